From an optimization exercise on the open Yosys and OpenROAD flow, aimed at small area; shortcuts taken in it are not production practice. At most, simulation tests tie the RTL to the original design; equivalence was not proved. Order is by start time. A run may have started before the one above it ended, and the first run may already hold edits. The series may have gaps, and a smaller design here may also do less where the tests do not look. The RTL of runs 4 to 8 and 13 was laid out without a check of its function. The clock input has no modelled driver; a real chip could not lean on it and would need a root buffer or a full tree.

==> flow/config.mk <==
export PLATFORM = sky130hd
export DESIGN_NAME = top
export DESIGN_NICKNAME = top
export VERILOG_FILES = /design/flow/design.v
export SDC_FILE = /design/flow/constraint.sdc
export NUM_CORES = 4
export LEC_CHECK = 0
export CAP_MARGIN = 20
export CORE_MARGIN = 2
export CORE_UTILIZATION = 40
export SLEW_MARGIN = 20
==> flow/constraint.sdc <==
create_clock -name core_clock -period 10.0 [get_ports {clk}]
set_input_delay 2.0000 -clock core_clock [delete_from_list [all_inputs] [get_ports {clk}]]
set_output_delay 2.0000 -clock core_clock [all_outputs]
set_load 0.01 [all_outputs]
==> flow/design.v <==
module seven_seg_decoder(
    input  [3:0] digit,
    output reg [6:0] segs
);
    always @(*) begin
        case (digit)
            4'd0: segs = 7'b1000000;
            4'd1: segs = 7'b1111001;
            4'd2: segs = 7'b0100100;
            4'd3: segs = 7'b0110000;
            4'd4: segs = 7'b0011001;
            4'd5: segs = 7'b0010010;
            4'd6: segs = 7'b0000010;
            4'd7: segs = 7'b1111000;
            4'd8: segs = 7'b0000000;
            4'd9: segs = 7'b0010000;
            default: segs = 7'b1111111;
        endcase
    end
endmodule
module scan_counter(
    input  wire clk,
    input  wire tick,       
    input  wire rst_n,
    output reg  [1:0] sel
);
    always @(posedge clk or negedge rst_n) begin
        if (!rst_n) begin
            sel <= 2'd0;
        end else if (tick) begin
            sel <= sel + 2'd1;
        end
    end
endmodule
module four_digit_7seg(
    input clk,
    input tick_1k,
    input rst_n,
    input [7:0] left_value,
    input [7:0] right_value,
    output reg [6:0] seg,
    output reg [3:0] an
);
    wire [1:0] digit_sel;
    wire [3:0] left_ones = left_value[3:0];
    wire [3:0] left_tens = left_value[7:4];
    wire [3:0] right_ones = right_value[3:0];
    wire [3:0] right_tens = right_value[7:4];
    wire [6:0] seg_left_tens;
    wire [6:0] seg_left_ones;
    wire [6:0] seg_right_tens;
    wire [6:0] seg_right_ones;
    seven_seg_decoder D1 (.digit(left_tens),  .segs(seg_left_tens));
    seven_seg_decoder D2 (.digit(left_ones),  .segs(seg_left_ones));
    seven_seg_decoder D3 (.digit(right_tens), .segs(seg_right_tens));
    seven_seg_decoder D4 (.digit(right_ones), .segs(seg_right_ones));
    scan_counter u_scan_counter (
        .clk      (clk),
        .tick     (tick_1k),
        .rst_n    (rst_n),
        .sel      (digit_sel)
    );
    always @(*) begin
        case (digit_sel)
            2'b00: begin
                an  = 4'b1110;
                seg = seg_left_ones;
            end
            2'b01: begin
                an  = 4'b1101;
                seg = seg_left_tens;
            end
            2'b10: begin
                an  = 4'b1011;
                seg = seg_right_ones;
            end
            2'b11: begin
                an  = 4'b0111;
                seg = seg_right_tens;
            end
            default: begin
                an  = 4'b1111;   
                seg = 7'b1111111;
            end
        endcase
    end
endmodule
module debounce_one_pulse #(
    parameter CNTR_WIDTH = 20
)(
    input  clk,
    input  rst_n,
    input  btn_raw,
    output reg btn_level,
    output reg btn_pulse
);
    reg sync_0, sync_1;
    always @(posedge clk or negedge rst_n) begin
        if (!rst_n) begin
            sync_0 <= 1'b0;
            sync_1 <= 1'b0;
        end else begin
            sync_0 <= btn_raw;
            sync_1 <= sync_0;
        end
    end
    reg [CNTR_WIDTH-1:0] cnt;
    always @(posedge clk or negedge rst_n) begin
        if (!rst_n) begin
            cnt       <= {CNTR_WIDTH{1'b0}};
            btn_level <= 1'b0;
        end else if (sync_1 == btn_level) begin
            cnt <= {CNTR_WIDTH{1'b0}};
        end else begin
            cnt <= cnt + 1'b1;
            if (&cnt) begin
                btn_level <= sync_1;
                cnt       <= {CNTR_WIDTH{1'b0}};
            end
        end
    end
    reg btn_level_d;
    always @(posedge clk or negedge rst_n) begin
        if (!rst_n) begin
            btn_level_d <= 1'b0;
            btn_pulse   <= 1'b0;
        end else begin
            btn_level_d <= btn_level;
            btn_pulse   <= btn_level & ~btn_level_d;
        end
    end
endmodule
module button_io #(
    parameter DEBOUNCE_CNTR_WIDTH = 20,
    parameter NUM_LEVELS          = 3,
    parameter LEVEL_BITS          = 2
)(
    input  clk,
    input  rst_n,
    input  btn_start,
    input  btn_difficulty,
    input  btn_clear,
    output start_pulse,
    output difficulty_pulse,
    output clear_pulse,
    output [LEVEL_BITS-1:0] difficulty_level
);
    wire start_level;
    wire diff_level_raw;
    wire clear_level;
    reg [LEVEL_BITS-1:0] difficulty_level_reg;
    assign difficulty_level = difficulty_level_reg;
    debounce_one_pulse #(
        .CNTR_WIDTH(DEBOUNCE_CNTR_WIDTH)
    ) u_start_button (
        .clk       (clk),
        .rst_n     (rst_n),
        .btn_raw   (btn_start),
        .btn_level (start_level),
        .btn_pulse (start_pulse)
    );
    debounce_one_pulse #(
        .CNTR_WIDTH(DEBOUNCE_CNTR_WIDTH)
    ) u_diff_button (
        .clk       (clk),
        .rst_n     (rst_n),
        .btn_raw   (btn_difficulty),
        .btn_level (diff_level_raw),
        .btn_pulse (difficulty_pulse)
    );
    debounce_one_pulse #(
        .CNTR_WIDTH(DEBOUNCE_CNTR_WIDTH)
    ) u_clear_button (
        .clk       (clk),
        .rst_n     (rst_n),
        .btn_raw   (btn_clear),
        .btn_level (clear_level),
        .btn_pulse (clear_pulse)
    );
    localparam [LEVEL_BITS-1:0] MAX_LEVEL = NUM_LEVELS - 1;
    always @(posedge clk or negedge rst_n) begin
        if (!rst_n) begin
            difficulty_level_reg <= {LEVEL_BITS{1'b0}};
        end else if (difficulty_pulse) begin
            if (difficulty_level_reg == MAX_LEVEL)
                difficulty_level_reg <= {LEVEL_BITS{1'b0}};
            else
                difficulty_level_reg <= difficulty_level_reg + 1'b1;
        end
    end
endmodule
module clock_divider #(
    parameter integer DIV_1HZ   = 100_000_000,   
    parameter integer DIV_SCAN = 50_000
)(
    input  wire clk,
    input  wire rst_n,
    output reg  clk_1hz,
    output reg  clk_scan,
    output wire tick_1hz,
    output wire tick_scan
);
    reg [31:0] cnt_1hz;
    reg [31:0] cnt_scan;
    assign tick_1hz  = (cnt_1hz  == (DIV_1HZ  / 2) - 1) && !clk_1hz;
    assign tick_scan = (cnt_scan == (DIV_SCAN / 2) - 1) && !clk_scan;
    always @(posedge clk or negedge rst_n) begin
        if (!rst_n) begin
            cnt_1hz  <= 32'd0;
            clk_1hz  <= 1'b0;
            cnt_scan <= 32'd0;
            clk_scan <= 1'b0;
        end else begin
            if (cnt_1hz == (DIV_1HZ / 2) - 1) begin
                cnt_1hz <= 32'd0;
                clk_1hz <= ~clk_1hz;
            end else begin
                cnt_1hz <= cnt_1hz + 32'd1;
            end
            if (cnt_scan == (DIV_SCAN / 2) - 1) begin
                cnt_scan <= 32'd0;
                clk_scan <= ~clk_scan;
            end else begin
                cnt_scan <= cnt_scan + 32'd1;
            end
        end
    end
endmodule
module sec_counter(
    input  wire clk,
    input  wire tick,       
    input  wire rst_n,
    input  wire enable,
    input  wire clear,
    output reg  [5:0] sec
);
    always @(posedge clk or negedge rst_n) begin
        if (!rst_n) begin
            sec <= 6'd0;
        end else begin
            if (clear) begin
                sec <= 6'd0;
            end else if (tick && enable) begin
                if (sec < 6'd63)
                    sec <= sec + 6'd1;
            end
        end
    end
endmodule
module random(
    input  wire clk,
    input  wire rst_n,
    input  wire enable,
    output reg  [2:0] random_num  
);
    reg [15:0] lfsr;
    wire feedback = lfsr[15] ^ lfsr[13] ^ lfsr[12] ^ lfsr[10];
    always @(posedge clk or negedge rst_n) begin
        if (!rst_n) begin
            lfsr <= 16'hACE1;    
            random_num <= 3'd0;
        end else begin
            lfsr <= {lfsr[14:0], feedback};
            if (enable) begin
                if (lfsr[2:0] < 5)
                    random_num <= lfsr[2:0];
                else
                    random_num <= lfsr[2:0] - 3'd3;    
            end
        end
    end
endmodule
module mole_led_ctrl(
    input  wire        clk_game,
    input  wire        rst_n,
    input  wire        enable,
    input  wire [2:0]  rand_idx,
    input  wire        timeout_pulse,
    input  wire [4:0]  btn_hit_pulse,
    output reg  [4:0]  mole_led,
    output reg         hit_pulse,
    output reg         start_timer
);
    reg [2:0] curr_idx;
    reg       has_mole;
    always @(posedge clk_game or negedge rst_n) begin
        if (!rst_n) begin
            mole_led    <= 5'b00000;
            curr_idx    <= 3'd0;
            hit_pulse   <= 1'b0;
            start_timer <= 1'b0;
            has_mole    <= 1'b0;
        end else begin
            hit_pulse   <= 1'b0;
            start_timer <= 1'b0;
            if (!enable) begin
                mole_led <= 5'b00000;
                has_mole <= 1'b0;
            end else begin
                if (!has_mole || timeout_pulse) begin
                    if (timeout_pulse) begin
                        curr_idx    <= rand_idx;               
                        mole_led    <= 5'b00001 << rand_idx;  
                        has_mole    <= 1'b1;                   
                        start_timer <= 1'b1;                   
                    end else begin
                        curr_idx    <= rand_idx;               
                        mole_led    <= 5'b00001 << rand_idx;  
                        has_mole    <= 1'b1;                   
                        start_timer <= 1'b1;                   
                    end
                end else begin
                    if (btn_hit_pulse[curr_idx]) begin
                        hit_pulse <= 1'b1;
                        mole_led  <= 5'b00000;
                        has_mole  <= 1'b0;
                    end
                end
            end
        end
    end
endmodule
module difficulty_timer #(
    parameter integer LED_TICKS_EASY = 10,
    parameter integer LED_TICKS_MED  = 7,
    parameter integer LED_TICKS_HARD = 4
)(
    input  wire       clk_game,
    input  wire       rst_n,
    input  wire       enable,  
    input  wire       start,  
    input  wire [1:0] level,
    output reg        timeout_pulse, 
    output reg        active  
);
    reg [31:0] tick_cnt;   
    wire [31:0] tick_limit;
    assign tick_limit = (level == 2'd0) ? LED_TICKS_EASY :
                        (level == 2'd1) ? LED_TICKS_MED  :
                                          LED_TICKS_HARD;
    always @(posedge clk_game or negedge rst_n) begin
        if (!rst_n) begin
            tick_cnt      <= 32'd0;
            timeout_pulse <= 1'b0;
            active        <= 1'b0;
        end else begin
            timeout_pulse <= 1'b0;
            if (!enable) begin
                tick_cnt <= 32'd0;
                active   <= 1'b0;
            end else begin
                if (start) begin
                    tick_cnt <= 32'd0;
                    active   <= 1'b1;
                end else if (active) begin
                    tick_cnt <= tick_cnt + 32'd1;
                    if (tick_cnt >= tick_limit - 1) begin
                        timeout_pulse <= 1'b1;
                        active        <= 1'b0;
                    end
                end
            end
        end
    end
endmodule
module mole_led_and_random #(
    parameter integer LED_TICKS_EASY = 10,
    parameter integer LED_TICKS_MED  = 7,
    parameter integer LED_TICKS_HARD = 4
)(
    input  wire        clk_game,
    input  wire        rst_n,
    input  wire        enable,
    input  wire [1:0]  level,
    input  wire [4:0]  btn_hit_pulse,
    output wire [4:0]  mole_led,
    output wire        hit_pulse,
    output wire        timeout_pulse
);
    wire [2:0] rand_num;
    wire       timer_start;
    wire       timer_active;
    random u_random(
        .clk        (clk_game),
        .rst_n      (rst_n),
        .enable     (enable),
        .random_num (rand_num)
    );
    mole_led_ctrl u_mole_led_ctrl(
        .clk_game      (clk_game),
        .rst_n         (rst_n),
        .enable        (enable),
        .rand_idx      (rand_num),
        .timeout_pulse (timeout_pulse),
        .btn_hit_pulse (btn_hit_pulse),
        .mole_led      (mole_led),
        .hit_pulse     (hit_pulse),
        .start_timer   (timer_start)
    );
    difficulty_timer #(
        .LED_TICKS_EASY (LED_TICKS_EASY),
        .LED_TICKS_MED  (LED_TICKS_MED),
        .LED_TICKS_HARD (LED_TICKS_HARD)
    ) u_difficulty_timer(
        .clk_game      (clk_game),
        .rst_n         (rst_n),
        .enable        (enable),
        .start         (timer_start),
        .level         (level),
        .timeout_pulse (timeout_pulse),
        .active        (timer_active)
    );
endmodule
module score_counter #(
    parameter WIDTH = 8,
    parameter MAX_SCORE = 99
)(
    input  wire             clk,
    input  wire             rst_n,
    input  wire             enable,
    input  wire             clear,
    input  wire             hit_pulse,
    output reg  [WIDTH-1:0] score   
);
    always @(posedge clk or negedge rst_n) begin
        if (!rst_n) begin
            score <= {WIDTH{1'b0}};
        end else begin
            if (clear) begin
                score <= {WIDTH{1'b0}};
            end else if (enable && hit_pulse) begin
                if (score[7:4] < 4'd9 || (score[7:4] == 4'd9 && score[3:0] < 4'd9)) begin
                    if (score[3:0] < 4'd9) begin
                        score[3:0] <= score[3:0] + 4'd1;
                    end else begin
                        score[3:0] <= 4'd0;
                        score[7:4] <= score[7:4] + 4'd1;
                    end
                end
            end
        end
    end
endmodule
module game_control_fsm(
    input  wire        clk,
    input  wire        rst_n,
    input  wire        btn_start,              
    input  wire        btn_clear_score,        
    input  wire        btn_difficulty_pulse,   
    input  wire [1:0]  difficulty_level_input,
    input  wire [5:0]  countdown_sec,          
    input  wire [5:0]  game_time_sec,          
    input  wire [7:0]  score,                  
    output reg         enable_countdown,
    output reg         clear_countdown,
    output reg         enable_game_timer,
    output reg         clear_game_timer,
    output reg         enable_score,
    output reg         clear_score,
    output reg         enable_mole_ctrl,
    output reg [1:0]   difficulty_level,
    output reg [7:0]   display_value,
    output reg [7:0]   display_left,
    output reg [7:0]   display_right
);
    localparam [1:0] STATE_IDLE      = 2'b00;
    localparam [1:0] STATE_COUNTDOWN = 2'b01;
    localparam [1:0] STATE_PLAYING   = 2'b10;
    localparam [1:0] STATE_GAME_OVER = 2'b11;
    localparam [5:0] COUNTDOWN_MAX = 6'd5;     
    localparam [5:0] GAME_TIME_MAX = 6'd30;    
    reg [1:0] state, next_state;
    reg [1:0] difficulty_reg;
    reg [1:0] prev_state;   
    always @(posedge clk or negedge rst_n) begin
        if (!rst_n) begin
            state          <= STATE_IDLE;
            prev_state     <= STATE_IDLE;
            difficulty_reg <= 2'b00;
        end else begin
            prev_state <= state;   
            state <= next_state;
            if ((state == STATE_IDLE || state == STATE_GAME_OVER) &&
                btn_difficulty_pulse) begin
                difficulty_reg <= difficulty_level_input;
            end
        end
    end
    always @(*) begin
        next_state = state;
        case (state)
            STATE_IDLE: begin
                if (btn_start)
                    next_state = STATE_COUNTDOWN;
            end
            STATE_COUNTDOWN: begin
                if (countdown_sec >= COUNTDOWN_MAX)
                    next_state = STATE_PLAYING;
                else if (btn_start)
                    next_state = STATE_COUNTDOWN;
            end
            STATE_PLAYING: begin
                if (game_time_sec >= GAME_TIME_MAX)
                    next_state = STATE_GAME_OVER;
                else if (btn_start)
                    next_state = STATE_COUNTDOWN;
            end
            STATE_GAME_OVER: begin
                if (btn_start)
                    next_state = STATE_COUNTDOWN;
            end
            default: begin
                next_state = STATE_IDLE;
            end
        endcase
    end
    always @(posedge clk or negedge rst_n) begin
        if (!rst_n) begin
            enable_countdown   <= 1'b0;
            clear_countdown    <= 1'b1;
            enable_game_timer  <= 1'b0;
            clear_game_timer   <= 1'b1;
            enable_score       <= 1'b0;
            clear_score        <= 1'b1;
            enable_mole_ctrl   <= 1'b0;
            difficulty_level   <= 2'b00;
            display_value      <= 8'd0;
            display_left       <= 8'd0;
            display_right      <= 8'd0;
        end else begin
            enable_countdown   <= 1'b0;
            enable_game_timer  <= 1'b0;
            enable_score       <= 1'b0;
            enable_mole_ctrl   <= 1'b0;
            clear_countdown    <= 1'b0;
            clear_game_timer   <= 1'b0;
            clear_score        <= 1'b0;
            difficulty_level   <= difficulty_reg;
            display_value      <= 8'd0;
            display_left       <= 8'd0;
            display_right      <= 8'd0;
            case (state)
                STATE_IDLE: begin
                    clear_countdown  <= 1'b1;
                    clear_game_timer <= 1'b1;
                    clear_score      <= 1'b1;
                    display_value    <= {4'd0, difficulty_reg};
                    display_left     <= 8'd0;
                    display_right    <= {4'd0, difficulty_reg};
                    if (btn_clear_score) begin
                        clear_score      <= 1'b1;
                        clear_game_timer <= 1'b1;
                    end
                end
                STATE_COUNTDOWN: begin
                    if (prev_state != STATE_COUNTDOWN) begin
                        clear_countdown <= 1'b1;
                    end
                    enable_countdown  <= 1'b1;
                    clear_game_timer  <= 1'b1;
                    clear_score       <= 1'b1;
                    display_left <= 8'd0;
                    if (countdown_sec < COUNTDOWN_MAX) begin
                        display_value <= {4'd0, (COUNTDOWN_MAX - countdown_sec)};
                        display_right <= {4'd0, (COUNTDOWN_MAX - countdown_sec)};
                    end else begin
                        display_value <= 8'd0;
                        display_right <= 8'd0;
                    end
                    if (btn_clear_score) begin
                        clear_score      <= 1'b1;
                        clear_game_timer <= 1'b1;
                    end
                    if (btn_start) begin
                        clear_countdown <= 1'b1;
                    end
                end
                STATE_PLAYING: begin
                    enable_game_timer <= 1'b1;
                    enable_score      <= 1'b1;
                    enable_mole_ctrl  <= 1'b1;
                    display_value     <= score;
                    if (game_time_sec <= GAME_TIME_MAX) begin
                        case (game_time_sec)
                            6'd0: display_left <= 8'h30;
                            6'd1: display_left <= 8'h29;
                            6'd2: display_left <= 8'h28;
                            6'd3: display_left <= 8'h27;
                            6'd4: display_left <= 8'h26;
                            6'd5: display_left <= 8'h25;
                            6'd6: display_left <= 8'h24;
                            6'd7: display_left <= 8'h23;
                            6'd8: display_left <= 8'h22;
                            6'd9: display_left <= 8'h21;
                            6'd10: display_left <= 8'h20;
                            6'd11: display_left <= 8'h19;
                            6'd12: display_left <= 8'h18;
                            6'd13: display_left <= 8'h17;
                            6'd14: display_left <= 8'h16;
                            6'd15: display_left <= 8'h15;
                            6'd16: display_left <= 8'h14;
                            6'd17: display_left <= 8'h13;
                            6'd18: display_left <= 8'h12;
                            6'd19: display_left <= 8'h11;
                            6'd20: display_left <= 8'h10;
                            6'd21: display_left <= 8'h09;
                            6'd22: display_left <= 8'h08;
                            6'd23: display_left <= 8'h07;
                            6'd24: display_left <= 8'h06;
                            6'd25: display_left <= 8'h05;
                            6'd26: display_left <= 8'h04;
                            6'd27: display_left <= 8'h03;
                            6'd28: display_left <= 8'h02;
                            6'd29: display_left <= 8'h01;
                            6'd30: display_left <= 8'h00;
                            default: display_left <= 8'd0;
                        endcase
                    end else begin
                        display_left <= 8'd0;
                    end
                    display_right <= score;
                    if (prev_state != STATE_PLAYING) begin
                        clear_game_timer <= 1'b1;
                    end
                    if (btn_clear_score) begin
                        clear_score      <= 1'b1;
                        clear_game_timer <= 1'b1;
                    end
                    if (btn_start) begin
                        clear_countdown  <= 1'b1;
                        clear_game_timer <= 1'b1;
                        clear_score      <= 1'b1;
                    end
                end
                STATE_GAME_OVER: begin
                    display_value <= score;
                    display_left  <= 8'd0;
                    display_right <= score;
                    if (btn_clear_score) begin
                        clear_score      <= 1'b1;
                        clear_game_timer <= 1'b1;
                    end
                end
                default: begin
                end
            endcase
        end
    end
endmodule
module top (
    input        clk,
    input        reset,
    input        button_start,
    input        button_clear,
    input        button_difficulity,
    input        button_hammer,
    input  [4:0] swith,
    output [4:0] LED,
    output [6:0] seg,
    output [3:0] digit_select
);
    wire rst_n;
    assign rst_n = ~reset;
    wire start_pulse;
    wire difficulty_pulse;
    wire clear_pulse;
    wire [1:0] difficulty_level_btn;
    button_io #(
        .DEBOUNCE_CNTR_WIDTH(4),
        .NUM_LEVELS(3),
        .LEVEL_BITS(2)
    ) u_button_io (
        .clk              (clk),
        .rst_n            (rst_n),
        .btn_start        (button_start),
        .btn_difficulty   (button_difficulity),
        .btn_clear        (button_clear),
        .start_pulse      (start_pulse),
        .difficulty_pulse (difficulty_pulse),
        .clear_pulse      (clear_pulse),
        .difficulty_level (difficulty_level_btn)
    );
    wire clk_1hz;
    wire clk_scan;
    wire tick_1hz;
    wire tick_scan;
    clock_divider #(
        .DIV_1HZ  (400),
        .DIV_SCAN (8)
    ) u_clk_divider (
        .clk      (clk),
        .rst_n    (rst_n),
        .clk_1hz  (clk_1hz),
        .clk_scan (clk_scan),
        .tick_1hz (tick_1hz),
        .tick_scan(tick_scan)
    );
    wire [5:0] countdown_sec;
    wire [5:0] game_time_sec;
    wire enable_countdown;
    wire clear_countdown;
    wire enable_game_timer;
    wire clear_game_timer;
    sec_counter u_countdown (
        .clk     (clk),
        .tick    (tick_1hz),
        .rst_n   (rst_n),
        .enable  (enable_countdown),
        .clear   (clear_countdown),
        .sec     (countdown_sec)
    );
    sec_counter u_game_timer (
        .clk     (clk),
        .tick    (tick_1hz),
        .rst_n   (rst_n),
        .enable  (enable_game_timer),
        .clear   (clear_game_timer),
        .sec     (game_time_sec)
    );
    wire hit_btn_level;
    wire hit_btn_pulse;
    debounce_one_pulse #(
        .CNTR_WIDTH(4)
    ) u_hit_button (
        .clk       (clk),
        .rst_n     (rst_n),
        .btn_raw   (button_hammer),
        .btn_level (hit_btn_level),
        .btn_pulse (hit_btn_pulse)
    );
    wire [4:0] mole_led;
    reg [4:0] btn_hit_pulse_vec;
    reg [4:0] swith_prev;               
    reg [4:0] switch_initial_state;     
    reg [4:0] switch_edge_detected;     
    reg [4:0] mole_led_prev;            
    always @(posedge clk or negedge rst_n) begin
        if (!rst_n) begin
            swith_prev          <= 5'b00000;
            switch_initial_state <= 5'b00000;
            switch_edge_detected <= 5'b00000;
            mole_led_prev       <= 5'b00000;
        end else begin
            swith_prev <= swith;
            mole_led_prev <= mole_led;
            if ((mole_led & ~mole_led_prev) != 5'b00000) begin
                switch_initial_state <= (switch_initial_state & ~(mole_led & ~mole_led_prev)) | 
                                        (swith & (mole_led & ~mole_led_prev));
                switch_edge_detected <= switch_edge_detected & ~(mole_led & ~mole_led_prev);
            end
            if (mole_led != 5'b00000) begin
                switch_edge_detected <= switch_edge_detected | 
                                        (mole_led & swith & ~swith_prev) |    
                                        (mole_led & ~swith & swith_prev);     
            end else begin
                switch_edge_detected <= 5'b00000;
            end
            if (hit_btn_pulse) begin
                switch_edge_detected <= 5'b00000;
            end
        end
    end
    always @(posedge clk or negedge rst_n) begin
        if (!rst_n) begin
            btn_hit_pulse_vec <= 5'b00000;
        end else begin
            if (hit_btn_pulse) begin
                btn_hit_pulse_vec <= switch_edge_detected & mole_led;
            end else begin
                btn_hit_pulse_vec <= 5'b00000;
            end
        end
    end
    wire       hit_pulse;
    wire       timeout_pulse;
    wire enable_mole_ctrl;
    wire enable_difficulty_timer;
    wire [1:0] difficulty_level_fsm;
    mole_led_and_random #(
        .LED_TICKS_EASY(1200),  
        .LED_TICKS_MED (800),   
        .LED_TICKS_HARD(400)    
    ) u_mole_led_and_random (
        .clk_game      (clk),
        .rst_n         (rst_n),
        .enable        (enable_mole_ctrl),
        .level         (difficulty_level_fsm),   
        .btn_hit_pulse (btn_hit_pulse_vec),
        .mole_led      (mole_led),
        .hit_pulse     (hit_pulse),
        .timeout_pulse (timeout_pulse)
    );
    assign LED = mole_led;
    wire enable_score;
    wire clear_score;
    wire [7:0] score;
    score_counter #(
        .WIDTH(8),
        .MAX_SCORE(99)
    ) u_score_counter (
        .clk       (clk),
        .rst_n     (rst_n),
        .enable    (enable_score),
        .clear     (clear_score),
        .hit_pulse (hit_pulse),
        .score     (score)
    );
    wire [7:0] display_value;
    wire [7:0] display_left;
    wire [7:0] display_right;
    game_control_fsm u_game_control_fsm (
        .clk                   (clk),
        .rst_n                 (rst_n),
        .btn_start             (start_pulse),
        .btn_clear_score       (clear_pulse),
        .btn_difficulty_pulse  (difficulty_pulse),
        .difficulty_level_input(difficulty_level_btn),
        .countdown_sec         (countdown_sec),
        .game_time_sec         (game_time_sec),
        .score                 (score),
        .enable_countdown      (enable_countdown),
        .clear_countdown       (clear_countdown),
        .enable_game_timer     (enable_game_timer),
        .clear_game_timer      (clear_game_timer),
        .enable_score          (enable_score),
        .clear_score           (clear_score),
        .enable_mole_ctrl      (enable_mole_ctrl),
        .difficulty_level      (difficulty_level_fsm),
        .display_value         (display_value),
        .display_left          (display_left),
        .display_right         (display_right)
    );
    four_digit_7seg u_four_digit_7seg (
        .clk         (clk),
        .tick_1k     (tick_scan),
        .rst_n       (rst_n),
        .left_value  (display_left),
        .right_value (display_right),
        .seg         (seg),
        .an          (digit_select)
    );
endmodule
==> flow/run.sh <==
#!/bin/bash
# synth_recipe.tcl (not shown) runs the flow's synth.tcl, then flattens the netlist and writes it again
# the make line also repeats each setting of config.mk as NAME=value (left out here)
make -C /OpenROAD-flow-scripts/flow DESIGN_CONFIG=/design/flow/config.mk WORK_HOME=/design/flow/orfs CLKGATE_MAP_FILE= SYNTH_SCRIPT=/design/flow/synth_recipe.tcl finish
==> results of run 1 <==
## worst reg2reg max path: stages, from the launching register on
cell and delay (ns):
dfrtp_1 0.68, nor2b_1 0.73, a21oi_1 0.29, nand3_1 0.23, nor2_1 0.06, o221a_2 0.24
## path summary, 6_finish.rpt
kind / start / end / slack (ns) / depth (start not counted)
min in group asynchronous: reset / u_button_io.u_clear_button.cnt[3] / 1.96 / 2
hold / removal: u_mole_led_and_random.u_random.lfsr[3] / u_mole_led_and_random.u_random.lfsr[4] / 0.35 / 0
setup reg to reg: u_game_control_fsm.enable_game_timer / register / 7.66 / 5
hold reg to reg: u_mole_led_and_random.u_random.lfsr[3] / u_mole_led_and_random.u_random.lfsr[4] / 0.35 / 0
max in group asynchronous: reset / u_score_counter.score[4] / 6.64 / 3
setup / recovery: u_four_digit_7seg.u_scan_counter.sel[0] / seg[0] / 5.40 / 6
## routing by layer
layer  share of wire [%]  vias up  track usage (%)
met5                   0        -                0
met4                 2.4        0            3.982
met3                 3.6       37            2.472
met2                  43      106            22.43
met1                  51     3774            22.23
li1                    -     3840                -
## cell usage in the layout, fill, tap and decap left out, types with 4 or more instances in the layout
cell	Yosys	layout
nor3_1	22	22
buf_4	1	5
nor4_4	5	5
a31oi_1	8	8
o221ai_1	4	4
a21o_1	4	4
nor3b_1	4	4
nand2b_1	17	17
o211ai_1	6	6
a311oi_1	9	9
clkbuf_8	0	4
clkdlybuf4s50_1	0	26
dfstp_2	11	11
xor2_1	35	35
and4_1	10	10
nor2b_1	22	22
nand3_1	43	43
and3_1	21	21
mux2_2	10	10
nand4_1	30	30
a21oi_1	41	41
a211oi_1	8	8
nand4b_1	4	4
nor2_1	108	108
dfrtp_1	221	221
o21a_1	4	4
nor4_1	19	19
ha_1	60	60
and2_1	4	4
inv_1	54	53
clkbuf_16	0	27
mux2i_1	15	15
clkinv_2	0	10
xnor2_1	68	68
o21ai_0	40	40
nand2_1	69	69
## final cells by class
type	count	area, µm²	area share [%]
inverter	54	210.2	1.627
clock inverter	14	147.6	1.143
timing repair buffer	31	297.8	2.306
sequential	232	5819	45.05
tap	378	473.0	3.662
multi-input combinational	758	5234	40.52
clock buffer	32	734.5	5.686
## kinds of logic (layout without fill, tap and decap cells)
logic type	count (synthesis)	count (layout)	synth area share, %
AND/OR/NAND/NOR	408	408	19.70
flip-flops	232	232	51.32
AO/OA/AOI/OAI	158	158	9.169
XOR/XNOR	103	103	7.955
buffers and inverters	74	131	2.560
adder cells (fa/ha/maj)	60	60	6.620
multiplexers	27	27	2.648
other	1	2	0.03307
## metrics by stage
stage,cell area [µm²],std cells
floorplan,11340,1064
global placement,12030,1453
detailed placement,12030,1453
CTS,12920,1499
global route,12920,1499
finish,12920,1499
==> metrics.yaml, run 1 <==
status: "no timing/DRC/antenna violations"
post-route-util_pct: 46.36
portBuffers: 26
ys_top_cells_by_area: "dfrtp_1 (49%), ha_1 (6.6%), xnor2_1 (5.3%), nor2_1 (3.6%), xor2_1 (2.7%)"
synth-edff-count: 0
yosysWarnings: 13
cp_top_family: "buffers and inverters"
rsz0062_at_grt: "no"
max_stage_delay_ns: 0.57
async_flop_share_pct: 100.0
synth_most_common_cell: "dfrtp_1"
cts_tree: "done"
netlist_area_um2: 11340
dieArea_um2: 29710
worstSetupPathType: "register to output pin"
coreArea_um2: 27860
via_per_inst: 5.175
clk_path_buf_depth: 3
grt_pass1_wl_um: 36960
drt-pass1-iter-count: 5
dp_hpwl_um: 14290
die_h_um: 172.4
end_kind: "output pin"
drv_cap: 0
postSynthAreaPerCell_um2: 10.67
finalCritPeriodShare_pct: 46.01
yosysUniqueCellTypes: 76
hold_path_class: "register to register"
synthTopCellsByCount: "dfrtp_1 (221), nor2_1 (108), nand2_1 (69)"
holdWs_ns: 0.3458
rows: 61
drc: 0
grt_pass1_vias: 7621
yosys_register_bits: 232
routed_wl_um: 21060
start_util_pct: 40.71
pre_cts_slack_ns: 5.945
crit_path_top_delay_cell: "clkdlybuf4s50_1"
clk_latency_ns: 0.53
grt.overflow.total: 0
htreeDepth: 1
hold_violations: 0
timing.fmax_mhz: 217.4
postCtsHoldBufs: 0
finalSetupTns_ns: 0
maxSlewHeadroom_pct: 37.60
dr_total_vias: 7757
synth_top_area_share_pct: 48.77
cp_max_fo: 6
cts_root_buffer: "clkbuf_16"
setup_viol: 0
final_layout_size_suffix_gt1_share_pct: 8.831
period_needed_ns: 4.601
cts_buffers: 26
clk_pin_slew_ns: 0.06
antennaDiodeCount: 0
crit_path_start_kind: "register"
pin_count: 27
gp_congestion: 0.7956
top_regs: "u_clk_divider.cnt_1hz (32), u_clk_divider.cnt_scan (32), u_mole_led_and_random.u_difficulty_timer.tick_cnt (32)"
syn_to_final_growth_pct: 13.90
grt_max_degree: 89
die_x_um: 172.4
cts_sinks: 232
synth_cells: 1063
report.final.slew_viol_count: 0
finClkSkew_ns: 0.01942
n_fill_cell: 2579
cts_resized: 0
crit_chain: "inv_1 -> ha_1 -> o21ai_0 -> o22a_1 -> a22oi_1 -> clkdlybuf4s50_1"
fin_nets: 1174
synth_ff_type: "dfrtp_1"
worst-path-buf-inv: 2
worst_pin_slew_ns: 0.9359
ant_nets: 0
track_usage_pct: 14.91
postCtsSetupBuffers: 0
crit_arrival_ns: 2.60
synth_top_area_cell: "dfrtp_1"
ys_seq_area_share_pct: 51.32
fin_ws_ns: 5.399
worstPathRequired_ns: 8.00
routedWlPerCell_um: 14.05
antenna_found_initial: 0
drt-initial-drc-count: 434
Power of run 1 is not shown: the default activity estimate is doubtful for this run.
==> inputs of run 2 (changes only) <==
==> flow/design.v (replaced) <==
module wam_debounce (
    input      clk,
    input      reset,
    input      raw,
    output reg pulse
);
    reg       s0, s1, lvl, lvl_d;
    reg [3:0] cnt;
    always @(posedge clk or posedge reset) begin
        if (reset) begin
            s0    <= 1'b0;
            s1    <= 1'b0;
            lvl   <= 1'b0;
            lvl_d <= 1'b0;
            pulse <= 1'b0;
            cnt   <= 4'd0;
        end else begin
            s0    <= raw;
            s1    <= s0;
            lvl_d <= lvl;
            pulse <= lvl & ~lvl_d;
            cnt   <= (s1 == lvl) ? 4'd0 : cnt + 4'd1;
            if (s1 != lvl && &cnt)
                lvl <= s1;
        end
    end
endmodule
module top (
    input        clk,
    input        reset,
    input        button_start,
    input        button_clear,
    input        button_difficulity,
    input        button_hammer,
    input  [4:0] swith,
    output [4:0] LED,
    output [6:0] seg,
    output [3:0] digit_select
);
    wire start_p, clear_p, diff_p, hammer_p;
    wam_debounce u_db_start (.clk(clk), .reset(reset), .raw(button_start),       .pulse(start_p));
    wam_debounce u_db_clear (.clk(clk), .reset(reset), .raw(button_clear),       .pulse(clear_p));
    wam_debounce u_db_diff  (.clk(clk), .reset(reset), .raw(button_difficulity), .pulse(diff_p));
    wam_debounce u_db_ham   (.clk(clk), .reset(reset), .raw(button_hammer),      .pulse(hammer_p));
    reg [1:0] dl;
    always @(posedge clk or posedge reset) begin
        if (reset)       dl <= 2'd0;
        else if (diff_p) dl <= (dl == 2'd2) ? 2'd0 : dl + 2'd1;
    end
    reg [9:0] R;
    always @(posedge clk or posedge reset) begin
        if (reset) R <= 10'd4;
        else       R <= (R == 10'd799) ? 10'd0 : R + 10'd1;
    end
    wire       tick = (R == 10'd203) || (R == 10'd603);
    wire [1:0] sel  = R[4:3];
    localparam [1:0] S_IDLE = 2'd0, S_CD = 2'd1, S_PLAY = 2'd2, S_GO = 2'd3;
    reg [1:0] state, prev;
    reg [1:0] diff_reg;
    reg       clr_cd, clr_gt, clr_sc;
    reg [2:0] cd;
    reg [4:0] gt;
    reg [7:0] score;
    reg [7:0] disp_l, disp_r;
    wire en_cd = (prev == S_CD);
    wire E     = (prev == S_PLAY);
    reg [1:0] nstate;
    always @(*) begin
        nstate = state;
        case (state)
            S_IDLE: if (start_p) nstate = S_CD;
            S_CD:   if (cd >= 3'd5) nstate = S_PLAY;
            S_PLAY: if (gt >= 5'd30) nstate = S_GO; else if (start_p) nstate = S_CD;
            S_GO:   if (start_p) nstate = S_CD;
        endcase
    end
    reg [7:0] left_bcd;
    always @(*) begin
        case (gt)
            5'd0:  left_bcd = 8'h30;
            5'd1:  left_bcd = 8'h29;
            5'd2:  left_bcd = 8'h28;
            5'd3:  left_bcd = 8'h27;
            5'd4:  left_bcd = 8'h26;
            5'd5:  left_bcd = 8'h25;
            5'd6:  left_bcd = 8'h24;
            5'd7:  left_bcd = 8'h23;
            5'd8:  left_bcd = 8'h22;
            5'd9:  left_bcd = 8'h21;
            5'd10: left_bcd = 8'h20;
            5'd11: left_bcd = 8'h19;
            5'd12: left_bcd = 8'h18;
            5'd13: left_bcd = 8'h17;
            5'd14: left_bcd = 8'h16;
            5'd15: left_bcd = 8'h15;
            5'd16: left_bcd = 8'h14;
            5'd17: left_bcd = 8'h13;
            5'd18: left_bcd = 8'h12;
            5'd19: left_bcd = 8'h11;
            5'd20: left_bcd = 8'h10;
            5'd21: left_bcd = 8'h09;
            5'd22: left_bcd = 8'h08;
            5'd23: left_bcd = 8'h07;
            5'd24: left_bcd = 8'h06;
            5'd25: left_bcd = 8'h05;
            5'd26: left_bcd = 8'h04;
            5'd27: left_bcd = 8'h03;
            5'd28: left_bcd = 8'h02;
            5'd29: left_bcd = 8'h01;
            default: left_bcd = 8'h00;
        endcase
    end
    always @(posedge clk or posedge reset) begin
        if (reset) begin
            state    <= S_IDLE;
            prev     <= S_IDLE;
            diff_reg <= 2'd0;
            clr_cd   <= 1'b1;
            clr_gt   <= 1'b1;
            clr_sc   <= 1'b1;
            disp_l   <= 8'd0;
            disp_r   <= 8'd0;
        end else begin
            state <= nstate;
            prev  <= state;
            if ((state == S_IDLE || state == S_GO) && diff_p)
                diff_reg <= dl;
            case (state)
                S_IDLE: begin
                    clr_cd <= 1'b1; clr_gt <= 1'b1; clr_sc <= 1'b1;
                    disp_l <= 8'd0;
                    disp_r <= {6'd0, diff_reg};
                end
                S_CD: begin
                    clr_cd <= (prev != S_CD) | start_p;
                    clr_gt <= 1'b1; clr_sc <= 1'b1;
                    disp_l <= 8'd0;
                    disp_r <= (cd < 3'd5) ? {5'd0, 3'd5 - cd} : 8'd0;
                end
                S_PLAY: begin
                    clr_cd <= start_p;
                    clr_gt <= (prev != S_PLAY) | clear_p | start_p;
                    clr_sc <= clear_p | start_p;
                    disp_l <= left_bcd;
                    disp_r <= score;
                end
                default: begin
                    clr_cd <= 1'b0;
                    clr_gt <= clear_p;
                    clr_sc <= clear_p;
                    disp_l <= 8'd0;
                    disp_r <= score;
                end
            endcase
        end
    end
    always @(posedge clk or posedge reset) begin
        if (reset) begin
            cd <= 3'd0;
            gt <= 5'd0;
        end else begin
            if (clr_cd)           cd <= 3'd0;
            else if (tick & en_cd) cd <= cd + 3'd1;
            if (clr_gt)           gt <= 5'd0;
            else if (tick & E)    gt <= gt + 5'd1;
        end
    end
    reg [15:0] lfsr;
    reg [2:0]  rn;
    wire fb = lfsr[15] ^ lfsr[13] ^ lfsr[12] ^ lfsr[10];
    always @(posedge clk or posedge reset) begin
        if (reset) begin
            lfsr <= 16'hACE1;
            rn   <= 3'd0;
        end else begin
            lfsr <= {lfsr[14:0], fb};
            if (E) rn <= lfsr[2:0];
        end
    end
    reg [4:0] rn_led;
    always @(*) begin
        case (rn)
            3'd0: rn_led = 5'b00001;
            3'd1: rn_led = 5'b00010;
            3'd2, 3'd5: rn_led = 5'b00100;
            3'd3, 3'd6: rn_led = 5'b01000;
            default: rn_led = 5'b10000;
        endcase
    end
    reg [4:0]  mole_led;
    reg [4:0]  sw_prev, sed;
    reg        hv, hit_pulse, st;
    reg [10:0] tcnt;
    wire has = |mole_led;
    reg [10:0] lim;
    always @(*) begin
        case (diff_reg)
            2'd0:    lim = 11'd1200;
            2'd1:    lim = 11'd800;
            default: lim = 11'd400;
        endcase
    end
    wire to   = (tcnt == lim);
    wire load = E & (~has | to);
    wire [4:0] led_n = ~E ? 5'd0 : (~has | to) ? rn_led : hv ? 5'd0 : mole_led;
    always @(posedge clk or posedge reset) begin
        if (reset) begin
            mole_led  <= 5'd0;
            sw_prev   <= 5'd0;
            sed       <= 5'd0;
            hv        <= 1'b0;
            hit_pulse <= 1'b0;
            st        <= 1'b0;
            tcnt      <= 11'd0;
        end else begin
            mole_led  <= led_n;
            sw_prev   <= swith;
            sed       <= (hammer_p | ~has) ? 5'd0 : sed | (mole_led & (swith ^ sw_prev));
            hv        <= hammer_p & |(sed & mole_led & led_n);
            hit_pulse <= E & has & ~to & hv;
            st        <= load;
            tcnt      <= (~E | st) ? 11'd0 : tcnt + 11'd1;
        end
    end
    always @(posedge clk or posedge reset) begin
        if (reset) begin
            score <= 8'd0;
        end else if (clr_sc) begin
            score <= 8'd0;
        end else if (E & hit_pulse & (score != 8'h99)) begin
            if (score[3:0] == 4'd9) score <= {score[7:4] + 4'd1, 4'd0};
            else                    score[3:0] <= score[3:0] + 4'd1;
        end
    end
    assign LED = mole_led;
    reg [3:0] nib;
    reg [3:0] an;
    always @(*) begin
        case (sel)
            2'd0: begin nib = disp_l[3:0]; an = 4'b1110; end
            2'd1: begin nib = disp_l[7:4]; an = 4'b1101; end
            2'd2: begin nib = disp_r[3:0]; an = 4'b1011; end
            default: begin nib = disp_r[7:4]; an = 4'b0111; end
        endcase
    end
    reg [6:0] sg;
    always @(*) begin
        case (nib)
            4'd0: sg = 7'b1000000;
            4'd1: sg = 7'b1111001;
            4'd2: sg = 7'b0100100;
            4'd3: sg = 7'b0110000;
            4'd4: sg = 7'b0011001;
            4'd5: sg = 7'b0010010;
            4'd6: sg = 7'b0000010;
            4'd7: sg = 7'b1111000;
            4'd8: sg = 7'b0000000;
            4'd9: sg = 7'b0010000;
            default: sg = 7'b1111111;
        endcase
    end
    assign seg = sg;
    assign digit_select = an;
endmodule
--- a/flow/config.mk
+++ b/flow/config.mk
@@ -5,6 +5,7 @@
 export SDC_FILE = /design/flow/constraint.sdc
 export NUM_CORES = 4
 export LEC_CHECK = 0
+export ABC_AREA = 1
 export CAP_MARGIN = 20
 export CORE_MARGIN = 2
 export CORE_UTILIZATION = 40
==> metrics.yaml, run 2 <==
fin_nets: 768  # -35%
r2r-start: "tcnt[0]"
antenna_found_initial: 0  # unchanged
coreArea_um2: 15260  # -45%
worstPathRequired_ns: 8.00  # about the same
crit_arrival_ns: 2.79  # +0.19 ns
rsz0062_at_grt: "no"
cts_root_buffer: "clkbuf_16"
cts_buffers: 17  # -35%
via_per_inst: 4.834  # -6.6%
worstRegToRegCells: 13  # +8
grt_pass1_vias: 4482  # -41%
crit_path_start_kind: "register"
maxSlewHeadroom_pct: 39.17  # +1.6 points
synth-edff-count: 0  # unchanged
reg2reg_setup_slack_ns: 8.27  # +0.61 ns
finalCritPeriodShare_pct: 47.90  # +1.9 points
dp_hpwl_um: 7883  # -45%
cp_max_fo: 9  # +3
start_util_pct: 40.97  # +0.26 points
drt-initial-drc-count: 296  # -32%
clk_pin_slew_ns: 0.06  # about the same
gp_congestion: 0.8632  # +8.5%
top_regs: "lfsr (16), tcnt (11), R (10)"
cts_sinks: 135  # -42%
portBuffers: 26  # unchanged
setup_viol: 0  # unchanged
status: "no timing/DRC/antenna violations"
period_needed_ns: 4.790  # +0.1897 ns
postLayoutCellArea_um2: 7363  # -43%
synth_cells: 688  # -35%
netlist_area_um2: 6251  # -45%
postCtsHoldBufs: 0  # unchanged
rows: 45  # -26%
grt_max_degree: 76  # -15%
ys_top_cells_by_area: "dfrtp_1 (49%), nand2_1 (6.5%), inv_1 (6.4%), ha_1 (5.8%), dfstp_2 (5.0%)"
clk_path_buf_depth: 2  # -1
dr_total_vias: 4602  # -41%
largest_register_ffs: 16
hold_start: "lfsr[3]"
ant_nets: 0  # unchanged
routed_wl_um: 11120  # -47%
clk_latency_ns: 0.42  # -0.11 ns
drt-pass1-iter-count: 4  # -1
drc: 0  # unchanged
worstSetupPathType: "register to output pin"
hold_path_class: "register to register"
synth_ff_type: "dfrtp_1"
cts_tree: "done"
yosys_register_bits: 135  # -42%
synth_top_area_cell: "dfrtp_1"
r2r_end: "hv"
die_h_um: 129.0  # -25%
routedWlPerCell_um: 11.68  # -17%
grt.overflow.total: 0  # unchanged
dpl_cell_area_um2: 6753  # -44%
dieArea_um2: 16640  # -44%
yosysUniqueCellTypes: 43  # -43%
worst_pin_slew_ns: 0.9125  # -0.02345 ns
syn_to_final_growth_pct: 17.79
htreeDepth: 4  # +3
hold_violations: 0  # unchanged
synth_top_area_share_pct: 49.24  # +0.47 points
largest_register: "lfsr"
finClkSkew_ns: 0.007779  # -0.01164 ns
cts_resized: 0  # unchanged
final_layout_size_suffix_gt1_share_pct: 10.26  # +1.4 points
antennaDiodeCount: 0  # unchanged
async_flop_share_pct: 100.0  # unchanged
track_usage_pct: 14.94  # +0.034 points
final_common_cell: "dfrtp_1"
drv_cap: 0  # unchanged
die_x_um: 129.0  # -25%
report.final.slew_viol_count: 0  # unchanged
n_fill_cell: 1395  # -46%
pin_count: 27  # unchanged
ys_seq_area_share_pct: 54.28  # +3.0 points
postCtsSetupBuffers: 0  # unchanged
hold_depth: 0  # unchanged
synth_most_common_cell: "dfrtp_1"
hold_end: "lfsr[4]"
synthTopCellsByCount: "dfrtp_1 (123), nand2_1 (108), inv_1 (106)"
grt_pass1_wl_um: 19910  # -46%
holdWs_ns: 0.3439  # -0.001888 ns
layout_common_cells: "dfrtp_1 (123), nand2_1 (108), inv_1 (105)"
yosysWarnings: 2  # -11
postSynthAreaPerCell_um2: 9.086  # -15%
finalSetupTns_ns: 0  # unchanged
end_kind: "output pin"
timing.fmax_mhz: 208.8  # -4.0%
==> run 2: cell count changes in the layout (fill, tap and decap cells not counted), moves of 19 or more <==
cell     previous run  this run
and3_1             21         1
nor4_1             19         0
nor2_1            108        78
xor2_1             35         6
nand2_1            69       108
ha_1               60        29
nor2b_1            22         0
xnor2_1            68        10
nand4_1            30         9
inv_1              53       105
dfrtp_1           221       123
==> run 2: cells by family (layout without fill, tap and decap cells) <==
logic type / count (synthesis) / after routing / share of synthesized area, %
compound gates: 107 / 107 / 9.728
simple gates: 284 / 284 / 20.68
fa+ha+maj: 29 / 29 / 5.805
flops: 135 / 135 / 54.28
buf+inv: 117 / 170 / 7.266
xor+xnor: 16 / 16 / 2.242
==> run 2: how the worst max path moves through the flow <==
stage	startpoint	end	slack (ns)	cells past startpoint
6_report	R[3]	seg[4]	5.21	10
5_1_grt	R[3]	seg[4]	4.97	10
4_1_cts	R[3]	seg[4]	5.20	10
3_5_place_dp	R[3]	seg[4]	5.67	10
3_3_place_gp	R[3]	seg[4]	5.83	10
2_1_floorplan	reset	R[0]	4.41	1
==> run 2: layout make-up <==
cell class | instances | area, µm² | share of cell area [%]
sequential | 135 | 3393 | 46.08
multi-input combinational | 436 | 2404 | 32.64
inverter | 111 | 424.2 | 5.760
timing repair buffer | 27 | 267.8 | 3.636
clock buffer | 19 | 452.9 | 6.151
tap | 211 | 264.0 | 3.585
clock inverter | 13 | 157.7 | 2.141
==> run 2: routing by layer <==
layer	wire length [µm]	GRT usage, %	vias up
met1	5315	19.16	2203
met2	5172	23.87	81
met5	0	0	-
met3	436	4.624	20
li1	-	-	2298
met4	199	5.818	0
==> run 2: worst max-delay path, stage by stage (launching register included) <==
cell             delay (ns)
dfrtp_1                0.57
inv_1                  0.17
nand3_1                0.11
nand3_1                0.10
o21ai_2                0.14
inv_1                  0.11
ha_1                   0.22
o21ai_0                0.21
a21oi_1                0.06
a21oi_1                0.14
clkdlybuf4s50_1        0.55
==> run 2: stage by stage <==
stage,worst slack (ns),utilization [%],instances
2_1_floorplan,4.409,-,688
3_3_place_gp,5.827,44.26,920
3_5_place_dp,5.671,44.26,920
4_1_cts,5.196,48.26,952
5_1_grt,4.974,48.26,952
6_report,5.210,48.26,952
Power of run 2 is not shown: the default activity estimate is doubtful for this run.
==> inputs of run 3 (changes only) <==
--- a/flow/config.mk
+++ b/flow/config.mk
@@ -5,7 +5,6 @@
 export SDC_FILE = /design/flow/constraint.sdc
 export NUM_CORES = 4
 export LEC_CHECK = 0
-export ABC_AREA = 1
 export CAP_MARGIN = 20
 export CORE_MARGIN = 2
 export CORE_UTILIZATION = 40
==> metrics.yaml, run 3 <==
postCtsSetupBuffers: 0  # unchanged
cts_resized: 0  # unchanged
crit_end: "seg[3]"
hold_depth: 0  # unchanged
worstPathRequired_ns: 8.00  # about the same
cp_top_family: "multiplexers"
synth_cells: 544  # -21%
grt_pass1_wl_um: 18670  # -6.2%
die_h_um: 127.4  # -1.2%
dr_total_vias: 3913  # -15%
crit_path_top_delay_cell: "mux4_2"
finClkSkew_ns: 0.007996  # +0.0002171 ns
postCtsHoldBufs: 0  # unchanged
layout_common_cells: "dfrtp_1 (123), nor2_1 (74), ha_1 (29)"
status: "no timing/DRC/antenna violations"
yosys_register_bits: 135  # unchanged
max_stage_delay_ns: 0.63  # +0.06 ns
finalSetupTns_ns: 0  # unchanged
start_util_pct: 40.54  # -0.43 points
portBuffers: 26  # unchanged
cts_sinks: 135  # unchanged
drt-initial-drc-count: 161  # -46%
synth_ff_type: "dfrtp_1"
syn_to_final_growth_pct: 17.45
cts_tree: "done"
crit_arrival_ns: 2.92  # +0.13 ns
coreArea_um2: 15030  # -1.5%
clk_pin_slew_ns: 0.06  # about the same
netlist_area_um2: 6095  # -2.5%
crit_path_start_kind: "register"
maxSlewHeadroom_pct: 39.50  # +0.34 points
cts_root_buffer: "clkbuf_16"
dp_hpwl_um: 7280  # -7.6%
hold_path_class: "register to register"
finalCritPeriodShare_pct: 49.21  # +1.3 points
r2r_end: "gt[4]"
synth_top_area_cell: "dfrtp_1"
grt_pass1_vias: 3961  # -12%
cts_buffers: 17  # unchanged
hold_violations: 0  # unchanged
postSynthAreaPerCell_um2: 11.20  # +23%
htreeDepth: 4  # unchanged
r2r-start: "R[0]"
die_x_um: 127.4  # -1.2%
async_flop_share_pct: 100.0  # unchanged
via_per_inst: 5.010  # +3.6%
crit_chain: "mux4_2 -> ha_1 -> nand2b_1 -> o21ai_0 -> a21oi_1 -> clkdlybuf4s50_1"
crit_start: "R[3]"
gp_congestion: 0.8377  # -3.0%
synth_top_area_share_pct: 50.50  # +1.3 points
top_regs: "lfsr (16), tcnt (11), R (10)"
ys_top_cells_by_area: "dfrtp_1 (51%), ha_1 (6.0%), dfstp_2 (5.2%), nor2_1 (4.6%), xor2_1 (3.9%)"
rsz0062_at_grt: "no"
grt_max_degree: 74  # -2.6%
report.final.slew_viol_count: 0  # unchanged
cp_max_fo: 12  # +3
synthTopCellsByCount: "dfrtp_1 (123), nor2_1 (74), ha_1 (29)"
worstSetupPathType: "register to output pin"
period_needed_ns: 4.921  # +0.1311 ns
synth_most_common_cell: "dfrtp_1"
setup_viol: 0  # unchanged
worst_pin_slew_ns: 0.9074  # -0.005061 ns
antennaDiodeCount: 0  # unchanged
clk_path_buf_depth: 2  # unchanged
fin_nets: 620  # -19%
largest_register_ffs: 16  # unchanged
final_layout_size_suffix_gt1_share_pct: 11.30  # +1.0 points
worstRegToRegCells: 6  # -7
track_usage_pct: 14.36  # -0.58 points
dieArea_um2: 16240  # -2.4%
pin_count: 27  # unchanged
worst-path-buf-inv: 1  # -2
routedWlPerCell_um: 13.65  # +17%
clk_latency_ns: 0.41  # about the same
end_kind: "output pin"
synth-edff-count: 0  # unchanged
timing.fmax_mhz: 203.2  # -2.7%
reg2reg_setup_slack_ns: 7.74  # -0.53 ns
drc: 0  # unchanged
ant_nets: 0  # unchanged
yosysWarnings: 2  # unchanged
grt.overflow.total: 0  # unchanged
antenna_found_initial: 0  # unchanged
final_common_cell: "dfrtp_1"
routed_wl_um: 10660  # -4.2%
drt-pass1-iter-count: 4  # unchanged
rows: 45  # unchanged
critical_path_depth: 6  # -4
post-route-util_pct: 47.62  # -0.64 points
largest_register: "lfsr"
yosysUniqueCellTypes: 51  # +19%
drv_cap: 0  # unchanged
ys_seq_area_share_pct: 55.68  # +1.4 points
## run 3: cell types whose count changed after synthesis, sizes merged, moves of 11 or more
cell,previous run,this run
nand3,48,27
o21ai,52,21
xor2,6,27
nor3,15,4
xnor2,10,21
nand2,115,27
inv,110,27
mux2i,0,11
nor2b,0,16
## run 3: area by class of cell
class                   count  area (µm²)
clock buffers              17       425.4
clock inverters            15       201.4
fillers                  1315        7875
inverters                  27       103.9
multi-input cells         372        2531
flip-flops and latches    135        3393
well taps                 188       235.2
repair buffers             27       267.8
## run 3: kinds of logic after synthesis
group / count (synthesis) / synth area share (%)
AOI/OAI and AO/OA: 71 / 7.617
xor gates and xnor gates: 48 / 6.898
adders and majority gates: 30 / 6.118
buffers and inverters: 37 / 2.792
DFF: 135 / 55.68
muxes: 23 / 4.393
and+or+nand+nor: 200 / 16.51
## run 3: routing by layer
metal,track usage [%],up-vias,routed length (µm)
met2,22.68,44,5065
met1,18.94,1928,5127
met5,0,-,0
met4,5.818,0,193
met3,3.769,20,271
li1,-,1921,-
## run 3: how the worst min path moves through the flow
stage	start	end	slack, ns
3_3_place_gp	u_db_clear.s0	u_db_clear.s1	0.33
5_1_grt	u_db_clear.s0	u_db_clear.s1	0.35
6_report	u_db_diff.s0	u_db_diff.s1	0.35
4_1_cts	u_db_diff.s0	u_db_diff.s1	0.35
2_1_floorplan	lfsr[3]	lfsr[4]	0.33
3_5_place_dp	u_db_clear.s0	u_db_clear.s1	0.34
## run 3: worst reg2reg max path, cell delays in order (launching register included)
cell and delay [ns]:
dfrtp_1 0.37, ha_1 0.29, or4b_4 0.54, a2111oi_4 0.54
nand4_1 0.18, xor2_1 0.17, nor2_1 0.10
## run 3: per-stage QoR
stage                     area [µm²]  setup slack, ns  hold slack (ns)  instances
final                           7158            5.079           0.3490        781
after CTS                       7158            5.096           0.3511        781
after global routing            7158            4.892           0.3549        781
after floorplan                 6095            4.409           0.3312        544
after global placement          6531            5.648           0.3334        749
after detailed placement        6531            5.550           0.3379        749
Power of run 3 is not shown: the default activity estimate is doubtful for this run.
==> inputs of run 4 (changes only) <==
==> flow/design.v (replaced) <==
module wam_debounce (
    input      clk,
    input      reset,
    input      raw,
    output reg pulse
);
    reg       s0, s1, lvl, lvl_d;
    reg [3:0] cnt;
    wire      diff = s1 ^ lvl;
    always @(posedge clk or posedge reset) begin
        if (reset) begin
            s0    <= 1'b0;
            s1    <= 1'b0;
            lvl   <= 1'b0;
            lvl_d <= 1'b0;
            pulse <= 1'b0;
            cnt   <= 4'd0;
        end else begin
            s0    <= raw;
            s1    <= s0;
            lvl_d <= lvl;
            pulse <= lvl & ~lvl_d;
            cnt   <= diff ? cnt + 4'd1 : 4'd0;
            lvl   <= lvl ^ (diff & (&cnt));
        end
    end
endmodule
module top (
    input        clk,
    input        reset,
    input        button_start,
    input        button_clear,
    input        button_difficulity,
    input        button_hammer,
    input  [4:0] swith,
    output [4:0] LED,
    output [6:0] seg,
    output [3:0] digit_select
);
    wire start_p, clear_p, diff_p, hammer_p;
    wam_debounce u_db_start (.clk(clk), .reset(reset), .raw(button_start),       .pulse(start_p));
    wam_debounce u_db_clear (.clk(clk), .reset(reset), .raw(button_clear),       .pulse(clear_p));
    wam_debounce u_db_diff  (.clk(clk), .reset(reset), .raw(button_difficulity), .pulse(diff_p));
    wam_debounce u_db_ham   (.clk(clk), .reset(reset), .raw(button_hammer),      .pulse(hammer_p));
    reg [1:0] dl;
    always @(posedge clk or posedge reset) begin
        if (reset)       dl <= 2'd0;
        else if (diff_p) dl <= {dl[0], ~dl[1] & ~dl[0]};
    end
    reg  [9:0] R;
    wire [9:0] R_inc = R + 10'd1;
    wire       R_wrap = R[9] & R[8] & (&R[4:0]);
    always @(posedge clk or posedge reset) begin
        if (reset) R <= 10'd4;
        else       R <= R_wrap ? 10'd0 : R_inc;
    end
    wire       tick     = (R == 10'd203) || (R == 10'd603);
    wire [1:0] sel      = R[4:3];
    wire [1:0] sel_next = R_inc[4:3];
    localparam [1:0] S_IDLE = 2'd0, S_CD = 2'd1, S_PLAY = 2'd2, S_GO = 2'd3;
    reg [1:0] state, prev;
    reg [1:0] diff_reg;
    reg       clr_cd, clr_gt, clr_sc;
    reg [2:0] c5;           
    reg [1:0] rt;           
    reg [3:0] ro;           
    reg [7:0] score;
    wire en_cd   = (prev == S_CD);
    wire E       = (prev == S_PLAY);
    wire cd_done = (c5 == 3'd0);
    wire gt_done = (rt == 2'd0) && (ro == 4'd0);
    reg [1:0] nstate;
    always @(*) begin
        nstate = state;
        case (state)
            S_IDLE: if (start_p) nstate = S_CD;
            S_CD:   if (cd_done) nstate = S_PLAY;
            S_PLAY: if (gt_done) nstate = S_GO; else if (start_p) nstate = S_CD;
            S_GO:   if (start_p) nstate = S_CD;
        endcase
    end
    always @(posedge clk or posedge reset) begin
        if (reset) begin
            state    <= S_IDLE;
            prev     <= S_IDLE;
            diff_reg <= 2'd0;
            clr_cd   <= 1'b1;
            clr_gt   <= 1'b1;
            clr_sc   <= 1'b1;
        end else begin
            state <= nstate;
            prev  <= state;
            if ((state == S_IDLE || state == S_GO) && diff_p)
                diff_reg <= dl;
            case (state)
                S_IDLE: begin
                    clr_cd <= 1'b1; clr_gt <= 1'b1; clr_sc <= 1'b1;
                end
                S_CD: begin
                    clr_cd <= (prev != S_CD) | start_p;
                    clr_gt <= 1'b1; clr_sc <= 1'b1;
                end
                S_PLAY: begin
                    clr_cd <= start_p;
                    clr_gt <= (prev != S_PLAY) | clear_p | start_p;
                    clr_sc <= clear_p | start_p;
                end
                default: begin
                    clr_cd <= 1'b0;
                    clr_gt <= clear_p;
                    clr_sc <= clear_p;
                end
            endcase
        end
    end
    always @(posedge clk or posedge reset) begin
        if (reset) begin
            c5 <= 3'd5;
            rt <= 2'd3;
            ro <= 4'd0;
        end else begin
            if (clr_cd)             c5 <= 3'd5;
            else if (tick & en_cd)  c5 <= c5 - 3'd1;
            if (clr_gt) begin
                rt <= 2'd3;
                ro <= 4'd0;
            end else if (tick & E) begin
                if (ro == 4'd0) begin
                    ro <= 4'd9;
                    rt <= rt - 2'd1;
                end else begin
                    ro <= ro - 4'd1;
                end
            end
        end
    end
    reg [15:0] lfsr;
    reg [2:0]  rn;
    wire fb = lfsr[15] ^ lfsr[13] ^ lfsr[12] ^ lfsr[10];
    always @(posedge clk or posedge reset) begin
        if (reset) begin
            lfsr <= 16'hACE1;
            rn   <= 3'd0;
        end else begin
            lfsr <= {lfsr[14:0], fb};
            if (E) rn <= lfsr[2:0];
        end
    end
    reg [4:0] rn_led;
    always @(*) begin
        case (rn)
            3'd0: rn_led = 5'b00001;
            3'd1: rn_led = 5'b00010;
            3'd2, 3'd5: rn_led = 5'b00100;
            3'd3, 3'd6: rn_led = 5'b01000;
            default: rn_led = 5'b10000;
        endcase
    end
    reg [4:0]  mole_led;
    reg [4:0]  sw_prev, sed;
    reg        hv;
    reg [10:0] v;
    wire has = |mole_led;
    reg lim_hi;    
    always @(*) begin
        case (diff_reg)
            2'd0:    lim_hi = v[10] & v[7] & v[5] & v[4];    
            2'd1:    lim_hi = v[9] & v[8] & v[5];            
            default: lim_hi = v[8] & v[7] & v[4];            
        endcase
    end
    wire at_lim = lim_hi & ~v[0];
    wire to     = lim_hi & v[0];
    wire load   = ~has | to;
    wire [4:0] led_n = ~E ? 5'd0 : load ? rn_led : hv ? 5'd0 : mole_led;
    always @(posedge clk or posedge reset) begin
        if (reset) begin
            mole_led <= 5'd0;
            sw_prev  <= 5'd0;
            sed      <= 5'd0;
            hv       <= 1'b0;
            v        <= 11'd0;
        end else begin
            mole_led <= led_n;
            sw_prev  <= swith;
            sed      <= (hammer_p | ~has) ? 5'd0 : sed | (mole_led & (swith ^ sw_prev));
            hv       <= hammer_p & |(sed & mole_led & led_n);
            v        <= (~E | (load & ~at_lim)) ? 11'd0 : v + 11'd1;
        end
    end
    wire hit = E & ~has & ~clr_gt;
    always @(posedge clk or posedge reset) begin
        if (reset) begin
            score <= 8'd0;
        end else if (clr_sc) begin
            score <= 8'd0;
        end else if (hit & (score != 8'h99)) begin
            if (score[3:0] == 4'd9) score <= {score[7:4] + 4'd1, 4'd0};
            else                    score[3:0] <= score[3:0] + 4'd1;
        end
    end
    assign LED = mole_led;
    reg [3:0] nr;
    reg [3:0] nib_n;
    always @(*) begin
        case (sel_next)
            2'd0: nib_n = (state == S_PLAY) ? ro : 4'd0;
            2'd1: nib_n = (state == S_PLAY) ? {2'd0, rt} : 4'd0;
            2'd2: case (state)
                      S_IDLE:  nib_n = {2'd0, diff_reg};
                      S_CD:    nib_n = {1'b0, c5};
                      default: nib_n = score[3:0];
                  endcase
            default: nib_n = state[1] ? score[7:4] : 4'd0;
        endcase
    end
    always @(posedge clk or posedge reset) begin
        if (reset) nr <= 4'd0;
        else       nr <= nib_n;
    end
    reg [3:0] an;
    always @(*) begin
        case (sel)
            2'd0:    an = 4'b1110;
            2'd1:    an = 4'b1101;
            2'd2:    an = 4'b1011;
            default: an = 4'b0111;
        endcase
    end
    reg [6:0] sg;
    always @(*) begin
        case (nr)
            4'd0: sg = 7'b1000000;
            4'd1: sg = 7'b1111001;
            4'd2: sg = 7'b0100100;
            4'd3: sg = 7'b0110000;
            4'd4: sg = 7'b0011001;
            4'd5: sg = 7'b0010010;
            4'd6: sg = 7'b0000010;
            4'd7: sg = 7'b1111000;
            4'd8: sg = 7'b0000000;
            4'd9: sg = 7'b0010000;
            default: sg = 7'b1111111;
        endcase
    end
    assign seg = sg;
    assign digit_select = an;
endmodule
==> metrics.yaml, run 4 <==
status: "no timing/DRC/antenna violations"
fin_nets: 590  # -4.8%
dieArea_um2: 15180  # -6.5%
post-route-util_pct: 48.68  # +1.1 points
async_flop_share_pct: 100.0  # unchanged
synth-compound-area-share_pct: 10.30  # +2.7 points
rows: 43  # -4.4%
cts_tree: "done"
synth-adder-area-share_pct: 5.503  # -0.61 points
drc: 0  # unchanged
synth_xor_area_share_pct: 5.239  # -1.7 points
crit_path_start_kind: "register"
largest_register_ffs: 16  # unchanged
postLayoutCellArea_um2: 6756  # -5.6%
period_needed_ns: 4.146  # -0.7752 ns
ys_top_cells_by_area: "dfrtp_1 (48%), dfstp_2 (7.4%), ha_1 (5.5%), a21oi_1 (3.3%), xnor2_1 (2.6%)"
yosys_register_bits: 124  # -8.1%
cp_max_fo: 5  # -7
dr_total_vias: 3916  # +0.077%
hold_path_class: "register to register"
cts_sinks: 124  # -8.1%
gp_congestion: 0.7867  # -6.1%
antennaDiodeCount: 0  # unchanged
track_usage_pct: 15.09  # +0.72 points
synth_most_common_cell: "dfrtp_1"
use_met1_pct: 19.60  # +0.65 points
grt_use_met2_pct: 23.94  # +1.3 points
syn_to_final_growth_pct: 18.86
drv_cap: 0  # unchanged
clk_latency_ns: 0.41  # about the same
grt_pass1_wl_um: 17900  # -4.1%
cts_resized: 0  # unchanged
coreArea_um2: 13880  # -7.7%
worstRegToRegCells: 4  # -2
grt_max_degree: 65  # -12%
cts_root_buffer: "clkbuf_16"
end_kind: "output pin"
finalSetupTns_ns: 0  # unchanged
setup_viol: 0  # unchanged
cts_buffers: 17  # unchanged
clk_pin_slew_ns: 0.05  # about the same
layout_common_cells: "dfrtp_1 (108), nor2_1 (37), a21oi_1 (37), nand2_1 (37), clkdlybuf4s50_1 (26)"
r2r_end: "score[7]"
yosysWarnings: 2  # unchanged
dpl_cell_area_um2: 6108  # -6.5%
via_per_inst: 5.242  # +4.6%
synthMuxAreaShare_pct: 3.236  # -1.2 points
postCtsHoldBufs: 0  # unchanged
report.final.slew_viol_count: 0  # unchanged
finalCritPeriodShare_pct: 41.46  # -7.8 points
worst-path-buf-inv: 2  # +1
largest_register: "lfsr"
synth_top_area_share_pct: 47.55  # -3.0 points
finClkSkew_ns: 0.003509  # -0.004487 ns
worstSetupPathType: "register to output pin"
yosysUniqueCellTypes: 56  # +9.8%
final_layout_size_suffix_gt1_share_pct: 13.05  # +1.8 points
met3_usage_pct: 3.782  # +0.013 points
grt.overflow.total: 0  # unchanged
synth_cells: 525  # -3.5%
hold_depth: 0  # unchanged
synth-simple-area-share_pct: 18.07  # +1.6 points
die_h_um: 123.2  # -3.3%
drt-initial-drc-count: 157  # -2.5%
ys_seq_area_share_pct: 54.94  # -0.73 points
drt-pass1-iter-count: 4  # unchanged
rsz0062_at_grt: "no"
n_fill_cell: 1226  # -6.8%
synth_top_family_by_area: "simple AND/OR/NAND/NOR gates"
max_stage_delay_ns: 0.48  # -0.15 ns
portBuffers: 26  # unchanged
hold_violations: 0  # unchanged
postCtsSetupBuffers: 0  # unchanged
pin_count: 27  # unchanged
crit_arrival_ns: 2.15  # -0.77 ns
reg2reg_setup_slack_ns: 7.61  # -0.13 ns
routedWlPerCell_um: 13.82  # +1.3%
synth_ff_type: "dfrtp_1"
crit_chain: "inv_1 -> ha_1 -> or2_2 -> a21oi_1 -> nor2_1 -> clkdlybuf4s50_1"
worst_pin_slew_ns: 0.8388  # -0.06861 ns
routed_wl_um: 10320  # -3.1%
htreeDepth: 4  # unchanged
top_regs: "lfsr (16), v (11), R (10)"
die_x_um: 123.2  # -3.3%
synth_top_area_cell: "dfrtp_1"
worstPathRequired_ns: 8.00  # about the same
clk_path_buf_depth: 2  # unchanged
final_common_cell: "dfrtp_1"
final-seq-area_um2: 3123  # -8.0%
hold_start: "u_db_ham.s0"
antenna_found_initial: 0  # unchanged
multi_input_area_um2: 2407  # -4.9%
dp_hpwl_um: 6900  # -5.2%
timing.fmax_mhz: 241.2  # +19%
crit_path_top_delay_cell: "clkdlybuf4s50_1"
cp_top_family: "buffers and inverters"
maxSlewHeadroom_pct: 43.89  # +4.4 points
netlist_area_um2: 5684  # -6.7%
ant_nets: 0  # unchanged
hold_end: "u_db_ham.s1"
busiest_layer: "met2"
synthTopCellsByCount: "dfrtp_1 (108), a21oi_1 (37), nand2_1 (37), nor2_1 (37), ha_1 (25)"
r2r-start: "mole_led[1]"
synth-edff-count: 0  # unchanged
grt_pass1_vias: 3804  # -4.0%
start_util_pct: 40.95  # +0.41 points
postSynthAreaPerCell_um2: 10.83  # -3.4%
==> run 4: changes by cell type in the layout (fill, tap and decap cells not counted), moves of 10 or more <==
cell / previous run / this run
xor2_1: 27 / 17
a21oi_1: 27 / 37
dfrtp_1: 123 / 108
nor2_1: 74 / 37
nor3_1: 4 / 22
nand2_1: 27 / 37
==> run 4: kinds of logic (layout without fill, tap and decap cells) <==
| logic type | Yosys count | count (layout) |
|---|---|---|
| simple gates | 192 | 192 |
| flops | 124 | 124 |
| compound gates | 95 | 95 |
| buf+inv | 39 | 81 |
| xor+xnor | 34 | 34 |
| fa+ha+maj | 25 | 25 |
| mux | 16 | 16 |
==> run 4: how the worst max path moves through the flow <==
stage / from / endpoint / slack, ns / cells after the start
floorplan: reset / R[0] / 4.73 / 1
global placement: reset / u_db_ham.cnt[1] / 6.17 / 3
detailed placement: reset / u_db_ham.cnt[0] / 6.14 / 3
CTS: nr[1] / seg[0] / 5.84 / 6
global route: nr[1] / seg[0] / 5.74 / 6
finish: nr[1] / seg[0] / 5.85 / 6
==> run 4: layout make-up <==
type | instances | share of cell area (%)
multi-input cells | 362 | 35.63
inverters | 22 | 1.259
well taps | 180 | 3.333
repair buffers | 27 | 3.963
clock inverters | 14 | 3.241
flip-flops and latches | 124 | 46.22
clock buffers | 18 | 6.352
==> run 4: metrics by stage <==
stage          setup slack (ns)  instances  hold slack (ns)
2_1_floorplan             4.727        525           0.3312
3_3_place_gp              6.171        715           0.3348
3_5_place_dp              6.138        715           0.3372
4_1_cts                   5.842        747           0.3501
5_1_grt                   5.741        747           0.3497
6_report                  5.854        747           0.3467
==> run 4: per-layer routing <==
layer | routed length (µm) | part of all wire [%]
met1 | 4849 | 47
met2 | 4981 | 48
met3 | 352 | 3.4
met4 | 138 | 1.3
met5 | 0 | 0
Power of run 4 is not shown: the default activity estimate is doubtful for this run.
==> inputs of run 5 (changes only) <==
--- a/flow/config.mk
+++ b/flow/config.mk
@@ -7,5 +7,7 @@
 export LEC_CHECK = 0
 export CAP_MARGIN = 20
 export CORE_MARGIN = 2
-export CORE_UTILIZATION = 40
+export CORE_UTILIZATION = 70
+export CTS_BUF_LIST = sky130_fd_sc_hd__clkbuf_4
+export CTS_CLUSTER_SIZE = 30
 export SLEW_MARGIN = 20
==> metrics.yaml, run 5 <==
status: "no timing/DRC/antenna violations"
hold_violations: 0  # unchanged
worstPathRequired_ns: 8.00  # about the same
synth_most_common_cell: "dfrtp_1"
crit_path_start_kind: "register"
hold_path_class: "register to register"
finalSetupTns_ns: 0  # unchanged
ys_seq_area_share_pct: 54.94  # unchanged
synth_cells: 525  # unchanged
dp_cells: 637  # -11%
maxSlewHeadroom_pct: 40.09  # -3.8 points
worstSetupPathType: "register to output pin"
grt_max_degree: 72  # +11%
cts_tree: "done"
synth_top_area_share_pct: 47.55  # unchanged
dr_total_vias: 3974  # +1.5%
track_usage_pct: 26.69  # +12 points
synth-edff-count: 0  # unchanged
rows: 32  # -26%
fin_nets: 590  # unchanged
drc: 0  # unchanged
rsz0062_at_grt: "no"
cts_root_buffer: "clkbuf_4"
cts_buffers: 17  # unchanged
synthTopCellsByCount: "dfrtp_1 (108), a21oi_1 (37), nand2_1 (37), nor2_1 (37), ha_1 (25)"
max_stage_delay_ns: 0.49  # about the same
coreArea_um2: 7807  # -44%
crit_chain: "inv_1 -> ha_1 -> or2_2 -> a21oi_1 -> a31oi_1 -> clkdlybuf4s50_1"
crit_path_top_delay_cell: "clkdlybuf4s50_1"
clk_latency_ns: 0.50  # +0.09 ns
postCtsHoldBufs: 0  # unchanged
gp_congestion: 0.8052  # +2.4%
drv_cap: 0  # unchanged
yosysWarnings: 2  # unchanged
grt_pass1_vias: 4018  # +5.6%
ant_nets: 0  # unchanged
cts_resized: 0  # unchanged
postCtsSetupBuffers: 0  # unchanged
routed_wl_um: 10330  # about the same
antennaDiodeCount: 0  # unchanged
pin_count: 27  # unchanged
dp_hpwl_um: 7297  # +5.7%
top_regs: "lfsr (16), v (11), R (10)"
netlist_area_um2: 5684  # unchanged
report.final.slew_viol_count: 0  # unchanged
layout_common_cells: "dfrtp_1 (108), nor2_1 (37), a21oi_1 (37), nand2_1 (37), clkdlybuf4s50_1 (26)"
drt-initial-drc-count: 214  # +36%
dieArea_um2: 8857  # -42%
htreeDepth: 4  # unchanged
timing.fmax_mhz: 236.3  # -2.0%
finClkSkew_ns: 0.01527  # +0.01176 ns
grt_pass1_wl_um: 18240  # +1.9%
cp_max_fo: 5  # unchanged
period_needed_ns: 4.233  # +0.08631 ns
end_kind: "output pin"
synth_top_area_cell: "dfrtp_1"
die_h_um: 94.11  # -24%
routedWlPerCell_um: 15.43  # +12%
crit_arrival_ns: 2.23  # +0.08 ns
async_flop_share_pct: 100.0  # unchanged
syn_to_final_growth_pct: 10.41
synth_ff_type: "dfrtp_1"
final_cell_count_no_fill: 669  # -10%
via_per_inst: 5.940  # +13%
die_x_um: 94.11  # -24%
final_common_cell: "dfrtp_1"
ys_top_cells_by_area: "dfrtp_1 (48%), dfstp_2 (7.4%), ha_1 (5.5%), a21oi_1 (3.3%), xnor2_1 (2.6%)"
yosys_register_bits: 124  # unchanged
yosysUniqueCellTypes: 56  # unchanged
final_layout_size_suffix_gt1_share_pct: 13.23  # +0.18 points
start_util_pct: 72.80  # +32 points
finalCritPeriodShare_pct: 42.33  # +0.86 points
portBuffers: 26  # unchanged
drt-pass1-iter-count: 4  # unchanged
clk_pin_slew_ns: 0.12  # +0.07 ns
largest_register_ffs: 16  # unchanged
cts_sinks: 124  # unchanged
antenna_found_initial: 0  # unchanged
postSynthAreaPerCell_um2: 10.83  # unchanged
largest_register: "lfsr"
setup_viol: 0  # unchanged
grt.overflow.total: 0  # unchanged
worst_pin_slew_ns: 0.8956  # +0.05683 ns
clk_path_buf_depth: 2  # unchanged
==> run 5: cell counts after synthesis <==
Identical to the previous run, type by type.
==> run 5: kinds of logic after synthesis <==
logic type                 Yosys count  synth area share, %
DFF                                124                54.94
and+or+nand+nor                    192                18.07
xor gates and xnor gates            34                5.239
AOI/OAI and AO/OA                   95                10.30
adders and majority gates           25                5.503
muxes                               16                3.236
buffers and inverters               39                2.708
==> run 5: critical path: cells and delay by family, from the launching register on <==
| family | cells | cell delay (ns) |
|---|---|---|
| and+or+nand+nor | 1 | 0.27 |
| buffers and inverters | 2 | 0.62 |
| adders and majority gates | 1 | 0.20 |
| DFF | 1 | 0.42 |
| AOI/OAI and AO/OA | 2 | 0.25 |
==> run 5: metal layers <==
layer,track usage (%),up-vias,part of all wire [%]
li1,-,1908,-
met1,33.39,1971,43
met2,46.13,77,52
met3,5.778,18,2.9
met4,9.179,0,1.5
met5,0,-,0
==> run 5: per-stage QoR <==
step / setup WS [ns] / utilization [%] / hold WS [ns] / instance area (µm²)
after floorplan: 4.727 / - / 0.3312 / 5684
after global placement: 6.204 / 76.99 / 0.3357 / 6011
after detailed placement: 6.149 / 76.99 / 0.3355 / 6011
after CTS: 5.729 / 80.38 / 0.3639 / 6276
after global routing: 5.602 / 80.38 / 0.3683 / 6276
final: 5.767 / 80.38 / 0.3629 / 6276
==> run 5: final cells by class <==
type | count | area [µm²]
Inverter | 22 | 85.08
Clock inverter | 12 | 115.1
Sequential cell | 124 | 3123
Multi-Input combinational cell | 362 | 2407
Clock buffer | 20 | 150.1
Fill cell | 480 | 1531
Tap cell | 102 | 127.6
Timing Repair Buffer | 27 | 267.8
==> run 5: final timing paths <==
kind / start / endpoint / slack (ns) / depth (start not counted)
setup / recovery: nr[1] / seg[3] / 5.77 / 6
hold / removal: u_db_start.s0 / u_db_start.s1 / 0.36 / 0
setup reg to reg: mole_led[2] / score[7] / 7.66 / 4
hold reg to reg: u_db_start.s0 / u_db_start.s1 / 0.36 / 0
max in group asynchronous: reset / score[0] / 6.79 / 3
min in group asynchronous: reset / u_db_start.cnt[2] / 1.93 / 2
Power of run 5 is not shown: the default activity estimate is doubtful for this run.
==> inputs of run 6 (changes only) <==
--- a/flow/config.mk
+++ b/flow/config.mk
@@ -8,6 +8,6 @@
 export CAP_MARGIN = 20
 export CORE_MARGIN = 2
 export CORE_UTILIZATION = 70
-export CTS_BUF_LIST = sky130_fd_sc_hd__clkbuf_4
+export CTS_BUF_LIST = sky130_fd_sc_hd__clkbuf_8
 export CTS_CLUSTER_SIZE = 30
 export SLEW_MARGIN = 20
==> metrics.yaml, run 6 <==
yosys_register_bits: 124  # unchanged
hold_depth: 0  # unchanged
ys_seq_area_share_pct: 54.94  # unchanged
htreeDepth: 4  # unchanged
grt_max_degree: 72  # unchanged
drt-pass1-iter-count: 4  # unchanged
dieArea_um2: 8857  # unchanged
die_x_um: 94.11  # unchanged
hold_path_class: "register to register"
cts_resized: 0  # unchanged
ys_top_cells_by_area: "dfrtp_1 (48%), dfstp_2 (7.4%), ha_1 (5.5%), a21oi_1 (3.3%), xnor2_1 (2.6%)"
synth_ff_type: "dfrtp_1"
clk_pin_slew_ns: 0.08  # -0.04 ns
fin_nets: 590  # unchanged
cts_root_buffer: "clkbuf_8"
cp_max_fo: 5  # unchanged
r2r-start: "R[0]"
maxSlewHeadroom_pct: 40.14  # +0.054 points
final_layout_size_suffix_gt1_share_pct: 12.70  # -0.53 points
grt_pass1_vias: 4103  # +2.1%
synth-edff-count: 0  # unchanged
largest_register: "lfsr"
yosysWarnings: 2  # unchanged
clk_path_buf_depth: 2  # unchanged
async_flop_share_pct: 100.0  # unchanged
crit_path_start_kind: "register"
postCtsSetupBuffers: 0  # unchanged
finalSetupTns_ns: 0  # unchanged
status: "no timing/DRC/antenna violations"
cts_tree: "done"
portBuffers: 26  # unchanged
clk_latency_ns: 0.43  # -0.07 ns
grt_pass1_wl_um: 18700  # +2.5%
routed_wl_um: 10650  # +3.1%
drv_cap: 0  # unchanged
via_per_inst: 5.952  # +0.20%
largest_register_ffs: 16  # unchanged
worst_pin_slew_ns: 0.8948  # -0.0008037 ns
crit_arrival_ns: 2.18  # -0.05 ns
cts_sinks: 124  # unchanged
antenna_found_initial: 0  # unchanged
postCtsHoldBufs: 0  # unchanged
routedWlPerCell_um: 15.91  # +3.1%
pin_count: 27  # unchanged
coreArea_um2: 7807  # unchanged
finalCritPeriodShare_pct: 41.75  # -0.57 points
start_util_pct: 72.80  # unchanged
grt.overflow.total: 0  # unchanged
top_regs: "lfsr (16), v (11), R (10)"
hold_violations: 0  # unchanged
synth_top_area_share_pct: 47.55  # unchanged
finClkSkew_ns: 0.007988  # -0.007282 ns
antennaDiodeCount: 0  # unchanged
timing.fmax_mhz: 239.5  # +1.4%
hold_end: "u_db_start.s1"
postSynthAreaPerCell_um2: 10.83  # unchanged
worstRegToRegCells: 5  # +1
worstSetupPathType: "register to output pin"
end_kind: "output pin"
r2r_end: "ro[3]"
synth_cells: 525  # unchanged
reg2reg_setup_slack_ns: 7.59  # -0.07 ns
rsz0062_at_grt: "no"
gp_congestion: 0.8052  # unchanged
synthTopCellsByCount: "dfrtp_1 (108), a21oi_1 (37), nand2_1 (37), nor2_1 (37), ha_1 (25)"
drc: 0  # unchanged
dp_hpwl_um: 7297  # unchanged
synth_top_area_cell: "dfrtp_1"
hold_start: "u_db_start.s0"
track_usage_pct: 27.62  # +0.93 points
syn_to_final_growth_pct: 12.08
rows: 32  # unchanged
yosysUniqueCellTypes: 56  # unchanged
worstPathRequired_ns: 8.00  # about the same
cts_buffers: 17  # unchanged
ant_nets: 0  # unchanged
period_needed_ns: 4.175  # -0.05727 ns
netlist_area_um2: 5684  # unchanged
drt-initial-drc-count: 197  # -7.9%
layout_common_cells: "dfrtp_1 (108), nor2_1 (37), a21oi_1 (37), nand2_1 (37), clkdlybuf4s50_1 (26)"
synth_most_common_cell: "dfrtp_1"
dr_total_vias: 3982  # +0.20%
final_common_cell: "dfrtp_1"
die_h_um: 94.11  # unchanged
report.final.slew_viol_count: 0  # unchanged
setup_viol: 0  # unchanged
==> run 6: through the flow <==
stage / worst slack [ns] / utilization (%) / hold WS, ns / cell area, µm² / instances
final: 5.825 / 81.60 / 0.3517 / 6371 / 669
after global routing: 5.698 / 81.60 / 0.3589 / 6371 / 669
after CTS: 5.796 / 81.60 / 0.3529 / 6371 / 669
after detailed placement: 6.149 / 76.99 / 0.3355 / 6011 / 637
after global placement: 6.204 / 76.99 / 0.3357 / 6011 / 637
after floorplan: 4.727 / - / 0.3312 / 5684 / 525
==> run 6: logic make-up after synthesis <==
family | Yosys count | share of synthesized area (%)
flops | 124 | 54.94
compound gates | 95 | 10.30
buf+inv | 39 | 2.708
mux | 16 | 3.236
xor+xnor | 34 | 5.239
simple gates | 192 | 18.07
fa+ha+maj | 25 | 5.503
==> run 6: how the worst max path moves through the flow <==
stage / from / slack (ns) / to / depth (start not counted)
finish: nr[1] / 5.82 / seg[3] / 6
global route: nr[1] / 5.70 / seg[3] / 6
CTS: nr[1] / 5.80 / seg[3] / 6
detailed placement: reset / 6.15 / nr[1] / 3
global placement: reset / 6.20 / score[4] / 3
floorplan: reset / 4.73 / R[0] / 1
==> run 6: metal layers <==
metal | share of wire, % | wire, µm | GRT usage (%) | vias to the layer above
met5 | 0 | 0 | 0 | -
met4 | 1.5 | 165 | 10.87 | 0
met3 | 3.5 | 372 | 6.982 | 19
met2 | 52 | 5499 | 46.96 | 71
met1 | 43 | 4609 | 33.96 | 1983
li1 | - | - | - | 1909
==> run 6: layout make-up <==
| class | instances | area (µm²) |
|---|---|---|
| fillers | 470 | 1436 |
| clock buffers | 17 | 234.0 |
| inverters | 22 | 85.08 |
| well taps | 102 | 127.6 |
| repair buffers | 27 | 267.8 |
| multi-input cells | 362 | 2407 |
| clock inverters | 15 | 126.4 |
| flip-flops and latches | 124 | 3123 |
==> run 6: worst max-delay path, cell delays in order (launching register included) <==
cell and delay (ns):
dfrtp_1 0.42, inv_1 0.13, ha_1 0.20, or2_2 0.27, a21oi_1 0.19, a31oi_1 0.06, clkdlybuf4s50_1 0.49
Power of run 6 is not shown: the default activity estimate is doubtful for this run.
==> inputs of run 7 (changes only) <==
--- a/flow/config.mk
+++ b/flow/config.mk
@@ -7,7 +7,7 @@
 export LEC_CHECK = 0
 export CAP_MARGIN = 20
 export CORE_MARGIN = 2
-export CORE_UTILIZATION = 70
-export CTS_BUF_LIST = sky130_fd_sc_hd__clkbuf_8
-export CTS_CLUSTER_SIZE = 30
+export CORE_UTILIZATION = 60
+export CTS_BUF_LIST = sky130_fd_sc_hd__clkbuf_4
+export CTS_CLUSTER_SIZE = 16
 export SLEW_MARGIN = 20
==> metrics.yaml, run 7 <==
critical_path_depth: 6  # unchanged
dpl_cell_area_um2: 6022  # +0.19%
clk_path_buf_depth: 2  # unchanged
worst_pin_slew_ns: 0.9254  # +0.03052 ns
cp_top_family: "buffers and inverters"
crit_path_top_delay_cell: "clkdlybuf4s50_1"
yosys_register_bits: 124  # unchanged
drt-pass1-iter-count: 4  # unchanged
syn_to_final_growth_pct: 10.57
async_flop_share_pct: 100.0  # unchanged
finalCritPeriodShare_pct: 43.27  # +1.5 points
period_needed_ns: 4.327  # +0.1518 ns
hold_violations: 0  # unchanged
grt.overflow.total: 0  # unchanged
ant_nets: 0  # unchanged
n_fill_cell: 708  # +51%
yosysUniqueCellTypes: 56  # unchanged
synth_cells: 525  # unchanged
dieArea_um2: 10270  # +16%
pre_cts_slack_ns: 6.175  # +0.02651 ns
synth_top_area_cell: "dfrtp_1"
synth-edff-count: 0  # unchanged
grt_pass1_wl_um: 17940  # -4.1%
track_usage_pct: 22.54  # -5.1 points
synth_most_common_cell: "dfrtp_1"
die_x_um: 101.3  # +7.7%
rows: 35  # +9.4%
final-seq-area_um2: 3123  # unchanged
yosysWarnings: 2  # unchanged
final_layout_size_suffix_gt1_share_pct: 12.35  # -0.35 points
cts_tree: "done"
synth_ff_type: "dfrtp_1"
largest_register_ffs: 16  # unchanged
multi_input_area_um2: 2407  # unchanged
max_stage_delay_ns: 0.50  # about the same
finalSetupTns_ns: 0  # unchanged
largest_register: "lfsr"
cts_buffers: 17  # unchanged
dr_total_vias: 3907  # -1.9%
final_cell_count_no_fill: 678  # +1.3%
hold_depth: 0  # unchanged
cts_root_buffer: "clkbuf_4"
setup_viol: 0  # unchanged
worstRegToRegCells: 4  # -1
routed_wl_um: 10170  # -4.5%
netlist_area_um2: 5684  # unchanged
maxSlewHeadroom_pct: 38.10  # -2.0 points
postCtsHoldBufs: 0  # unchanged
drt-initial-drc-count: 179  # -9.1%
antennaDiodeCount: 0  # unchanged
htreeDepth: 4  # unchanged
synth_top_area_share_pct: 47.55  # unchanged
top_regs: "lfsr (16), v (11), R (10)"
clk_latency_ns: 0.51  # +0.08 ns
cts_resized: 0  # unchanged
worstSetupPathType: "register to output pin"
coreArea_um2: 9196  # +18%
layout_common_cells: "dfrtp_1 (108), nor2_1 (37), a21oi_1 (37), nand2_1 (37), clkdlybuf4s50_1 (26)"
pin_count: 27  # unchanged
rsz0062_at_grt: "no"
gp_congestion: 0.8355  # +3.8%
postSynthAreaPerCell_um2: 10.83  # unchanged
fin_ws_ns: 5.673  # -0.1518 ns
start_util_pct: 61.81  # -11 points
clk_pin_slew_ns: 0.10  # +0.02 ns
synthTopCellsByCount: "dfrtp_1 (108), a21oi_1 (37), nand2_1 (37), nor2_1 (37), ha_1 (25)"
crit_path_start_kind: "register"
worst-path-buf-inv: 2  # unchanged
finClkSkew_ns: 0.02234  # +0.01436 ns
portBuffers: 26  # unchanged
dp_cells: 646  # +1.4%
cts_sinks: 124  # unchanged
dp_hpwl_um: 6982  # -4.3%
via_per_inst: 5.763  # -3.2%
hold_path_class: "register to register"
status: "no timing/DRC/antenna violations"
postCtsSetupBuffers: 0  # unchanged
final_common_cell: "dfrtp_1"
report.final.slew_viol_count: 0  # unchanged
grt_max_degree: 67  # -6.9%
crit_arrival_ns: 2.33  # +0.15 ns
grt_pass1_vias: 3859  # -5.9%
ys_top_cells_by_area: "dfrtp_1 (48%), dfstp_2 (7.4%), ha_1 (5.5%), a21oi_1 (3.3%), xnor2_1 (2.6%)"
cp_max_fo: 5  # unchanged
end_kind: "output pin"
fin_nets: 590  # unchanged
die_h_um: 101.3  # +7.7%
timing.fmax_mhz: 231.1  # -3.5%
drc: 0  # unchanged
postLayoutCellArea_um2: 6285  # -1.4%
drv_cap: 0  # unchanged
worstPathRequired_ns: 8.00  # about the same
ys_seq_area_share_pct: 54.94  # unchanged
routedWlPerCell_um: 14.99  # -5.8%
antenna_found_initial: 0  # unchanged
crit_chain: "inv_1 -> ha_1 -> or2_2 -> a21oi_1 -> nor2_1 -> clkdlybuf4s50_1"
==> run 7: cell count changes in the layout (fill, tap and decap cells not counted), sizes merged <==
cell      delta
inv          -5
clkinv       +2
bufinv       +1
clkbuf       +1
clkinvlp     +1
==> run 7: cell families (layout without fill, tap and decap cells) <==
logic type	count (synthesis)	count (layout)	synth area share, %
buf+inv	39	81	2.708
mux	16	16	3.236
fa+ha+maj	25	25	5.503
flops	124	124	54.94
compound gates	95	95	10.30
simple gates	192	192	18.07
xor+xnor	34	34	5.239
==> run 7: worst paths after layout <==
| path | to | startpoint | slack (ns) |
|---|---|---|---|
| hold / removal | lfsr[6] | lfsr[5] | 0.36 |
| hold reg to reg | lfsr[6] | lfsr[5] | 0.36 |
| max in group asynchronous | mole_led[1] | reset | 6.80 |
| setup / recovery | seg[0] | nr[1] | 5.67 |
| setup reg to reg | score[7] | mole_led[1] | 7.64 |
| min in group asynchronous | lfsr[9] | reset | 1.96 |
==> run 7: per-layer routing <==
metal  vias to the layer above  wire length [µm]  GRT usage (%)
met4                         0               124          9.044
met3                        13               310          5.590
met2                        60              5177          37.49
met1                      1922              4554          28.51
li1                       1912                 -              -
met5                         -                 0              0
==> run 7: worst reg2reg max path: stages, from the launching register on <==
cell and delay [ns]:
dfrtp_1 0.46, or4_4 0.60, or4_4 0.57, or4_1 0.52
a21oi_1 0.16
==> run 7: layout make-up <==
class                      count  share of cell area, %
tap                          111                  2.210
inverter                      22                  1.354
multi-input combinational    362                  38.30
sequential                   124                  49.69
clock buffer                  18                  2.150
timing repair buffer          27                  4.260
clock inverter                14                  2.031
==> run 7: stage by stage <==
step | utilization [%] | hold WS [ns]
final | 68.34 | 0.3563
after global routing | 68.34 | 0.3662
after CTS | 68.34 | 0.3594
after detailed placement | 65.48 | 0.3386
after global placement | 65.48 | 0.3314
after floorplan | - | 0.3312
Power of run 7 is not shown: the default activity estimate is doubtful for this run.
==> inputs of run 8 (changes only) <==
==> flow/flow/run.sh (new file) <==
#!/bin/bash
set -euo pipefail
cd "$(dirname "$0")/.."
cp config.mk config_own.mk
cat >> config_own.mk <<'EOC'
export BUFFER_PORTS_ARGS = -buffer_cell sky130_fd_sc_hd__buf_1
export CTS_ARGS = -sink_clustering_enable -repair_clock_nets -buf_list sky130_fd_sc_hd__clkbuf_8 -dont_use_dummy_load
EOC
sed "s#DESIGN_CONFIG=[^ ]*#DESIGN_CONFIG=$PWD/config_own.mk#" standard.sh > standard_own.sh
bash standard_own.sh > flow_standard.log 2>&1
==> flow/standard.sh (new file) <==
#!/bin/bash
# synth_recipe.tcl (not shown) runs the flow's synth.tcl, then flattens the netlist and writes it again
# the make line also repeats each setting of config.mk as NAME=value (left out here)
make -C /OpenROAD-flow-scripts/flow DESIGN_CONFIG=/design/flow/config.mk WORK_HOME=/design/flow/orfs CLKGATE_MAP_FILE= SYNTH_SCRIPT=/design/flow/synth_recipe.tcl "${@:-finish}"
--- a/flow/config.mk
+++ b/flow/config.mk
@@ -7,7 +7,7 @@
 export LEC_CHECK = 0
 export CAP_MARGIN = 20
 export CORE_MARGIN = 2
-export CORE_UTILIZATION = 60
-export CTS_BUF_LIST = sky130_fd_sc_hd__clkbuf_4
-export CTS_CLUSTER_SIZE = 16
+export CORE_UTILIZATION = 70
+export CTS_BUF_LIST = sky130_fd_sc_hd__clkbuf_8
+export CTS_CLUSTER_SIZE = 30
 export SLEW_MARGIN = 20
removed: flow/run.sh
==> metrics.yaml, run 8 <==
maxSlewHeadroom_pct: 42.11  # +4.0 points
finalCritPeriodShare_pct: 37.66  # -5.6 points
via_per_inst: 5.965  # +3.5%
synth_ff_type: "dfrtp_1"
crit_chain: "inv_1 -> ha_1 -> or2_2 -> a21oi_1 -> a31oi_1 -> buf_1"
drt-initial-drc-count: 203  # +13%
htreeDepth: 4  # unchanged
track_usage_pct: 26.54  # +4.0 points
multi_input_area_um2: 2407  # unchanged
hold_path_class: "register to register"
yosysWarnings: 2  # unchanged
postCtsSetupBuffers: 0  # unchanged
routedWlPerCell_um: 15.89  # +6.0%
period_needed_ns: 3.766  # -0.5611 ns
routed_wl_um: 10400  # +2.3%
cts_tree: "done"
hold_violations: 0  # unchanged
die_x_um: 94.11  # -7.1%
synth_most_common_cell: "dfrtp_1"
n_fill_cell: 501  # -29%
gp_congestion: 0.8115  # -2.9%
cts_buffers: 17  # unchanged
yosys_register_bits: 124  # unchanged
drv_cap: 0  # unchanged
dr_total_vias: 3901  # -0.15%
coreArea_um2: 7807  # -15%
ant_nets: 0  # unchanged
ys_top_cells_by_area: "dfrtp_1 (48%), dfstp_2 (7.4%), ha_1 (5.5%), a21oi_1 (3.3%), xnor2_1 (2.6%)"
crit_path_start_kind: "register"
cp_top_family: "flip-flops"
finClkSkew_ns: 0.02776  # +0.005417 ns
postCtsHoldBufs: 0  # unchanged
report.final.slew_viol_count: 0  # unchanged
cts_root_buffer: "clkbuf_8"
worst-path-buf-inv: 2  # unchanged
layout_common_cells: "dfrtp_1 (108), nor2_1 (37), a21oi_1 (37), nand2_1 (37), buf_1 (26)"
postSynthAreaPerCell_um2: 10.83  # unchanged
final_common_cell: "dfrtp_1"
top_regs: "lfsr (16), v (11), R (10)"
worstSetupPathType: "register to output pin"
synth_top_area_share_pct: 47.55  # unchanged
start_util_pct: 72.80  # +11 points
grt.overflow.total: 0  # unchanged
dp_hpwl_um: 7000  # +0.27%
cts_sinks: 124  # unchanged
clk_latency_ns: 0.43  # -0.08 ns
timing.fmax_mhz: 265.5  # +15%
synth_cells: 525  # unchanged
crit_path_top_delay_cell: "dfrtp_1"
antennaDiodeCount: 0  # unchanged
grt_max_degree: 73  # +9.0%
rows: 32  # -8.6%
synth_top_area_cell: "dfrtp_1"
rsz0062_at_grt: "no"
cts_resized: 0  # unchanged
worstPathRequired_ns: 8.00  # about the same
cp_max_fo: 5  # unchanged
grt_pass1_vias: 3916  # +1.5%
die_h_um: 94.11  # -7.1%
portBuffers: 26  # unchanged
clk_pin_slew_ns: 0.07  # -0.03 ns
netlist_area_um2: 5684  # unchanged
max_stage_delay_ns: 0.40  # -0.10 ns
setup_viol: 0  # unchanged
grt_pass1_wl_um: 17980  # +0.23%
final_layout_size_suffix_gt1_share_pct: 10.87  # -1.5 points
pin_count: 27  # unchanged
synth-edff-count: 0  # unchanged
syn_to_final_growth_pct: 7.000
yosysUniqueCellTypes: 56  # unchanged
status: "no timing/DRC/antenna violations"
largest_register: "lfsr"
drc: 0  # unchanged
crit_arrival_ns: 1.77  # -0.56 ns
end_kind: "output pin"
dieArea_um2: 8857  # -14%
async_flop_share_pct: 100.0  # unchanged
finalSetupTns_ns: 0  # unchanged
post-route-util_pct: 77.90  # +9.6 points
clk_path_buf_depth: 2  # unchanged
worst_pin_slew_ns: 0.8683  # -0.05701 ns
fin_nets: 590  # unchanged
final-seq-area_um2: 3123  # unchanged
drt-pass1-iter-count: 5  # +1
ys_seq_area_share_pct: 54.94  # unchanged
antenna_found_initial: 0  # unchanged
synthTopCellsByCount: "dfrtp_1 (108), a21oi_1 (37), nand2_1 (37), nor2_1 (37), ha_1 (25)"
largest_register_ffs: 16  # unchanged
==> run 8: cell counts after synthesis <==
Identical to the previous run, type by type.
==> run 8: kinds of logic (layout without fill, tap and decap cells) <==
group                      after synthesis  in the layout  synth area share, %
adders and majority gates               25             25                5.503
and+or+nand+nor                        192            192                18.07
xor gates and xnor gates                34             34                5.239
buffers and inverters                   39             66                2.708
AOI/OAI and AO/OA                       95             95                10.30
muxes                                   16             16                3.236
DFF                                    124            124                54.94
==> run 8: final timing paths <==
| check | from | endpoint | slack, ns | depth (start not counted) |
|---|---|---|---|---|
| max | nr[1] | seg[3] | 6.23 | 6 |
| min | u_db_clear.s0 | u_db_clear.s1 | 0.34 | 0 |
| max reg2reg | mole_led[1] | score[7] | 7.59 | 4 |
| min reg2reg | u_db_clear.s0 | u_db_clear.s1 | 0.34 | 0 |
| max in group asynchronous | reset | score[4] | 7.02 | 3 |
| min in group asynchronous | reset | lfsr[12] | 1.66 | 2 |
==> run 8: per-layer routing <==
layer	share of wire (%)	wire (µm)	GRT usage [%]
met1	45	4642	34.32
met2	51	5352	44.70
met3	2.6	269	4.735
met4	1.3	130	10.63
met5	0	0	0
==> run 8: per-stage QoR <==
step / hold WS [ns] / cells / cell area (µm²) / setup slack (ns)
after CTS: 0.3416 / 654 / 6082 / 6.220
after global routing: 0.3523 / 654 / 6082 / 6.081
final: 0.3411 / 654 / 6082 / 6.234
after detailed placement: 0.3371 / 637 / 5848 / 6.509
after floorplan: 0.3312 / 525 / 5684 / 4.727
after global placement: 0.3370 / 637 / 5848 / 6.540
==> run 8: layout make-up <==
type | instances | share of cell area (%)
Timing Repair Buffer | 27 | 1.728
Sequential cell | 124 | 51.35
Tap cell | 102 | 2.098
Multi-Input combinational cell | 362 | 39.58
Inverter | 22 | 1.399
Clock buffer | 17 | 3.847
Power of run 8 is not shown: the default activity estimate is doubtful for this run.
==> inputs of run 9 (changes only) <==
--- a/flow/design.v
+++ b/flow/design.v
@@ -156,22 +156,24 @@
             default: rn_led = 5'b10000;
         endcase
     end
-    reg [4:0]  mole_led;
-    reg [4:0]  sw_prev, sed;
-    reg        hv;
-    reg [10:0] v;
-    wire has = |mole_led;
-    reg lim_hi;    
+    reg [4:0] mole_led;
+    reg [4:0] sw_prev, sed;
+    reg       hv, to;
+    reg [8:0] lo;
+    reg [1:0] hi;
+    wire has    = |mole_led;
+    wire lo_end = (lo == 9'b110101000);    
+    wire lo_beg = (lo == 9'd0);
+    reg  hi_lim;
     always @(*) begin
         case (diff_reg)
-            2'd0:    lim_hi = v[10] & v[7] & v[5] & v[4];    
-            2'd1:    lim_hi = v[9] & v[8] & v[5];            
-            default: lim_hi = v[8] & v[7] & v[4];            
-        endcase
-    end
-    wire at_lim = lim_hi & ~v[0];
-    wire to     = lim_hi & v[0];
-    wire load   = ~has | to;
+            2'd0:    hi_lim = (hi == 2'd3);
+            2'd1:    hi_lim = (hi == 2'd2);
+            default: hi_lim = (hi == 2'd1);
+        endcase
+    end
+    wire load = ~has | to;
+    wire trst = ~E | load;
     wire [4:0] led_n = ~E ? 5'd0 : load ? rn_led : hv ? 5'd0 : mole_led;
     always @(posedge clk or posedge reset) begin
         if (reset) begin
@@ -179,25 +181,30 @@
             sw_prev  <= 5'd0;
             sed      <= 5'd0;
             hv       <= 1'b0;
-            v        <= 11'd0;
+            to       <= 1'b0;
+            lo       <= 9'd0;
+            hi       <= 2'd0;
         end else begin
             mole_led <= led_n;
             sw_prev  <= swith;
             sed      <= (hammer_p | ~has) ? 5'd0 : sed | (mole_led & (swith ^ sw_prev));
             hv       <= hammer_p & |(sed & mole_led & led_n);
-            v        <= (~E | (load & ~at_lim)) ? 11'd0 : v + 11'd1;
+            to       <= E & hi_lim & lo_beg;
+            lo       <= (trst | lo_end) ? 9'd0 : {lo[7:0], ~(lo[8] ^ lo[4])};
+            hi       <= trst ? 2'd0 : hi + {1'b0, lo_end};
         end
     end
     wire hit = E & ~has & ~clr_gt;
-    always @(posedge clk or posedge reset) begin
-        if (reset) begin
-            score <= 8'd0;
-        end else if (clr_sc) begin
-            score <= 8'd0;
-        end else if (hit & (score != 8'h99)) begin
-            if (score[3:0] == 4'd9) score <= {score[7:4] + 4'd1, 4'd0};
-            else                    score[3:0] <= score[3:0] + 4'd1;
-        end
+    wire [3:0] so = score[3:0];
+    wire [3:0] st = score[7:4];
+    wire o9  = so[3] & so[0];
+    wire inc = hit & ~(o9 & st[3] & st[0]);
+    wire ti  = inc & o9;
+    wire [7:0] tg = {ti & st[0] & (st[3] | (st[2] & st[1])), ti & st[1] & st[0], ti & st[0] & ~st[3], ti,
+                     inc & so[0] & (so[3] | (so[2] & so[1])), inc & so[1] & so[0], inc & so[0] & ~so[3], inc};
+    always @(posedge clk or posedge reset) begin
+        if (reset) score <= 8'd0;
+        else       score <= clr_sc ? 8'd0 : score ^ tg;
     end
     assign LED = mole_led;
     reg [3:0] nr;
@@ -227,22 +234,15 @@
             default: an = 4'b0111;
         endcase
     end
-    reg [6:0] sg;
-    always @(*) begin
-        case (nr)
-            4'd0: sg = 7'b1000000;
-            4'd1: sg = 7'b1111001;
-            4'd2: sg = 7'b0100100;
-            4'd3: sg = 7'b0110000;
-            4'd4: sg = 7'b0011001;
-            4'd5: sg = 7'b0010010;
-            4'd6: sg = 7'b0000010;
-            4'd7: sg = 7'b1111000;
-            4'd8: sg = 7'b0000000;
-            4'd9: sg = 7'b0010000;
-            default: sg = 7'b1111111;
-        endcase
-    end
+    wire [3:0] d = nr;
+    wire sa = d[3] | d[1] | (d[2] & d[0]) | (~d[2] & ~d[0]);
+    wire sb = ~d[2] | (d[1] & d[0]) | (~d[1] & ~d[0]);
+    wire sc = d[2] | ~d[1] | d[0];
+    wire sd = d[3] | (~d[2] & ~d[0]) | (d[1] & ~d[0]) | (~d[2] & d[1]) | (d[2] & ~d[1] & d[0]);
+    wire se = (~d[2] & ~d[0]) | (d[1] & ~d[0]);
+    wire sf = d[3] | (~d[1] & ~d[0]) | (d[2] & ~d[1]) | (d[2] & ~d[0]);
+    wire sgg = d[3] | (d[2] & ~d[1]) | (~d[2] & d[1]) | (d[1] & ~d[0]);
+    wire [6:0] sg = ~{sgg, sf, se, sd, sc, sb, sa};
     assign seg = sg;
     assign digit_select = an;
 endmodule
==> metrics.yaml, run 9 <==
status: "no timing/DRC/antenna violations"
period_needed_ns: 3.494  # -0.2718 ns
die_h_um: 91.57  # -2.7%
finalCritPeriodShare_pct: 34.94  # -2.7 points
final_cell_count_no_fill: 600  # -8.3%
worstSetupPathType: "register to output pin"
n_fill_cell: 467  # -6.8%
drv_cap: 0  # unchanged
worstPathRequired_ns: 8.00  # about the same
dr_total_vias: 3546  # -9.1%
start_util_pct: 73.22  # +0.42 points
reg2reg_setup_slack_ns: 7.78  # +0.19 ns
worst_pin_slew_ns: 0.8526  # -0.01571 ns
crit_arrival_ns: 1.49  # -0.28 ns
setup_viol: 0  # unchanged
ys_seq_area_share_pct: 58.65  # +3.7 points
end_kind: "output pin"
drt-pass1-iter-count: 5  # unchanged
die_x_um: 91.57  # -2.7%
timing.fmax_mhz: 286.2  # +7.8%
via_per_inst: 5.910  # -0.92%
final_layout_size_suffix_gt1_share_pct: 10.78  # -0.091 points
async_flop_share_pct: 100.0  # unchanged
final_common_cell: "dfrtp_1"
synth_ff_type: "dfrtp_1"
postSynthAreaPerCell_um2: 11.49  # +6.2%
clk_pin_slew_ns: 0.08  # about the same
synth_top_area_cell: "dfrtp_1"
cts_buffers: 17  # unchanged
coreArea_um2: 7331  # -6.1%
cts_root_buffer: "clkbuf_8"
syn_to_final_growth_pct: 8.345
dp_cells: 582  # -8.6%
hold_violations: 0  # unchanged
synthTopCellsByCount: "dfrtp_1 (109), nor2_1 (45), a21oi_1 (27)"
synth-edff-count: 0  # unchanged
ant_nets: 0  # unchanged
antenna_found_initial: 0  # unchanged
drc: 0  # unchanged
antennaDiodeCount: 0  # unchanged
rows: 31  # -3.1%
routedWlPerCell_um: 15.52  # -2.4%
yosys_register_bits: 125  # +0.81%
dp_hpwl_um: 6307  # -9.9%
clk_latency_ns: 0.42  # about the same
maxSlewHeadroom_pct: 42.96  # +0.85 points
cp_max_fo: 6  # +1
synth_most_common_cell: "dfrtp_1"
yosysWarnings: 2  # unchanged
top_regs: "lfsr (16), R (10), lo (9)"
routed_wl_um: 9311  # -10%
grt_pass1_wl_um: 16090  # -11%
clk_path_buf_depth: 2  # unchanged
grt.overflow.total: 0  # unchanged
cts_tree: "done"
fin_nets: 533  # -9.7%
largest_register: "lfsr"
pre_cts_slack_ns: 6.512  # +0.003340 ns
crit_path_start_kind: "register"
yosysUniqueCellTypes: 55  # -1.8%
cts_resized: 0  # unchanged
report.final.slew_viol_count: 0  # unchanged
drt-initial-drc-count: 183  # -9.9%
pin_count: 27  # unchanged
finClkSkew_ns: 0.02450  # -0.003262 ns
gp_congestion: 0.8979  # +11%
htreeDepth: 4  # unchanged
synth_cells: 467  # -11%
rsz0062_at_grt: "no"
portBuffers: 26  # unchanged
grt_max_degree: 84  # +15%
dieArea_um2: 8384  # -5.3%
fin_ws_ns: 6.506  # +0.2718 ns
layout_common_cells: "dfrtp_1 (109), nor2_1 (45), a21oi_1 (27)"
ys_top_cells_by_area: "dfrtp_1 (51%), dfstp_2 (7.8%), ha_1 (4.4%), nor2_1 (3.1%), xnor2_1 (2.9%)"
track_usage_pct: 24.72  # -1.8 points
grt_pass1_vias: 3514  # -10%
cts_sinks: 125  # +0.81%
postCtsHoldBufs: 0  # unchanged
largest_register_ffs: 16  # unchanged
postCtsSetupBuffers: 0  # unchanged
synth_top_area_share_pct: 50.82  # +3.3 points
netlist_area_um2: 5368  # -5.6%
hold_path_class: "register to register"
finalSetupTns_ns: 0  # unchanged
run 9: cell count changes after synthesis, moves of 6 or more:
cell and delta:
a21oi_1 -10, nand2b_1 +6, nand2_1 -17, and2_1 +7, nor3_1 -13, nor2_1 +8
a31oi_1 +6, nand3_1 -6, o21ai_0 -10, ha_1 -6
run 9: cells by family (layout without fill, tap and decap cells):
| kind of cell | after synthesis | count (layout) | synth area share [%] |
|---|---|---|---|
| AND/OR/NAND/NOR | 172 | 172 | 17.88 |
| flip-flops | 125 | 125 | 58.65 |
| AO/OA/AOI/OAI | 76 | 76 | 9.044 |
| XOR/XNOR | 32 | 32 | 5.221 |
| buffers and inverters | 30 | 64 | 2.168 |
| adder cells (fa/ha/maj) | 19 | 19 | 4.429 |
| multiplexers | 13 | 13 | 2.611 |
run 9: per-stage QoR:
step	cell area [µm²]	hold WS, ns	utilization (%)
3_5_place_dp	5554	0.3347	75.76
4_1_cts	5788	0.3453	78.96
5_1_grt	5816	0.3427	79.33
3_3_place_gp	5554	0.3347	75.76
6_report	5816	0.3468	79.33
2_1_floorplan	5368	0.3312	-
run 9: critical path: stages (launching register included):
cell,delay [ns]
dfrtp_1,0.43
nand2b_1,0.18
a21o_1,0.19
a21oi_1,0.12
buf_1,0.16
run 9: cell type report:
class	instances	area, µm²	area share, %
Tap cell	99	123.9	2.130
Inverter	19	73.82	1.269
Timing Repair Buffer	28	132.6	2.281
Multi-Input combinational cell	312	2103	36.17
Clock buffer	17	234.0	4.023
Sequential cell	125	3148	54.13
run 9: final timing paths:
kind,from,endpoint,cells after the start
max,nr[0],seg[3],4
min,lfsr[5],lfsr[6],0
max reg2reg,prev[1],rt[0],4
min reg2reg,lfsr[5],lfsr[6],0
max in group asynchronous,reset,R[2],4
min in group asynchronous,reset,u_db_start.s0,2
run 9: layer usage:
| metal | part of all wire [%] | up-vias | track usage (%) |
|---|---|---|---|
| met1 | 43 | 1760 | 32.15 |
| li1 | - | 1681 | - |
| met4 | 1.8 | 0 | 9.848 |
| met5 | 0 | - | 0 |
| met3 | 5.1 | 15 | 6.722 |
| met2 | 50 | 90 | 39.77 |
Power of run 9 is not shown: the default activity estimate is doubtful for this run.
==> inputs of run 10 (changes only) <==
--- a/flow/config.mk
+++ b/flow/config.mk
@@ -5,9 +5,9 @@
 export SDC_FILE = /design/flow/constraint.sdc
 export NUM_CORES = 4
 export LEC_CHECK = 0
-export CAP_MARGIN = 20
+export CAP_MARGIN = 0
 export CORE_MARGIN = 2
 export CORE_UTILIZATION = 70
 export CTS_BUF_LIST = sky130_fd_sc_hd__clkbuf_8
 export CTS_CLUSTER_SIZE = 30
-export SLEW_MARGIN = 20
+export SLEW_MARGIN = 0
==> metrics.yaml, run 10 <==
die_x_um: 91.57  # unchanged
crit_path_start_kind: "register"
reg2reg_setup_slack_ns: 7.78  # about the same
synthTopCellsByCount: "dfrtp_1 (109), nor2_1 (45), a21oi_1 (27)"
hold_end: "lfsr[6]"
timing.fmax_mhz: 286.2  # about the same
antennaDiodeCount: 0  # unchanged
dp_cells: 582  # unchanged
cts_sinks: 125  # unchanged
coreArea_um2: 7331  # unchanged
die_h_um: 91.57  # unchanged
fin_nets: 532  # -0.19%
pre_cts_slack_ns: 6.512  # unchanged
routedWlPerCell_um: 15.24  # -1.8%
largest_register: "lfsr"
fin_ws_ns: 6.506  # +0.0004100 ns
multi_input_area_um2: 2103  # unchanged
top_regs: "lfsr (16), R (10), lo (9)"
hold_violations: 0  # unchanged
worst_pin_slew_ns: 0.9506  # +0.09797 ns
r2r_end: "rt[0]"
ys_seq_area_share_pct: 58.65  # unchanged
period_needed_ns: 3.494  # -0.0004100 ns
syn_to_final_growth_pct: 7.832
antenna_found_initial: 0  # unchanged
start_util_pct: 73.22  # unchanged
final-seq-area_um2: 3148  # unchanged
drc: 0  # unchanged
layout_common_cells: "dfrtp_1 (109), nor2_1 (45), a21oi_1 (27)"
dieArea_um2: 8384  # unchanged
worstRegToRegCells: 4  # unchanged
crit_arrival_ns: 1.49  # about the same
htreeDepth: 4  # unchanged
setup_viol: 0  # unchanged
grt_max_degree: 84  # unchanged
clk_pin_slew_ns: 0.08  # about the same
cp_max_fo: 6  # unchanged
postCtsHoldBufs: 0  # unchanged
grt_pass1_wl_um: 16090  # unchanged
worstPathRequired_ns: 8.00  # about the same
finalCritPeriodShare_pct: 34.94  # about the same
grt.overflow.total: 0  # unchanged
clk_latency_ns: 0.43  # about the same
hold_path_class: "register to register"
routed_wl_um: 9131  # -1.9%
cts_buffers: 17  # unchanged
clk_path_buf_depth: 2  # unchanged
hold_start: "lfsr[5]"
final_cell_count_no_fill: 599  # -0.17%
async_flop_share_pct: 100.0  # unchanged
track_usage_pct: 24.72  # unchanged
netlist_area_um2: 5368  # unchanged
dp_hpwl_um: 6307  # unchanged
hold_depth: 0  # unchanged
end_kind: "output pin"
yosysUniqueCellTypes: 55  # unchanged
synth-edff-count: 0  # unchanged
synth_most_common_cell: "dfrtp_1"
status: "no timing/DRC/antenna violations"
cts_resized: 0  # unchanged
synth_ff_type: "dfrtp_1"
largest_register_ffs: 16  # unchanged
pin_count: 27  # unchanged
cts_tree: "done"
rsz0062_at_grt: "no"
synth_top_area_share_pct: 50.82  # unchanged
yosys_register_bits: 125  # unchanged
crit_start: "nr[0]"
via_per_inst: 5.868  # -0.71%
dr_total_vias: 3515  # -0.87%
n_fill_cell: 480  # +2.8%
maxSlewHeadroom_pct: 36.63  # -6.3 points
rows: 31  # unchanged
ant_nets: 0  # unchanged
portBuffers: 26  # unchanged
final_common_cell: "dfrtp_1"
drv_cap: 0  # unchanged
finalSetupTns_ns: 0  # unchanged
drt-pass1-iter-count: 5  # unchanged
yosysWarnings: 2  # unchanged
gp_congestion: 0.8979  # unchanged
report.final.slew_viol_count: 0  # unchanged
grt_pass1_vias: 3514  # unchanged
finClkSkew_ns: 0.02771  # +0.003213 ns
r2r-start: "prev[1]"
synth_top_area_cell: "dfrtp_1"
drt-initial-drc-count: 223  # +22%
ys_top_cells_by_area: "dfrtp_1 (51%), dfstp_2 (7.8%), ha_1 (4.4%), nor2_1 (3.1%), xnor2_1 (2.9%)"
cts_root_buffer: "clkbuf_8"
postCtsSetupBuffers: 0  # unchanged
synth_cells: 467  # unchanged
postSynthAreaPerCell_um2: 11.49  # unchanged
worstSetupPathType: "register to output pin"
final_layout_size_suffix_gt1_share_pct: 10.60  # -0.18 points
## run 10: cell counts after synthesis
Identical to the previous run, type by type.
## run 10: per-layer routing
layer / track usage [%] / up-vias / share of wire [%]
li1: - / 1679 / -
met1: 32.15 / 1735 / 45
met2: 39.77 / 87 / 49
met3: 6.722 / 14 / 4.8
met4: 9.848 / 0 / 1.7
met5: 0 / - / 0
## run 10: cell type report
| cell class | instances | area share, % |
|---|---|---|
| sequential | 125 | 54.39 |
| multi-input combinational | 312 | 36.34 |
| clock buffer | 17 | 4.042 |
| tap | 99 | 2.140 |
| timing repair buffer | 27 | 1.816 |
| inverter | 19 | 1.275 |
## run 10: worst max path at each step
stage                      end  depth (start not counted)
CTS                     seg[3]                          4
floorplan                 R[0]                          1
finish                  seg[3]                          4
detailed placement  sw_prev[3]                          3
global placement    sw_prev[0]                          3
global route            seg[3]                          4
## run 10: kinds of logic (layout without fill, tap and decap cells)
kind of cell             Yosys count  in the layout  share of synthesized area (%)
adder cells (fa/ha/maj)           19             19                          4.429
buffers and inverters             30             63                          2.168
AO/OA/AOI/OAI                     76             76                          9.044
AND/OR/NAND/NOR                  172            172                          17.88
XOR/XNOR                          32             32                          5.221
multiplexers                      13             13                          2.611
flip-flops                       125            125                          58.65
## run 10: through the flow
step	instance area [µm²]	hold WS, ns	util [%]
global placement	5554	0.3347	75.76
global route	5788	0.3422	78.96
finish	5788	0.3435	78.96
CTS	5788	0.3453	78.96
floorplan	5368	0.3312	-
detailed placement	5554	0.3347	75.76
## run 10: worst max-delay path, stage by stage (launching register included)
cell and delay [ns]:
dfrtp_1 0.43, nand2b_1 0.18, a21o_1 0.19, a21oi_1 0.12, buf_1 0.16
Power of run 10 is not shown: the default activity estimate is doubtful for this run.
==> inputs of run 11 (changes only) <==
--- a/flow/flow/run.sh
+++ b/flow/flow/run.sh
@@ -7,4 +7,7 @@
 export CTS_ARGS = -sink_clustering_enable -repair_clock_nets -buf_list sky130_fd_sc_hd__clkbuf_8 -dont_use_dummy_load
 EOC
 sed "s#DESIGN_CONFIG=[^ ]*#DESIGN_CONFIG=$PWD/config_own.mk#" standard.sh > standard_own.sh
-bash standard_own.sh > flow_standard.log 2>&1
+bash standard_own.sh cts > flow_standard_to_cts.log 2>&1
+RES=$(ls -d "$PWD"/orfs/results/*/top/base)
+CTS_ODB=$RES/4_cts.odb MAX_LEAF_SINKS=14 openroad -no_init -exit flow/merge_cts.tcl > flow_merge_cts.log 2>&1
+bash standard_own.sh > flow_standard_finish.log 2>&1
==> flow/flow/merge_cts.tcl (new file) <==
# Merge pairs of nearby clock-tree leaf buffers whose combined sink count
# stays small, so fewer leaf buffers drive the registers.
proc leaf_bufs {block} {
  set leaves {}
  foreach inst [$block getInsts] {
    set m [[$inst getMaster] getName]
    if {![string match "sky130_fd_sc_hd__clkbuf_*" $m]} continue
    set onet [[$inst findITerm X] getNet]
    if {$onet == "NULL"} continue
    set allff 1; set n 0
    foreach it [$onet getITerms] {
      if {[$it isOutputSignal]} continue
      incr n
      set mm [[[$it getInst] getMaster] getName]
      if {![string match "sky130_fd_sc_hd__df*" $mm]} { set allff 0 }
    }
    if {$allff && $n > 0} { lappend leaves $inst }
  }
  return $leaves
}
proc merge_round {block maxsinks} {
  set leaves [leaf_bufs $block]
  set used {}
  set merged 0
  set pairs {}
  foreach a $leaves {
    foreach b $leaves {
      if {[$a getId] >= [$b getId]} continue
      lassign [$a getLocation] ax ay
      lassign [$b getLocation] bx by
      lappend pairs [list [expr {abs($ax-$bx)+abs($ay-$by)}] $a $b]
    }
  }
  foreach p [lsort -integer -index 0 $pairs] {
    lassign $p d a b
    if {[lsearch -exact $used $a] >= 0 || [lsearch -exact $used $b] >= 0} continue
    set na [[$a findITerm X] getNet]
    set nb [[$b findITerm X] getNet]
    set sinks {}
    foreach it [$nb getITerms] { if {![$it isOutputSignal]} { lappend sinks $it } }
    set cnt [expr {[llength $sinks] + [llength [$na getITerms]] - 1}]
    if {$cnt > $maxsinks} continue
    foreach it $sinks { $it disconnect; $it connect $na }
    [$b findITerm A] disconnect
    [$b findITerm X] disconnect
    odb::dbInst_destroy $b
    odb::dbNet_destroy $nb
    lappend used $a $b
    incr merged
  }
  puts "merged $merged leaf buffer pairs (at most $maxsinks sinks each)"
}
set odb_file $::env(CTS_ODB)
read_db $odb_file
set block [ord::get_db_block]
puts "leaf buffers before: [llength [leaf_bufs $block]]"
merge_round $block $::env(MAX_LEAF_SINKS)
puts "leaf buffers after: [llength [leaf_bufs $block]]"
write_db $odb_file
==> metrics.yaml, run 11 <==
status: "no timing/DRC/antenna violations"
dieArea_um2: 8384  # unchanged
hold_path_class: "register to register"
yosysUniqueCellTypes: 55  # unchanged
drc: 0  # unchanged
fin_ws_ns: 6.536  # +0.02957 ns
grt_max_degree: 84  # unchanged
postSynthAreaPerCell_um2: 11.49  # unchanged
postCtsSetupBuffers: 0  # unchanged
grt_pass1_wl_um: 16040  # -0.34%
largest_register: "lfsr"
clk_pin_slew_ns: 0.09  # about the same
synth-adder-area-share_pct: 4.429  # unchanged
pre_cts_slack_ns: 6.512  # unchanged
crit_path_start_kind: "register"
start_util_pct: 73.22  # unchanged
finalCritPeriodShare_pct: 34.64  # -0.30 points
async_flop_share_pct: 100.0  # unchanged
finClkSkew_ns: 0.02691  # -0.0007969 ns
coreArea_um2: 7331  # unchanged
syn_to_final_growth_pct: 6.550
hold_violations: 0  # unchanged
fin_nets: 527  # -0.94%
final_layout_size_suffix_gt1_share_pct: 9.697  # -0.90 points
portBuffers: 26  # unchanged
synth_most_common_cell: "dfrtp_1"
die_x_um: 91.57  # unchanged
synth_cells: 467  # unchanged
yosysWarnings: 2  # unchanged
post-route-util_pct: 78.02  # -0.94 points
synth_ff_type: "dfrtp_1"
cts_resized: 0  # unchanged
synthTopCellsByCount: "dfrtp_1 (109), nor2_1 (45), a21oi_1 (27)"
drv_cap: 0  # unchanged
dp_hpwl_um: 6307  # unchanged
clk_latency_ns: 0.38  # -0.05 ns
synth_xor_area_share_pct: 5.221  # unchanged
track_usage_pct: 24.48  # -0.24 points
synth-simple-area-share_pct: 17.88  # unchanged
pin_count: 27  # unchanged
netlist_area_um2: 5368  # unchanged
via_per_inst: 5.854  # -0.25%
routed_wl_um: 9065  # -0.72%
rows: 31  # unchanged
antenna_found_initial: 0  # unchanged
rsz0062_at_grt: "no"
drt-initial-drc-count: 219  # -1.8%
dr_total_vias: 3477  # -1.1%
synth-compound-area-share_pct: 9.044  # unchanged
worst_pin_slew_ns: 0.9574  # +0.006793 ns
worstRegToRegCells: 4  # unchanged
cts_sinks: 125  # unchanged
postCtsHoldBufs: 0  # unchanged
period_needed_ns: 3.464  # -0.02957 ns
ys_seq_area_share_pct: 58.65  # unchanged
worstSetupPathType: "register to output pin"
synth_top_family_by_area: "simple AND/OR/NAND/NOR gates"
largest_register_ffs: 16  # unchanged
layout_common_cells: "dfrtp_1 (109), nor2_1 (45), a21oi_1 (27)"
synth_top_area_share_pct: 50.82  # unchanged
postLayoutCellArea_um2: 5719  # -1.2%
grt_pass1_vias: 3460  # -1.5%
ant_nets: 0  # unchanged
cp_max_fo: 6  # unchanged
ys_top_cells_by_area: "dfrtp_1 (51%), dfstp_2 (7.8%), ha_1 (4.4%), nor2_1 (3.1%), xnor2_1 (2.9%)"
end_kind: "output pin"
yosys_register_bits: 125  # unchanged
die_h_um: 91.57  # unchanged
gp_congestion: 0.8979  # unchanged
top_regs: "lfsr (16), R (10), lo (9)"
report.final.slew_viol_count: 0  # unchanged
routedWlPerCell_um: 15.26  # +0.11%
synth_top_area_cell: "dfrtp_1"
synth-edff-count: 0  # unchanged
hold_depth: 0  # unchanged
dpl_cell_area_um2: 5554  # unchanged
final_common_cell: "dfrtp_1"
maxSlewHeadroom_pct: 36.17  # -0.45 points
drt-pass1-iter-count: 6  # +1
grt.overflow.total: 0  # unchanged
setup_viol: 0  # unchanged
timing.fmax_mhz: 288.7  # +0.85%
finalSetupTns_ns: 0  # unchanged
worstPathRequired_ns: 8.00  # about the same
crit_arrival_ns: 1.46  # -0.03 ns
antennaDiodeCount: 0  # unchanged
synthMuxAreaShare_pct: 2.611  # unchanged
==> run 11: cell counts after synthesis <==
Identical to the previous run, type by type.
==> run 11: cells by family after synthesis <==
kind of cell               Yosys count
adders and majority gates           19
xor gates and xnor gates            32
and+or+nand+nor                    172
muxes                               13
AOI/OAI and AO/OA                   76
DFF                                125
buffers and inverters               30
==> run 11: worst paths after layout <==
kind                                     end  startpoint  slack (ns)
setup / recovery                      seg[3]       nr[0]        6.54
hold / removal                       lfsr[9]     lfsr[8]        0.33
setup reg to reg                       rt[1]     prev[1]        7.74
hold reg to reg                      lfsr[9]     lfsr[8]        0.33
max in group asynchronous               R[9]       reset        7.02
min in group asynchronous  u_db_clear.cnt[2]       reset        1.64
==> run 11: per-stage QoR <==
stage,cells,hold WS (ns)
after global placement,582,0.3347
after CTS,599,0.3453
after floorplan,467,0.3312
after global routing,594,0.3333
after detailed placement,582,0.3347
final,594,0.3317
==> run 11: layout make-up <==
type | count | area [µm²]
clock buffers | 12 | 165.2
fillers | 486 | 1612
inverters | 19 | 73.82
multi-input cells | 312 | 2103
flip-flops and latches | 125 | 3148
well taps | 99 | 123.9
repair buffers | 27 | 105.1
==> run 11: critical path: stages, from the launching register on <==
cell and delay, ns:
dfrtp_1 0.44, nand2b_1 0.18, a21o_1 0.20, a21oi_1 0.12, buf_1 0.16
==> run 11: metal layers <==
metal  routed length (µm)  track usage, %  up-vias
met4                  124           8.333        0
met3                  444           5.809       10
met2                 4453           39.83      100
met5                    0               0        -
met1                 4043           32.67     1700
li1                     -               -     1667
Power of run 11 is not shown: the default activity estimate is doubtful for this run.
==> inputs of run 12 (changes only) <==
--- a/flow/design.v
+++ b/flow/design.v
@@ -157,7 +157,8 @@
         endcase
     end
     reg [4:0] mole_led;
-    reg [4:0] sw_prev, sed;
+    reg [4:0] sed;
+    reg       sw_ref;    
     reg       hv, to;
     reg [8:0] lo;
     reg [1:0] hi;
@@ -178,7 +179,7 @@
     always @(posedge clk or posedge reset) begin
         if (reset) begin
             mole_led <= 5'd0;
-            sw_prev  <= 5'd0;
+            sw_ref   <= 1'b0;
             sed      <= 5'd0;
             hv       <= 1'b0;
             to       <= 1'b0;
@@ -186,8 +187,8 @@
             hi       <= 2'd0;
         end else begin
             mole_led <= led_n;
-            sw_prev  <= swith;
-            sed      <= (hammer_p | ~has) ? 5'd0 : sed | (mole_led & (swith ^ sw_prev));
+            sw_ref   <= |(led_n & swith);
+            sed      <= (hammer_p | ~has) ? 5'd0 : sed | (mole_led & {5{|(mole_led & swith) ^ sw_ref}});
             hv       <= hammer_p & |(sed & mole_led & led_n);
             to       <= E & hi_lim & lo_beg;
             lo       <= (trst | lo_end) ? 9'd0 : {lo[7:0], ~(lo[8] ^ lo[4])};
==> metrics.yaml, run 12 <==
start_util_pct: 72.11  # -1.1 points
maxSlewHeadroom_pct: 43.93  # +7.8 points
worstSetupPathType: "register to output pin"
synth_top_area_share_pct: 50.51  # -0.31 points
coreArea_um2: 7214  # -1.6%
cp_max_fo: 6  # unchanged
antennaDiodeCount: 0  # unchanged
finClkSkew_ns: 0.01991  # -0.007006 ns
grt_pass1_wl_um: 16170  # +0.86%
period_needed_ns: 3.467  # +0.002400 ns
synth_top_family_by_area: "simple AND/OR/NAND/NOR gates"
max_stage_delay_ns: 0.44  # about the same
yosysUniqueCellTypes: 54  # -1.8%
dpl_cell_area_um2: 5410  # -2.6%
synth_xor_area_share_pct: 5.387  # +0.17 points
pin_count: 27  # unchanged
netlist_area_um2: 5202  # -3.1%
synthTopCellsByCount: "dfrtp_1 (105), nor2_1 (47), nand2_1 (32)"
ys_seq_area_share_pct: 58.59  # -0.062 points
ys_top_cells_by_area: "dfrtp_1 (51%), dfstp_2 (8.1%), ha_1 (4.6%), xnor2_1 (3.7%), nor2_1 (3.4%)"
gp_congestion: 0.8206  # -8.6%
synth_top_area_cell: "dfrtp_1"
postCtsSetupBuffers: 0  # unchanged
hold_violations: 0  # unchanged
clk_latency_ns: 0.38  # about the same
synth_cells: 463  # -0.86%
yosys_register_bits: 121  # -3.2%
synthMuxAreaShare_pct: 1.732  # -0.88 points
cts_sinks: 121  # -3.2%
routed_wl_um: 8989  # -0.84%
postCtsHoldBufs: 0  # unchanged
drc: 0  # unchanged
timing.fmax_mhz: 288.5  # about the same
largest_register: "lfsr"
fin_nets: 527  # unchanged
yosysWarnings: 2  # unchanged
portBuffers: 26  # unchanged
worstPathRequired_ns: 8.00  # about the same
rsz0062_at_grt: "no"
die_x_um: 90.21  # -1.5%
antenna_found_initial: 0  # unchanged
synth-adder-area-share_pct: 4.570  # +0.14 points
crit_chain: "nand2b_1 -> a21o_1 -> a21oi_1 -> buf_1"
syn_to_final_growth_pct: 6.902
finalCritPeriodShare_pct: 34.67  # about the same
dr_total_vias: 3401  # -2.2%
rows: 31  # unchanged
synth_most_common_cell: "dfrtp_1"
hold_path_class: "register to register"
grt_max_degree: 73  # -13%
grt_pass1_vias: 3529  # +2.0%
drt-pass1-iter-count: 4  # -2
layout_common_cells: "dfrtp_1 (105), nor2_1 (47), nand2_1 (32)"
drt-initial-drc-count: 174  # -21%
worst_pin_slew_ns: 0.8410  # -0.1164 ns
status: "no timing/DRC/antenna violations"
track_usage_pct: 24.88  # +0.40 points
end_kind: "output pin"
crit_path_start_kind: "register"
synth_ff_type: "dfrtp_1"
final_common_cell: "dfrtp_1"
ant_nets: 0  # unchanged
dp_hpwl_um: 6315  # +0.13%
async_flop_share_pct: 100.0  # unchanged
synth-compound-area-share_pct: 9.981  # +0.94 points
routedWlPerCell_um: 15.13  # -0.84%
drv_cap: 0  # unchanged
final_layout_size_suffix_gt1_share_pct: 8.889  # -0.81 points
top_regs: "lfsr (16), R (10), lo (9)"
finalSetupTns_ns: 0  # unchanged
clk_pin_slew_ns: 0.08  # about the same
crit_path_top_delay_cell: "dfrtp_1"
largest_register_ffs: 16  # unchanged
cts_resized: 0  # unchanged
reg2reg_setup_slack_ns: 7.66  # -0.08 ns
synth-simple-area-share_pct: 17.99  # +0.11 points
postSynthAreaPerCell_um2: 11.24  # -2.2%
synth-edff-count: 0  # unchanged
postLayoutCellArea_um2: 5562  # -2.8%
setup_viol: 0  # unchanged
report.final.slew_viol_count: 0  # unchanged
die_h_um: 90.21  # -1.5%
grt.overflow.total: 0  # unchanged
crit_arrival_ns: 1.47  # about the same
dieArea_um2: 8138  # -2.9%
via_per_inst: 5.726  # -2.2%
[run 12: cell count changes after synthesis, moves of 4 or more]
cell and delta:
xnor2_1 +4, o21ai_1 +7, a31oi_1 -4, mux2i_1 -5
a21oi_1 -4, nand3_1 +5, nor3b_1 -4, a22o_1 +4
xor2_1 -4, nand2_1 +12, dfrtp_1 -4
[run 12: layout make-up]
cell class / count / area [µm²]
repair buffers: 27 / 105.1
fillers: 503 / 1653
clock buffers: 11 / 151.4
flip-flops and latches: 121 / 3048
well taps: 99 / 123.9
inverters: 18 / 70.07
multi-input cells: 318 / 2063
[run 12: path summary, 6_finish.rpt]
kind                            cells after the start           from            end
worst max-delay path                                4          nr[0]         seg[3]
worst min-delay path                                0  u_db_clear.s0  u_db_clear.s1
worst max register to register                      7        prev[0]       score[7]
worst min register to register                      0  u_db_clear.s0  u_db_clear.s1
max in group asynchronous                           3          reset        lfsr[1]
min in group asynchronous                           2          reset    diff_reg[1]
[run 12: layer usage]
| metal | part of all wire, % | up-vias | global-route usage, % |
|---|---|---|---|
| li1 | - | 1651 | - |
| met1 | 47 | 1682 | 33.90 |
| met2 | 49 | 53 | 40.29 |
| met3 | 2.7 | 15 | 5.197 |
| met4 | 1.7 | 0 | 8.718 |
| met5 | 0 | - | 0 |
[run 12: critical path: cells and delay by family (launching register included)]
family          cells  cell delay, ns
flops               1            0.44
buf+inv             1            0.16
compound gates      2            0.31
simple gates        1            0.18
[run 12: kinds of logic (layout without fill, tap and decap cells)]
family,Yosys count,in the layout
AO/OA/AOI/OAI,77,77
XOR/XNOR,32,32
adder cells (fa/ha/maj),19,19
buffers and inverters,24,56
flip-flops,121,121
multiplexers,8,8
AND/OR/NAND/NOR,182,182
[run 12: metrics by stage]
stage | worst slack (ns) | utilization, % | instances | hold WS (ns)
3_5_place_dp | 6.564 | 74.99 | 583 | 0.3407
2_1_floorplan | 4.812 | - | 463 | 0.3312
6_report | 6.533 | 77.09 | 594 | 0.3415
4_1_cts | 6.479 | 78.23 | 600 | 0.3551
3_3_place_gp | 6.611 | 74.99 | 583 | 0.3344
5_1_grt | 6.427 | 77.09 | 594 | 0.3465
Power of run 12 is not shown: the default activity estimate is doubtful for this run.
==> inputs of run 13 (changes only) <==
--- a/flow/design.v
+++ b/flow/design.v
@@ -159,12 +159,12 @@
     reg [4:0] mole_led;
     reg [4:0] sed;
     reg       sw_ref;    
-    reg       hv, to;
+    reg       hv;
     reg [8:0] lo;
     reg [1:0] hi;
     wire has    = |mole_led;
     wire lo_end = (lo == 9'b110101000);    
-    wire lo_beg = (lo == 9'd0);
+    wire lo_hi0 = (lo[8:1] == 8'd0);
     reg  hi_lim;
     always @(*) begin
         case (diff_reg)
@@ -173,8 +173,10 @@
             default: hi_lim = (hi == 2'd1);
         endcase
     end
-    wire load = ~has | to;
-    wire trst = ~E | load;
+    wire at_lim = hi_lim & lo_hi0 & ~lo[0];
+    wire to     = hi_lim & lo_hi0 & lo[0];
+    wire load   = ~has | to;
+    wire trst   = ~E | (load & ~at_lim);
     wire [4:0] led_n = ~E ? 5'd0 : load ? rn_led : hv ? 5'd0 : mole_led;
     always @(posedge clk or posedge reset) begin
         if (reset) begin
@@ -182,7 +184,6 @@
             sw_ref   <= 1'b0;
             sed      <= 5'd0;
             hv       <= 1'b0;
-            to       <= 1'b0;
             lo       <= 9'd0;
             hi       <= 2'd0;
         end else begin
@@ -190,7 +191,6 @@
             sw_ref   <= |(led_n & swith);
             sed      <= (hammer_p | ~has) ? 5'd0 : sed | (mole_led & {5{|(mole_led & swith) ^ sw_ref}});
             hv       <= hammer_p & |(sed & mole_led & led_n);
-            to       <= E & hi_lim & lo_beg;
             lo       <= (trst | lo_end) ? 9'd0 : {lo[7:0], ~(lo[8] ^ lo[4])};
             hi       <= trst ? 2'd0 : hi + {1'b0, lo_end};
         end
==> metrics.yaml, run 13 <==
status: "no timing/DRC/antenna violations"
cts_sinks: 120  # -0.83%
yosys_register_bits: 120  # -0.83%
use_met1_pct: 33.16  # -0.74 points
final_common_cell: "dfrtp_1"
postSynthAreaPerCell_um2: 11.16  # -0.69%
crit_arrival_ns: 1.49  # +0.02 ns
hold_path_class: "register to register"
antenna_found_initial: 0  # unchanged
largest_register_ffs: 16  # unchanged
grt_max_degree: 87  # +19%
synth-adder-area-share_pct: 4.303  # -0.27 points
clk_pin_slew_ns: 0.08  # about the same
synthMuxAreaShare_pct: 3.323  # +1.6 points
period_needed_ns: 3.486  # +0.01898 ns
synth-simple-area-share_pct: 18.43  # +0.44 points
worst_pin_slew_ns: 1.053  # +0.2115 ns
synth-edff-count: 0  # unchanged
grt_use_met2_pct: 38.68  # -1.6 points
busiest_layer: "met2"
drt-initial-drc-count: 195  # +12%
end_kind: "output pin"
routed_wl_um: 9246  # +2.9%
drv_cap: 0  # unchanged
cts_resized: 0  # unchanged
grt_pass1_vias: 3428  # -2.9%
syn_to_final_growth_pct: 6.837  # about the same
met3_usage_pct: 6.177  # +0.98 points
dp_hpwl_um: 6444  # +2.0%
postCtsSetupBuffers: 0  # unchanged
dr_total_vias: 3482  # +2.4%
setup_viol: 0  # unchanged
report.final.slew_viol_count: 0  # unchanged
start_util_pct: 72.16  # about the same
yosysUniqueCellTypes: 51  # -5.6%
grt_pass1_wl_um: 15680  # -3.1%
die_x_um: 90.47  # +0.29%
finalCritPeriodShare_pct: 34.86  # +0.19 points
rows: 31  # unchanged
largest_register: "lfsr"
ant_nets: 0  # unchanged
finClkSkew_ns: 0.02015  # +0.0002388 ns
cp_top_family: "flip-flops"
gp_congestion: 0.8236  # +0.37%
worst-path-buf-inv: 1  # unchanged
crit_path_start_kind: "register"
synth_top_family_by_area: "simple AND/OR/NAND/NOR gates"
via_per_inst: 5.832  # +1.9%
antennaDiodeCount: 0  # unchanged
crit_path_top_delay_cell: "dfrtp_1"
portBuffers: 26  # unchanged
drc: 0  # unchanged
netlist_area_um2: 5234  # +0.60%
postCtsHoldBufs: 0  # unchanged
yosysWarnings: 2  # unchanged
synth_top_area_cell: "dfrtp_1"
synth_cells: 469  # +1.3%
synthTopCellsByCount: "dfrtp_1 (104), nor2_1 (41), nand2_1 (28)"
ys_seq_area_share_pct: 57.76  # -0.83 points
max_stage_delay_ns: 0.43  # about the same
fin_ws_ns: 6.514  # -0.01898 ns
hold_violations: 0  # unchanged
worstSetupPathType: "register to output pin"
layout_common_cells: "dfrtp_1 (104), nor2_1 (41), nand2_1 (28)"
top_regs: "lfsr (16), R (10), lo (9)"
rsz0062_at_grt: "no"
track_usage_pct: 24.35  # -0.53 points
pin_count: 27  # unchanged
grt.overflow.total: 0  # unchanged
clk_latency_ns: 0.39  # about the same
synth_most_common_cell: "dfrtp_1"
dp_cells: 585  # +0.34%
synth_ff_type: "dfrtp_1"
ys_top_cells_by_area: "dfrtp_1 (50%), dfstp_2 (8.0%), ha_1 (4.3%), xnor2_1 (3.5%), nor2_1 (2.9%)"
async_flop_share_pct: 100.0  # unchanged
final_cell_count_no_fill: 597  # +0.51%
synth-compound-area-share_pct: 8.798  # -1.2 points
routedWlPerCell_um: 15.49  # +2.3%
synth_xor_area_share_pct: 5.355  # -0.032 points
timing.fmax_mhz: 286.9  # -0.54%
pre_cts_slack_ns: 6.540  # -0.02392 ns
drt-pass1-iter-count: 4  # unchanged
finalSetupTns_ns: 0  # unchanged
coreArea_um2: 7253  # +0.54%
crit_chain: "nand2b_1 -> a21o_1 -> a21oi_1 -> buf_1"
worstPathRequired_ns: 8.00  # about the same
holdWs_ns: 0.3523  # +0.01083 ns
die_h_um: 90.47  # +0.29%
synth_top_area_share_pct: 49.73  # -0.78 points
dieArea_um2: 8185  # +0.58%
maxSlewHeadroom_pct: 29.83  # -14 points
cp_max_fo: 6  # unchanged
fin_nets: 529  # +0.38%
final_layout_size_suffix_gt1_share_pct: 10.24  # +1.4 points
==> run 13: changes by cell type in the layout (fill, tap and decap cells not counted), moves of 4 or more <==
cell,change
a22o_1,-5
or3b_2,+4
o21ai_1,-7
a21oi_1,+4
nor2_1,-6
or4_1,+4
and3_1,+7
nand2_1,-4
mux2i_1,+5
==> run 13: area by class of cell <==
| type | instances | area, µm² |
|---|---|---|
| inverters | 18 | 70.07 |
| multi-input cells | 321 | 2105 |
| well taps | 99 | 123.9 |
| clock buffers | 12 | 165.2 |
| flip-flops and latches | 120 | 3023 |
| fillers | 496 | 1662 |
| repair buffers | 27 | 105.1 |
==> run 13: metal layers <==
| metal | vias to the layer above | part of all wire, % |
|---|---|---|
| met3 | 17 | 3.9 |
| li1 | 1679 | - |
| met1 | 1712 | 46 |
| met4 | 0 | 1.5 |
| met5 | - | 0 |
| met2 | 74 | 48 |
==> run 13: logic make-up after synthesis <==
logic type,after synthesis
AO/OA/AOI/OAI,72
XOR/XNOR,32
adder cells (fa/ha/maj),18
buffers and inverters,28
flip-flops,120
multiplexers,15
AND/OR/NAND/NOR,184
==> run 13: final timing paths <==
check / startpoint / cells past startpoint / slack (ns) / to
hold / removal: lfsr[14] / 0 / 0.35 / lfsr[15]
min in group asynchronous: reset / 2 / 1.61 / u_db_start.pulse
setup reg to reg: mole_led[1] / 7 / 7.47 / score[3]
setup / recovery: nr[0] / 4 / 6.51 / seg[3]
hold reg to reg: lfsr[14] / 0 / 0.35 / lfsr[15]
max in group asynchronous: reset / 3 / 6.99 / asynchronous set/reset pin
==> run 13: metrics by stage <==
step | cell area (µm²) | utilization, %
final | 5592 | 77.09
after CTS | 5660 | 78.04
after floorplan | 5234 | -
after global placement | 5426 | 74.81
after detailed placement | 5426 | 74.81
after global routing | 5592 | 77.09
Power of run 13 is not shown: the default activity estimate is doubtful for this run.
==> inputs of run 14 (changes only) <==
--- a/flow/design.v
+++ b/flow/design.v
@@ -159,12 +159,12 @@
     reg [4:0] mole_led;
     reg [4:0] sed;
     reg       sw_ref;    
-    reg       hv;
+    reg       hv, to;
     reg [8:0] lo;
     reg [1:0] hi;
     wire has    = |mole_led;
     wire lo_end = (lo == 9'b110101000);    
-    wire lo_hi0 = (lo[8:1] == 8'd0);
+    wire lo_beg = (lo == 9'd0);
     reg  hi_lim;
     always @(*) begin
         case (diff_reg)
@@ -173,10 +173,8 @@
             default: hi_lim = (hi == 2'd1);
         endcase
     end
-    wire at_lim = hi_lim & lo_hi0 & ~lo[0];
-    wire to     = hi_lim & lo_hi0 & lo[0];
-    wire load   = ~has | to;
-    wire trst   = ~E | (load & ~at_lim);
+    wire load = ~has | to;
+    wire trst = ~E | load;
     wire [4:0] led_n = ~E ? 5'd0 : load ? rn_led : hv ? 5'd0 : mole_led;
     always @(posedge clk or posedge reset) begin
         if (reset) begin
@@ -184,6 +182,7 @@
             sw_ref   <= 1'b0;
             sed      <= 5'd0;
             hv       <= 1'b0;
+            to       <= 1'b0;
             lo       <= 9'd0;
             hi       <= 2'd0;
         end else begin
@@ -191,6 +190,7 @@
             sw_ref   <= |(led_n & swith);
             sed      <= (hammer_p | ~has) ? 5'd0 : sed | (mole_led & {5{|(mole_led & swith) ^ sw_ref}});
             hv       <= hammer_p & |(sed & mole_led & led_n);
+            to       <= E & hi_lim & lo_beg;
             lo       <= (trst | lo_end) ? 9'd0 : {lo[7:0], ~(lo[8] ^ lo[4])};
             hi       <= trst ? 2'd0 : hi + {1'b0, lo_end};
         end
--- a/flow/flow/run.sh
+++ b/flow/flow/run.sh
@@ -9,5 +9,5 @@
 sed "s#DESIGN_CONFIG=[^ ]*#DESIGN_CONFIG=$PWD/config_own.mk#" standard.sh > standard_own.sh
 bash standard_own.sh cts > flow_standard_to_cts.log 2>&1
 RES=$(ls -d "$PWD"/orfs/results/*/top/base)
-CTS_ODB=$RES/4_cts.odb MAX_LEAF_SINKS=14 openroad -no_init -exit flow/merge_cts.tcl > flow_merge_cts.log 2>&1
+CTS_ODB=$RES/4_cts.odb MAX_LEAF_SINKS=18 openroad -no_init -exit flow/merge_cts.tcl > flow_merge_cts.log 2>&1
 bash standard_own.sh > flow_standard_finish.log 2>&1
==> metrics.yaml, run 14 <==
status: "no timing/DRC/antenna violations"
worstSetupPathType: "register to output pin"
yosysUniqueCellTypes: 54  # +5.9%
synth_cells: 463  # -1.3%
period_needed_ns: 3.463  # -0.02300 ns
routedWlPerCell_um: 15.11  # -2.5%
drc: 0  # unchanged
gp_congestion: 0.8206  # -0.36%
top_regs: "lfsr (16), R (10), lo (9)"
hold_depth: 0  # unchanged
antennaDiodeCount: 0  # unchanged
finalSetupTns_ns: 0  # unchanged
reg2reg_setup_slack_ns: 7.65  # +0.18 ns
antenna_found_initial: 0  # unchanged
die_x_um: 90.21  # -0.29%
worstPathRequired_ns: 8.00  # about the same
crit_arrival_ns: 1.46  # -0.03 ns
grt_pass1_wl_um: 16200  # +3.3%
grt_pass1_vias: 3530  # +3.0%
routed_wl_um: 8958  # -3.1%
worst_pin_slew_ns: 0.8473  # -0.2053 ns
drv_cap: 0  # unchanged
drt-pass1-iter-count: 4  # unchanged
dieArea_um2: 8138  # -0.57%
synth-compound-area-share_pct: 9.981  # +1.2 points
r2r-start: "prev[0]"
synth_most_common_cell: "dfrtp_1"
hold_end: "lfsr[4]"
final-seq-area_um2: 3048  # +0.83%
grt_max_degree: 73  # -16%
finClkSkew_ns: 0.03795  # +0.01781 ns
synth-simple-area-share_pct: 17.99  # -0.44 points
async_flop_share_pct: 100.0  # unchanged
n_fill_cell: 506  # +2.0%
largest_register: "lfsr"
via_per_inst: 5.744  # -1.5%
postSynthAreaPerCell_um2: 11.24  # +0.69%
cts_sinks: 121  # +0.83%
synth_top_area_share_pct: 50.51  # +0.78 points
end_kind: "output pin"
start_util_pct: 72.11  # about the same
multi_input_area_um2: 2063  # -2.0%
cp_max_fo: 6  # unchanged
timing.fmax_mhz: 288.8  # +0.66%
clk_pin_slew_ns: 0.08  # about the same
dp_hpwl_um: 6315  # -2.0%
maxSlewHeadroom_pct: 43.52  # +14 points
dp_cells: 583  # -0.34%
cts_resized: 0  # unchanged
report.final.slew_viol_count: 0  # unchanged
crit_path_start_kind: "register"
final_layout_size_suffix_gt1_share_pct: 8.704  # -1.5 points
rows: 31  # unchanged
rsz0062_at_grt: "no"
hold_start: "lfsr[3]"
postCtsHoldBufs: 0  # unchanged
synth_ff_type: "dfrtp_1"
hold_violations: 0  # unchanged
layout_common_cells: "dfrtp_1 (105), nor2_1 (47), nand2_1 (32)"
synth_xor_area_share_pct: 5.387  # +0.032 points
track_usage_pct: 24.90  # +0.55 points
synth_top_family_by_area: "simple AND/OR/NAND/NOR gates"
portBuffers: 26  # unchanged
largest_register_ffs: 16  # unchanged
postCtsSetupBuffers: 0  # unchanged
clk_latency_ns: 0.38  # about the same
synthTopCellsByCount: "dfrtp_1 (105), nor2_1 (47), nand2_1 (32)"
fin_nets: 526  # -0.57%
final_common_cell: "dfrtp_1"
pin_count: 27  # unchanged
r2r_end: "score[7]"
synth-adder-area-share_pct: 4.570  # +0.27 points
syn_to_final_growth_pct: 6.638
synth-edff-count: 0  # unchanged
setup_viol: 0  # unchanged
synthMuxAreaShare_pct: 1.732  # -1.6 points
post-route-util_pct: 76.90  # -0.19 points
ant_nets: 0  # unchanged
synth_top_area_cell: "dfrtp_1"
ys_seq_area_share_pct: 58.59  # +0.83 points
hold_path_class: "register to register"
netlist_area_um2: 5202  # -0.60%
dr_total_vias: 3406  # -2.2%
finalCritPeriodShare_pct: 34.63  # -0.23 points
die_h_um: 90.21  # -0.29%
ys_top_cells_by_area: "dfrtp_1 (51%), dfstp_2 (8.1%), ha_1 (4.6%), xnor2_1 (3.7%), nor2_1 (3.4%)"
grt.overflow.total: 0  # unchanged
drt-initial-drc-count: 191  # -2.1%
yosys_register_bits: 121  # +0.83%
coreArea_um2: 7214  # -0.53%
yosysWarnings: 2  # unchanged
final_cell_count_no_fill: 593  # -0.67%
worstRegToRegCells: 7  # unchanged
==> run 14: worst max-delay path by stage <==
stage           from           to  slack, ns  depth (start not counted)
6_report       nr[0]       seg[3]       6.54                          4
5_1_grt        nr[0]       seg[3]       6.43                          4
4_1_cts        nr[0]       seg[3]       6.48                          4
3_5_place_dp   reset  mole_led[1]       6.56                          3
3_3_place_gp   reset  mole_led[4]       6.61                          3
2_1_floorplan  reset         R[0]       4.81                          1
==> run 14: per-layer routing <==
layer,vias up,track usage (%),wire [µm]
li1,1651,-,-
met1,1668,33.55,4106
met2,69,40.54,4359
met3,18,4.946,310
met4,0,9.487,181
met5,-,0,0
==> run 14: worst max-delay path, cell delays in order, from the launching register on <==
cell,delay [ns]
dfrtp_1,0.44
nand2b_1,0.18
a21o_1,0.19
a21oi_1,0.12
buf_1,0.16
==> run 14: kinds of logic (layout without fill, tap and decap cells) <==
family,after synthesis,after routing
compound gates,77,77
fa+ha+maj,19,19
buf+inv,24,55
flops,121,121
mux,8,8
simple gates,182,182
xor+xnor,32,32
==> run 14: stage by stage <==
stage / instance area (µm²) / setup slack (ns) / hold slack (ns)
floorplan: 5202 / 4.812 / 0.3312
global placement: 5410 / 6.611 / 0.3344
detailed placement: 5410 / 6.564 / 0.3407
CTS: 5644 / 6.479 / 0.3551
global route: 5548 / 6.434 / 0.3693
finish: 5548 / 6.537 / 0.3543
==> run 14: area by class of cell <==
cell class / count / area share [%]
Inverter: 18 / 1.263
Tap cell: 99 / 2.233
Timing Repair Buffer: 27 / 1.894
Sequential cell: 121 / 54.94
Multi-Input combinational cell: 318 / 37.19
Clock buffer: 10 / 2.481
Power of run 14 is not shown: the default activity estimate is doubtful for this run.
==> inputs of run 15 (changes only) <==
--- a/flow/design.v
+++ b/flow/design.v
@@ -57,16 +57,17 @@
     wire       tick     = (R == 10'd203) || (R == 10'd603);
     wire [1:0] sel      = R[4:3];
     wire [1:0] sel_next = R_inc[4:3];
-    localparam [1:0] S_IDLE = 2'd0, S_CD = 2'd1, S_PLAY = 2'd2, S_GO = 2'd3;
-    reg [1:0] state, prev;
+    localparam [1:0] S_IDLE = 2'd0, S_CD = 2'd1, S_PLAY = 2'd3, S_GO = 2'd2;
+    reg [1:0] state;
+    reg       pp, pc;       
     reg [1:0] diff_reg;
     reg       clr_cd, clr_gt, clr_sc;
     reg [2:0] c5;           
     reg [1:0] rt;           
     reg [3:0] ro;           
     reg [7:0] score;
-    wire en_cd   = (prev == S_CD);
-    wire E       = (prev == S_PLAY);
+    wire en_cd   = pc;
+    wire E       = pp;
     wire cd_done = (c5 == 3'd0);
     wire gt_done = (rt == 2'd0) && (ro == 4'd0);
     reg [1:0] nstate;
@@ -82,14 +83,16 @@
     always @(posedge clk or posedge reset) begin
         if (reset) begin
             state    <= S_IDLE;
-            prev     <= S_IDLE;
+            pp       <= 1'b0;
+            pc       <= 1'b0;
             diff_reg <= 2'd0;
             clr_cd   <= 1'b1;
             clr_gt   <= 1'b1;
             clr_sc   <= 1'b1;
         end else begin
             state <= nstate;
-            prev  <= state;
+            pp    <= (state == S_PLAY);
+            pc    <= (state == S_CD);
             if ((state == S_IDLE || state == S_GO) && diff_p)
                 diff_reg <= dl;
             case (state)
@@ -97,12 +100,12 @@
                     clr_cd <= 1'b1; clr_gt <= 1'b1; clr_sc <= 1'b1;
                 end
                 S_CD: begin
-                    clr_cd <= (prev != S_CD) | start_p;
+                    clr_cd <= ~pc | start_p;
                     clr_gt <= 1'b1; clr_sc <= 1'b1;
                 end
                 S_PLAY: begin
                     clr_cd <= start_p;
-                    clr_gt <= (prev != S_PLAY) | clear_p | start_p;
+                    clr_gt <= ~pp | clear_p | start_p;
                     clr_sc <= clear_p | start_p;
                 end
                 default: begin
@@ -219,7 +222,7 @@
                       S_CD:    nib_n = {1'b0, c5};
                       default: nib_n = score[3:0];
                   endcase
-            default: nib_n = state[1] ? score[7:4] : 4'd0;
+            default: nib_n = state[1] ? score[7:4] : 4'd0;    
         endcase
     end
     always @(posedge clk or posedge reset) begin
==> metrics.yaml, run 15 <==
worst_pin_slew_ns: 1.122  # +0.2749 ns
cts_resized: 0  # unchanged
antenna_found_initial: 0  # unchanged
rsz0062_at_grt: "no"
dr_total_vias: 3317  # -2.6%
async_flop_share_pct: 100.0  # unchanged
largest_register_ffs: 16  # unchanged
clk_pin_slew_ns: 0.10  # +0.02 ns
synth_cells: 445  # -3.9%
top_regs: "lfsr (16), R (10), lo (9)"
status: "no timing/DRC/antenna violations"
pin_count: 27  # unchanged
final_layout_size_suffix_gt1_share_pct: 9.746  # +1.0 points
ys_top_cells_by_area: "dfrtp_1 (51%), dfstp_2 (8.2%), ha_1 (3.4%), xnor2_1 (3.2%), mux2_2 (2.9%)"
worstSetupPathType: "register to output pin"
crit_path_start_kind: "register"
via_per_inst: 5.809  # +1.1%
netlist_area_um2: 5129  # -1.4%
maxSlewHeadroom_pct: 25.19  # -18 points
multi_input_area_um2: 1987  # -3.7%
finClkSkew_ns: 0.02766  # -0.01029 ns
period_needed_ns: 3.461  # -0.001290 ns
yosys_register_bits: 121  # unchanged
grt_max_degree: 97  # +33%
report.final.slew_viol_count: 0  # unchanged
drt-initial-drc-count: 198  # +3.7%
ys_seq_area_share_pct: 59.43  # +0.84 points
hold_path_class: "register to register"
hold_depth: 0  # unchanged
setup_viol: 0  # unchanged
synth_most_common_cell: "dfrtp_1"
fin_nets: 499  # -5.1%
drt-pass1-iter-count: 5  # +1
clk_latency_ns: 0.38  # about the same
ant_nets: 0  # unchanged
worstRegToRegCells: 5  # -2
crit_arrival_ns: 1.46  # about the same
postCtsSetupBuffers: 0  # unchanged
gp_congestion: 0.8325  # +1.5%
finalCritPeriodShare_pct: 34.61  # about the same
hold_violations: 0  # unchanged
drc: 0  # unchanged
coreArea_um2: 7176  # -0.54%
cts_sinks: 121  # unchanged
dp_hpwl_um: 6181  # -2.1%
r2r_end: "nr[0]"
reg2reg_setup_slack_ns: 7.64  # about the same
grt_pass1_wl_um: 14460  # -11%
synth-edff-count: 0  # unchanged
synth_ff_type: "dfrtp_1"
postCtsHoldBufs: 0  # unchanged
yosysUniqueCellTypes: 57  # +5.6%
end_kind: "output pin"
hold_start: "u_db_clear.s0"
routed_wl_um: 8978  # +0.22%
grt_pass1_vias: 3112  # -12%
cp_max_fo: 6  # unchanged
start_util_pct: 71.47  # -0.64 points
synthTopCellsByCount: "dfrtp_1 (105), nor2_1 (36), nand2_1 (29)"
yosysWarnings: 2  # unchanged
finalSetupTns_ns: 0  # unchanged
synth_top_area_cell: "dfrtp_1"
portBuffers: 26  # unchanged
hold_end: "u_db_clear.s1"
die_h_um: 89.60  # -0.68%
n_fill_cell: 461  # -8.9%
timing.fmax_mhz: 288.9  # about the same
die_x_um: 89.60  # -0.68%
layout_common_cells: "dfrtp_1 (105), nor2_1 (36), nand2_1 (29)"
worstPathRequired_ns: 8.00  # about the same
dp_cells: 561  # -3.8%
dieArea_um2: 8027  # -1.4%
final_cell_count_no_fill: 571  # -3.7%
track_usage_pct: 24.14  # -0.76 points
drv_cap: 0  # unchanged
antennaDiodeCount: 0  # unchanged
syn_to_final_growth_pct: 6.465
post-route-util_pct: 76.09  # -0.80 points
grt.overflow.total: 0  # unchanged
postSynthAreaPerCell_um2: 11.53  # +2.6%
final-seq-area_um2: 3048  # unchanged
routedWlPerCell_um: 15.72  # +4.1%
final_common_cell: "dfrtp_1"
rows: 31  # unchanged
r2r-start: "R[2]"
largest_register: "lfsr"
synth_top_area_share_pct: 51.23  # +0.73 points
## run 15: cell types whose count changed after synthesis, sizes merged, moves of 4 or more
cell / previous run / this run
nor2: 47 / 36
a21oi: 24 / 18
o21ai: 18 / 12
a22oi: 6 / 1
and3: 4 / 9
ha: 19 / 14
mux2: 8 / 13
clkbuf: 5 / 9
nand2: 33 / 29
o22ai: 0 / 4
## run 15: critical path, stage by stage, from the launching register on
cell and delay (ns):
dfrtp_1 0.44, nand2b_1 0.18, a21o_1 0.19, a21oi_1 0.12
buf_1 0.16
## run 15: stage by stage
stage	setup WS, ns	cell area (µm²)	hold slack, ns
finish	6.539	5460	0.3339
global route	6.398	5460	0.3384
CTS	6.488	5557	0.3388
detailed placement	6.519	5323	0.3396
global placement	6.561	5323	0.3320
floorplan	4.812	5129	0.3312
## run 15: cell families after synthesis
group / Yosys count / share of synthesized area (%)
flops: 121 / 59.43
compound gates: 69 / 9.246
buf+inv: 25 / 1.830
fa+ha+maj: 14 / 3.416
xor+xnor: 31 / 5.294
mux: 15 / 3.245
simple gates: 170 / 17.54
## run 15: area by class of cell
type,instances,share of cell area (%)
multi-input cells,299,36.39
inverters,15,1.077
clock buffers,10,2.521
repair buffers,27,1.925
flip-flops and latches,121,55.82
well taps,99,2.269
## run 15: worst max-delay path by stage
stage | slack [ns] | to | depth (start not counted) | startpoint
global route | 6.40 | seg[3] | 4 | nr[0]
global placement | 6.56 | u_db_ham.cnt[1] | 3 | reset
detailed placement | 6.52 | u_db_diff.cnt[2] | 3 | reset
floorplan | 4.81 | R[0] | 1 | reset
CTS | 6.49 | seg[3] | 4 | nr[0]
finish | 6.54 | seg[3] | 4 | nr[0]
## run 15: layer usage
metal | vias up | global-route usage [%] | wire (µm)
met2 | 56 | 40.24 | 4550
li1 | 1600 | - | -
met1 | 1654 | 31.95 | 4078
met5 | - | 0 | 0
met3 | 7 | 6.490 | 271
met4 | 0 | 6.106 | 78
Power of run 15 is not shown: the default activity estimate is doubtful for this run.
==> inputs of run 16 (changes only) <==
--- a/flow/flow/run.sh
+++ b/flow/flow/run.sh
@@ -9,5 +9,5 @@
 sed "s#DESIGN_CONFIG=[^ ]*#DESIGN_CONFIG=$PWD/config_own.mk#" standard.sh > standard_own.sh
 bash standard_own.sh cts > flow_standard_to_cts.log 2>&1
 RES=$(ls -d "$PWD"/orfs/results/*/top/base)
-CTS_ODB=$RES/4_cts.odb MAX_LEAF_SINKS=18 openroad -no_init -exit flow/merge_cts.tcl > flow_merge_cts.log 2>&1
+CTS_ODB=$RES/4_cts.odb MAX_LEAF_SINKS=22 openroad -no_init -exit flow/merge_cts.tcl > flow_merge_cts.log 2>&1
 bash standard_own.sh > flow_standard_finish.log 2>&1
--- a/flow/config.mk
+++ b/flow/config.mk
@@ -7,7 +7,7 @@
 export LEC_CHECK = 0
 export CAP_MARGIN = 0
 export CORE_MARGIN = 2
-export CORE_UTILIZATION = 70
+export CORE_UTILIZATION = 85
 export CTS_BUF_LIST = sky130_fd_sc_hd__clkbuf_8
 export CTS_CLUSTER_SIZE = 30
 export SLEW_MARGIN = 0
==> metrics.yaml, run 16 <==
hold_depth: 0  # unchanged
die_x_um: 81.68  # -8.8%
clk_latency_ns: 0.38  # about the same
finalCritPeriodShare_pct: 35.37  # +0.76 points
fin_nets: 498  # -0.20%
synth-edff-count: 0  # unchanged
maxSlewHeadroom_pct: 31.42  # +6.2 points
gp_congestion: 0.8671  # +4.2%
ys_seq_area_share_pct: 59.43  # unchanged
cts_sinks: 121  # unchanged
largest_register_ffs: 16  # unchanged
dp_hpwl_um: 7520  # +22%
dieArea_um2: 6671  # -17%
clk_pin_slew_ns: 0.10  # about the same
track_usage_pct: 44.90  # +21 points
m1WireLength_um: 4818  # +18%
grt.overflow.total: 0  # unchanged
drt-initial-drc-count: 561  # +180%
cp_max_fo: 6  # unchanged
yosys_register_bits: 121  # unchanged
grt_pass1_vias: 4001  # +29%
netlist_area_um2: 5129  # unchanged
crit_chain: "nand2b_1 -> a21o_1 -> a21oi_1 -> buf_1"
drv_cap: 0  # unchanged
crit_path_top_delay_cell: "dfrtp_1"
synth_top_area_cell: "dfrtp_1"
worstRegToRegCells: 7  # +2
status: "no timing/DRC/antenna violations"
dr_wl_met3_um: 1312  # +380%
worstSetupPathType: "register to output pin"
rows: 28  # -9.7%
yosysWarnings: 2  # unchanged
cp_top_family: "flip-flops"
reg2reg_setup_slack_ns: 7.39  # -0.25 ns
portBuffers: 26  # unchanged
highest_layer: "met4"
crit_arrival_ns: 1.54  # +0.08 ns
yosysUniqueCellTypes: 57  # unchanged
timing.fmax_mhz: 282.7  # -2.1%
final_common_cell: "dfrtp_1"
routed_wl_um: 13610  # +52%
die_h_um: 81.68  # -8.8%
finalSetupTns_ns: 0  # unchanged
routedWlPerCell_um: 24.93  # +59%
grt_max_degree: 71  # -27%
start_util_pct: 87.14  # +16 points
dr_total_vias: 4059  # +22%
coreArea_um2: 5886  # -18%
period_needed_ns: 3.537  # +0.07560 ns
postSynthAreaPerCell_um2: 11.53  # unchanged
worstPathRequired_ns: 8.00  # about the same
ant_nets: 0  # unchanged
antennaDiodeCount: 0  # unchanged
hold_violations: 0  # unchanged
top_regs: "lfsr (16), R (10), lo (9)"
postCtsHoldBufs: 0  # unchanged
synth_top_area_share_pct: 51.23  # unchanged
synth_most_common_cell: "dfrtp_1"
antenna_found_initial: 0  # unchanged
rsz0062_at_grt: "no"
worst_pin_slew_ns: 1.021  # -0.1008 ns
synth_cells: 445  # unchanged
hold_path_class: "register to register"
via_per_inst: 7.434  # +28%
end_kind: "output pin"
largest_register: "lfsr"
synthTopCellsByCount: "dfrtp_1 (105), nor2_1 (36), nand2_1 (29)"
hold_start: "u_db_diff.s0"
ys_top_cells_by_area: "dfrtp_1 (51%), dfstp_2 (8.2%), ha_1 (3.4%), xnor2_1 (3.2%), mux2_2 (2.9%)"
layout_common_cells: "dfrtp_1 (105), nor2_1 (36), nand2_1 (29)"
async_flop_share_pct: 100.0  # unchanged
r2r-start: "mole_led[2]"
crit_path_start_kind: "register"
worst-path-buf-inv: 1  # unchanged
drc: 0  # unchanged
drt-pass1-iter-count: 12  # +7
syn_to_final_growth_pct: 5.611
pin_count: 27  # unchanged
dr_wl_met2_um: 6665  # +46%
holdWs_ns: 0.3594  # +0.02550 ns
cts_resized: 0  # unchanged
grt_pass1_wl_um: 21400  # +48%
max_stage_delay_ns: 0.45  # about the same
final_layout_size_suffix_gt1_share_pct: 9.554  # -0.19 points
synth_ff_type: "dfrtp_1"
finClkSkew_ns: 0.02142  # -0.006242 ns
postCtsSetupBuffers: 0  # unchanged
hold_end: "u_db_diff.s1"
setup_viol: 0  # unchanged
r2r_end: "score[7]"
report.final.slew_viol_count: 0  # unchanged
n_fill_cell: 184  # -60%
run 16: cell counts after synthesis:
Identical to the previous run, type by type.
run 16: worst max path at each step:
stage | cells after the start | start | slack, ns | to
after floorplan | 1 | reset | 4.81 | R[0]
after global placement | 3 | reset | 6.63 | u_db_ham.cnt[0]
after detailed placement | 3 | reset | 6.60 | lo[3]
after CTS | 4 | nr[0] | 6.42 | seg[3]
after global routing | 4 | nr[0] | 6.36 | seg[3]
final | 4 | nr[0] | 6.46 | seg[3]
run 16: worst register-to-register path, stage by stage, from the launching register on:
cell and delay (ns):
dfrtp_1 0.52, or4_1 0.60, nor4_2 0.50, and3_1 0.25, ha_1 0.19, nor2b_1 0.21, nand3_1 0.11, a21oi_1 0.15
run 16: cell families (layout without fill, tap and decap cells):
| group | after synthesis | after routing | synth area share (%) |
|---|---|---|---|
| and+or+nand+nor | 170 | 170 | 17.54 |
| DFF | 121 | 121 | 59.43 |
| AOI/OAI and AO/OA | 69 | 69 | 9.246 |
| xor gates and xnor gates | 31 | 31 | 5.294 |
| buffers and inverters | 25 | 51 | 1.830 |
| muxes | 15 | 15 | 3.245 |
| adders and majority gates | 14 | 14 | 3.416 |
run 16: metrics by stage:
stage	cell area (µm²)	util (%)	cells	setup WS [ns]
global placement	5293	89.92	537	6.625
floorplan	5129	-	445	4.812
CTS	5527	93.90	554	6.419
detailed placement	5293	89.92	537	6.600
global route	5416	92.03	546	6.359
finish	5416	92.03	546	6.463
run 16: routing by layer:
layer	GRT usage [%]	up-vias
met4	25.50	0
li1	-	1596
met3	9.560	104
met1	56.17	1977
met5	0	-
met2	73.52	382
run 16: final cells by class:
class	count	area [µm²]	share of cell area [%]
Timing Repair Buffer	27	105.1	1.940
Multi-Input combinational cell	299	1987	36.68
Inverter	15	58.81	1.086
Sequential cell	121	3048	56.27
Tap cell	75	93.84	1.733
Clock buffer	9	123.9	2.287
Power of run 16 is not shown: the default activity estimate is doubtful for this run.
==> inputs of run 17 (changes only) <==
--- a/flow/flow/run.sh
+++ b/flow/flow/run.sh
@@ -9,5 +9,5 @@
 sed "s#DESIGN_CONFIG=[^ ]*#DESIGN_CONFIG=$PWD/config_own.mk#" standard.sh > standard_own.sh
 bash standard_own.sh cts > flow_standard_to_cts.log 2>&1
 RES=$(ls -d "$PWD"/orfs/results/*/top/base)
-CTS_ODB=$RES/4_cts.odb MAX_LEAF_SINKS=22 openroad -no_init -exit flow/merge_cts.tcl > flow_merge_cts.log 2>&1
+CTS_ODB=$RES/4_cts.odb MAX_LEAF_SINKS=18 ROOT_NET=clk ROOT_CELL=sky130_fd_sc_hd__clkbuf_4 openroad -no_init -exit flow/merge_cts.tcl > flow_merge_cts.log 2>&1
 bash standard_own.sh > flow_standard_finish.log 2>&1
--- a/flow/flow/merge_cts.tcl
+++ b/flow/flow/merge_cts.tcl
@@ -56,4 +56,13 @@
 puts "leaf buffers before: [llength [leaf_bufs $block]]"
 merge_round $block $::env(MAX_LEAF_SINKS)
 puts "leaf buffers after: [llength [leaf_bufs $block]]"
+# the root buffer now drives only a few leaf buffers: use a smaller one
+set clknet [$block findNet $::env(ROOT_NET)]
+foreach it [$clknet getITerms] {
+  set inst [$it getInst]
+  if {[string match "sky130_fd_sc_hd__clkbuf_*" [[$inst getMaster] getName]]} {
+    $inst swapMaster [[ord::get_db] findMaster $::env(ROOT_CELL)]
+    puts "root buffer [$inst getName] is now $::env(ROOT_CELL)"
+  }
+}
 write_db $odb_file
--- a/flow/config.mk
+++ b/flow/config.mk
@@ -7,7 +7,7 @@
 export LEC_CHECK = 0
 export CAP_MARGIN = 0
 export CORE_MARGIN = 2
-export CORE_UTILIZATION = 85
+export CORE_UTILIZATION = 70
 export CTS_BUF_LIST = sky130_fd_sc_hd__clkbuf_8
 export CTS_CLUSTER_SIZE = 30
 export SLEW_MARGIN = 0
==> metrics.yaml, run 17 <==
cts_resized: 0  # unchanged
synth-simple-area-share_pct: 17.54  # unchanged
coreArea_um2: 7176  # +22%
final_layout_size_suffix_gt1_share_pct: 9.746  # +0.19 points
top_regs: "lfsr (16), R (10), lo (9)"
grt.overflow.total: 0  # unchanged
antennaDiodeCount: 0  # unchanged
synth-compound-area-share_pct: 9.246  # unchanged
ys_top_cells_by_area: "dfrtp_1 (51%), dfstp_2 (8.2%), ha_1 (3.4%), xnor2_1 (3.2%), mux2_2 (2.9%)"
layout_common_cells: "dfrtp_1 (105), nor2_1 (36), nand2_1 (29)"
worst_pin_slew_ns: 1.123  # +0.1020 ns
grt_max_degree: 97  # +37%
postCtsSetupBuffers: 0  # unchanged
crit_path_start_kind: "register"
via_per_inst: 5.820  # -22%
die_x_um: 89.60  # +9.7%
antenna_found_initial: 0  # unchanged
clk_latency_ns: 0.47  # +0.09 ns
rows: 31  # +11%
cp_max_fo: 6  # unchanged
die_h_um: 89.60  # +9.7%
synth_xor_area_share_pct: 5.294  # unchanged
gp_congestion: 0.8325  # -4.0%
netlist_area_um2: 5129  # unchanged
hold_violations: 0  # unchanged
synthMuxAreaShare_pct: 3.245  # unchanged
synth_ff_type: "dfrtp_1"
synth_most_common_cell: "dfrtp_1"
routed_wl_um: 8984  # -34%
setup_viol: 0  # unchanged
portBuffers: 26  # unchanged
worstSetupPathType: "register to output pin"
dp_hpwl_um: 6181  # -18%
r2r-start: "R[2]"
reg2reg_setup_slack_ns: 7.64  # +0.25 ns
worstRegToRegCells: 5  # -2
largest_register: "lfsr"
ys_seq_area_share_pct: 59.43  # unchanged
grt_pass1_wl_um: 14460  # -32%
postSynthAreaPerCell_um2: 11.53  # unchanged
maxSlewHeadroom_pct: 25.11  # -6.3 points
finClkSkew_ns: 0.02716  # +0.005742 ns
synth_top_family_by_area: "simple AND/OR/NAND/NOR gates"
report.final.slew_viol_count: 0  # unchanged
synth-edff-count: 0  # unchanged
grt_pass1_vias: 3112  # -22%
finalCritPeriodShare_pct: 35.50  # +0.13 points
max_stage_delay_ns: 0.44  # about the same
final_common_cell: "dfrtp_1"
syn_to_final_growth_pct: 6.343
synthTopCellsByCount: "dfrtp_1 (105), nor2_1 (36), nand2_1 (29)"
final_cell_count_no_fill: 571  # +4.6%
yosysUniqueCellTypes: 57  # unchanged
dr_total_vias: 3323  # -18%
track_usage_pct: 24.14  # -21 points
hold_end: "u_db_clear.s1"
cts_sinks: 121  # unchanged
period_needed_ns: 3.550  # +0.01262 ns
drc: 0  # unchanged
crit_arrival_ns: 1.55  # about the same
crit_path_top_delay_cell: "dfrtp_1"
yosysWarnings: 2  # unchanged
ant_nets: 0  # unchanged
fin_nets: 499  # +0.20%
largest_register_ffs: 16  # unchanged
yosys_register_bits: 121  # unchanged
n_fill_cell: 462  # +150%
synth_top_area_share_pct: 51.23  # unchanged
synth-adder-area-share_pct: 3.415  # unchanged
synth_cells: 445  # unchanged
rsz0062_at_grt: "no"
postCtsHoldBufs: 0  # unchanged
drt-initial-drc-count: 202  # -64%
worstPathRequired_ns: 8.00  # about the same
pin_count: 27  # unchanged
hold_depth: 0  # unchanged
synth_top_area_cell: "dfrtp_1"
r2r_end: "nr[0]"
start_util_pct: 71.47  # -16 points
end_kind: "output pin"
routedWlPerCell_um: 15.73  # -37%
dieArea_um2: 8027  # +20%
hold_path_class: "register to register"
drt-pass1-iter-count: 4  # -8
drv_cap: 0  # unchanged
async_flop_share_pct: 100.0  # unchanged
hold_start: "u_db_clear.s0"
status: "no timing/DRC/antenna violations"
finalSetupTns_ns: 0  # unchanged
dp_cells: 561  # +4.5%
timing.fmax_mhz: 281.7  # -0.36%
crit_chain: "nand2b_1 -> a21o_1 -> a21oi_1 -> buf_1"
clk_pin_slew_ns: 0.10  # about the same
==> run 17: cell counts after synthesis <==
No cell type changed its count.
==> run 17: how the worst max path moves through the flow <==
| stage | start | to | slack, ns |
|---|---|---|---|
| 2_1_floorplan | reset | R[0] | 4.81 |
| 6_report | nr[0] | seg[3] | 6.45 |
| 4_1_cts | nr[0] | seg[3] | 6.49 |
| 3_3_place_gp | reset | u_db_ham.cnt[1] | 6.56 |
| 5_1_grt | nr[0] | seg[3] | 6.30 |
| 3_5_place_dp | reset | u_db_diff.cnt[2] | 6.52 |
==> run 17: metrics by stage <==
| step | util (%) | hold WS (ns) | setup slack (ns) | cell area, µm² |
|---|---|---|---|---|
| 2_1_floorplan | - | 0.3312 | 4.812 | 5129 |
| 3_3_place_gp | 74.18 | 0.3320 | 6.561 | 5323 |
| 3_5_place_dp | 74.18 | 0.3396 | 6.519 | 5323 |
| 4_1_cts | 77.44 | 0.3388 | 6.488 | 5557 |
| 5_1_grt | 76.01 | 0.3386 | 6.300 | 5454 |
| 6_report | 76.01 | 0.3341 | 6.451 | 5454 |
==> run 17: layout make-up <==
class | count | area [µm²] | share of cell area (%)
inverter | 15 | 58.81 | 1.078
clock buffer | 10 | 131.4 | 2.409
multi-input combinational | 299 | 1987 | 36.43
tap | 99 | 123.9 | 2.271
timing repair buffer | 27 | 105.1 | 1.927
sequential | 121 | 3048 | 55.88
==> run 17: layer usage <==
layer	GRT usage, %	wire [µm]	up-vias
met5	0	0	-
met4	6.106	78	0
met3	6.490	272	7
met2	40.24	4556	58
met1	31.95	4076	1657
li1	-	-	1601
==> run 17: cells by family (layout without fill, tap and decap cells) <==
group	after synthesis	in the layout
buffers and inverters	25	52
adders and majority gates	14	14
DFF	121	121
and+or+nand+nor	170	170
muxes	15	15
AOI/OAI and AO/OA	69	69
xor gates and xnor gates	31	31
==> run 17: worst max-delay path: cells and delay by family (launching register included) <==
kind,cells,cell delay (ns)
AOI/OAI and AO/OA,2,0.31
buffers and inverters,1,0.16
DFF,1,0.44
and+or+nand+nor,1,0.18
Power of run 17 is not shown: the default activity estimate is doubtful for this run.

## separate check: timing with driven ports
No port has a modelled driver above. Below, the same layouts with a new extraction and two added sets of constraints. Step 1 assumes that a clkbuf_16 drives the clock port and a buf_2 every other input. Step 2 adds t to the input delays and takes it off the output delays; t is the mean of the earliest and latest rising clock arrival at the registers after step 1. Input paths then give back, and output paths get back, about the clock's delay inside the block. Three values: ideal, step 1, step 2; two values: the first two.
run	t (ns)	slack for setup (ns)	worst hold slack (ns)	slew at the worst register clock pin (ns)
run 1	0.562	5.399 / 5.354 / 5.916	0.346 / 0.346 / 0.346	0.07 / 0.07
run 2	0.453	5.210 / 5.171 / 5.624	0.344 / 0.344 / 0.344	0.06 / 0.06
run 3	0.449	5.079 / 5.037 / 5.486	0.349 / 0.349 / 0.349	0.06 / 0.06
run 4	0.448	5.854 / 5.813 / 6.261	0.347 / 0.347 / 0.347	0.06 / 0.06
run 5	0.518	5.767 / 5.737 / 6.255	0.363 / 0.363 / 0.363	0.12 / 0.12
run 6	0.456	5.825 / 5.793 / 6.244	0.352 / 0.352 / 0.352	0.08 / 0.08
run 7	0.531	5.673 / 5.643 / 6.174	0.356 / 0.356 / 0.356	0.12 / 0.12
run 8	0.446	6.234 / 6.200 / 6.586	0.341 / 0.341 / 0.341	0.07 / 0.07
run 9	0.446	6.506 / 6.470 / 6.886	0.347 / 0.347 / 0.347	0.08 / 0.08
run 10	0.446	6.506 / 6.472 / 6.623	0.344 / 0.344 / 0.344	0.08 / 0.08
run 11	0.401	6.536 / 6.501 / 6.629	0.332 / 0.332 / 0.332	0.09 / 0.09
run 12	0.398	6.533 / 6.502 / 6.651	0.341 / 0.341 / 0.341	0.08 / 0.08
run 13	0.410	6.514 / 6.481 / 6.593	0.352 / 0.352 / 0.352	0.09 / 0.09
run 14	0.393	6.537 / 6.506 / 6.638	0.354 / 0.354 / 0.354	0.09 / 0.09
run 15	0.395	6.539 / 6.509 / 6.588	0.334 / 0.334 / 0.334	0.10 / 0.10
run 16	0.404	6.463 / 6.429 / 6.609	0.359 / 0.359 / 0.359	0.11 / 0.11
run 17	0.482	6.450 / 6.423 / 6.587	0.334 / 0.334 / 0.334	0.10 / 0.10
After both steps every run listed still meets setup and hold. Setup slack includes reset recovery checks.
